Background: an optimization exercise with open tools, aiming at a short achievable clock period and few clock cycles. Do not read the settings as production practice. At most, simulation tests tie the RTL to the original design; equivalence was not proved. Runs are listed by start time; runs that overlapped did not see each other's results, and the first one shown may already differ from the original design. Not every run is shown, and edits may drop behaviour that the tests do not exercise. No functional check of the RTL was part of runs 3, 4, 6, 7 and 9. Power and IR drop assume default switching activity.

==> design/flow/design.v <==
module proc (DIN, Resetn, Clock, Run, Done, W, DOUT, ADDR, BusWires, Tstep_Q, R0, R1, R2, R3, R4, R5, R6, R7, G, A, IR);
    input [15:0] DIN;
    input Resetn, Clock, Run;
    output Done, W;
	 output [15:0] ADDR, DOUT;
	 output [15:0] BusWires;
    output [8:0] IR;
    wire [2:0] opcode, RX, RY;
    assign opcode = IR[8:6];
    assign RX = IR[5:3];
    assign RY = IR[2:0];
    output [15:0] R0, R1, R2, R3, R4, R5, R6, R7, G, A;
    wire [15:0] AddSubOut;
    reg Done;
    wire [7:0] Rin;
    wire [7:0] Rout;
    reg [2:0] ERin, ERout;
    reg IRin, Enable_in, Enable_out, DINout, Ain, Gin, Gout, ADDRin, DOUTin, AddSub, Clear, W_D, incr_PC; 
    output [2:0] Tstep_Q;
    wire G_ne_0;
	parameter [2:0]	T0 = 3'b000, 
							T1 = 3'b001, 
							T2 = 3'b010, 
							T3 = 3'b011,
							T4 = 3'b100,
							T5 = 3'b101,
							T6 = 3'b110,
							T7 = 3'b111;
	parameter [2:0]	mv = 3'b000, 
							mvi = 3'b001, 
							add = 3'b010, 
							sub = 3'b011,
							ld  = 3'b100,
							st  = 3'b101,
							mvnz = 3'b110;
	parameter [2:0] reg7 = 3'b111;
	upcount #(3) Tstep (Clear | ~Resetn, Clock, Tstep_Q);
	dec3to8 EnableRin(ERin, Enable_in, Rin);
	dec3to8 EnableRout(ERout, Enable_out, Rout);
	regn reg_0 (BusWires, Rin[0], Clock, R0);
	regn reg_1 (BusWires, Rin[1], Clock, R1);
	regn reg_2 (BusWires, Rin[2], Clock, R2);
	regn reg_3 (BusWires, Rin[3], Clock, R3);
	regn reg_4 (BusWires, Rin[4], Clock, R4);
	regn reg_5 (BusWires, Rin[5], Clock, R5);
	regn reg_6 (BusWires, Rin[6], Clock, R6);
	regn reg_A (BusWires, Ain, Clock, A);
	regn reg_G (AddSubOut, Gin, Clock, G);
	regn #(9) reg_IR (DIN[15:7], IRin, Clock, IR);
	regn #(1) reg_W (W_D & Resetn, 1'b1, Clock, W);
	regn reg_ADDR (BusWires, ADDRin, Clock, ADDR);
	regn reg_DOUT (BusWires, DOUTin, Clock, DOUT);
	alu AddSubALU (AddSub, A, BusWires, AddSubOut);
	megamux Multiplexers ({DINout, Rout[7:0], Gout}, DIN, R7, R6, R5, R4, R3, R2, R1, R0, G, BusWires);
	not_equal_0 G_not_0(G, G_ne_0);
	Program_Counter PC(Resetn, BusWires, incr_PC, Rin[7], Clock, R7);
	always@(*) begin
		IRin = 0;
		Enable_in = 0;
		Enable_out = 0;
		Done = 0;
		DINout = 0;
		Ain = 0;
		Gin = 0;
		Gout = 0;
		AddSub = 0;
		Clear = 0;
		ERin = 0;
		ERout = 0;
		ADDRin = 0;
		DOUTin = 0;
		W_D = 0;
		incr_PC = 0;
		case(Tstep_Q)
			T0: begin
					ERout = reg7;
					Enable_out = 1;
					ADDRin = 1;
					if(~Run)		Clear = 1;
				end
			T1: begin	
					incr_PC = 1;
				end
			T2: begin
					IRin = 1;
				end
			T3: begin
					case(opcode)
						mv: 	begin
									ERout = RY;
									ERin = RX;
									Enable_in = 1;
									Enable_out = 1;
									Done = 1;
									Clear = 1;
								end
						mvi: 	begin
									ERout = reg7;
									Enable_out = 1;
									ADDRin = 1;
								end
						add:	begin
									ERout = RX;
									Enable_out = 1;
									Ain = 1;
								end
						sub: 	begin
									ERout = RX;
									Enable_out = 1;
									Ain = 1;
								end
						ld:	begin
									ERout = RY;
									Enable_out = 1;
									ADDRin = 1;
								end
						st:	begin
									ERout = RX;
									Enable_out = 1;
									DOUTin = 1;
								end
						mvnz:	begin
									if(G_ne_0) begin
										ERout = RY;
										ERin = RX;
										Enable_in = 1;
										Enable_out = 1;
									end
									Done = 1;
									Clear = 1;
								end
						default:	;
					endcase
				end
			T4: 	begin
						case(opcode)
							mvi: 	begin
										incr_PC = 1;
									end
							add: 	begin
										ERout = RY;
										Enable_out = 1;
										Gin = 1;
									end
							sub: 	begin
										ERout = RY;
										Enable_out = 1;
										Gin = 1;
										AddSub = 1;
									end
							st:	begin
										ERout = RY;
										Enable_out = 1;
										ADDRin = 1;
										W_D = 1;
									end
							default: ;
						endcase
					end
			T5: 	begin
						case(opcode)
							mvi: 	begin
										DINout = 1;
										ERin = RX;
										Enable_in = 1;
									end
							add: 	begin
										Gout = 1;
										ERin = RX;
										Enable_in = 1;
									end
							sub: 	begin
										Gout = 1;
										ERin = RX;
										Enable_in = 1;
									end
							ld: 	begin
										DINout = 1;
										ERin = RX;
										Enable_in = 1;
									end
							default: ;
						endcase
						Done = 1;
						Clear = 1;
					end
			default:	;
		endcase
	end
endmodule
module not_equal_0(D, Din_ne_0);
	input [15:0] D;
	output Din_ne_0;
	assign Din_ne_0 = (D != 0);
endmodule
module Program_Counter(Resetn, D, incr_PC, R7in, Clock, Q);
	input Resetn, Clock, incr_PC, R7in;
	input [15:0] D;
	output reg [15:0] Q;
	always @(posedge Clock)
		if (~Resetn)
			Q <= 0;
		else if(incr_PC)
			Q <= Q + 1'b1;
		else if(R7in)
			Q <= D;
endmodule
module upcount(Clear, Clock, Q);
	parameter n = 3;
	input Clear, Clock;
	output [n-1:0] Q;
	reg [n-1:0] Q;
	always @(posedge Clock)
		if (Clear)
			Q <= 0;
		else
			Q <= Q + 1;
endmodule
module dec3to8(W, En, Y);
	input [2:0] W;
	input En;
	output [7:0] Y;
	reg [7:0] Y;
	always @(W or En) begin
		if (En == 1)
			case(W)
				3'b111: Y = 8'b10000000;
				3'b110: Y = 8'b01000000;
				3'b101: Y = 8'b00100000;
				3'b100: Y = 8'b00010000;
				3'b011: Y = 8'b00001000;
				3'b010: Y = 8'b00000100;
				3'b001: Y = 8'b00000010;
				3'b000: Y = 8'b00000001;
			endcase
		else
			Y = 8'b00000000;
	end
endmodule
module regn(R, Rin, Clock, Q);
	parameter n = 16;
	input [n-1:0] R;
	input Rin, Clock;
	output [n-1:0] Q;
	reg [n-1:0] Q;
	always @(posedge Clock)
		if (Rin)
			Q <= R;
endmodule
module megamux(Select, IN1, IN2, IN3, IN4, IN5, IN6, IN7, IN8, IN9, IN10, OUT);
	parameter n = 16;
	input [9:0] Select;
	input [n-1:0] IN1, IN2, IN3, IN4, IN5, IN6, IN7, IN8, IN9, IN10;
	output [n-1:0] OUT;
	reg [n-1:0] OUT;
	always @(*) begin
		OUT = IN1;
		case (Select)
			10'b0000000001: OUT = IN10;
			10'b0000000010: OUT = IN9;
			10'b0000000100: OUT = IN8;
			10'b0000001000: OUT = IN7;
			10'b0000010000: OUT = IN6;
			10'b0000100000: OUT = IN5;
			10'b0001000000: OUT = IN4;
			10'b0010000000: OUT = IN3;
			10'b0100000000: OUT = IN2;
			10'b1000000000: OUT = IN1;
			default:	;
		endcase
	end
endmodule
module alu(OP, IN1, IN2, OUT);
	parameter n = 16;
	input OP;
	input [n-1:0] IN1, IN2;
	output [n-1:0] OUT;
	reg [n-1:0] OUT;
	always @(*) begin
		case (OP)
			1'b0: OUT = IN1 + IN2;
			1'b1: OUT = IN1 - IN2;
		endcase
	end
endmodule
module chipselect (A, write, mem_wr_en, led_en, seg_en, port_en, din, portn_out, mem_out);
	input [3:0] A;
	input write;
	output mem_wr_en, led_en, seg_en, port_en;
	input [15:0] portn_out, mem_out;
	output [15:0] din;
	assign mem_wr_en	 = (~(A[3] | A[2] | A[1] | A[0])) & write;
	assign led_en		 = (~(A[3] | A[2] | A[1] | ~A[0])) & write;
	assign seg_en		 = (~(A[3] | A[2] | ~A[1] | A[0])) & write;
	assign port_en		 = (~(A[3] | ~A[2] | A[1] | A[0])) & ~write;
	assign din = (port_en)?portn_out:mem_out;
endmodule
module port_n (SW, Clock, swout);
	input [15:0] SW;
	output [15:0] swout;
	input Clock;
	regn reg_sw(SW, 1'b1, Clock, swout);
endmodule
module seg7_scroll (En, Data, Select, HEX0, HEX1, HEX2, HEX3, HEX4, HEX5, HEX6, Clock, Resetn);
	input [6:0] Data;
	input [2:0] Select;
	output reg [6:0] HEX0, HEX1, HEX2, HEX3, HEX4, HEX5, HEX6;
	input En, Clock, Resetn;
	always@(posedge Clock) begin
		if(~Resetn) begin
			HEX0 <= 7'd0; HEX1 <= 7'd0; HEX2 <= 7'd0; HEX3 <= 7'd0;
			HEX4 <= 7'd0; HEX5 <= 7'd0; HEX6 <= 7'd0;
		end
		else if(En) begin
			case(Select)
				3'b000: HEX0 <= Data;
				3'b001: HEX1 <= Data;
				3'b010: HEX2 <= Data;
				3'b011: HEX3 <= Data;
				3'b100: HEX4 <= Data;
				3'b101: HEX5 <= Data;
				3'b110: HEX6 <= Data;
				default: ;
			endcase
		end
	end
endmodule	
module simple_proc (clk, resetn, sw, mem_rdata, mem_addr, mem_wdata, mem_we,
                    led, hex0, hex1, hex2, hex3, hex4, hex5, hex6);
	input clk, resetn;
	input [15:0] sw;
	input [15:0] mem_rdata;
	output [11:0] mem_addr;
	output [15:0] mem_wdata;
	output mem_we;
	output reg [15:0] led;
	output [6:0] hex0, hex1, hex2, hex3, hex4, hex5, hex6;
	wire [15:0] addr, data_out, din, portn_out;
	wire write, mem_wr_en, led_en, seg_en, port_en, done;
	wire [15:0] bus, R0, R1, R2, R3, R4, R5, R6, R7, G, A;
	wire [2:0] tstep;
	wire [8:0] IR;
	assign mem_addr = addr[11:0];
	assign mem_wdata = data_out;
	assign mem_we = mem_wr_en;
	chipselect cs(addr[15:12], write, mem_wr_en, led_en, seg_en, port_en, din, portn_out, mem_rdata);
	port_n switches(sw, clk, portn_out);
	seg7_scroll seg7(seg_en, data_out[6:0], addr[2:0], hex0, hex1, hex2, hex3, hex4, hex5, hex6, clk, resetn);
	always @(posedge clk)
		if (~resetn)
			led <= 16'd0;
		else if (led_en)
			led <= data_out;
	proc p (din, resetn, clk, 1'b1, done, write, data_out, addr, bus, tstep, R0, R1, R2, R3, R4, R5, R6, R7, G, A, IR);
endmodule
==> design/flow/run.sh <==
#!/bin/bash
# synth_recipe.tcl (not shown) runs the flow's synth.tcl, then flattens the netlist and writes it again
# the make line also repeats each setting of config.mk as NAME=value (left out here)
make -C /OpenROAD-flow-scripts/flow DESIGN_CONFIG=/design/flow/config.mk WORK_HOME=/design/flow/orfs CLKGATE_MAP_FILE= SYNTH_SCRIPT=/design/flow/synth_recipe.tcl finish
==> design/flow/config.mk <==
export PLATFORM = sky130hd
export DESIGN_NAME = simple_proc
export DESIGN_NICKNAME = simple_proc
export VERILOG_FILES = /design/flow/design.v
export SDC_FILE = /design/flow/constraint.sdc
export NUM_CORES = 4
export LEC_CHECK = 0
export CAP_MARGIN = 20
export CORE_MARGIN = 2
export CORE_UTILIZATION = 40
export SLEW_MARGIN = 20
==> design/flow/constraint.sdc <==
create_clock -name core_clock -period 6.3 [get_ports {clk}]
set_input_delay 1.2600 -clock core_clock [delete_from_list [all_inputs] [get_ports {clk}]]
set_output_delay 1.2600 -clock core_clock [all_outputs]
set_load 0.01 [all_outputs]
==> results of run 1 <==
-- worst paths after layout --
kind	start	end	slack, ps
setup / recovery	p.reg_G.Q[14]	p.reg_G.Q[15]	150
hold / removal	seg7.HEX4[5]	seg7.HEX4[5]	490
hold reg to reg	seg7.HEX4[5]	seg7.HEX4[5]	490
setup reg to reg	p.reg_G.Q[14]	p.reg_G.Q[15]	150
-- cell usage in the layout (no fill, tap or decap), types with 7 or more instances in the layout --
cell type / netlist / layout
o21a_1: 7 / 7
nor4_4: 5 / 7
a21oi_1: 30 / 29
and3_1: 17 / 17
buf_4: 14 / 125
o21ai_0: 39 / 37
a22o_1: 7 / 7
xnor2_1: 15 / 15
clkdlybuf4s50_1: 0 / 127
a21o_1: 7 / 7
nand4_1: 15 / 15
a22oi_1: 10 / 10
nand3_1: 33 / 32
edfxtp_1: 185 / 185
nand2b_1: 9 / 9
nor2b_1: 15 / 15
a31oi_1: 7 / 7
nor2_1: 133 / 129
and2_1: 10 / 9
or2_2: 7 / 7
clkbuf_16: 0 / 31
a222oi_1: 7 / 7
mux2_2: 7 / 7
ha_1: 22 / 18
a21boi_0: 9 / 7
mux2i_1: 83 / 83
xor2_1: 8 / 8
nor3_1: 24 / 19
clkinv_2: 0 / 9
dfxtp_1: 101 / 101
inv_1: 38 / 38
a221oi_1: 11 / 10
nand2_1: 48 / 47
-- stage by stage --
stage | hold slack, ps | instance area [µm²] | TNS [ps] | setup slack [ps] | utilization
after floorplan | 433.2 | 12820 | 0 | 149.6 | -
after global placement | 477.5 | 15250 | -200.7 | -200.7 | 0.4834
after detailed placement | 483.6 | 15270 | -259.1 | -259.1 | 0.4838
after CTS | 498.3 | 16390 | 0 | 73.72 | 0.5193
after global routing | 512.9 | 16610 | -117.4 | -117.4 | 0.5264
final | 495.0 | 16610 | 0 | 154.0 | 0.5264
-- per-layer routing --
| metal | GRT usage | wire (µm) |
|---|---|---|
| met5 | 0 | 0 |
| met1 | 0.3366 | 17790 |
| met4 | 0.07872 | 1411 |
| met3 | 0.04746 | 3406 |
| met2 | 0.3636 | 17590 |
-- power by group through the flow --
stage	logic, W	registers (W)	clock network (W)
after floorplan	0.000980	0.00232	0
after global placement	0.00178	0.00234	0
after detailed placement	0.00179	0.00233	0
after CTS	0.00182	0.00230	0.00194
after global routing	0.00204	0.00230	0.00201
final	0.00190	0.00230	0.00191
-- kinds of logic after synthesis --
logic type / count (synthesis) / synth area share
flip-flops: 286 / 0.5908
AO/OA/AOI/OAI: 210 / 0.1230
XOR/XNOR: 23 / 0.01571
buffers and inverters: 103 / 0.03590
adder cells (fa/ha/maj): 23 / 0.02302
multiplexers: 90 / 0.07093
AND/OR/NAND/NOR: 350 / 0.1406
-- tightest hold or removal path: stages, from the launching register on --
cell and delay (ps):
dfxtp_1 320, mux2i_1 60, nor2_1 70
-- final cells by class --
type,count,area [µm²]
Clock buffer,36,814.5
Clock inverter,22,260.3
Fill cell,2727,14940
Inverter,39,146.4
Multi-Input combinational cell,696,5030
Sequential cell,286,7577
Tap cell,402,503.0
Timing Repair Buffer,256,2281
-- repair_timing --
item                                    4_1_cts  5_1_grt
gates resized for setup                      11       29
gates cloned                                  0        0
pin swaps                                     0       13
setup buffers                                 0       11
endpoints found under the setup margin        1        3
==> impl_metrics.tcl, run 1 <==
set metrics [dict create \
    rsz_0062_raised_after_global_routing "true" \
    p_clk_frac 0.312 \
    synthTopCellsByCount "edfxtp_1 (185), nor2_1 (133), dfxtp_1 (101)" \
    numPortBuffers 127 \
    ir_drop_v 0.0002643 \
    cp_slowest_cell "edfxtp_1" \
    final_antenna_net_count 0 \
    share_comb_of_total_power 0.312 \
    min_path_type "register to register" \
    cp-end-kind "register" \
    report.final.setup_viol 0 \
    power.density_mw_per_mm2 367.6 \
    coreArea_mm2 0.03156 \
    totalWireLength_um 40200 \
    fmax_mhz 162.7 \
    start_util 0.4064 \
    first_pass_grt_wire_length_um 59810 \
    clkTransAtPathRegs_ps 60 \
    synth_top_cells_by_area "edfxtp_1 (43%), dfxtp_1 (16%), mux2i_1 (6.5%), nor2_1 (3.9%), ha_1 (2.1%)" \
    yosysSeqAreaShare 0.5908 \
    cts.root.buffer_cell "clkbuf_16" \
    crit_family "compound AO/OA/AOI/OAI gates" \
    ys_types 84 \
    cts_made_buffers 31 \
    timing.critical_path.arrival_ps 6460 \
    drt-initial-drc-count 877 \
    worstMarginPinSlew_ps 1164 \
    synthCells 1085 \
    swShare 0.3164 \
    fp-row-count 65 \
    fin_cells 1737 \
    worst-endpoint-required_ps 6620 \
    finalMaxSlewViolations 0 \
    postCtsHoldBufs 0 \
    number_of_synthesized_register_bits 286 \
    final_net_count 1367 \
    cp_cell_sequence "nor4_4 -> a41oi_4 -> buf_4 -> a311oi_4 -> nand2_1 -> and3_1 -> buf_4 -> a222oi_1 -> a22oi_1 -> buf_4 -> or3_4 -> o31ai_4 -> xor2_1 -> ha_1 -> nand3_1 -> o2111ai_2 -> a41oi_2 -> o21a_1 -> buf_4 -> nand2_1 -> nor4_1 -> a221o_1 -> or4_1" \
    detailedRoute.firstPassIterationCount 7 \
    global_placer_s_final_weighted_congestion 0.9154 \
    cp-start-kind "register" \
    die_height_um 183.1 \
    layout_worst_path_cycle_share 0.9756 \
    slew_headroom 0.2216 \
    h-tree-depth 1 \
    remaining_drc_errors 0 \
    antenna_found_initial 0 \
    critical_path_peak_fanout 9 \
    mappedNetlistNets 1142 \
    setup.worst_path.class "register to register" \
    dpl.cell_count 1668 \
    yosys.cell_count.top_type "edfxtp_1" \
    antenna_cells 0 \
    postSynthAreaPerCell_um2 11.82 \
    flow.area_growth_from_synthesis_pct 29.53 \
    async_flop_share 0 \
    power.share.sequential 0.376 \
    min_path_cells 2 \
    net-switching-power_w 0.001932 \
    clock-sinks 286 \
    final.setup_skew_ps 14.30 \
    cell_type_with_the_largest_total_area_after_synthesis "edfxtp_1" \
    yosys_warnings 11 \
    power.total_w 0.006107 \
    leakage_nw 6.394 \
    outcome "timing/DRC/antenna clean" \
    synth_area_mm2 0.01282 \
    dominantRegCellSynth "edfxtp_1" \
    maximum_number_of_pins_on_one_net_before_global_route_repair 82 \
    die-area_mm2 0.03351 \
    crit_buf_inv 4 \
    globalRouteTotalUtil 0.2370 \
    post_route_cells_drive_above_1_share 0.1888 \
    max_cap_check_violation_count 0 \
    first_global_vias 9561 \
    routed-via-count 9857 \
    timing.critical_path.mode_cell "buf_4" \
    hold_violations 0 \
    minimum_clock_period_ps 6146 \
    avgRoutedWirePerCell_um 23.14 \
    synth_top_cell_area_share 0.4332 \
    clk_path_buf_depth 3 \
    detail_route.vias_per_cell 5.675 \
    fp.dieW_um 183.1 \
    clk_latency_ps 580 \
    num_io_pins 128 \
    critPathMaxStageDelay_ps 460 \
    power_report.internal_total_w 0.004175 \
    place_hpwl_um 28470 \
    aggregate_global_routing_overflow 0 \
    cts_tree "built" \
    synth_edf_count 185 \
    path_depth 23 \
    reg2regPathDepth 23 \
]
Testbench counts, summed over its fixed seeds: cycles 136,224.
==> inputs of run 2 (changes only) <==
==> design/flow/design.v (replaced) <==
module proc_core (clk, resetn, sw, mem_rdata, mem_addr, mem_wdata, mem_we,
                  led, hex0, hex1, hex2, hex3, hex4, hex5, hex6);
	input clk, resetn;
	input [15:0] sw;
	input [15:0] mem_rdata;
	output [11:0] mem_addr;
	output [15:0] mem_wdata;
	output mem_we;
	output reg [15:0] led;
	output reg [6:0] hex0, hex1, hex2, hex3, hex4, hex5, hex6;
	reg s_instr, s_imm, s_ld, s_jmpg;
	reg [15:0] R0, R1, R2, R3, R4, R5, R6;
	reg [15:0] fa;           
	reg [15:0] G;
	reg gnz;
	reg [2:0] dx;            
	wire [15:0] pc = fa + 16'd1;
	wire [15:0] w = mem_rdata;
	wire [2:0] op = w[15:13];
	wire [2:0] X = w[12:10];
	wire [2:0] Y = w[9:7];
	reg [15:0] RX, RY;
	always @(*) begin
		case (X)
			3'd0: RX = R0; 3'd1: RX = R1; 3'd2: RX = R2; 3'd3: RX = R3;
			3'd4: RX = R4; 3'd5: RX = R5; 3'd6: RX = R6; default: RX = pc;
		endcase
		case (Y)
			3'd0: RY = R0; 3'd1: RY = R1; 3'd2: RY = R2; 3'd3: RY = R3;
			3'd4: RY = R4; 3'd5: RY = R5; 3'd6: RY = R6; default: RY = pc;
		endcase
	end
	wire [7:0] reg0 = {pc[15:12] == 4'h0, R6[15:12] == 4'h0, R5[15:12] == 4'h0, R4[15:12] == 4'h0,
	                   R3[15:12] == 4'h0, R2[15:12] == 4'h0, R1[15:12] == 4'h0, R0[15:12] == 4'h0};
	wire [7:0] reg4 = {pc[15:12] == 4'h4, R6[15:12] == 4'h4, R5[15:12] == 4'h4, R4[15:12] == 4'h4,
	                   R3[15:12] == 4'h4, R2[15:12] == 4'h4, R1[15:12] == 4'h4, R0[15:12] == 4'h4};
	wire [7:0] reg1 = {pc[15:12] == 4'h1, R6[15:12] == 4'h1, R5[15:12] == 4'h1, R4[15:12] == 4'h1,
	                   R3[15:12] == 4'h1, R2[15:12] == 4'h1, R1[15:12] == 4'h1, R0[15:12] == 4'h1};
	wire [7:0] reg2 = {pc[15:12] == 4'h2, R6[15:12] == 4'h2, R5[15:12] == 4'h2, R4[15:12] == 4'h2,
	                   R3[15:12] == 4'h2, R2[15:12] == 4'h2, R1[15:12] == 4'h2, R0[15:12] == 4'h2};
	wire x7 = (X == 3'd7);
	wire i_mv   = s_instr & ((op == 3'd0) | ((op == 3'd6) & gnz));
	wire i_mvi  = s_instr & (op == 3'd1);
	wire i_alu  = s_instr & ((op == 3'd2) | (op == 3'd3));
	wire i_ld   = s_instr & (op == 3'd4);
	wire i_st   = s_instr & (op == 3'd5);
	wire ld_sw  = i_ld & reg4[Y];
	wire ld_mem = i_ld & ~reg4[Y];
	wire st_mem = i_st & reg0[Y];
	wire st_led = i_st & reg1[Y];
	wire st_hex = i_st & reg2[Y];
	wire [15:0] alu = (op[0]) ? (RX - RY) : (RX + RY);
	wire use_ry   = (i_mv & x7) | ld_mem | st_mem;
	wire use_sw   = ld_sw & x7;
	wire use_rd   = (s_imm | s_ld) & (dx == 3'd7);
	wire [15:0] A = use_ry ? RY : use_sw ? sw : use_rd ? mem_rdata : s_jmpg ? G : pc;
	wire fetch = ~(ld_mem | st_mem);
	assign mem_addr = A[11:0];
	assign mem_wdata = RX;
	assign mem_we = st_mem;
	always @(posedge clk) begin
		if (~resetn) begin
			s_instr <= 1'b0;
			s_imm <= 1'b0;
			s_ld <= 1'b0;
			s_jmpg <= 1'b0;
			fa <= 16'hffff;
		end else begin
			s_instr <= ~(i_mvi | ld_mem | st_mem | (i_alu & x7));
			s_imm <= i_mvi;
			s_ld <= ld_mem;
			s_jmpg <= i_alu & x7;
			if (fetch & ~(i_alu & x7))
				fa <= A;
		end
	end
	wire wr_i = (i_mv | i_alu | ld_sw) & ~x7;
	wire [15:0] wd_i = i_alu ? alu : ld_sw ? sw : RY;
	wire wr_d = (s_imm | s_ld) & (dx != 3'd7);
	always @(posedge clk) begin
		if (i_mvi | ld_mem)
			dx <= X;
		if (i_alu) begin
			G <= alu;
			gnz <= (alu != 16'd0);
		end
		if (wr_i) begin
			case (X)
				3'd0: R0 <= wd_i; 3'd1: R1 <= wd_i; 3'd2: R2 <= wd_i; 3'd3: R3 <= wd_i;
				3'd4: R4 <= wd_i; 3'd5: R5 <= wd_i; 3'd6: R6 <= wd_i; default: ;
			endcase
		end
		if (wr_d) begin
			case (dx)
				3'd0: R0 <= mem_rdata; 3'd1: R1 <= mem_rdata; 3'd2: R2 <= mem_rdata; 3'd3: R3 <= mem_rdata;
				3'd4: R4 <= mem_rdata; 3'd5: R5 <= mem_rdata; 3'd6: R6 <= mem_rdata; default: ;
			endcase
		end
	end
	always @(posedge clk) begin
		if (~resetn) begin
			led <= 16'd0;
			hex0 <= 7'd0; hex1 <= 7'd0; hex2 <= 7'd0; hex3 <= 7'd0;
			hex4 <= 7'd0; hex5 <= 7'd0; hex6 <= 7'd0;
		end else begin
			if (st_led)
				led <= RX;
			if (st_hex) begin
				case (RY[2:0])
					3'd0: hex0 <= RX[6:0]; 3'd1: hex1 <= RX[6:0]; 3'd2: hex2 <= RX[6:0];
					3'd3: hex3 <= RX[6:0]; 3'd4: hex4 <= RX[6:0]; 3'd5: hex5 <= RX[6:0];
					3'd6: hex6 <= RX[6:0]; default: ;
				endcase
			end
		end
	end
endmodule
module simple_proc (clk, resetn, sw, mem_rdata, mem_addr, mem_wdata, mem_we,
                    led, hex0, hex1, hex2, hex3, hex4, hex5, hex6);
	input clk, resetn;
	input [15:0] sw;
	input [15:0] mem_rdata;
	output [11:0] mem_addr;
	output [15:0] mem_wdata;
	output mem_we;
	output [15:0] led;
	output [6:0] hex0, hex1, hex2, hex3, hex4, hex5, hex6;
	proc_core core (.clk(clk), .resetn(resetn), .sw(sw), .mem_rdata(mem_rdata),
	                .mem_addr(mem_addr), .mem_wdata(mem_wdata), .mem_we(mem_we),
	                .led(led), .hex0(hex0), .hex1(hex1), .hex2(hex2), .hex3(hex3),
	                .hex4(hex4), .hex5(hex5), .hex6(hex6));
endmodule
==> run 2 against run 1 <==
Net effect:
- worst setup slack better by 220 ps
- sequential power fell by 4%
- die area rose by 5.0%
- highest routed layer unchanged
- critical endpoint is now mem_addr[3]
- global-route usage grew 5.3 points
- routed wire length is 31% higher
- worst hold slack lost 40 ps
- combinational power rose by about 50%
- synthesized cell count increased by 54%
- utilization fell by 4.2 points
- clock power is 19% lower
- sequential share of layout area decreased by 18 points
- non-clock buffer count is 45 lower
==> impl_metrics.tcl, run 2 <==
set metrics [dict create \
    aggregate_global_routing_overflow 0 \
    power.share.sequential 0.333 \
    post_route_cells_drive_above_1_share 0.1143 \
    synthTopCellsByCount "nand2_1 (241), nand3_1 (223), dfxtp_1 (197)" \
    totalWireLength_um 52710 \
    final.setup_skew_ps 15.16 \
    postCtsSetupRepairBufs 0 \
    global_placer_s_final_weighted_congestion 0.9854 \
    start_util 0.4040 \
    final_net_count 1815 \
    minimum_clock_period_ps 5928 \
    leakage_nw 6.149 \
    rsz_0062_raised_after_global_routing "false" \
    grt.busiest_layer "met1" \
    ys_types 89 \
    detail_route.vias_per_cell 6.145 \
    crit_buf_inv 5 \
    first_pass_grt_wire_length_um 79130 \
    globalRouteTotalUtil 0.2898 \
    synth_edf_count 20 \
    p_clk_frac 0.235 \
    cell_type_with_the_largest_total_area_after_synthesis "dfxtp_1" \
    drt-initial-drc-count 1667 \
    power_report.internal_total_w 0.003928 \
    cp-end-kind "primary output" \
    cts.root.buffer_cell "clkbuf_16" \
    layout.cells.most_common "nand2_1" \
    clk_latency_ps 540 \
    highest_count_cells_in_the_layout_ignoring_fill_and_taps "nand2_1 (241), nand3_1 (223), dfxtp_1 (197)" \
    outcome "timing/DRC/antenna clean" \
    cts_tree "built" \
    synth_top_cells_by_area "dfxtp_1 (29%), nand3_1 (8.3%), nand2_1 (6.7%), mux2i_1 (6.5%), edfxtp_1 (4.5%)" \
    report.final.setup_viol 0 \
    routed-via-count 13672 \
    maximum_number_of_pins_on_one_net_before_global_route_repair 63 \
    die-area_mm2 0.03518 \
    fp-row-count 67 \
    fp.dieW_um 187.6 \
    finalMaxSlewViolations 0 \
    synth_area_mm2 0.01348 \
    postLayoutCellArea_mm2 0.01617 \
    antenna_found_initial 3 \
    first_global_vias 12449 \
    mappedNetlistNets 1726 \
    dominantRegCellSynth "dfxtp_1" \
    clk_path_buf_depth 3 \
    h-tree-depth 1 \
    share_comb_of_total_power 0.432 \
    finalSetupTns_ps 0 \
    coreArea_mm2 0.03336 \
    synth_top_cell_area_share 0.2926 \
    fmax_mhz 168.7 \
    worst-endpoint-required_ps 5040 \
    slew_headroom 0.2829 \
    number_of_synthesized_register_bits 217 \
    ir_drop_v 0.0002029 \
    cp_cell_sequence "buf_2 -> buf_4 -> buf_4 -> a311oi_1 -> a211oi_1 -> a31oi_1 -> or3_1 -> nand3_1 -> buf_4 -> mux2i_1 -> clkdlybuf4s50_1" \
    cp-start-kind "input port" \
    num_io_pins 128 \
    net-switching-power_w 0.002683 \
    yosysSeqAreaShare 0.3372 \
    synthCells 1668 \
    cts_made_buffers 26 \
    worstMarginPinSlew_ps 1072 \
    detailed_place.area_mm2 0.01529 \
    postSynthAreaPerCell_um2 8.080 \
    place_hpwl_um 39550 \
    cp_slowest_cell "clkdlybuf4s50_1" \
    remaining_drc_errors 0 \
    crit_family "buffers and inverters" \
    clock-sinks 217 \
    die_height_um 187.6 \
    avgRoutedWirePerCell_um 23.69 \
    layout_worst_path_cycle_share 0.9409 \
    power.density_mw_per_mm2 408.8 \
    setup.worst_path.class "input port to primary output" \
    hold_violations 0 \
    swShare 0.4058 \
    async_flop_share 0 \
    numPortBuffers 127 \
    timing.critical_path.arrival_ps 4670 \
    timing.critical_path.mode_cell "buf_4" \
    ctsResizeCount 0 \
    yosys.cell_count.top_type "nand2_1" \
    gr-usage-met3 0.07561 \
    grtUsageMet2 0.4218 \
    max_cap_check_violation_count 0 \
    flow.area_growth_from_synthesis_pct 19.99 \
    min_path_type "register to register" \
    yosys_warnings 1 \
    clkTransAtPathRegs_ps 60 \
    detailedRoute.firstPassIterationCount 6 \
    postCtsHoldBufs 0 \
    final_antenna_net_count 0 \
    critPathMaxStageDelay_ps 620 \
    critical_path_peak_fanout 32 \
    globalRouteMet1Util 0.4251 \
]
## run 2: cell count changes after synthesis, sizes merged, moves of 20 or more
| cell | delta |
|---|---|
| mux4 | +20 |
| a21oi | +34 |
| dfxtp | +96 |
| o211ai | +20 |
| nand2 | +193 |
| nand3 | +189 |
| edfxtp | -165 |
| o21ai | +71 |
| buf | +37 |
| nor2 | -40 |
| clkbuf | +49 |
## run 2: path summary, 6_finish.rpt
kind / from / to / slack (ps) / cells past startpoint
setup reg to reg: core.fa[1] / core.gnz / 1240 / 18
setup / recovery: mem_rdata[7] / mem_addr[3] / 370 / 11
hold reg to reg: core.hex1[3] / core.hex1[3] / 450 / 2
hold / removal: core.hex1[3] / core.hex1[3] / 450 / 2
## run 2: layer usage
metal,share of wire,up-vias
met2,0.42,748
met3,0.11,71
met4,0.021,0
li1,-,6284
met5,0,-
met1,0.45,6569
## run 2: worst reg2reg max path, delay by kind of cell, from the launching register on
kind	cells	cell delay, ps
compound gates	6	1470
simple gates	6	1410
fa+ha+maj	4	1230
flops	1	350
xor+xnor	1	160
buf+inv	1	150
## run 2: kinds of logic after synthesis
logic type,count (synthesis),synth area share
AOI/OAI and AO/OA,377,0.1869
xor gates and xnor gates,39,0.02646
adders and majority gates,24,0.02284
buffers and inverters,182,0.05941
DFF,217,0.3372
muxes,128,0.1160
and+or+nand+nor,701,0.2512
## run 2: layout make-up
class | instances | area [µm²]
repair buffers | 211 | 1897
fillers | 3259 | 17190
multi-input cells | 1269 | 8165
clock inverters | 5 | 57.56
clock buffers | 42 | 824.5
diodes | 1 | 2.502
inverters | 32 | 120.1
well taps | 448 | 560.5
flip-flops and latches | 217 | 4544
## run 2: metrics by stage
| stage | worst slack [ps] | power, W | util | hold slack (ps) | cells |
|---|---|---|---|---|---|
| floorplan | 356.9 | 0.003909 | - | 453.6 | 1668 |
| global placement | 273.5 | 0.004938 | 0.4582 | 442.6 | 2177 |
| detailed placement | 202.1 | 0.004963 | 0.4582 | 447.8 | 2177 |
| CTS | 480.3 | 0.006526 | 0.4846 | 458.5 | 2224 |
| global route | 333.5 | 0.006938 | 0.4846 | 473.9 | 2224 |
| finish | 372.0 | 0.006611 | 0.4847 | 454.5 | 2225 |
## run 2: power groups by stage
stage	clock, W	combinational (W)	sequential (W)
2_1_floorplan	0	0.00190	0.00201
3_3_place_gp	0	0.00274	0.00220
3_5_place_dp	0	0.00276	0.00220
4_1_cts	0.00157	0.00278	0.00218
5_1_grt	0.00163	0.00307	0.00223
6_report	0.00155	0.00285	0.00220
Testbench counts for the RTL of run 2, summed over its fixed seeds: cycles 35,721.
==> inputs of run 3 (changes only) <==
==> design/flow/design.v (replaced) <==
module proc_core (clk, resetn, sw, mem_rdata, mem_addr, mem_wdata, mem_we,
                  led, hex0, hex1, hex2, hex3, hex4, hex5, hex6);
	input clk, resetn;
	input [15:0] sw;
	input [15:0] mem_rdata;
	output [11:0] mem_addr;
	output [15:0] mem_wdata;
	output mem_we;
	output reg [15:0] led;
	output reg [6:0] hex0, hex1, hex2, hex3, hex4, hex5, hex6;
	localparam K_NONE = 2'd0, K_FETCH = 2'd1, K_DATA = 2'd2;
	reg [11:0] ma;
	reg mwe;
	reg [15:0] mwd;
	reg [1:0] rq_k, ar_k;
	reg rq_ep, ar_ep;
	assign mem_addr = ma;
	assign mem_we = mwe;
	assign mem_wdata = mwd;
	reg ep;                  
	reg [15:0] fp;           
	reg [15:0] q0, q1, q2, q3;
	reg [2:0] cnt;           
	reg [15:0] epc;          
	reg ldw;                 
	reg jg;                  
	reg [2:0] dx;            
	reg [15:0] R0, R1, R2, R3, R4, R5, R6;
	reg [15:0] G;
	wire [15:0] pc = epc + 16'd1;
	wire acc_in = (ar_k == K_FETCH) & (ar_ep == ep);
	wire [15:0] w = q0;
	wire [2:0] op = w[15:13];
	wire [2:0] X = w[12:10];
	wire [2:0] Y = w[9:7];
	reg [15:0] RX, RY;
	always @(*) begin
		case (X)
			3'd0: RX = R0; 3'd1: RX = R1; 3'd2: RX = R2; 3'd3: RX = R3;
			3'd4: RX = R4; 3'd5: RX = R5; 3'd6: RX = R6; default: RX = pc;
		endcase
		case (Y)
			3'd0: RY = R0; 3'd1: RY = R1; 3'd2: RY = R2; 3'd3: RY = R3;
			3'd4: RY = R4; 3'd5: RY = R5; 3'd6: RY = R6; default: RY = pc;
		endcase
	end
	wire gnz = (G != 16'd0);
	wire x7 = (X == 3'd7);
	wire e_ok = (cnt != 3'd0) & ~ldw & ~jg;
	wire have_imm = (cnt >= 3'd2) | acc_in;
	wire [15:0] immv = (cnt >= 3'd2) ? q1 : mem_rdata;
	wire i_mv   = e_ok & ((op == 3'd0) | ((op == 3'd6) & gnz));
	wire i_mvi  = e_ok & (op == 3'd1) & have_imm;
	wire i_alu  = e_ok & ((op == 3'd2) | (op == 3'd3));
	wire i_ld   = e_ok & (op == 3'd4);
	wire i_st   = e_ok & (op == 3'd5);
	wire [3:0] ry_reg = RY[15:12];
	wire ld_sw  = i_ld & (ry_reg == 4'h4);
	wire ld_mem = i_ld & (ry_reg != 4'h4);
	wire st_mem = i_st & (ry_reg == 4'h0);
	wire st_led = i_st & (ry_reg == 4'h1);
	wire st_hex = i_st & (ry_reg == 4'h2);
	wire [15:0] alu = op[0] ? (RX - RY) : (RX + RY);
	wire stall = ~e_ok | ((op == 3'd1) & ~have_imm);
	wire [1:0] ncons = stall ? 2'd0 : (op == 3'd1) ? 2'd2 : 2'd1;
	wire ld_arr = ldw & (ar_k == K_DATA);
	wire rd_ry  = i_mv & x7;
	wire rd_imm = i_mvi & x7;
	wire rd_sw  = ld_sw & x7;
	wire rd_ld  = ld_arr & (dx == 3'd7);
	wire redirect = rd_ry | rd_imm | rd_sw | rd_ld | jg;
	wire [15:0] tgt = rd_ry ? RY : rd_imm ? immv : rd_sw ? sw : rd_ld ? mem_rdata : G;
	wire [2:0] total = cnt + {2'd0, acc_in};
	reg [15:0] nq [0:3];
	integer i;
	always @(*) begin
		for (i = 0; i < 4; i = i + 1) begin
			case (i + ncons)
				0: nq[i] = (cnt > 3'd0) ? q0 : mem_rdata;
				1: nq[i] = (cnt > 3'd1) ? q1 : mem_rdata;
				2: nq[i] = (cnt > 3'd2) ? q2 : mem_rdata;
				3: nq[i] = (cnt > 3'd3) ? q3 : mem_rdata;
				default: nq[i] = mem_rdata;
			endcase
		end
	end
	wire inflight = (rq_k == K_FETCH) & (rq_ep == ep);
	wire f_ok = (total + {2'd0, inflight}) < 3'd4;
	always @(posedge clk) begin
		if (~resetn) begin
			ma <= 12'd0;
			mwe <= 1'b0;
			rq_k <= K_FETCH;
			rq_ep <= 1'b0;
			ar_k <= K_NONE;
			ar_ep <= 1'b0;
			ep <= 1'b0;
			fp <= 16'd1;
			cnt <= 3'd0;
			epc <= 16'd0;
			ldw <= 1'b0;
			jg <= 1'b0;
		end else begin
			ar_k <= rq_k;
			ar_ep <= rq_ep;
			jg <= i_alu & x7;
			if (ld_mem)
				ldw <= 1'b1;
			else if (ld_arr)
				ldw <= 1'b0;
			if (redirect) begin
				ep <= ~ep;
				cnt <= 3'd0;
				epc <= tgt;
				fp <= tgt + 16'd1;
				ma <= tgt[11:0];
				mwe <= 1'b0;
				rq_k <= K_FETCH;
				rq_ep <= ~ep;
			end else begin
				cnt <= total - {1'b0, ncons};
				epc <= epc + {14'd0, ncons};
				if (ld_mem | st_mem) begin
					ma <= RY[11:0];
					mwe <= st_mem;
					rq_k <= st_mem ? K_NONE : K_DATA;
				end else if (f_ok) begin
					ma <= fp[11:0];
					mwe <= 1'b0;
					rq_k <= K_FETCH;
					rq_ep <= ep;
					fp <= fp + 16'd1;
				end else begin
					mwe <= 1'b0;
					rq_k <= K_NONE;
				end
			end
		end
	end
	always @(posedge clk) begin
		q0 <= nq[0];
		q1 <= nq[1];
		q2 <= nq[2];
		q3 <= nq[3];
		if (st_mem)
			mwd <= RX;
		if (ld_mem)
			dx <= X;
		if (i_alu)
			G <= alu;
	end
	wire wr_e = (i_mv | i_mvi | i_alu | ld_sw) & ~x7;
	wire [15:0] wd_e = i_alu ? alu : ld_sw ? sw : i_mvi ? immv : RY;
	wire wr_l = ld_arr & (dx != 3'd7);
	always @(posedge clk) begin
		if (wr_e) begin
			case (X)
				3'd0: R0 <= wd_e; 3'd1: R1 <= wd_e; 3'd2: R2 <= wd_e; 3'd3: R3 <= wd_e;
				3'd4: R4 <= wd_e; 3'd5: R5 <= wd_e; 3'd6: R6 <= wd_e; default: ;
			endcase
		end
		if (wr_l) begin
			case (dx)
				3'd0: R0 <= mem_rdata; 3'd1: R1 <= mem_rdata; 3'd2: R2 <= mem_rdata; 3'd3: R3 <= mem_rdata;
				3'd4: R4 <= mem_rdata; 3'd5: R5 <= mem_rdata; 3'd6: R6 <= mem_rdata; default: ;
			endcase
		end
	end
	always @(posedge clk) begin
		if (~resetn) begin
			led <= 16'd0;
			hex0 <= 7'd0; hex1 <= 7'd0; hex2 <= 7'd0; hex3 <= 7'd0;
			hex4 <= 7'd0; hex5 <= 7'd0; hex6 <= 7'd0;
		end else begin
			if (st_led)
				led <= RX;
			if (st_hex) begin
				case (RY[2:0])
					3'd0: hex0 <= RX[6:0]; 3'd1: hex1 <= RX[6:0]; 3'd2: hex2 <= RX[6:0];
					3'd3: hex3 <= RX[6:0]; 3'd4: hex4 <= RX[6:0]; 3'd5: hex5 <= RX[6:0];
					3'd6: hex6 <= RX[6:0]; default: ;
				endcase
			end
		end
	end
endmodule
module simple_proc (clk, resetn, sw, mem_rdata, mem_addr, mem_wdata, mem_we,
                    led, hex0, hex1, hex2, hex3, hex4, hex5, hex6);
	input clk, resetn;
	input [15:0] sw;
	input [15:0] mem_rdata;
	output [11:0] mem_addr;
	output [15:0] mem_wdata;
	output mem_we;
	output [15:0] led;
	output [6:0] hex0, hex1, hex2, hex3, hex4, hex5, hex6;
	proc_core core (.clk(clk), .resetn(resetn), .sw(sw), .mem_rdata(mem_rdata),
	                .mem_addr(mem_addr), .mem_wdata(mem_wdata), .mem_we(mem_we),
	                .led(led), .hex0(hex0), .hex1(hex1), .hex2(hex2), .hex3(hex3),
	                .hex4(hex4), .hex5(hex5), .hex6(hex6));
endmodule
--- a/design/flow/config.mk
+++ b/design/flow/config.mk
@@ -7,2 +7,3 @@
 export LEC_CHECK = 0
+export ABC_CLOCK_PERIOD_IN_PS = 2500
 export CAP_MARGIN = 20
@@ -10,2 +11,3 @@
 export CORE_UTILIZATION = 40
+export SETUP_SLACK_MARGIN = 3.8
 export SLEW_MARGIN = 20
==> run 3 against run 2 <==
Net effect:
- sequential share of layout area decreased by 2.4 points
- worst setup slack gained 1100 ps
- worst hold slack improved by 5.9 ps
- non-clock buffer count rose by 214
- first-iteration DRC count is 38% higher
- clock skew up 12 ps
- critical path depth grew 10
- cell area rose by 65%
- synthesized cell count up 35%
- clock-buffer cell count rose by 13
- critical endpoint is now core.R5[12]
==> impl_metrics.tcl, run 3 <==
set metrics [dict create \
    postSynthAreaPerCell_um2 8.336 \
    post_synth_simple_gate_area 0.1864 \
    fp-row-count 79 \
    post_synth_xor_area_fraction 0.02713 \
    routed-via-count 20031 \
    yosys.cell_count.top_type "dfxtp_1" \
    antenna_cells 0 \
    min_path_cells 2 \
    globalRouteTotalUtil 0.3197 \
    detailedRoute.firstPassIterationCount 10 \
    synthTopCellsByCount "dfxtp_1 (287), nand2_1 (277), nor2_1 (230)" \
    first_global_vias 18899 \
    synthCells 2246 \
    finalMaxSlewViolations 0 \
    flow.area_growth_from_synthesis_pct 42.37 \
    yosys_warnings 2 \
    remaining_drc_errors 0 \
    finalSetupTns_ps 0 \
    setup.worst_path.class "register to register" \
    synth_area_mm2 0.01872 \
    coreArea_mm2 0.04636 \
    avgRoutedWirePerCell_um 25.53 \
    synthAdderAreaFrac 0.02326 \
    critical_path_peak_fanout 7 \
    post_route_cells_drive_above_1_share 0.3151 \
    synth.mux.area_fraction 0.1413 \
    clock-sinks 322 \
    synth_top_cells_by_area "dfxtp_1 (31%), mux2i_1 (8.2%), edfxtp_1 (5.6%), nand2_1 (5.6%), nor2_1 (4.6%)" \
    outcome "timing/DRC/antenna clean" \
    dominantRegCellSynth "dfxtp_1" \
    timing.critical_path.arrival_ps 5240 \
    cell_type_with_the_largest_total_area_after_synthesis "dfxtp_1" \
    reg2regPathDepth 21 \
    clkTransAtPathRegs_ps 60 \
    first_pass_grt_wire_length_um 117300 \
    global_placer_s_final_weighted_congestion 1.002 \
    fmax_mhz 208.3 \
    timing.final.ws_setup_ps 1500 \
    clk_latency_ps 570 \
    number_of_synthesized_register_bits 322 \
    postCtsHoldBufs 0 \
    highest_count_cells_in_the_layout_ignoring_fill_and_taps "dfxtp_1 (266), nand2_1 (234), nor2_1 (191)" \
    die_height_um 220.4 \
    cts_tree "built" \
    layout.cells.most_common "dfxtp_1" \
    slew_headroom 0.2547 \
    cts.root.buffer_cell "clkbuf_16" \
    async_flop_share 0 \
    layout_worst_path_cycle_share 0.7620 \
    min_path_type "register to register" \
    place_hpwl_um 50990 \
    synth_top_cell_area_share 0.3069 \
    yosysSeqAreaShare 0.3630 \
    worst-endpoint-required_ps 6740 \
    synth-compound-area-share 0.2128 \
    synth_edf_count 35 \
    h-tree-depth 2 \
    totalWireLength_um 80940 \
    numPortBuffers 127 \
    cp-end-kind "register" \
    detail_route.vias_per_cell 6.317 \
    pre_cts_slack_ps 638.2 \
    rsz_0062_raised_after_global_routing "true" \
    final.setup_skew_ps 26.83 \
    final_antenna_net_count 0 \
    num_io_pins 128 \
    cp-start-kind "register" \
    start_util 0.4039 \
    largest_family_of_logic_cells_by_synthesized_area "compound AO/OA/AOI/OAI gates" \
    maximum_number_of_pins_on_one_net_before_global_route_repair 90 \
    final_net_count 2605 \
    drt-initial-drc-count 2295 \
    aggregate_global_routing_overflow 0 \
    mappedNetlistNets 2313 \
    ys_types 85 \
    clk_path_buf_depth 3 \
    max_cap_check_violation_count 0 \
    die-area_mm2 0.04855 \
    report.final.setup_viol 0 \
    cts_made_buffers 37 \
    minimum_clock_period_ps 4800 \
    worstMarginPinSlew_ps 1118 \
    antenna_found_initial 1 \
    fp.dieW_um 220.4 \
    hold_violations 0 \
]
==> run 3: metal layers <==
layer,routed length (µm),track usage,up-vias,part of all wire
li1,-,-,8734,-
met1,31930,0.4202,9523,0.39
met2,33830,0.4710,1408,0.42
met3,9660,0.07904,364,0.12
met4,5518,0.1966,2,0.068
met5,11,0,-,0.00014
==> run 3: cell families after synthesis <==
| kind of cell | Yosys count |
|---|---|
| and+or+nand+nor | 757 |
| adders and majority gates | 33 |
| xor gates and xnor gates | 58 |
| AOI/OAI and AO/OA | 621 |
| muxes | 237 |
| buffers and inverters | 218 |
| DFF | 322 |
==> run 3: final cells by class <==
type	count	area, µm²
inverters	36	160.2
repair buffers	425	4339
well taps	607	759.5
fillers	3857	19700
multi-input cells	1716	13340
flip-flops and latches	322	6848
clock buffers	55	1127
clock inverters	10	80.08
==> run 3: critical path, cell delays in order (launching register included) <==
cell      delay (ps)
dfxtp_4          380
buf_6            140
buf_4            130
nor2b_2          410
a22oi_1          180
nor2_1           220
o32ai_4          120
buf_6            190
ha_4             260
mux2i_1           60
ha_1             330
nor2b_1          150
o21ai_1          200
a21boi_1         120
o21a_1           200
o21a_1           190
o21a_1           210
or3_4            390
a21oi_4          150
xnor2_2          120
mux2_4           350
a21o_1           170
==> run 3: final timing paths <==
kind / slack, ps / startpoint / endpoint
worst max-delay path: 1500 / core.q0[8] / core.R5[12]
worst min-delay path: 460 / core.hex0[4] / core.hex0[4]
worst max register to register: 1500 / core.q0[8] / core.R5[12]
worst min register to register: 460 / core.hex0[4] / core.hex0[4]
==> run 3: through the flow <==
step	cell area, µm²	cells	hold slack, ps	utilization
CTS	25720	3124	453.4	0.5549
floorplan	19880	2246	406.4	-
detailed placement	21360	2859	448.3	0.4607
finish	26660	3171	460.4	0.5750
global route	26660	3171	484.2	0.5750
global placement	21330	2858	442.1	0.4601
==> run 3: repair_timing <==
item | 4_1_cts | 5_1_grt
endpoints found under the setup margin | 370 | 313
gates resized for setup | 434 | 155
gates cloned | 19 | 2
setup buffers | 181 | 45
pin swaps | 127 | 112
Power of run 3 is not shown: the default activity estimate is doubtful for this run.
==> inputs of run 4 (changes only) <==
==> design/flow/design.v (replaced) <==
module proc_core (clk, resetn, sw, mem_rdata, mem_addr, mem_wdata, mem_we,
                  led, hex0, hex1, hex2, hex3, hex4, hex5, hex6);
	input clk, resetn;
	input [15:0] sw;
	input [15:0] mem_rdata;
	output [11:0] mem_addr;
	output [15:0] mem_wdata;
	output mem_we;
	output reg [15:0] led;
	output reg [6:0] hex0, hex1, hex2, hex3, hex4, hex5, hex6;
	localparam K_NONE = 2'd0, K_FETCH = 2'd1, K_DATA = 2'd2;
	reg [11:0] ma;
	reg mwe;
	reg [15:0] mwd;
	reg [1:0] rq_k, ar_k;
	reg rq_ep, ar_ep;
	assign mem_addr = ma;
	assign mem_we = mwe;
	assign mem_wdata = mwd;
	reg ep;                  
	reg [15:0] fp;           
	reg [15:0] q0, q1, q2, q3;
	reg qp0, qp1, qp2, qp3;              
	reg [15:0] qt0, qt1, qt2, qt3;       
	reg rq_p, ar_p;
	reg [15:0] rq_t, ar_t;
	reg pv;                  
	reg [15:0] pt;           
	reg [2:0] cnt;           
	reg [15:0] pc;           
	reg pcfix;               
	reg ldw;                 
	reg jg;                  
	reg [2:0] dx;            
	reg [15:0] R0, R1, R2, R3, R4, R5, R6;
	reg [15:0] G;
	reg wv, wsub;
	reg [15:0] wa, wb;
	reg [7:0] wm;            
	wire [15:0] pc1 = pc + 16'd1;
	wire [15:0] pc2 = pc + 16'd2;
	wire [15:0] fp1 = fp + 16'd1;
	wire [15:0] nf = pv ? pt : fp1;      
	localparam NB = 8;
	reg [NB-1:0] bv;
	reg [11:0] btag [0:NB-1];
	reg [15:0] btgt [0:NB-1];
	reg [2:0] brr;
	reg [NB-1:0] bhit;
	reg [15:0] bpt;
	integer j;
	always @(*) begin
		bpt = 16'd0;
		for (j = 0; j < NB; j = j + 1) begin
			bhit[j] = bv[j] & (btag[j] == nf[11:0]);
			bpt = bpt | ({16{bhit[j]}} & btgt[j]);
		end
	end
	wire bh = bhit != {NB{1'b0}};
	wire acc_in = (ar_k == K_FETCH) & (ar_ep == ep);
	reg [7:0] xs, ys;        
	reg d_mv, d_mvi, d_alu, d_sub, d_ld, d_st, d_mvnz, d_rd;
	reg [2:0] X;
	reg [15:0] RX, RY;
	always @(*) begin
		RX = ({16{xs[0]}} & R0) | ({16{xs[1]}} & R1) | ({16{xs[2]}} & R2) | ({16{xs[3]}} & R3) |
		     ({16{xs[4]}} & R4) | ({16{xs[5]}} & R5) | ({16{xs[6]}} & R6) | ({16{xs[7]}} & pc);
		RY = ({16{ys[0]}} & R0) | ({16{ys[1]}} & R1) | ({16{ys[2]}} & R2) | ({16{ys[3]}} & R3) |
		     ({16{ys[4]}} & R4) | ({16{ys[5]}} & R5) | ({16{ys[6]}} & R6) | ({16{ys[7]}} & pc);
	end
	wire [7:0] rg0 = {pc[15:12] == 4'h0, R6[15:12] == 4'h0, R5[15:12] == 4'h0, R4[15:12] == 4'h0,
	                  R3[15:12] == 4'h0, R2[15:12] == 4'h0, R1[15:12] == 4'h0, R0[15:12] == 4'h0};
	wire [7:0] rg1 = {pc[15:12] == 4'h1, R6[15:12] == 4'h1, R5[15:12] == 4'h1, R4[15:12] == 4'h1,
	                  R3[15:12] == 4'h1, R2[15:12] == 4'h1, R1[15:12] == 4'h1, R0[15:12] == 4'h1};
	wire [7:0] rg2 = {pc[15:12] == 4'h2, R6[15:12] == 4'h2, R5[15:12] == 4'h2, R4[15:12] == 4'h2,
	                  R3[15:12] == 4'h2, R2[15:12] == 4'h2, R1[15:12] == 4'h2, R0[15:12] == 4'h2};
	wire [7:0] rg4 = {pc[15:12] == 4'h4, R6[15:12] == 4'h4, R5[15:12] == 4'h4, R4[15:12] == 4'h4,
	                  R3[15:12] == 4'h4, R2[15:12] == 4'h4, R1[15:12] == 4'h4, R0[15:12] == 4'h4};
	wire ry0 = (rg0 & ys) != 8'd0;
	wire ry1 = (rg1 & ys) != 8'd0;
	wire ry2 = (rg2 & ys) != 8'd0;
	wire ry4 = (rg4 & ys) != 8'd0;
	wire [7:0] eqt = {pc == qt0, R6 == qt0, R5 == qt0, R4 == qt0, R3 == qt0, R2 == qt0, R1 == qt0, R0 == qt0};
	wire ry_eqt = (eqt & ys) != 8'd0;
	wire gnz = (G != 16'd0);
	wire x7 = xs[7];
	wire dep = wv & (wm[7] | d_mvnz | (d_rd & (((xs | ys) & wm) != 8'd0)));
	wire e_ok = (cnt != 3'd0) & ~ldw & ~jg & ~dep;
	wire have_imm = (cnt >= 3'd2) | acc_in;
	wire [15:0] immv = (cnt >= 3'd2) ? q1 : mem_rdata;
	wire immp = (cnt >= 3'd2) ? qp1 : ar_p;
	wire i_mv   = e_ok & (d_mv | (d_mvnz & gnz));
	wire i_mvi  = e_ok & d_mvi & have_imm;
	wire i_alu  = e_ok & d_alu;
	wire i_ld   = e_ok & d_ld;
	wire i_st   = e_ok & d_st;
	wire ld_mem = i_ld;
	wire st_mem = i_st & ry0;
	wire st_led = i_st & ry1;
	wire st_hex = i_st & ry2;
	wire [15:0] sum, dif;
	ks_add16 u_add (.a(wa), .b(wb), .cin(1'b0), .s(sum));
	ks_add16 u_sub (.a(wa), .b(~wb), .cin(1'b1), .s(dif));
	wire [15:0] alu = wsub ? dif : sum;
	wire stall = ~e_ok | (d_mvi & ~have_imm);
	wire [1:0] ncons = stall ? 2'd0 : d_mvi ? 2'd2 : 2'd1;
	wire ld_arr = ldw & (ar_k == K_DATA);
	reg ldsw;                
	wire [15:0] ldv = ldsw ? sw : mem_rdata;
	wire j_ok   = i_mv & x7 & qp0 & ry_eqt;            
	wire rd_ry  = i_mv & x7 & ~j_ok;
	wire rd_nt  = e_ok & (d_mv | d_mvnz) & x7 & qp0 & ~i_mv;   
	wire rd_mvp = i_mvi & ~x7 & immp;                  
	wire rd_imm = i_mvi & x7;
	wire rd_ld  = ld_arr & (dx == 3'd7);
	wire redirect = rd_ry | rd_imm | rd_ld | rd_nt | rd_mvp | jg;
	wire [15:0] tgt = rd_ry ? RY : rd_imm ? immv : rd_ld ? ldv : rd_nt ? pc : rd_mvp ? pc1 : G;
	wire [2:0] total = cnt + {2'd0, acc_in};
	reg [15:0] nq [0:3];
	reg [15:0] nt [0:3];
	reg np [0:3];
	integer i;
	always @(*) begin
		for (i = 0; i < 4; i = i + 1) begin
			case (i + ncons)
				0: begin nq[i] = (cnt > 3'd0) ? q0 : mem_rdata; np[i] = (cnt > 3'd0) ? qp0 : ar_p; nt[i] = (cnt > 3'd0) ? qt0 : ar_t; end
				1: begin nq[i] = (cnt > 3'd1) ? q1 : mem_rdata; np[i] = (cnt > 3'd1) ? qp1 : ar_p; nt[i] = (cnt > 3'd1) ? qt1 : ar_t; end
				2: begin nq[i] = (cnt > 3'd2) ? q2 : mem_rdata; np[i] = (cnt > 3'd2) ? qp2 : ar_p; nt[i] = (cnt > 3'd2) ? qt2 : ar_t; end
				3: begin nq[i] = (cnt > 3'd3) ? q3 : mem_rdata; np[i] = (cnt > 3'd3) ? qp3 : ar_p; nt[i] = (cnt > 3'd3) ? qt3 : ar_t; end
				default: begin nq[i] = mem_rdata; np[i] = ar_p; nt[i] = ar_t; end
			endcase
		end
	end
	wire inflight = (rq_k == K_FETCH) & (rq_ep == ep);
	wire f_ok = (total + {2'd0, inflight}) < 3'd4;
	always @(posedge clk) begin
		if (~resetn) begin
			ma <= 12'd0;
			mwe <= 1'b0;
			rq_k <= K_FETCH;
			rq_ep <= 1'b0;
			ar_k <= K_NONE;
			ar_ep <= 1'b0;
			ep <= 1'b0;
			fp <= 16'd0;
			cnt <= 3'd0;
			pc <= 16'd1;
			pcfix <= 1'b0;
			ldw <= 1'b0;
			jg <= 1'b0;
			wv <= 1'b0;
			pv <= 1'b0;
			rq_p <= 1'b0;
		end else begin
			ar_k <= rq_k;
			ar_ep <= rq_ep;
			ar_p <= rq_p;
			ar_t <= rq_t;
			jg <= wv & wm[7];
			wv <= i_alu;
			if (ld_mem)
				ldw <= 1'b1;
			else if (ld_arr)
				ldw <= 1'b0;
			if (redirect) begin
				ep <= ~ep;
				cnt <= 3'd0;
				pc <= tgt;
				pcfix <= 1'b1;
				fp <= tgt;
				pv <= 1'b0;
				ma <= tgt[11:0];
				mwe <= 1'b0;
				rq_k <= K_FETCH;
				rq_ep <= ~ep;
				rq_p <= 1'b0;
			end else begin
				cnt <= total - {1'b0, ncons};
				pcfix <= 1'b0;
				pc <= j_ok ? qt0 + 16'd1 : (pcfix | (ncons == 2'd1)) ? pc1 : (ncons == 2'd2) ? pc2 : pc;
				if (ld_mem | st_mem) begin
					ma <= RY[11:0];
					mwe <= st_mem;
					rq_k <= st_mem ? K_NONE : K_DATA;
				end else if (f_ok) begin
					ma <= nf[11:0];
					mwe <= 1'b0;
					rq_k <= K_FETCH;
					rq_ep <= ep;
					rq_p <= bh;
					rq_t <= bpt;
					fp <= nf;
					pv <= bh;
					pt <= bpt;
				end else begin
					mwe <= 1'b0;
					rq_k <= K_NONE;
				end
			end
		end
	end
	always @(posedge clk) begin
		q0 <= nq[0];
		q1 <= nq[1];
		q2 <= nq[2];
		q3 <= nq[3];
		qp0 <= np[0];
		qp1 <= np[1];
		qp2 <= np[2];
		qp3 <= np[3];
		qt0 <= nt[0];
		qt1 <= nt[1];
		qt2 <= nt[2];
		qt3 <= nt[3];
		X <= nq[0][12:10];
		xs <= 8'd1 << nq[0][12:10];
		ys <= 8'd1 << nq[0][9:7];
		d_mv <= nq[0][15:13] == 3'd0;
		d_mvi <= nq[0][15:13] == 3'd1;
		d_alu <= nq[0][15:14] == 2'b01;
		d_sub <= nq[0][13];
		d_ld <= nq[0][15:13] == 3'd4;
		d_st <= nq[0][15:13] == 3'd5;
		d_mvnz <= nq[0][15:13] == 3'd6;
		d_rd <= (nq[0][15:13] != 3'd1) & (nq[0][15:13] != 3'd7);
		if (st_mem)
			mwd <= RX;
		if (ld_mem) begin
			dx <= X;
			ldsw <= ry4;
		end
		if (i_alu) begin
			wa <= RX;
			wb <= RY;
			wsub <= d_sub;
			wm <= xs;
		end
		if (wv)
			G <= alu;
	end
	reg iv;
	reg [11:0] ia;
	reg [15:0] itg;
	reg [NB-1:0] bsame;
	always @(*)
		for (j = 0; j < NB; j = j + 1)
			bsame[j] = bv[j] & (btag[j] == ia);
	wire bupd = bsame != {NB{1'b0}};
	always @(posedge clk) begin
		ia <= pc[11:0] - 12'd1;
		itg <= RY;
		if (~resetn) begin
			iv <= 1'b0;
			bv <= {NB{1'b0}};
			brr <= 3'd0;
		end else begin
			iv <= rd_ry;
			if (iv) begin
				for (j = 0; j < NB; j = j + 1)
					if (bupd ? bsame[j] : (brr == j)) begin
						bv[j] <= 1'b1;
						btag[j] <= ia;
						btgt[j] <= itg;
					end
				if (~bupd)
					brr <= brr + 3'd1;
			end
		end
	end
	wire wr_e = (i_mv | i_mvi) & ~x7;
	wire [15:0] wd_e = i_mvi ? immv : RY;
	wire [7:0] we_e = wr_e ? xs : 8'd0;
	wire [7:0] we_w = wv ? wm : 8'd0;
	wire [7:0] we_l = ld_arr ? (8'd1 << dx) : 8'd0;
	always @(posedge clk) begin
		if (we_e[0]) R0 <= wd_e; else if (we_w[0]) R0 <= alu; else if (we_l[0]) R0 <= ldv;
		if (we_e[1]) R1 <= wd_e; else if (we_w[1]) R1 <= alu; else if (we_l[1]) R1 <= ldv;
		if (we_e[2]) R2 <= wd_e; else if (we_w[2]) R2 <= alu; else if (we_l[2]) R2 <= ldv;
		if (we_e[3]) R3 <= wd_e; else if (we_w[3]) R3 <= alu; else if (we_l[3]) R3 <= ldv;
		if (we_e[4]) R4 <= wd_e; else if (we_w[4]) R4 <= alu; else if (we_l[4]) R4 <= ldv;
		if (we_e[5]) R5 <= wd_e; else if (we_w[5]) R5 <= alu; else if (we_l[5]) R5 <= ldv;
		if (we_e[6]) R6 <= wd_e; else if (we_w[6]) R6 <= alu; else if (we_l[6]) R6 <= ldv;
	end
	reg sb_led, sb_hex;
	reg [15:0] sb_d;
	reg [2:0] sb_a;
	always @(posedge clk) begin
		sb_d <= RX;
		sb_a <= RY[2:0];
		if (~resetn) begin
			sb_led <= 1'b0;
			sb_hex <= 1'b0;
		end else begin
			sb_led <= st_led;
			sb_hex <= st_hex;
		end
	end
	always @(posedge clk) begin
		if (~resetn) begin
			led <= 16'd0;
			hex0 <= 7'd0; hex1 <= 7'd0; hex2 <= 7'd0; hex3 <= 7'd0;
			hex4 <= 7'd0; hex5 <= 7'd0; hex6 <= 7'd0;
		end else begin
			if (sb_led)
				led <= sb_d;
			if (sb_hex) begin
				case (sb_a)
					3'd0: hex0 <= sb_d[6:0]; 3'd1: hex1 <= sb_d[6:0]; 3'd2: hex2 <= sb_d[6:0];
					3'd3: hex3 <= sb_d[6:0]; 3'd4: hex4 <= sb_d[6:0]; 3'd5: hex5 <= sb_d[6:0];
					3'd6: hex6 <= sb_d[6:0]; default: ;
				endcase
			end
		end
	end
endmodule
module ks_add16 (a, b, cin, s);
	input [15:0] a, b;
	input cin;
	output [15:0] s;
	wire [15:0] p0 = a ^ b;
	wire [15:0] g0 = a & b;
	wire [15:0] g1, p1, g2, p2, g3, p3, g4, p4;
	wire [15:0] gi = {g0[15:1], g0[0] | (p0[0] & cin)};
	genvar i;
	generate
		for (i = 0; i < 16; i = i + 1) begin : l1
			if (i >= 1) begin : a1
				assign g1[i] = gi[i] | (p0[i] & gi[i-1]);
				assign p1[i] = p0[i] & p0[i-1];
			end else begin : b1
				assign g1[i] = gi[i];
				assign p1[i] = p0[i];
			end
			if (i >= 2) begin : a2
				assign g2[i] = g1[i] | (p1[i] & g1[i-2]);
				assign p2[i] = p1[i] & p1[i-2];
			end else begin : b2
				assign g2[i] = g1[i];
				assign p2[i] = p1[i];
			end
			if (i >= 4) begin : a3
				assign g3[i] = g2[i] | (p2[i] & g2[i-4]);
				assign p3[i] = p2[i] & p2[i-4];
			end else begin : b3
				assign g3[i] = g2[i];
				assign p3[i] = p2[i];
			end
			if (i >= 8) begin : a4
				assign g4[i] = g3[i] | (p3[i] & g3[i-8]);
			end else begin : b4
				assign g4[i] = g3[i];
			end
		end
	endgenerate
	assign s = p0 ^ {g4[14:0], cin};
endmodule
module simple_proc (clk, resetn, sw, mem_rdata, mem_addr, mem_wdata, mem_we,
                    led, hex0, hex1, hex2, hex3, hex4, hex5, hex6);
	input clk, resetn;
	input [15:0] sw;
	input [15:0] mem_rdata;
	output [11:0] mem_addr;
	output [15:0] mem_wdata;
	output mem_we;
	output [15:0] led;
	output [6:0] hex0, hex1, hex2, hex3, hex4, hex5, hex6;
	proc_core core (.clk(clk), .resetn(resetn), .sw(sw), .mem_rdata(mem_rdata),
	                .mem_addr(mem_addr), .mem_wdata(mem_wdata), .mem_we(mem_we),
	                .led(led), .hex0(hex0), .hex1(hex1), .hex2(hex2), .hex3(hex3),
	                .hex4(hex4), .hex5(hex5), .hex6(hex6));
endmodule
==> run 4 against run 3 <==
Net effect:
- utilization shrank 1.4 points
- non-clock buffer count increased by 312
- flip-flop and latch count up 451
- still clean
==> impl_metrics.tcl, run 4 <==
set metrics [dict create \
    fp-row-count 117 \
    clk_path_buf_depth 3 \
    die_height_um 325.1 \
    postCtsHoldBufs 0 \
    synth_edf_count 446 \
    min_path_type "register to register" \
    yosysSeqAreaShare 0.4835 \
    synthTopCellsByCount "edfxtp_1 (446), nand2_1 (356), nor2_1 (329)" \
    reg2reg_to "core.ma[8]" \
    remaining_drc_errors 0 \
    cp-end-kind "register" \
    antenna_found_initial 6 \
    aggregate_global_routing_overflow 0 \
    postLayoutCoreUtil 0.5613 \
    flow.area_growth_from_synthesis_pct 38.86 \
    min-delay-start "core.X[1]" \
    rsz_0062_raised_after_global_routing "true" \
    clkTransAtPathRegs_ps 60 \
    reg2regPathDepth 11 \
    h-tree-depth 3 \
    worst_r2r_startpoint "core.R4[2]" \
    first_pass_grt_wire_length_um 261100 \
    power.density_mw_per_mm2 510.7 \
    detail_route.vias_per_cell 6.460 \
    synth_area_mm2 0.04124 \
    timing.final.ws_setup_ps 2748 \
    cts_tree "built" \
    synth_top_cell_area_share 0.3247 \
    timing.critical_path.arrival_ps 4140 \
    regToRegSetupSlack_ps 2750 \
    first_global_vias 35771 \
    final_antenna_net_count 0 \
    coreArea_mm2 0.1020 \
    numPortBuffers 127 \
    number_of_synthesized_register_bits 773 \
    largest_register "core.btgt" \
    min_path_cells 0 \
    routed-via-count 39426 \
    mappedNetlistNets 4221 \
    final.setup_skew_ps 48.55 \
    hold_violations 0 \
    fmax_mhz 281.6 \
    layout_worst_path_cycle_share 0.5638 \
    finalHoldWorstSlack_ps 442.6 \
    pre_cts_slack_ps 1964 \
    dominantRegCellSynth "edfxtp_1" \
    layout_top_registers "core.btgt x128, core.btag x96" \
    async_flop_share 0 \
    avgRoutedWirePerCell_um 31.71 \
    outcome "timing/DRC/antenna clean" \
    post_route_cells_drive_above_1_share 0.3242 \
    minimum_clock_period_ps 3552 \
    slew_headroom 0.1962 \
    min_delay_worst_endpoint "core.dx[1]" \
    max_cap_check_violation_count 0 \
    yosys.cell_count.top_type "edfxtp_1" \
    drt-initial-drc-count 5811 \
    setup.worst_path.class "register to register" \
    clock-sinks 773 \
    postSynthAreaPerCell_um2 9.966 \
    num_io_pins 128 \
    detailedRoute.firstPassIterationCount 9 \
    yosys_warnings 6 \
    finalSetupTns_ps 0 \
    maximum_number_of_pins_on_one_net_before_global_route_repair 80 \
    largest_reg_flops 128 \
    globalRouteTotalUtil 0.3358 \
    final_net_count 4740 \
    die-area_mm2 0.1057 \
    leakage_nw 21.08 \
    worstMarginPinSlew_ps 1182 \
    synth_top_cells_by_area "edfxtp_1 (32%), dfxtp_1 (16%), xnor2_1 (5.6%), mux2i_1 (5.1%), nand2_1 (3.2%)" \
    ys_types 92 \
    synthCells 4138 \
    ir_drop_v 0.0002912 \
    cts_made_buffers 87 \
    layout.cells.most_common "edfxtp_1" \
    place_hpwl_um 119400 \
    clk_latency_ps 710 \
    finalMaxSlewViolations 0 \
    power.total_w 0.02925 \
    fp.dieW_um 325.1 \
    highest_count_cells_in_the_layout_ignoring_fill_and_taps "edfxtp_1 (446), buf_4 (310), nand2_1 (298)" \
    totalWireLength_um 193500 \
    worst-endpoint-required_ps 6890 \
    cp-start-kind "register" \
    report.final.setup_viol 0 \
    cell_type_with_the_largest_total_area_after_synthesis "edfxtp_1" \
    critical_path_peak_fanout 5 \
    global_placer_s_final_weighted_congestion 1.026 \
    start_util 0.4042 \
    cts.root.buffer_cell "clkbuf_16" \
]
==> run 4: final cells by class <==
| class | count | area (µm²) |
|---|---|---|
| antenna | 7 | 17.52 |
| clock buffer | 127 | 2481 |
| clock inverter | 33 | 301.5 |
| fill | 8440 | 44770 |
| inverter | 78 | 356.6 |
| multi-input combinational | 2973 | 23990 |
| sequential | 773 | 20110 |
| tap | 1368 | 1712 |
| timing repair buffer | 737 | 8205 |
| timing repair inverter | 7 | 103.9 |
==> run 4: worst max-delay path by stage <==
stage,cells past startpoint,end,startpoint
after floorplan,11,core.rq_t[0],core.pc[4]
after global placement,9,core.ma[10],core.qt0[6]
after detailed placement,9,core.ma[10],core.qt0[6]
after CTS,11,core.pc[8],core.R4[11]
after global routing,12,core.pc[9],core.wm[7]
final,11,core.ma[8],core.R4[2]
==> run 4: layer usage <==
layer / global-route usage / vias up / routed length, µm
met5: 0 / - / 20
met4: 0.2027 / 2 / 14900
met3: 0.08391 / 714 / 22610
met2: 0.4999 / 2979 / 82960
met1: 0.4394 / 19183 / 73010
li1: - / 16548 / -
==> run 4: cell families after synthesis <==
kind of cell	count (synthesis)	synth area share
buf+inv	406	0.03895
fa+ha+maj	49	0.01541
flops	773	0.4835
simple gates	1252	0.1505
mux	250	0.06253
xor+xnor	392	0.08325
compound gates	1016	0.1659
==> run 4: power by group <==
group | internal (W) | switching [W] | leakage (nW)
logic | 0.00673 | 0.00931 | 12.9
registers | 0.00680 | 0.00137 | 6.82
clock network | 0.00281 | 0.00223 | 1.34
total | 0.0163 | 0.0129 | 21.1
==> run 4: timing repair <==
action                                   CTS  global route
cloned                                    45            26
endpoints found under the setup margin   923           824
setup buffers                            256           169
pin swaps                                148           189
resized for setup                       1008           581
==> run 4: worst max-delay path, stage by stage, from the launching register on <==
cell and delay (ps):
edfxtp_1 500, xnor2_1 510, nand4_1 230, or4_4 590, o22ai_4 190, o41ai_4 120, o2111a_2 400, buf_12 170
nor4_4 260, buf_4 210, a221oi_2 50, a221oi_2 230
==> run 4: per-stage QoR <==
stage | instance area (µm²) | instances
final | 57270 | 6103
after global routing | 57260 | 6099
after CTS | 52880 | 5901
after detailed placement | 44650 | 5440
after global placement | 44580 | 5436
after floorplan | 42150 | 4138
==> inputs of run 5 (changes only) <==
--- a/design/flow/design.v
+++ b/design/flow/design.v
@@ -22,8 +22,2 @@
 	reg [15:0] q0, q1, q2, q3;
-	reg qp0, qp1, qp2, qp3;              
-	reg [15:0] qt0, qt1, qt2, qt3;       
-	reg rq_p, ar_p;
-	reg [15:0] rq_t, ar_t;
-	reg pv;                  
-	reg [15:0] pt;           
 	reg [2:0] cnt;           
@@ -42,19 +36,2 @@
 	wire [15:0] fp1 = fp + 16'd1;
-	wire [15:0] nf = pv ? pt : fp1;      
-	localparam NB = 8;
-	reg [NB-1:0] bv;
-	reg [11:0] btag [0:NB-1];
-	reg [15:0] btgt [0:NB-1];
-	reg [2:0] brr;
-	reg [NB-1:0] bhit;
-	reg [15:0] bpt;
-	integer j;
-	always @(*) begin
-		bpt = 16'd0;
-		for (j = 0; j < NB; j = j + 1) begin
-			bhit[j] = bv[j] & (btag[j] == nf[11:0]);
-			bpt = bpt | ({16{bhit[j]}} & btgt[j]);
-		end
-	end
-	wire bh = bhit != {NB{1'b0}};
 	wire acc_in = (ar_k == K_FETCH) & (ar_ep == ep);
@@ -82,4 +59,2 @@
 	wire ry4 = (rg4 & ys) != 8'd0;
-	wire [7:0] eqt = {pc == qt0, R6 == qt0, R5 == qt0, R4 == qt0, R3 == qt0, R2 == qt0, R1 == qt0, R0 == qt0};
-	wire ry_eqt = (eqt & ys) != 8'd0;
 	wire gnz = (G != 16'd0);
@@ -90,3 +65,2 @@
 	wire [15:0] immv = (cnt >= 3'd2) ? q1 : mem_rdata;
-	wire immp = (cnt >= 3'd2) ? qp1 : ar_p;
 	wire i_mv   = e_ok & (d_mv | (d_mvnz & gnz));
@@ -109,14 +83,9 @@
 	wire [15:0] ldv = ldsw ? sw : mem_rdata;
-	wire j_ok   = i_mv & x7 & qp0 & ry_eqt;            
-	wire rd_ry  = i_mv & x7 & ~j_ok;
-	wire rd_nt  = e_ok & (d_mv | d_mvnz) & x7 & qp0 & ~i_mv;   
-	wire rd_mvp = i_mvi & ~x7 & immp;                  
+	wire rd_ry  = i_mv & x7;
 	wire rd_imm = i_mvi & x7;
 	wire rd_ld  = ld_arr & (dx == 3'd7);
-	wire redirect = rd_ry | rd_imm | rd_ld | rd_nt | rd_mvp | jg;
-	wire [15:0] tgt = rd_ry ? RY : rd_imm ? immv : rd_ld ? ldv : rd_nt ? pc : rd_mvp ? pc1 : G;
+	wire redirect = rd_ry | rd_imm | rd_ld | jg;
+	wire [15:0] tgt = rd_ry ? RY : rd_imm ? immv : rd_ld ? ldv : G;
 	wire [2:0] total = cnt + {2'd0, acc_in};
 	reg [15:0] nq [0:3];
-	reg [15:0] nt [0:3];
-	reg np [0:3];
 	integer i;
@@ -125,7 +94,7 @@
 			case (i + ncons)
-				0: begin nq[i] = (cnt > 3'd0) ? q0 : mem_rdata; np[i] = (cnt > 3'd0) ? qp0 : ar_p; nt[i] = (cnt > 3'd0) ? qt0 : ar_t; end
-				1: begin nq[i] = (cnt > 3'd1) ? q1 : mem_rdata; np[i] = (cnt > 3'd1) ? qp1 : ar_p; nt[i] = (cnt > 3'd1) ? qt1 : ar_t; end
-				2: begin nq[i] = (cnt > 3'd2) ? q2 : mem_rdata; np[i] = (cnt > 3'd2) ? qp2 : ar_p; nt[i] = (cnt > 3'd2) ? qt2 : ar_t; end
-				3: begin nq[i] = (cnt > 3'd3) ? q3 : mem_rdata; np[i] = (cnt > 3'd3) ? qp3 : ar_p; nt[i] = (cnt > 3'd3) ? qt3 : ar_t; end
-				default: begin nq[i] = mem_rdata; np[i] = ar_p; nt[i] = ar_t; end
+				0: nq[i] = (cnt > 3'd0) ? q0 : mem_rdata;
+				1: nq[i] = (cnt > 3'd1) ? q1 : mem_rdata;
+				2: nq[i] = (cnt > 3'd2) ? q2 : mem_rdata;
+				3: nq[i] = (cnt > 3'd3) ? q3 : mem_rdata;
+				default: nq[i] = mem_rdata;
 			endcase
@@ -151,4 +120,2 @@
 			wv <= 1'b0;
-			pv <= 1'b0;
-			rq_p <= 1'b0;
 		end else begin
@@ -156,4 +123,2 @@
 			ar_ep <= rq_ep;
-			ar_p <= rq_p;
-			ar_t <= rq_t;
 			jg <= wv & wm[7];
@@ -170,3 +135,2 @@
 				fp <= tgt;
-				pv <= 1'b0;
 				ma <= tgt[11:0];
@@ -175,3 +139,2 @@
 				rq_ep <= ~ep;
-				rq_p <= 1'b0;
 			end else begin
@@ -179,3 +142,3 @@
 				pcfix <= 1'b0;
-				pc <= j_ok ? qt0 + 16'd1 : (pcfix | (ncons == 2'd1)) ? pc1 : (ncons == 2'd2) ? pc2 : pc;
+				pc <= (pcfix | (ncons == 2'd1)) ? pc1 : (ncons == 2'd2) ? pc2 : pc;
 				if (ld_mem | st_mem) begin
@@ -185,3 +148,3 @@
 				end else if (f_ok) begin
-					ma <= nf[11:0];
+					ma <= fp1[11:0];
 					mwe <= 1'b0;
@@ -189,7 +152,3 @@
 					rq_ep <= ep;
-					rq_p <= bh;
-					rq_t <= bpt;
-					fp <= nf;
-					pv <= bh;
-					pt <= bpt;
+					fp <= fp1;
 				end else begin
@@ -206,10 +165,2 @@
 		q3 <= nq[3];
-		qp0 <= np[0];
-		qp1 <= np[1];
-		qp2 <= np[2];
-		qp3 <= np[3];
-		qt0 <= nt[0];
-		qt1 <= nt[1];
-		qt2 <= nt[2];
-		qt3 <= nt[3];
 		X <= nq[0][12:10];
@@ -240,31 +191,2 @@
 	end
-	reg iv;
-	reg [11:0] ia;
-	reg [15:0] itg;
-	reg [NB-1:0] bsame;
-	always @(*)
-		for (j = 0; j < NB; j = j + 1)
-			bsame[j] = bv[j] & (btag[j] == ia);
-	wire bupd = bsame != {NB{1'b0}};
-	always @(posedge clk) begin
-		ia <= pc[11:0] - 12'd1;
-		itg <= RY;
-		if (~resetn) begin
-			iv <= 1'b0;
-			bv <= {NB{1'b0}};
-			brr <= 3'd0;
-		end else begin
-			iv <= rd_ry;
-			if (iv) begin
-				for (j = 0; j < NB; j = j + 1)
-					if (bupd ? bsame[j] : (brr == j)) begin
-						bv[j] <= 1'b1;
-						btag[j] <= ia;
-						btgt[j] <= itg;
-					end
-				if (~bupd)
-					brr <= brr + 3'd1;
-			end
-		end
-	end
 	wire wr_e = (i_mv | i_mvi) & ~x7;
==> run 5 against run 4 <==
Net effect:
- via count decreased by 41%
- register-to-register slack better by 60 ps
- synthesized cell count shrank 42%
- critical endpoint is now core.R6[14]
==> impl_metrics.tcl, run 5 <==
set metrics [dict create \
    synth_top_cell_area_share 0.2592 \
    place_hpwl_um 58740 \
    ys_types 84 \
    filler_cell_count 4143 \
    yosys_warnings 2 \
    avgRoutedWirePerCell_um 30.95 \
    synth-compound-area-share 0.2183 \
    highest_count_cells_in_the_layout_ignoring_fill_and_taps "nand2_1 (274), dfxtp_1 (200), edfxtp_1 (189)" \
    remaining_drc_errors 0 \
    cp-end-kind "register" \
    synthTopCellsByCount "nand2_1 (298), dfxtp_1 (221), nor2_1 (193)" \
    layout_worst_path_cycle_share 0.5547 \
    clk_path_buf_depth 3 \
    synth_area_mm2 0.02190 \
    cts.root.buffer_cell "clkbuf_16" \
    numPortBuffers 127 \
    rsz_0062_raised_after_global_routing "true" \
    aggregate_global_routing_overflow 0 \
    cell_type_with_the_largest_total_area_after_synthesis "edfxtp_1" \
    min_path_cells 2 \
    synth.mux.area_fraction 0.06691 \
    fp-row-count 85 \
    layout.cells.most_common "nand2_1" \
    h-tree-depth 2 \
    yosysSeqAreaShare 0.4613 \
    crit_buf_inv 0 \
    report.final.setup_viol 0 \
    detailedRoute.firstPassIterationCount 14 \
    crit_family "simple AND/OR/NAND/NOR gates" \
    postSynthAreaPerCell_um2 9.188 \
    net-switching-power_w 0.006858 \
    first_pass_grt_wire_length_um 144300 \
    swShare 0.4466 \
    globalRouteTotalUtil 0.3444 \
    synthAdderAreaFrac 0.02331 \
    post_synth_xor_area_fraction 0.01520 \
    dominantRegCellSynth "dfxtp_1" \
    min_path_type "register to register" \
    clkTransAtPathRegs_ps 60 \
    cp_cell_sequence "a22o_1 -> a221oi_1 -> nand4_1 -> mux2i_2 -> nand2_1 -> nand2_1 -> a31oi_1" \
    die-area_mm2 0.05663 \
    detail_route.vias_per_cell 6.736 \
    final_antenna_net_count 0 \
    minimum_clock_period_ps 3495 \
    reg2regPathDepth 7 \
    cp_slowest_cell "mux2i_2" \
    worst-endpoint-required_ps 6640 \
    setup.worst_path.class "register to register" \
    timing.critical_path.arrival_ps 3830 \
    hold_violations 0 \
    cts_made_buffers 45 \
    largest_family_of_logic_cells_by_synthesized_area "compound AO/OA/AOI/OAI gates" \
    clock-sinks 410 \
    power.share.sequential 0.264 \
    slew_headroom 0.1052 \
    start_util 0.4061 \
    first_global_vias 21136 \
    yosys.cell_count.top_type "nand2_1" \
    fp.dieW_um 238.0 \
    antenna_found_initial 5 \
    leakage_nw 12.14 \
    number_of_synthesized_register_bits 410 \
    synthCells 2383 \
    final.setup_skew_ps 34.93 \
    synth_edf_count 189 \
    power.density_mw_per_mm2 483.9 \
    synth_top_cells_by_area "edfxtp_1 (26%), dfxtp_1 (20%), mux2i_1 (6.1%), nand2_1 (5.1%), a22oi_1 (4.2%)" \
    coreArea_mm2 0.05392 \
    p_clk_frac 0.180 \
    finalSetupTns_ps 0 \
    drt-initial-drc-count 4859 \
    mappedNetlistNets 2456 \
    maximum_number_of_pins_on_one_net_before_global_route_repair 83 \
    num_io_pins 128 \
    postCtsHoldBufs 0 \
    post_synth_simple_gate_area 0.1661 \
    critical_path_peak_fanout 7 \
    totalWireLength_um 107700 \
    ir_drop_v 0.0002227 \
    clk_latency_ps 630 \
    path_depth 7 \
    outcome "timing/DRC/antenna clean" \
    worstMarginPinSlew_ps 1339 \
    final_net_count 2816 \
    flow.area_growth_from_synthesis_pct 44.94 \
    cp-start-kind "register" \
    fmax_mhz 286.2 \
    share_comb_of_total_power 0.556 \
    async_flop_share 0 \
    global_placer_s_final_weighted_congestion 1.045 \
    die_height_um 238.0 \
    power_report.internal_total_w 0.008497 \
    power.total_w 0.01536 \
    finalMaxSlewViolations 0 \
    critPathMaxStageDelay_ps 980 \
    cts_tree "built" \
    post_route_cells_drive_above_1_share 0.3048 \
    timing.critical_path.mode_cell "nand2_1" \
    routed-via-count 23448 \
    max_cap_check_violation_count 0 \
]
run 5: layout make-up:
cell class / count / area, µm² / area share
inverters: 65 / 272.8 / 0.008595
repair inverters: 4 / 87.58 / 0.002760
repair buffers: 484 / 5424 / 0.1709
clock inverters: 24 / 245.2 / 0.007727
flip-flops and latches: 410 / 10150 / 0.3199
clock buffers: 59 / 1241 / 0.03911
well taps: 696 / 870.8 / 0.02744
diodes: 6 / 15.01 / 0.0004731
multi-input cells: 1733 / 13430 / 0.4230
run 5: what timing repair did:
item	CTS	global route
endpoints found under the setup margin	522	399
buffers inserted	192	77
pin swaps	83	116
gates resized for setup	565	394
gates cloned	36	15
run 5: per-stage QoR:
stage               hold WS [ps]  cell area (µm²)  utilization  instances  worst slack [ps]
global route               466.9            31720       0.5883       3476              2812
detailed placement         442.3            23830       0.4420       3070              1922
finish                     467.1            31740       0.5886       3481              2805
CTS                        466.5            29370       0.5447       3381              3398
global placement           433.8            23820       0.4417       3070              1950
floorplan                  402.9            22190            -       2383              3679
run 5: worst min-delay path, stage by stage, from the launching register on:
cell	delay, ps
dfxtp_1	310
nand2_1	50
a21boi_0	60
run 5: per-layer routing:
layer / GRT usage / up-vias / share of wire
li1: - / 9577 / -
met1: 0.4178 / 11001 / 0.34
met2: 0.5100 / 2178 / 0.42
met3: 0.1293 / 688 / 0.15
met4: 0.2287 / 4 / 0.087
met5: 0 / - / 0.00068
run 5: cells by family (layout without fill, tap and decap cells):
| kind of cell | count (synthesis) | count (layout) |
|---|---|---|
| flip-flops | 410 | 410 |
| buffers and inverters | 259 | 636 |
| other | 0 | 6 |
| AND/OR/NAND/NOR | 774 | 792 |
| adder cells (fa/ha/maj) | 39 | 39 |
| multiplexers | 145 | 145 |
| XOR/XNOR | 38 | 38 |
| AO/OA/AOI/OAI | 718 | 719 |
run 5: worst paths after layout:
check	end	start	slack, ps
setup / recovery	core.R6[14]	core.R6[14]	2810
hold / removal	core.hex0[4]	core.hex0[4]	470
setup reg to reg	core.R6[14]	core.R6[14]	2810
hold reg to reg	core.hex0[4]	core.hex0[4]	470
run 5: power groups by stage:
stage	Clock (W)	Sequential, W	Combinational [W]
2_1_floorplan	0	0.00379	0.00325
3_3_place_gp	0	0.00400	0.00476
3_5_place_dp	0	0.00402	0.00483
4_1_cts	0.00275	0.00398	0.00668
5_1_grt	0.00287	0.00408	0.00873
6_report	0.00277	0.00405	0.00854
Testbench counts for the RTL of run 5, summed over its fixed seeds: cycles 42,004.
==> inputs of run 6 (changes only) <==
--- a/design/flow/design.v
+++ b/design/flow/design.v
@@ -30,3 +30,3 @@
 	reg [15:0] G;
-	reg wv, wsub;
+	reg wv, wsub, wg;       
 	reg [15:0] wa, wb;
@@ -61,3 +61,3 @@
 	wire x7 = xs[7];
-	wire dep = wv & (wm[7] | d_mvnz | (d_rd & (((xs | ys) & wm) != 8'd0)));
+	wire dep = wv & (wm[7] | (d_mvnz & wg) | (d_rd & (((xs | ys) & wm) != 8'd0)));
 	wire e_ok = (cnt != 3'd0) & ~ldw & ~jg & ~dep;
@@ -124,3 +124,3 @@
 			jg <= wv & wm[7];
-			wv <= i_alu;
+			wv <= i_alu | (i_mv & ~x7);
 			if (ld_mem)
@@ -182,13 +182,14 @@
 		end
-		if (i_alu) begin
-			wa <= RX;
-			wb <= RY;
-			wsub <= d_sub;
+		if (i_alu | i_mv) begin
+			wa <= i_alu ? RX : RY;
+			wb <= i_alu ? RY : 16'd0;
+			wsub <= i_alu & d_sub;
+			wg <= i_alu;
 			wm <= xs;
 		end
-		if (wv)
+		if (wv & wg)
 			G <= alu;
 	end
-	wire wr_e = (i_mv | i_mvi) & ~x7;
-	wire [15:0] wd_e = i_mvi ? immv : RY;
+	wire wr_e = i_mvi & ~x7;
+	wire [15:0] wd_e = immv;
 	wire [7:0] we_e = wr_e ? xs : 8'd0;
==> run 6 against run 5 <==
Net effect:
- still clean
- sequential share of layout area rose by 0.95 points
- clock skew down 1.4 ps
- non-clock buffer count down 39
==> impl_metrics.tcl, run 6 <==
set metrics [dict create \
    outcome "timing/DRC/antenna clean" \
    cts.root.buffer_cell "clkbuf_16" \
    maximum_number_of_pins_on_one_net_before_global_route_repair 66 \
    worst-endpoint-required_ps 6630 \
    yosys_warnings 2 \
    detailedRoute.firstPassIterationCount 7 \
    h-tree-depth 2 \
    leakage_nw 11.80 \
    cp-end-kind "register" \
    critPathMaxStageDelay_ps 410 \
    drt-initial-drc-count 3149 \
    start_util 0.4050 \
    fp.dieW_um 237.4 \
    layout_worst_path_cycle_share 0.4687 \
    yosys.cell_count.top_type "nand2_1" \
    antenna_found_initial 2 \
    global_placer_s_final_weighted_congestion 0.9811 \
    critical_path_peak_fanout 8 \
    postCtsHoldBufs 0 \
    aggregate_global_routing_overflow 0 \
    hold_violations 0 \
    flow.area_growth_from_synthesis_pct 41.84 \
    mappedNetlistNets 2417 \
    power.total_w 0.01719 \
    clk_latency_ps 620 \
    cp-start-kind "register" \
    slew_headroom 0.2081 \
    clock-sinks 411 \
    synth_top_cells_by_area "edfxtp_1 (26%), dfxtp_1 (20%), mux2i_1 (6.8%), a22oi_1 (4.4%), nand2_1 (3.9%)" \
    synth_edf_count 190 \
    worstMarginPinSlew_ps 1179 \
    globalRouteTotalUtil 0.3290 \
    ir_drop_v 0.0003757 \
    final_antenna_net_count 0 \
    numPortBuffers 127 \
    timing.critical_path.mode_cell "buf_6" \
    reg2regPathDepth 13 \
    cp_slowest_cell "edfxtp_1" \
    cell_type_with_the_largest_total_area_after_synthesis "edfxtp_1" \
    synthCells 2344 \
    max_cap_check_violation_count 0 \
    number_of_synthesized_register_bits 411 \
    finalSetupTns_ps 0 \
    fp-row-count 85 \
    synth_area_mm2 0.02180 \
    avgRoutedWirePerCell_um 29.66 \
    report.final.setup_viol 0 \
    async_flop_share 0 \
    final_net_count 2725 \
    remaining_drc_errors 0 \
    cp_cell_sequence "buf_6 -> ha_4 -> fa_2 -> nor2b_4 -> o31a_1 -> buf_6 -> o2111ai_4 -> a31oi_1 -> nand2_1 -> a32o_2 -> xnor2_4 -> buf_12 -> a31oi_2" \
    num_io_pins 128 \
    coreArea_mm2 0.05381 \
    detail_route.vias_per_cell 6.572 \
    cts_tree "built" \
    clkTransAtPathRegs_ps 60 \
    min_path_cells 0 \
    postSynthAreaPerCell_um2 9.299 \
    min_path_type "register to register" \
    place_hpwl_um 59500 \
    timing.critical_path.arrival_ps 3280 \
    highest_count_cells_in_the_layout_ignoring_fill_and_taps "nand2_1 (198), dfxtp_1 (196), edfxtp_1 (190)" \
    routed-via-count 22274 \
    fmax_mhz 338.6 \
    die_height_um 237.4 \
    cts_made_buffers 47 \
    setup.worst_path.class "register to register" \
    die-area_mm2 0.05637 \
    rsz_0062_raised_after_global_routing "true" \
    first_global_vias 20059 \
    post_route_cells_drive_above_1_share 0.3192 \
    synthTopCellsByCount "nand2_1 (225), dfxtp_1 (221), nor2_1 (210)" \
    power.density_mw_per_mm2 556.1 \
    clk_path_buf_depth 3 \
    final.setup_skew_ps 33.58 \
    ys_types 80 \
    finalMaxSlewViolations 0 \
    synth_top_cell_area_share 0.2618 \
    yosysSeqAreaShare 0.4648 \
    layout.cells.most_common "nand2_1" \
    first_pass_grt_wire_length_um 137200 \
    minimum_clock_period_ps 2953 \
    dominantRegCellSynth "dfxtp_1" \
    totalWireLength_um 100500 \
]
[run 6: cell types whose count changed after synthesis, moves of 17 or more]
cell,before,now
a21oi_1,128,161
a31oi_1,54,15
clkbuf_1,115,144
mux2_2,11,43
nand2_1,298,225
nor2_1,193,210
nor2b_1,64,8
o21ai_0,124,153
o31ai_1,6,24
[run 6: per-layer routing]
metal,up-vias,global-route usage,share of wire
met5,-,0,0.00026
li1,9375,-,-
met1,10648,0.4171,0.37
met3,417,0.1023,0.13
met4,4,0.1761,0.070
met2,1830,0.5020,0.43
[run 6: layout make-up]
type	count	area [µm²]
fillers	4286	22900
multi-input cells	1678	13090
flip-flops and latches	411	10190
repair buffers	445	4831
clock buffers	60	1361
well taps	696	870.8
clock inverters	28	294.0
inverters	69	275.3
diodes	2	5.005
[run 6: final timing paths]
path | start | to | slack [ps]
max | core.wb[0] | core.R0[10] | 3350
min | core.X[1] | core.dx[1] | 460
max reg2reg | core.wb[0] | core.R0[10] | 3350
min reg2reg | core.X[1] | core.dx[1] | 460
[run 6: through the flow]
step,setup slack [ps],hold slack (ps),instance area [µm²],util,instances
floorplan,3646,402.9,22070,-,2344
finish,3347,458.4,30920,0.5745,3389
global placement,2138,423.3,23780,0.4420,3025
global route,3252,457.1,30910,0.5744,3387
CTS,3418,449.5,28840,0.5358,3295
detailed placement,1986,439.5,23800,0.4422,3026
[run 6: logic make-up after synthesis]
kind of cell    synth area share
buf+inv                  0.04874
fa+ha+maj                0.02342
simple gates              0.1490
mux                      0.08972
xor+xnor                 0.01326
flops                     0.4648
compound gates            0.2111
[run 6: power by group]
part / total, W / switching [W] / internal [W] / leakage, nW
clock: 0.00294 / 0.00123 / 0.00171 / 0.816
combinational: 0.0100 / 0.00597 / 0.00406 / 7.42
sequential: 0.00422 / 0.000593 / 0.00363 / 3.57
total: 0.0172 / 0.00779 / 0.00940 / 11.8
[run 6: repair_timing]
| item | 4_1_cts | 5_1_grt |
|---|---|---|
| pin swaps | 112 | 95 |
| cloned | 30 | 15 |
| buffers inserted | 151 | 77 |
| resized for setup | 639 | 358 |
| setup endpoints to repair | 620 | 454 |
[run 6: worst max-delay path: cells and delay by family, from the launching register on]
family / cells / cell delay [ps]
flip-flops: 1 / 410
AO/OA/AOI/OAI: 5 / 890
buffers and inverters: 3 / 460
AND/OR/NAND/NOR: 2 / 210
adder cells (fa/ha/maj): 2 / 520
XOR/XNOR: 1 / 160
==> inputs of run 7 (changes only) <==
--- a/design/flow/design.v
+++ b/design/flow/design.v
@@ -22,2 +22,10 @@
 	reg [15:0] q0, q1, q2, q3;
+	reg qp0, qp1, qp2, qp3;              
+	reg [15:0] qt0, qt1, qt2, qt3;       
+	reg rq_p, ar_p;
+	reg [15:0] rq_t, ar_t;
+	reg pv;                  
+	reg [15:0] pt;           
+	reg jbad;                
+	reg [15:0] jtg;          
 	reg [2:0] cnt;           
@@ -26,2 +34,3 @@
 	reg ldw;                 
+	reg ldc;                 
 	reg jg;                  
@@ -36,2 +45,20 @@
 	wire [15:0] fp1 = fp + 16'd1;
+	wire [15:0] nf = pv ? pt : fp1;      
+	localparam NB = 8;
+	reg [NB-1:0] bv;
+	reg [11:0] btag [0:NB-1];
+	reg [11:0] btagm [0:NB-1];           
+	reg [15:0] btgt [0:NB-1];
+	reg [2:0] brr;
+	reg [NB-1:0] bhit;
+	reg [15:0] bpt;
+	integer j;
+	always @(*) begin
+		bpt = 16'd0;
+		for (j = 0; j < NB; j = j + 1) begin
+			bhit[j] = bv[j] & (pv ? (btag[j] == pt[11:0]) : (btagm[j] == fp[11:0]));
+			bpt = bpt | ({16{bhit[j]}} & btgt[j]);
+		end
+	end
+	wire bh = bhit != {NB{1'b0}};
 	wire acc_in = (ar_k == K_FETCH) & (ar_ep == ep);
@@ -59,8 +86,11 @@
 	wire ry4 = (rg4 & ys) != 8'd0;
+	wire [7:0] eqt = {pc == qt0, R6 == qt0, R5 == qt0, R4 == qt0, R3 == qt0, R2 == qt0, R1 == qt0, R0 == qt0};
+	wire ry_eqt = (eqt & ys) != 8'd0;
 	wire gnz = (G != 16'd0);
 	wire x7 = xs[7];
-	wire dep = wv & (wm[7] | (d_mvnz & wg) | (d_rd & (((xs | ys) & wm) != 8'd0)));
-	wire e_ok = (cnt != 3'd0) & ~ldw & ~jg & ~dep;
+	reg dep;                 
+	wire e_ok = (cnt != 3'd0) & ~ldc & ~jg & ~dep & ~jbad;
 	wire have_imm = (cnt >= 3'd2) | acc_in;
 	wire [15:0] immv = (cnt >= 3'd2) ? q1 : mem_rdata;
+	wire immp = (cnt >= 3'd2) ? qp1 : ar_p;
 	wire i_mv   = e_ok & (d_mv | (d_mvnz & gnz));
@@ -83,9 +113,13 @@
 	wire [15:0] ldv = ldsw ? sw : mem_rdata;
-	wire rd_ry  = i_mv & x7;
+	wire j_pr   = e_ok & (d_mv | d_mvnz) & x7 & qp0;   
+	wire rd_ry  = i_mv & x7 & ~qp0;
+	wire rd_mvp = i_mvi & ~x7 & immp;                  
 	wire rd_imm = i_mvi & x7;
 	wire rd_ld  = ld_arr & (dx == 3'd7);
-	wire redirect = rd_ry | rd_imm | rd_ld | jg;
-	wire [15:0] tgt = rd_ry ? RY : rd_imm ? immv : rd_ld ? ldv : G;
+	wire redirect = jbad | rd_ry | rd_imm | rd_ld | rd_mvp | jg;
+	wire [15:0] tgt = jbad ? jtg : rd_ry ? RY : rd_imm ? immv : rd_ld ? ldv : rd_mvp ? pc1 : G;
 	wire [2:0] total = cnt + {2'd0, acc_in};
 	reg [15:0] nq [0:3];
+	reg [15:0] nt [0:3];
+	reg np [0:3];
 	integer i;
@@ -94,7 +128,7 @@
 			case (i + ncons)
-				0: nq[i] = (cnt > 3'd0) ? q0 : mem_rdata;
-				1: nq[i] = (cnt > 3'd1) ? q1 : mem_rdata;
-				2: nq[i] = (cnt > 3'd2) ? q2 : mem_rdata;
-				3: nq[i] = (cnt > 3'd3) ? q3 : mem_rdata;
-				default: nq[i] = mem_rdata;
+				0: begin nq[i] = (cnt > 3'd0) ? q0 : mem_rdata; np[i] = (cnt > 3'd0) ? qp0 : ar_p; nt[i] = (cnt > 3'd0) ? qt0 : ar_t; end
+				1: begin nq[i] = (cnt > 3'd1) ? q1 : mem_rdata; np[i] = (cnt > 3'd1) ? qp1 : ar_p; nt[i] = (cnt > 3'd1) ? qt1 : ar_t; end
+				2: begin nq[i] = (cnt > 3'd2) ? q2 : mem_rdata; np[i] = (cnt > 3'd2) ? qp2 : ar_p; nt[i] = (cnt > 3'd2) ? qt2 : ar_t; end
+				3: begin nq[i] = (cnt > 3'd3) ? q3 : mem_rdata; np[i] = (cnt > 3'd3) ? qp3 : ar_p; nt[i] = (cnt > 3'd3) ? qt3 : ar_t; end
+				default: begin nq[i] = mem_rdata; np[i] = ar_p; nt[i] = ar_t; end
 			endcase
@@ -102,2 +136,12 @@
 	end
+	wire [15:0] s0 = (cnt > 3'd0) ? q0 : mem_rdata;
+	wire [15:0] s1 = (cnt > 3'd1) ? q1 : mem_rdata;
+	wire [15:0] s2 = (cnt > 3'd2) ? q2 : mem_rdata;
+	wire [2:0] cw, cx, cd;
+	nq_wait w0 (.w(s0), .x(X), .dx(dx), .x7(x7), .alu(d_alu), .cw(cw[0]), .cx(cx[0]), .cd(cd[0]));
+	nq_wait w1 (.w(s1), .x(X), .dx(dx), .x7(x7), .alu(d_alu), .cw(cw[1]), .cx(cx[1]), .cd(cd[1]));
+	nq_wait w2 (.w(s2), .x(X), .dx(dx), .x7(x7), .alu(d_alu), .cw(cw[2]), .cx(cx[2]), .cd(cd[2]));
+	wire ncw = (ncons == 2'd0) ? cw[0] : (ncons == 2'd1) ? cw[1] : cw[2];
+	wire ncx = (ncons == 2'd0) ? cx[0] : (ncons == 2'd1) ? cx[1] : cx[2];
+	wire ncd = (ncons == 2'd0) ? cd[0] : (ncons == 2'd1) ? cd[1] : cd[2];
 	wire inflight = (rq_k == K_FETCH) & (rq_ep == ep);
@@ -118,4 +162,8 @@
 			ldw <= 1'b0;
+			ldc <= 1'b0;
 			jg <= 1'b0;
 			wv <= 1'b0;
+			pv <= 1'b0;
+			rq_p <= 1'b0;
+			jbad <= 1'b0;
 		end else begin
@@ -123,2 +171,6 @@
 			ar_ep <= rq_ep;
+			ar_p <= rq_p;
+			ar_t <= rq_t;
+			rq_t <= bpt;         
+			jbad <= j_pr & ~(i_mv & ry_eqt);
 			jg <= wv & wm[7];
@@ -129,2 +181,3 @@
 				ldw <= 1'b0;
+			ldc <= ld_mem ? ncx : (ldw & ~ld_arr & ncd);
 			if (redirect) begin
@@ -135,2 +188,3 @@
 				fp <= tgt;
+				pv <= 1'b0;
 				ma <= tgt[11:0];
@@ -139,2 +193,3 @@
 				rq_ep <= ~ep;
+				rq_p <= 1'b0;
 			end else begin
@@ -142,3 +197,3 @@
 				pcfix <= 1'b0;
-				pc <= (pcfix | (ncons == 2'd1)) ? pc1 : (ncons == 2'd2) ? pc2 : pc;
+				pc <= j_pr ? qt0 + 16'd1 : (pcfix | (ncons == 2'd1)) ? pc1 : (ncons == 2'd2) ? pc2 : pc;
 				if (ld_mem | st_mem) begin
@@ -148,3 +203,3 @@
 				end else if (f_ok) begin
-					ma <= fp1[11:0];
+					ma <= nf[11:0];
 					mwe <= 1'b0;
@@ -152,3 +207,6 @@
 					rq_ep <= ep;
-					fp <= fp1;
+					rq_p <= bh;
+					fp <= nf;
+					pv <= bh;
+					pt <= bpt;
 				end else begin
@@ -165,2 +223,11 @@
 		q3 <= nq[3];
+		qp0 <= np[0];
+		qp1 <= np[1];
+		qp2 <= np[2];
+		qp3 <= np[3];
+		qt0 <= nt[0];
+		qt1 <= nt[1];
+		qt2 <= nt[2];
+		qt3 <= nt[3];
+		jtg <= i_mv ? RY : pc;
 		X <= nq[0][12:10];
@@ -176,2 +243,3 @@
 		d_rd <= (nq[0][15:13] != 3'd1) & (nq[0][15:13] != 3'd7);
+		dep <= (i_alu | (i_mv & ~x7)) & ncw;
 		if (st_mem)
@@ -182,9 +250,7 @@
 		end
-		if (i_alu | i_mv) begin
-			wa <= i_alu ? RX : RY;
-			wb <= i_alu ? RY : 16'd0;
-			wsub <= i_alu & d_sub;
-			wg <= i_alu;
-			wm <= xs;
-		end
+		wa <= d_alu ? RX : RY;
+		wb <= d_alu ? RY : 16'd0;
+		wsub <= d_alu & d_sub;
+		wg <= d_alu;
+		wm <= xs;
 		if (wv & wg)
@@ -192,2 +258,40 @@
 	end
+	reg iv, iv2;
+	reg [11:0] ia, iam, ia2, iam2;
+	reg [15:0] itg, itg2;
+	reg [NB-1:0] bsame, bsel;
+	always @(*)
+		for (j = 0; j < NB; j = j + 1)
+			bsame[j] = bv[j] & (btag[j] == ia);
+	wire bupd = bsame != {NB{1'b0}};
+	always @(posedge clk) begin
+		ia <= pc[11:0] - 12'd1;
+		iam <= pc[11:0] - 12'd2;
+		itg <= RY;
+		ia2 <= ia;
+		iam2 <= iam;
+		itg2 <= itg;
+		for (j = 0; j < NB; j = j + 1)
+			bsel[j] <= bupd ? bsame[j] : (brr == j);
+		if (~resetn) begin
+			iv <= 1'b0;
+			iv2 <= 1'b0;
+			bv <= {NB{1'b0}};
+			brr <= 3'd0;
+		end else begin
+			iv <= i_mv & x7 & ~(qp0 & ry_eqt);
+			iv2 <= iv;
+			if (iv & ~bupd)
+				brr <= brr + 3'd1;
+			if (iv2) begin
+				for (j = 0; j < NB; j = j + 1)
+					if (bsel[j]) begin
+						bv[j] <= 1'b1;
+						btag[j] <= ia2;
+						btagm[j] <= iam2;
+						btgt[j] <= itg2;
+					end
+			end
+		end
+	end
 	wire wr_e = i_mvi & ~x7;
@@ -279,2 +383,14 @@
 endmodule
+module nq_wait (w, x, dx, x7, alu, cw, cx, cd);
+	input [15:0] w;
+	input [2:0] x, dx;
+	input x7, alu;
+	output cw, cx, cd;
+	wire [2:0] op = w[15:13];
+	wire nop = (op == 3'd7);
+	wire rdy = (op != 3'd1) & ~nop;      
+	assign cw = x7 | (alu & (op == 3'd6)) | (rdy & ((w[12:10] == x) | (w[9:7] == x)));
+	assign cx = (x == 3'd7) | (op == 3'd4) | (~nop & (w[12:10] == x)) | (rdy & (w[9:7] == x));
+	assign cd = (dx == 3'd7) | (op == 3'd4) | (~nop & (w[12:10] == dx)) | (rdy & (w[9:7] == dx));
+endmodule
 module simple_proc (clk, resetn, sw, mem_rdata, mem_addr, mem_wdata, mem_we,
==> run 7 against run 6 <==
Net effect:
- register-to-register slack got worse by 50 ps
- combinational power increased by 37%
- clock skew grew 5.5 ps
- critical endpoint is now core.fp[10]
- worst setup slack worse by 49 ps
- first-iteration DRC count up 75%
- critical path depth stayed put
- largest power group unchanged
- via count is 75% higher
- sequential share of layout area is 8.9 points higher
- still clean on timing, DRC and antenna
- critical path type unchanged
==> impl_metrics.tcl, run 7 <==
set metrics [dict create \
    fp-row-count 124 \
    yosysSeqAreaShare 0.5301 \
    cp-start-kind "register" \
    first_pass_grt_wire_length_um 257900 \
    critPathMaxStageDelay_ps 410 \
    antenna_found_initial 9 \
    dominantRegCellSynth "edfxtp_1" \
    detail_route.vias_per_cell 6.232 \
    globalRouteTotalUtil 0.3003 \
    min_delay_worst_endpoint "core.itg2[8]" \
    cp_cell_sequence "xor2_4 -> or3b_4 -> inv_4 -> ha_4 -> ha_4 -> nand2_4 -> nor4_4 -> xor2_4 -> o21bai_4 -> buf_12 -> a211oi_4 -> nor2_1 -> o221a_2" \
    global_placer_s_final_weighted_congestion 1.013 \
    synth_top_cells_by_area "edfxtp_1 (34%), dfxtp_1 (20%), xnor2_1 (7.7%), mux2i_1 (3.9%), a22oi_1 (2.7%)" \
    mappedNetlistNets 4402 \
    num_io_pins 128 \
    area.sequential_mm2 0.02461 \
    ir_drop_v 0.0003742 \
    maximum_number_of_pins_on_one_net_before_global_route_repair 69 \
    hold_violations 0 \
    aggregate_global_routing_overflow 0 \
    synthCells 4319 \
    layout_worst_path_cycle_share 0.4765 \
    layout.cells.most_common "edfxtp_1" \
    ys_types 88 \
    flow.area_growth_from_synthesis_pct 27.85 \
    drt-initial-drc-count 5508 \
    post_route_cells_drive_above_1_share 0.2743 \
    power.density_mw_per_mm2 510.7 \
    timing.critical_path.arrival_ps 3590 \
    leakage_nw 21.19 \
    finalMaxSlewViolations 0 \
    synth_top_cell_area_share 0.3350 \
    worst-endpoint-required_ps 6890 \
    routed-via-count 38869 \
    rsz_0062_raised_after_global_routing "true" \
    cts_made_buffers 101 \
    die-area_mm2 0.1177 \
    die_height_um 343.0 \
    remaining_drc_errors 0 \
    start_util 0.4027 \
    cts_tree "built" \
    final_antenna_net_count 0 \
    area_taken_by_multi_input_logic_gates_mm2 0.02278 \
    min_path_cells 0 \
    largest_register "core.btgt" \
    clock-sinks 961 \
    async_flop_share 0 \
    slew_headroom 0.06906 \
    number_of_synthesized_register_bits 961 \
    fp.dieW_um 343.0 \
    detailedRoute.firstPassIterationCount 8 \
    critical_path_peak_fanout 7 \
    worstMarginPinSlew_ps 1395 \
    synthTopCellsByCount "edfxtp_1 (513), dfxtp_1 (448), xnor2_1 (402)" \
    final_net_count 4715 \
    cts.root.buffer_cell "clkbuf_16" \
    largest_reg_flops 128 \
    filler_cell_count 9950 \
    outcome "timing/DRC/antenna clean" \
    worst_r2r_startpoint "core.ar_ep" \
    dpl.cell_count 5711 \
    synth_edf_count 513 \
    min-delay-start "core.itg[8]" \
    coreArea_mm2 0.1142 \
    fin_cells 6237 \
    cp-end-kind "register" \
    yosys.cell_count.top_type "edfxtp_1" \
    max_cap_check_violation_count 0 \
    reg2reg_to "core.fp[10]" \
    min_path_type "register to register" \
    crit_buf_inv 2 \
    place_hpwl_um 113600 \
    reg2regPathDepth 13 \
    synth_area_mm2 0.04598 \
    regToRegSetupSlack_ps 3300 \
    highest_count_cells_in_the_layout_ignoring_fill_and_taps "edfxtp_1 (513), xnor2_1 (391), dfxtp_1 (342)" \
    layout_top_registers "core.btgt x128, core.btag x96, core.btagm x96" \
    report.final.setup_viol 0 \
    final.setup_skew_ps 39.11 \
    postCtsHoldBufs 0 \
    numPortBuffers 127 \
    setup.worst_path.class "register to register" \
    clkTransAtPathRegs_ps 60 \
    totalWireLength_um 186300 \
    avgRoutedWirePerCell_um 29.86 \
    clk_path_buf_depth 3 \
    path_depth 13 \
    fmax_mhz 333.1 \
    minimum_clock_period_ps 3002 \
    cp_slowest_cell "or3b_4" \
    yosys_warnings 7 \
    postSynthAreaPerCell_um2 10.65 \
    cell_type_with_the_largest_total_area_after_synthesis "edfxtp_1" \
    clk_latency_ps 730 \
    first_global_vias 36056 \
    finalSetupTns_ps 0 \
    crit_family "simple AND/OR/NAND/NOR gates" \
    h-tree-depth 3 \
]
[run 7: changes by cell type in the layout (fill, tap and decap cells not counted), moves of 93 or more]
cell and change:
xnor2_1 +373, edfxtp_1 +323, dfxtp_1 +146, xor2_1 +112
buf_4 +95, o21ai_0 +93
[run 7: stage by stage]
step                utilization  area [µm²]  total power [W]  hold slack, ps  setup WS (ps)
finish                   0.5148       58790          0.03002           323.7           3298
global route             0.5147       58780          0.03097           325.5           3227
detailed placement       0.4296       49060          0.01965           312.1           2239
CTS                      0.4948       56500          0.02825           320.3           3438
floorplan                     -       46680          0.01599           309.6           3609
global placement         0.4296       49050          0.01958           310.7           2251
[run 7: worst max path at each step]
stage | startpoint | to | slack, ps
detailed placement | core.jbad | core.pt[5] | 2240
CTS | core.ep | core.ma[4] | 3440
finish | core.ar_ep | core.fp[10] | 3300
floorplan | mem_rdata[10] | core.fp[10] | 3610
global placement | core.ys[7] | core.fp[1] | 2250
global route | core.ar_ep | core.fp[10] | 3230
[run 7: metal layers]
layer	vias to the layer above	GRT usage	wire, µm
met1	18955	0.3902	71460
met5	-	0	13
met4	2	0.1895	14780
met2	2680	0.4424	79330
li1	16489	-	-
met3	743	0.08167	20670
[run 7: report_power, final]
part,internal [W],switching [W]
Sequential,0.00818,0.00183
Combinational,0.00580,0.00788
Clock,0.00362,0.00272
[run 7: final cells by class]
type,instances,area share
Timing Repair Buffer,548,0.09631
Clock buffer,138,0.04827
Clock inverter,54,0.01168
Sequential cell,961,0.4187
Multi-Input combinational cell,2947,0.3875
Inverter,73,0.005215
Tap cell,1512,0.03218
Antenna cell,4,0.0001703
[run 7: timing repair]
| action | CTS | global route |
|---|---|---|
| gates cloned | 22 | 9 |
| pin swaps | 164 | 138 |
| endpoints found under the setup margin | 647 | 601 |
| gates resized for setup | 1008 | 337 |
| setup buffers | 193 | 106 |
[run 7: cells by family after synthesis]
family                     Yosys count  share of synthesized area
AOI/OAI and AO/OA                  982                     0.1411
xor gates and xnor gates           533                     0.1017
adders and majority gates           49                    0.01382
buffers and inverters              416                    0.03494
DFF                                961                     0.5301
muxes                              265                    0.06008
and+or+nand+nor                   1113                     0.1183
[run 7: worst register-to-register path, stage by stage, from the launching register on]
cell and delay, ps:
dfxtp_2 340, xor2_4 200, or3b_4 410, inv_4 80, ha_4 130, ha_4 140, nand2_4 50, nor4_4 350
xor2_4 170, o21bai_4 220, buf_12 150, a211oi_4 280, nor2_1 120, o221a_2 260
==> inputs of run 8 (changes only) <==
--- a/design/flow/design.v
+++ b/design/flow/design.v
@@ -40,2 +40,8 @@
 	reg wv, wsub, wg;       
+	reg [2:0] wx;            
+	reg [15:0] ar;           
+	reg arnz;                
+	reg w2g;                 
+	reg [6:0] w2m;           
+	reg xbp, ybp;            
 	reg [15:0] wa, wb;
@@ -65,2 +71,3 @@
 	reg [7:0] xs, ys;        
+	reg [7:0] xd;            
 	reg d_mv, d_mvi, d_alu, d_sub, d_ld, d_st, d_mvnz, d_rd;
@@ -70,5 +77,7 @@
 		RX = ({16{xs[0]}} & R0) | ({16{xs[1]}} & R1) | ({16{xs[2]}} & R2) | ({16{xs[3]}} & R3) |
-		     ({16{xs[4]}} & R4) | ({16{xs[5]}} & R5) | ({16{xs[6]}} & R6) | ({16{xs[7]}} & pc);
+		     ({16{xs[4]}} & R4) | ({16{xs[5]}} & R5) | ({16{xs[6]}} & R6) | ({16{xs[7]}} & pc) |
+		     ({16{xbp}} & ar);
 		RY = ({16{ys[0]}} & R0) | ({16{ys[1]}} & R1) | ({16{ys[2]}} & R2) | ({16{ys[3]}} & R3) |
-		     ({16{ys[4]}} & R4) | ({16{ys[5]}} & R5) | ({16{ys[6]}} & R6) | ({16{ys[7]}} & pc);
+		     ({16{ys[4]}} & R4) | ({16{ys[5]}} & R5) | ({16{ys[6]}} & R6) | ({16{ys[7]}} & pc) |
+		     ({16{ybp}} & ar);
 	end
@@ -82,10 +91,11 @@
 	                  R3[15:12] == 4'h4, R2[15:12] == 4'h4, R1[15:12] == 4'h4, R0[15:12] == 4'h4};
-	wire ry0 = (rg0 & ys) != 8'd0;
-	wire ry1 = (rg1 & ys) != 8'd0;
-	wire ry2 = (rg2 & ys) != 8'd0;
-	wire ry4 = (rg4 & ys) != 8'd0;
+	wire ry0 = ((rg0 & ys) != 8'd0) | (ybp & (ar[15:12] == 4'h0));
+	wire ry1 = ((rg1 & ys) != 8'd0) | (ybp & (ar[15:12] == 4'h1));
+	wire ry2 = ((rg2 & ys) != 8'd0) | (ybp & (ar[15:12] == 4'h2));
+	wire ry4 = ((rg4 & ys) != 8'd0) | (ybp & (ar[15:12] == 4'h4));
 	wire [7:0] eqt = {pc == qt0, R6 == qt0, R5 == qt0, R4 == qt0, R3 == qt0, R2 == qt0, R1 == qt0, R0 == qt0};
-	wire ry_eqt = (eqt & ys) != 8'd0;
-	wire gnz = (G != 16'd0);
-	wire x7 = xs[7];
+	wire ry_eqt = ((eqt & ys) != 8'd0) | (ybp & (ar == qt0));
+	reg gnz0;                
+	wire gnz = w2g ? arnz : gnz0;
+	wire x7 = xd[7];
 	reg dep;                 
@@ -108,2 +118,6 @@
 	wire [15:0] alu = wsub ? dif : sum;
+	wire [15:0] bb = wsub ? ~wb : wb;
+	wire [15:0] zp = wa ^ bb;
+	wire [15:0] zt = {wa[14:0] | bb[14:0], wsub};
+	wire nz = (zp != zt);
 	wire stall = ~e_ok | (d_mvi & ~have_imm);
@@ -119,3 +133,3 @@
 	wire redirect = jbad | rd_ry | rd_imm | rd_ld | rd_mvp | jg;
-	wire [15:0] tgt = jbad ? jtg : rd_ry ? RY : rd_imm ? immv : rd_ld ? ldv : rd_mvp ? pc1 : G;
+	wire [15:0] tgt = jbad ? jtg : rd_ry ? RY : rd_imm ? immv : rd_ld ? ldv : rd_mvp ? pc1 : ar;
 	wire [2:0] total = cnt + {2'd0, acc_in};
@@ -146,2 +160,19 @@
 	wire ncd = (ncons == 2'd0) ? cd[0] : (ncons == 2'd1) ? cd[1] : cd[2];
+	wire wr_e = i_mvi & ~x7;
+	wire [7:0] we_e = wr_e ? xd : 8'd0;
+	wire w2n = wv & ~wm[7] & ~(wr_e & (X == wx));
+	wire [7:0] dxo [0:2];
+	wire [7:0] dyo [0:2];
+	wire [2:0] dxe, dye;
+	wire [7:0] dop [0:2];
+	nq_dec c0 (.w(s0), .wx(wx), .xo(dxo[0]), .yo(dyo[0]), .xe(dxe[0]), .ye(dye[0]), .op(dop[0]));
+	nq_dec c1 (.w(s1), .wx(wx), .xo(dxo[1]), .yo(dyo[1]), .xe(dxe[1]), .ye(dye[1]), .op(dop[1]));
+	nq_dec c2 (.w(s2), .wx(wx), .xo(dxo[2]), .yo(dyo[2]), .xe(dxe[2]), .ye(dye[2]), .op(dop[2]));
+	wire [7:0] nxo = (ncons == 2'd0) ? dxo[0] : (ncons == 2'd1) ? dxo[1] : dxo[2];
+	wire [7:0] nyo = (ncons == 2'd0) ? dyo[0] : (ncons == 2'd1) ? dyo[1] : dyo[2];
+	wire [7:0] nop8 = (ncons == 2'd0) ? dop[0] : (ncons == 2'd1) ? dop[1] : dop[2];
+	wire nxe = (ncons == 2'd0) ? dxe[0] : (ncons == 2'd1) ? dxe[1] : dxe[2];
+	wire nye = (ncons == 2'd0) ? dye[0] : (ncons == 2'd1) ? dye[1] : dye[2];
+	wire nxbp = w2n & nxe;
+	wire nybp = w2n & nye;
 	wire inflight = (rq_k == K_FETCH) & (rq_ep == ep);
@@ -165,2 +196,4 @@
 			wv <= 1'b0;
+			w2g <= 1'b0;
+			w2m <= 7'd0;
 			pv <= 1'b0;
@@ -177,2 +210,4 @@
 			wv <= i_alu | (i_mv & ~x7);
+			w2g <= wv & wg;
+			w2m <= wv ? (wm[6:0] & ~we_e[6:0]) : 7'd0;
 			if (ld_mem)
@@ -233,12 +268,15 @@
 		X <= nq[0][12:10];
-		xs <= 8'd1 << nq[0][12:10];
-		ys <= 8'd1 << nq[0][9:7];
-		d_mv <= nq[0][15:13] == 3'd0;
-		d_mvi <= nq[0][15:13] == 3'd1;
-		d_alu <= nq[0][15:14] == 2'b01;
-		d_sub <= nq[0][13];
-		d_ld <= nq[0][15:13] == 3'd4;
-		d_st <= nq[0][15:13] == 3'd5;
-		d_mvnz <= nq[0][15:13] == 3'd6;
-		d_rd <= (nq[0][15:13] != 3'd1) & (nq[0][15:13] != 3'd7);
+		xs <= nxbp ? 8'd0 : nxo;
+		ys <= nybp ? 8'd0 : nyo;
+		xd <= nxo;
+		xbp <= nxbp;
+		ybp <= nybp;
+		d_mv <= nop8[0];
+		d_mvi <= nop8[1];
+		d_alu <= nop8[2] | nop8[3];
+		d_sub <= nop8[3];
+		d_ld <= nop8[4];
+		d_st <= nop8[5];
+		d_mvnz <= nop8[6];
+		d_rd <= ~nop8[1] & ~nop8[7];
 		dep <= (i_alu | (i_mv & ~x7)) & ncw;
@@ -254,5 +292,10 @@
 		wg <= d_alu;
-		wm <= xs;
-		if (wv & wg)
-			G <= alu;
+		wm <= xd;
+		wx <= X;
+		ar <= alu;
+		arnz <= nz;
+		if (w2g) begin
+			G <= ar;
+			gnz0 <= arnz;
+		end
 	end
@@ -296,15 +339,13 @@
 	end
-	wire wr_e = i_mvi & ~x7;
 	wire [15:0] wd_e = immv;
-	wire [7:0] we_e = wr_e ? xs : 8'd0;
-	wire [7:0] we_w = wv ? wm : 8'd0;
+	wire [6:0] we_w = w2m;
 	wire [7:0] we_l = ld_arr ? (8'd1 << dx) : 8'd0;
 	always @(posedge clk) begin
-		if (we_e[0]) R0 <= wd_e; else if (we_w[0]) R0 <= alu; else if (we_l[0]) R0 <= ldv;
-		if (we_e[1]) R1 <= wd_e; else if (we_w[1]) R1 <= alu; else if (we_l[1]) R1 <= ldv;
-		if (we_e[2]) R2 <= wd_e; else if (we_w[2]) R2 <= alu; else if (we_l[2]) R2 <= ldv;
-		if (we_e[3]) R3 <= wd_e; else if (we_w[3]) R3 <= alu; else if (we_l[3]) R3 <= ldv;
-		if (we_e[4]) R4 <= wd_e; else if (we_w[4]) R4 <= alu; else if (we_l[4]) R4 <= ldv;
-		if (we_e[5]) R5 <= wd_e; else if (we_w[5]) R5 <= alu; else if (we_l[5]) R5 <= ldv;
-		if (we_e[6]) R6 <= wd_e; else if (we_w[6]) R6 <= alu; else if (we_l[6]) R6 <= ldv;
+		if (we_e[0]) R0 <= wd_e; else if (we_w[0]) R0 <= ar; else if (we_l[0]) R0 <= ldv;
+		if (we_e[1]) R1 <= wd_e; else if (we_w[1]) R1 <= ar; else if (we_l[1]) R1 <= ldv;
+		if (we_e[2]) R2 <= wd_e; else if (we_w[2]) R2 <= ar; else if (we_l[2]) R2 <= ldv;
+		if (we_e[3]) R3 <= wd_e; else if (we_w[3]) R3 <= ar; else if (we_l[3]) R3 <= ldv;
+		if (we_e[4]) R4 <= wd_e; else if (we_w[4]) R4 <= ar; else if (we_l[4]) R4 <= ldv;
+		if (we_e[5]) R5 <= wd_e; else if (we_w[5]) R5 <= ar; else if (we_l[5]) R5 <= ldv;
+		if (we_e[6]) R6 <= wd_e; else if (we_w[6]) R6 <= ar; else if (we_l[6]) R6 <= ldv;
 	end
@@ -395,2 +436,13 @@
 endmodule
+module nq_dec (w, wx, xo, yo, xe, ye, op);
+	input [15:0] w;
+	input [2:0] wx;
+	output [7:0] xo, yo, op;
+	output xe, ye;
+	assign xo = 8'd1 << w[12:10];
+	assign yo = 8'd1 << w[9:7];
+	assign op = 8'd1 << w[15:13];
+	assign xe = (w[12:10] == wx);
+	assign ye = (w[9:7] == wx);
+endmodule
 module simple_proc (clk, resetn, sw, mem_rdata, mem_addr, mem_wdata, mem_we,
==> run 8 against run 7 <==
Net effect:
- still clean
- via count fell by 1.4%
- clock power is 0.8% higher
- non-clock buffer count is 1 higher
- routed wire length fell by 3.0%
- power is 1.7% higher
- sequential power up 4%
- global-route usage down 1.4 points
- worst setup slack improved by 290 ps
- critical path depth up 2
- first-iteration DRC count down 9.4%
- clock-buffer cell count increased by 3
- largest cell class unchanged
- highest routed layer unchanged
==> impl_metrics.tcl, run 8 <==
set metrics [dict create \
    maximum_number_of_pins_on_one_net_before_global_route_repair 69 \
    globalRouteTotalUtil 0.2863 \
    synthCells 4409 \
    totalWireLength_um 180600 \
    fin_cells 6351 \
    drt-initial-drc-count 4988 \
    h-tree-depth 3 \
    mappedNetlistNets 4506 \
    largest_reg_flops 128 \
    die_height_um 348.1 \
    aggregate_global_routing_overflow 0 \
    cp-start-kind "register" \
    final.setup_skew_ps 49.10 \
    yosys.cell_count.top_type "edfxtp_1" \
    detailedRoute.firstPassIterationCount 14 \
    ys_types 90 \
    start_util 0.4022 \
    clock-sinks 985 \
    num_io_pins 128 \
    slew_headroom 0.2699 \
    final_antenna_net_count 0 \
    fp.dieW_um 348.1 \
    clk_latency_ps 740 \
    post_route_cells_drive_above_1_share 0.2603 \
    detail_route.vias_per_cell 6.033 \
    finalSetupTns_ps 0 \
    highest_count_cells_in_the_layout_ignoring_fill_and_taps "edfxtp_1 (497), xnor2_1 (397), dfxtp_1 (388)" \
    power.total_w 0.03053 \
    first_pass_grt_wire_length_um 256900 \
    max_cap_check_violation_count 0 \
    min_path_type "register to register" \
    clkTransAtPathRegs_ps 70 \
    final_net_count 4822 \
    cts.root.buffer_cell "clkbuf_16" \
    synthTopCellsByCount "edfxtp_1 (497), dfxtp_1 (488), xnor2_1 (409)" \
    remaining_drc_errors 0 \
    hold_violations 0 \
    critical_path_peak_fanout 5 \
    worstMarginPinSlew_ps 1094 \
    yosysSeqAreaShare 0.5213 \
    report.final.setup_viol 0 \
    cp-end-kind "register" \
    dominantRegCellSynth "edfxtp_1" \
    rsz_0062_raised_after_global_routing "true" \
    fmax_mhz 368.2 \
    largest_register "core.btgt" \
    place_hpwl_um 116900 \
    first_global_vias 36867 \
    worst-endpoint-required_ps 6960 \
    minimum_clock_period_ps 2716 \
    layout.cells.most_common "edfxtp_1" \
    synth_area_mm2 0.04737 \
    flow.area_growth_from_synthesis_pct 26.11 \
    setup.worst_path.class "register to register" \
    synth_top_cell_area_share 0.3151 \
    global_placer_s_final_weighted_congestion 1.035 \
    fp-row-count 126 \
    leakage_nw 21.85 \
    number_of_synthesized_register_bits 985 \
    timing.final.ws_setup_ps 3584 \
    finalMaxSlewViolations 0 \
    cts_made_buffers 101 \
    layout_top_registers "core.btgt x128, core.btag x96, core.btagm x96" \
    timing.critical_path.arrival_ps 3370 \
    ir_drop_v 0.0003846 \
    postSynthAreaPerCell_um2 10.74 \
    antenna_found_initial 10 \
    dpl.cell_count 5809 \
    cts_tree "built" \
    outcome "timing/DRC/antenna clean" \
    clk_path_buf_depth 3 \
    layout_worst_path_cycle_share 0.4311 \
    numPortBuffers 127 \
    die-area_mm2 0.1212 \
    synth_top_cells_by_area "edfxtp_1 (32%), dfxtp_1 (21%), xnor2_1 (7.6%), mux2i_1 (6.1%), xor2_1 (3.4%)" \
    avgRoutedWirePerCell_um 28.44 \
    postLayoutCoreUtil 0.5072 \
    yosys_warnings 13 \
    coreArea_mm2 0.1178 \
    cell_type_with_the_largest_total_area_after_synthesis "edfxtp_1" \
    power.density_mw_per_mm2 511.1 \
    async_flop_share 0 \
    synth_edf_count 497 \
    pre_cts_slack_ps 2205 \
    routed-via-count 38316 \
]
run 8: changes by cell type after synthesis, moves of 22 or more:
cell and change:
mux2i_1 +110, o21ai_0 -105, a22oi_1 -72, nor2_1 +72
xor2_1 +54, nand2_1 -47, a21oi_1 +44, o211ai_1 -41
dfxtp_1 +40, a222oi_1 +32, nand4_1 -25, a221oi_1 +22
o22ai_1 -22
run 8: stage by stage:
stage	hold slack [ps]	instance area [µm²]
3_5_place_dp	312.1	50050
2_1_floorplan	309.6	47620
3_3_place_gp	311.0	50040
6_report	304.1	59730
4_1_cts	300.2	57900
5_1_grt	299.5	59730
run 8: worst paths after layout:
kind | start | endpoint | slack, ps | cells past startpoint
worst max-delay path | core.ep | core.fp[11] | 3580 | 15
worst min-delay path | core.itg[13] | core.itg2[13] | 300 | 0
worst max register to register | core.ep | core.fp[11] | 3580 | 15
worst min register to register | core.itg[13] | core.itg2[13] | 300 | 0
run 8: layout make-up:
class                   count  area (µm²)
multi-input cells        2992       23730
inverters                  96       401.6
clock inverters            50       673.1
fillers                 10166       58030
diodes                      2       5.005
clock buffers             141        2883
flip-flops and latches    985       24900
repair buffers            549        5219
well taps                1536        1922
run 8: power breakdown:
| group | total, W | switching, W | internal (W) |
|---|---|---|---|
| logic | 0.0138 | 0.00771 | 0.00608 |
| registers | 0.0104 | 0.00202 | 0.00834 |
| clock network | 0.00639 | 0.00271 | 0.00368 |
| total | 0.0305 | 0.0124 | 0.0181 |
run 8: logic make-up after synthesis:
family	synth area share
AO/OA/AOI/OAI	0.1256
XOR/XNOR	0.1096
adder cells (fa/ha/maj)	0.01712
buffers and inverters	0.03669
flip-flops	0.5213
multiplexers	0.07771
AND/OR/NAND/NOR	0.1119
run 8: timing repair:
item,CTS,global route
pin swaps,124,124
endpoints found under the setup margin,843,418
buffers inserted,254,67
hold buffers,0,0
gates resized for setup,945,252
cloned,23,5
run 8: metal layers:
metal / global-route usage / wire (µm) / vias up
met5: 0 / 83 / -
met4: 0.1625 / 12240 / 12
met3: 0.06049 / 17080 / 616
met2: 0.4379 / 79520 / 2274
met1: 0.3762 / 71700 / 18740
li1: - / - / 16674
run 8: critical path: stages, from the launching register on:
cell	delay (ps)
dfxtp_4	380
xor2_4	210
nor2_2	60
ha_2	180
ha_4	280
nand2_4	50
nor4_4	260
xor2_2	110
buf_6	140
buf_6	120
buf_8	120
buf_4	130
o21ai_4	190
buf_6	170
o21ai_4	60
a21oi_2	140
Testbench counts for the RTL of run 8, summed over its fixed seeds: cycles 39,551.
==> inputs of run 9 (changes only) <==
--- a/design/flow/design.v
+++ b/design/flow/design.v
@@ -20,10 +20,11 @@
 	reg ep;                  
-	reg [15:0] fp;           
-	reg [15:0] q0, q1, q2, q3;
-	reg qp0, qp1, qp2, qp3;              
-	reg [15:0] qt0, qt1, qt2, qt3;       
-	reg rq_p, ar_p;
+	reg [11:0] fp;           
+	reg [15:0] q0, q1, q2, q3, q4, q5;
+	reg qp0, qp1, qp2, qp3, qp4, qp5;              
+	reg qi0, qi1, qi2, qi3, qi4, qi5;              
+	reg [15:0] qt0, qt1, qt2, qt3, qt4, qt5;       
+	reg rq_p, ar_p, rq_i, ar_i;
 	reg [15:0] rq_t, ar_t;
 	reg pv;                  
-	reg [15:0] pt;           
+	reg [11:0] pt;           
 	reg jbad;                
@@ -50,5 +51,5 @@
 	wire [15:0] pc2 = pc + 16'd2;
-	wire [15:0] fp1 = fp + 16'd1;
-	wire [15:0] nf = pv ? pt : fp1;      
-	localparam NB = 8;
+	wire [11:0] fp1 = fp + 12'd1;
+	wire [11:0] nf = pv ? pt : fp1;      
+	localparam NB = 12;
 	reg [NB-1:0] bv;
@@ -57,5 +58,8 @@
 	reg [15:0] btgt [0:NB-1];
-	reg [2:0] brr;
+	reg [NB-1:0] bk;                     
+	reg [3:0] brr;
 	reg [NB-1:0] bhit;
 	reg [15:0] bpt;
+	reg [11:0] bnx;                      
+	reg [11:0] bnxt [0:NB-1];            
 	integer j;
@@ -63,5 +67,7 @@
 		bpt = 16'd0;
+		bnx = 12'd0;
 		for (j = 0; j < NB; j = j + 1) begin
-			bhit[j] = bv[j] & (pv ? (btag[j] == pt[11:0]) : (btagm[j] == fp[11:0]));
+			bhit[j] = bv[j] & (pv ? (btag[j] == pt) : (btagm[j] == fp));
 			bpt = bpt | ({16{bhit[j]}} & btgt[j]);
+			bnx = bnx | ({12{bhit[j]}} & (bk[j] ? bnxt[j] : btgt[j][11:0]));
 		end
@@ -69,2 +75,3 @@
 	wire bh = bhit != {NB{1'b0}};
+	wire bki = (bhit & bk) != {NB{1'b0}};
 	wire acc_in = (ar_k == K_FETCH) & (ar_ep == ep);
@@ -83,14 +90,13 @@
 	end
-	wire [7:0] rg0 = {pc[15:12] == 4'h0, R6[15:12] == 4'h0, R5[15:12] == 4'h0, R4[15:12] == 4'h0,
-	                  R3[15:12] == 4'h0, R2[15:12] == 4'h0, R1[15:12] == 4'h0, R0[15:12] == 4'h0};
-	wire [7:0] rg1 = {pc[15:12] == 4'h1, R6[15:12] == 4'h1, R5[15:12] == 4'h1, R4[15:12] == 4'h1,
-	                  R3[15:12] == 4'h1, R2[15:12] == 4'h1, R1[15:12] == 4'h1, R0[15:12] == 4'h1};
-	wire [7:0] rg2 = {pc[15:12] == 4'h2, R6[15:12] == 4'h2, R5[15:12] == 4'h2, R4[15:12] == 4'h2,
-	                  R3[15:12] == 4'h2, R2[15:12] == 4'h2, R1[15:12] == 4'h2, R0[15:12] == 4'h2};
-	wire [7:0] rg4 = {pc[15:12] == 4'h4, R6[15:12] == 4'h4, R5[15:12] == 4'h4, R4[15:12] == 4'h4,
-	                  R3[15:12] == 4'h4, R2[15:12] == 4'h4, R1[15:12] == 4'h4, R0[15:12] == 4'h4};
-	wire ry0 = ((rg0 & ys) != 8'd0) | (ybp & (ar[15:12] == 4'h0));
-	wire ry1 = ((rg1 & ys) != 8'd0) | (ybp & (ar[15:12] == 4'h1));
-	wire ry2 = ((rg2 & ys) != 8'd0) | (ybp & (ar[15:12] == 4'h2));
-	wire ry4 = ((rg4 & ys) != 8'd0) | (ybp & (ar[15:12] == 4'h4));
+	reg [3:0] F0, F1, F2, F3, F4, F5, F6;
+	wire [3:0] fpc = {pc[15:12] == 4'h4, pc[15:12] == 4'h2, pc[15:12] == 4'h1, pc[15:12] == 4'h0};
+	wire [3:0] far = {ar[15:12] == 4'h4, ar[15:12] == 4'h2, ar[15:12] == 4'h1, ar[15:12] == 4'h0};
+	wire [7:0] rg0 = {fpc[0], F6[0], F5[0], F4[0], F3[0], F2[0], F1[0], F0[0]};
+	wire [7:0] rg1 = {fpc[1], F6[1], F5[1], F4[1], F3[1], F2[1], F1[1], F0[1]};
+	wire [7:0] rg2 = {fpc[2], F6[2], F5[2], F4[2], F3[2], F2[2], F1[2], F0[2]};
+	wire [7:0] rg4 = {fpc[3], F6[3], F5[3], F4[3], F3[3], F2[3], F1[3], F0[3]};
+	wire ry0 = ((rg0 & ys) != 8'd0) | (ybp & far[0]);
+	wire ry1 = ((rg1 & ys) != 8'd0) | (ybp & far[1]);
+	wire ry2 = ((rg2 & ys) != 8'd0) | (ybp & far[2]);
+	wire ry4 = ((rg4 & ys) != 8'd0) | (ybp & far[3]);
 	wire [7:0] eqt = {pc == qt0, R6 == qt0, R5 == qt0, R4 == qt0, R3 == qt0, R2 == qt0, R1 == qt0, R0 == qt0};
@@ -102,5 +108,5 @@
 	wire e_ok = (cnt != 3'd0) & ~ldc & ~jg & ~dep & ~jbad;
-	wire have_imm = (cnt >= 3'd2) | acc_in;
-	wire [15:0] immv = (cnt >= 3'd2) ? q1 : mem_rdata;
-	wire immp = (cnt >= 3'd2) ? qp1 : ar_p;
+	wire have_imm = qi0 | (cnt >= 3'd2) | acc_in;
+	wire [15:0] immv = qi0 ? qt0 : (cnt >= 3'd2) ? q1 : mem_rdata;
+	wire immp = (cnt >= 3'd2) ? (qp1 | qi1) : (ar_p | ar_i);
 	wire i_mv   = e_ok & (d_mv | (d_mvnz & gnz));
@@ -123,3 +129,3 @@
 	wire stall = ~e_ok | (d_mvi & ~have_imm);
-	wire [1:0] ncons = stall ? 2'd0 : d_mvi ? 2'd2 : 2'd1;
+	wire [1:0] ncons = stall ? 2'd0 : (d_mvi & ~qi0) ? 2'd2 : 2'd1;
 	wire ld_arr = ldw & (ar_k == K_DATA);
@@ -129,3 +135,3 @@
 	wire rd_ry  = i_mv & x7 & ~qp0;
-	wire rd_mvp = i_mvi & ~x7 & immp;                  
+	wire rd_mvp = i_mvi & ~x7 & ~qi0 & immp;           
 	wire rd_imm = i_mvi & x7;
@@ -135,14 +141,19 @@
 	wire [2:0] total = cnt + {2'd0, acc_in};
-	reg [15:0] nq [0:3];
-	reg [15:0] nt [0:3];
-	reg np [0:3];
+	wire [2:0] total_m1 = cnt + {2'd0, acc_in} - 3'd1;
+	wire [2:0] total_m2 = cnt + {2'd0, acc_in} - 3'd2;
+	reg [15:0] nq [0:5];
+	reg [15:0] nt [0:5];
+	reg np [0:5];
+	reg ni [0:5];
 	integer i;
 	always @(*) begin
-		for (i = 0; i < 4; i = i + 1) begin
+		for (i = 0; i < 6; i = i + 1) begin
 			case (i + ncons)
-				0: begin nq[i] = (cnt > 3'd0) ? q0 : mem_rdata; np[i] = (cnt > 3'd0) ? qp0 : ar_p; nt[i] = (cnt > 3'd0) ? qt0 : ar_t; end
-				1: begin nq[i] = (cnt > 3'd1) ? q1 : mem_rdata; np[i] = (cnt > 3'd1) ? qp1 : ar_p; nt[i] = (cnt > 3'd1) ? qt1 : ar_t; end
-				2: begin nq[i] = (cnt > 3'd2) ? q2 : mem_rdata; np[i] = (cnt > 3'd2) ? qp2 : ar_p; nt[i] = (cnt > 3'd2) ? qt2 : ar_t; end
-				3: begin nq[i] = (cnt > 3'd3) ? q3 : mem_rdata; np[i] = (cnt > 3'd3) ? qp3 : ar_p; nt[i] = (cnt > 3'd3) ? qt3 : ar_t; end
-				default: begin nq[i] = mem_rdata; np[i] = ar_p; nt[i] = ar_t; end
+				0: begin nq[i] = (cnt > 3'd0) ? q0 : mem_rdata; np[i] = (cnt > 3'd0) ? qp0 : ar_p; ni[i] = (cnt > 3'd0) ? qi0 : ar_i; nt[i] = (cnt > 3'd0) ? qt0 : ar_t; end
+				1: begin nq[i] = (cnt > 3'd1) ? q1 : mem_rdata; np[i] = (cnt > 3'd1) ? qp1 : ar_p; ni[i] = (cnt > 3'd1) ? qi1 : ar_i; nt[i] = (cnt > 3'd1) ? qt1 : ar_t; end
+				2: begin nq[i] = (cnt > 3'd2) ? q2 : mem_rdata; np[i] = (cnt > 3'd2) ? qp2 : ar_p; ni[i] = (cnt > 3'd2) ? qi2 : ar_i; nt[i] = (cnt > 3'd2) ? qt2 : ar_t; end
+				3: begin nq[i] = (cnt > 3'd3) ? q3 : mem_rdata; np[i] = (cnt > 3'd3) ? qp3 : ar_p; ni[i] = (cnt > 3'd3) ? qi3 : ar_i; nt[i] = (cnt > 3'd3) ? qt3 : ar_t; end
+				4: begin nq[i] = (cnt > 3'd4) ? q4 : mem_rdata; np[i] = (cnt > 3'd4) ? qp4 : ar_p; ni[i] = (cnt > 3'd4) ? qi4 : ar_i; nt[i] = (cnt > 3'd4) ? qt4 : ar_t; end
+				5: begin nq[i] = (cnt > 3'd5) ? q5 : mem_rdata; np[i] = (cnt > 3'd5) ? qp5 : ar_p; ni[i] = (cnt > 3'd5) ? qi5 : ar_i; nt[i] = (cnt > 3'd5) ? qt5 : ar_t; end
+				default: begin nq[i] = mem_rdata; np[i] = ar_p; ni[i] = ar_i; nt[i] = ar_t; end
 			endcase
@@ -178,3 +189,3 @@
 	wire inflight = (rq_k == K_FETCH) & (rq_ep == ep);
-	wire f_ok = (total + {2'd0, inflight}) < 3'd4;
+	wire f_ok = (cnt <= 3'd3) | ((cnt == 3'd4) & ~(acc_in & inflight)) | ((cnt == 3'd5) & ~acc_in & ~inflight);
 	always @(posedge clk) begin
@@ -188,3 +199,3 @@
 			ep <= 1'b0;
-			fp <= 16'd0;
+			fp <= 12'd0;
 			cnt <= 3'd0;
@@ -200,2 +211,3 @@
 			rq_p <= 1'b0;
+			rq_i <= 1'b0;
 			jbad <= 1'b0;
@@ -205,2 +217,3 @@
 			ar_p <= rq_p;
+			ar_i <= rq_i;
 			ar_t <= rq_t;
@@ -222,3 +235,3 @@
 				pcfix <= 1'b1;
-				fp <= tgt;
+				fp <= tgt[11:0];
 				pv <= 1'b0;
@@ -229,6 +242,7 @@
 				rq_p <= 1'b0;
+				rq_i <= 1'b0;
 			end else begin
-				cnt <= total - {1'b0, ncons};
+				cnt <= (ncons == 2'd0) ? total : (ncons == 2'd1) ? total_m1 : total_m2;
 				pcfix <= 1'b0;
-				pc <= j_pr ? qt0 + 16'd1 : (pcfix | (ncons == 2'd1)) ? pc1 : (ncons == 2'd2) ? pc2 : pc;
+				pc <= j_pr ? qt0 + 16'd1 : (pcfix | ((ncons != 2'd0) & ~d_mvi)) ? pc1 : (ncons != 2'd0) ? pc2 : pc;
 				if (ld_mem | st_mem) begin
@@ -238,3 +252,3 @@
 				end else if (f_ok) begin
-					ma <= nf[11:0];
+					ma <= nf;
 					mwe <= 1'b0;
@@ -242,6 +256,7 @@
 					rq_ep <= ep;
-					rq_p <= bh;
+					rq_p <= bh & ~bki;
+					rq_i <= bh & bki;
 					fp <= nf;
 					pv <= bh;
-					pt <= bpt;
+					pt <= bnx;
 				end else begin
@@ -258,2 +273,4 @@
 		q3 <= nq[3];
+		q4 <= nq[4];
+		q5 <= nq[5];
 		qp0 <= np[0];
@@ -262,2 +279,10 @@
 		qp3 <= np[3];
+		qp4 <= np[4];
+		qp5 <= np[5];
+		qi0 <= ni[0];
+		qi1 <= ni[1];
+		qi2 <= ni[2];
+		qi3 <= ni[3];
+		qi4 <= ni[4];
+		qi5 <= ni[5];
 		qt0 <= nt[0];
@@ -266,2 +291,4 @@
 		qt3 <= nt[3];
+		qt4 <= nt[4];
+		qt5 <= nt[5];
 		jtg <= i_mv ? RY : pc;
@@ -304,2 +331,3 @@
 	reg [15:0] itg, itg2;
+	reg ik, ik2;
 	reg [NB-1:0] bsame, bsel;
@@ -309,2 +337,16 @@
 	wire bupd = bsame != {NB{1'b0}};
+	reg sv;
+	reg [11:0] sa, sam1;
+	reg [NB-1:0] binv;
+	always @(*)
+		for (j = 0; j < NB; j = j + 1)
+			binv[j] = sv & ((btag[j] == sa) | (bk[j] & (btag[j] == sam1)));
+	always @(posedge clk) begin
+		sa <= RY[11:0];
+		sam1 <= RY[11:0] - 12'd1;
+		if (~resetn)
+			sv <= 1'b0;
+		else
+			sv <= st_mem;
+	end
 	always @(posedge clk) begin
@@ -312,3 +354,5 @@
 		iam <= pc[11:0] - 12'd2;
-		itg <= RY;
+		itg <= d_mvi ? immv : RY;
+		ik <= d_mvi;
+		ik2 <= ik;
 		ia2 <= ia;
@@ -322,17 +366,18 @@
 			bv <= {NB{1'b0}};
-			brr <= 3'd0;
+			brr <= 4'd0;
 		end else begin
-			iv <= i_mv & x7 & ~(qp0 & ry_eqt);
+			iv <= (i_mv & x7 & ~(qp0 & ry_eqt)) | (i_mvi & ~qi0);
 			iv2 <= iv;
 			if (iv & ~bupd)
-				brr <= brr + 3'd1;
-			if (iv2) begin
-				for (j = 0; j < NB; j = j + 1)
-					if (bsel[j]) begin
-						bv[j] <= 1'b1;
-						btag[j] <= ia2;
-						btagm[j] <= iam2;
-						btgt[j] <= itg2;
-					end
-			end
+				brr <= (brr == 4'd11) ? 4'd0 : brr + 4'd1;
+			for (j = 0; j < NB; j = j + 1)
+				if (iv2 & bsel[j]) begin
+					bv[j] <= 1'b1;
+					btag[j] <= ia2;
+					btagm[j] <= iam2;
+					bnxt[j] <= ia2 + 12'd2;
+					btgt[j] <= itg2;
+					bk[j] <= ik2;
+				end else if (binv[j])
+					bv[j] <= 1'b0;
 		end
@@ -340,2 +385,4 @@
 	wire [15:0] wd_e = immv;
+	wire [3:0] fwd = {wd_e[15:12] == 4'h4, wd_e[15:12] == 4'h2, wd_e[15:12] == 4'h1, wd_e[15:12] == 4'h0};
+	wire [3:0] fld = {ldv[15:12] == 4'h4, ldv[15:12] == 4'h2, ldv[15:12] == 4'h1, ldv[15:12] == 4'h0};
 	wire [6:0] we_w = w2m;
@@ -343,9 +390,9 @@
 	always @(posedge clk) begin
-		if (we_e[0]) R0 <= wd_e; else if (we_w[0]) R0 <= ar; else if (we_l[0]) R0 <= ldv;
-		if (we_e[1]) R1 <= wd_e; else if (we_w[1]) R1 <= ar; else if (we_l[1]) R1 <= ldv;
-		if (we_e[2]) R2 <= wd_e; else if (we_w[2]) R2 <= ar; else if (we_l[2]) R2 <= ldv;
-		if (we_e[3]) R3 <= wd_e; else if (we_w[3]) R3 <= ar; else if (we_l[3]) R3 <= ldv;
-		if (we_e[4]) R4 <= wd_e; else if (we_w[4]) R4 <= ar; else if (we_l[4]) R4 <= ldv;
-		if (we_e[5]) R5 <= wd_e; else if (we_w[5]) R5 <= ar; else if (we_l[5]) R5 <= ldv;
-		if (we_e[6]) R6 <= wd_e; else if (we_w[6]) R6 <= ar; else if (we_l[6]) R6 <= ldv;
+		if (we_e[0]) begin R0 <= wd_e; F0 <= fwd; end else if (we_w[0]) begin R0 <= ar; F0 <= far; end else if (we_l[0]) begin R0 <= ldv; F0 <= fld; end
+		if (we_e[1]) begin R1 <= wd_e; F1 <= fwd; end else if (we_w[1]) begin R1 <= ar; F1 <= far; end else if (we_l[1]) begin R1 <= ldv; F1 <= fld; end
+		if (we_e[2]) begin R2 <= wd_e; F2 <= fwd; end else if (we_w[2]) begin R2 <= ar; F2 <= far; end else if (we_l[2]) begin R2 <= ldv; F2 <= fld; end
+		if (we_e[3]) begin R3 <= wd_e; F3 <= fwd; end else if (we_w[3]) begin R3 <= ar; F3 <= far; end else if (we_l[3]) begin R3 <= ldv; F3 <= fld; end
+		if (we_e[4]) begin R4 <= wd_e; F4 <= fwd; end else if (we_w[4]) begin R4 <= ar; F4 <= far; end else if (we_l[4]) begin R4 <= ldv; F4 <= fld; end
+		if (we_e[5]) begin R5 <= wd_e; F5 <= fwd; end else if (we_w[5]) begin R5 <= ar; F5 <= far; end else if (we_l[5]) begin R5 <= ldv; F5 <= fld; end
+		if (we_e[6]) begin R6 <= wd_e; F6 <= fwd; end else if (we_w[6]) begin R6 <= ar; F6 <= far; end else if (we_l[6]) begin R6 <= ldv; F6 <= fld; end
 	end
==> run 9 against run 8 <==
Net effect:
- synthesized area grew 50%
- final cell count up 49%
- routed wire length increased by 75%
- combinational power grew 56%
- sequential power up 39%
- clock skew down 6.7 ps
- global-route usage is 4.5 points higher
- fmax decreased by 7.9%
- synthesized cell count increased by 49%
- worst setup slack worse by 230 ps
- register-to-register slack got worse by 230 ps
- cell area grew 56%
- largest cell class unchanged
==> impl_metrics.tcl, run 9 <==
set metrics [dict create \
    outcome "timing/DRC/antenna clean" \
    drt-initial-drc-count 9466 \
    fmax_mhz 339.1 \
    coreArea_mm2 0.1765 \
    rsz_0062_raised_after_global_routing "true" \
    regToRegSetupSlack_ps 3350 \
    die-area_mm2 0.1813 \
    num_io_pins 128 \
    largest_reg_flops 192 \
    m1WireLength_um 116900 \
    h-tree-depth 4 \
    cts.root.buffer_cell "clkbuf_16" \
    leakage_nw 33.09 \
    pre_cts_slack_ps 2034 \
    report.final.setup_viol 0 \
    cp-end-kind "register" \
    yosys.cell_count.top_type "edfxtp_1" \
    start_util 0.4033 \
    totalWireLength_um 316800 \
    synthCells 6561 \
    timing.final.ws_setup_ps 3351 \
    aggregate_global_routing_overflow 0 \
    remaining_drc_errors 0 \
    layout_worst_path_cycle_share 0.4681 \
    synth_top_cell_area_share 0.3502 \
    ys_types 90 \
    post_route_cells_drive_above_1_share 0.3040 \
    wl_met2_um 134300 \
    detailedRoute.firstPassIterationCount 15 \
    max_cap_check_violation_count 0 \
    cp-start-kind "register" \
    minimum_clock_period_ps 2949 \
    min-delay-start "core.iam[9]" \
    largest_register "core.btgt" \
    setup.worst_path.class "register to register" \
    postCtsHoldBufs 0 \
    first_pass_grt_wire_length_um 431700 \
    met3_length_um 40190 \
    avgRoutedWirePerCell_um 33.43 \
    flow.area_growth_from_synthesis_pct 30.77 \
    number_of_synthesized_register_bits 1428 \
    place_hpwl_um 174900 \
    finalMaxSlewViolations 0 \
    cts_tree "built" \
    slew_headroom 0.09898 \
    async_flop_share 0 \
    critical_path_peak_fanout 5 \
    synth_area_mm2 0.07118 \
    antenna_found_initial 18 \
    finalSetupTns_ps 0 \
    min_delay_worst_endpoint "core.iam2[9]" \
    final_antenna_net_count 0 \
    layout.cells.most_common "edfxtp_1" \
    reg2reg_to "core.ma[9]" \
    filler_cell_count 14914 \
    first_global_vias 57063 \
    yosys_warnings 17 \
    synth_top_cells_by_area "edfxtp_1 (35%), dfxtp_1 (17%), xnor2_1 (9.5%), mux2i_1 (4.6%), xor2_1 (3.3%)" \
    fp-row-count 154 \
    numPortBuffers 127 \
    cell_type_with_the_largest_total_area_after_synthesis "edfxtp_1" \
    die_height_um 425.8 \
    reg2regPathDepth 11 \
    fp.dieW_um 425.8 \
    globalRouteTotalUtil 0.3310 \
    postSynthAreaPerCell_um2 10.85 \
    global_placer_s_final_weighted_congestion 0.9714 \
    highest_count_cells_in_the_layout_ignoring_fill_and_taps "edfxtp_1 (830), xnor2_1 (733), dfxtp_1 (468)" \
    synth_edf_count 830 \
    synthTopCellsByCount "edfxtp_1 (830), xnor2_1 (776), dfxtp_1 (598)" \
    cts_made_buffers 154 \
    uppermost_layer_routed "met5" \
    layout_top_registers "core.btgt x192, core.bnxt x144, core.btagm x144" \
    clk_path_buf_depth 3 \
    power.total_w 0.04536 \
    maximum_number_of_pins_on_one_net_before_global_route_repair 73 \
    routed-via-count 60793 \
    power.density_mw_per_mm2 487.3 \
    min_path_cells 0 \
    clock-sinks 1428 \
    final_net_count 7094 \
    worst-endpoint-required_ps 6980 \
    worst_r2r_startpoint "core.jbad" \
    worstMarginPinSlew_ps 1347 \
    mappedNetlistNets 6657 \
    yosysSeqAreaShare 0.5183 \
    hold_violations 0 \
    clk_latency_ps 820 \
    detail_route.vias_per_cell 6.415 \
    dominantRegCellSynth "edfxtp_1" \
    min_path_type "register to register" \
    clkTransAtPathRegs_ps 60 \
    timing.critical_path.arrival_ps 3630 \
    final.setup_skew_ps 42.36 \
    ir_drop_v 0.0004234 \
]
## run 9: cell types whose count changed in the layout (fill, tap and decap cells not counted), moves of 94 or more
cell / delta
xor2_1: +94
buf_6: +117
edfxtp_1: +333
xnor2_1: +336
nand3_1: +110
a21oi_1: +110
mux2_2: +137
nor2_4: +105
## run 9: cells by family (layout without fill, tap and decap cells)
family | Yosys count | after routing | share of synthesized area
other cells | 0 | 9 | 0
fa+ha+maj | 63 | 63 | 0.01125
mux | 537 | 537 | 0.07956
flops | 1428 | 1428 | 0.5183
xor+xnor | 1046 | 1046 | 0.1287
simple gates | 1444 | 1484 | 0.09930
compound gates | 1320 | 1323 | 0.1228
buf+inv | 723 | 1247 | 0.04001
## run 9: what timing repair did
item | CTS | global route
setup buffers | 304 | 150
hold endpoints to repair | 0 | 0
gates cloned | 101 | 17
pin swaps | 198 | 190
gates resized for setup | 1463 | 591
setup endpoints to repair | 1446 | 1000
## run 9: worst max-delay path: stages, from the launching register on
cell      delay [ps]
dfxtp_4          350
buf_12           120
or4_4            500
or3_4            370
nor3_4           220
buf_12           160
buf_12           120
a211oi_2          50
o21a_1           270
o211ai_1         340
o21a_1           250
a21oi_2           70
## run 9: per-stage QoR
step / area (µm²) / utilization / instances / hold WS [ps]
4_1_cts: 88890 / 0.5037 / 9301 / 323.4
3_3_place_gp: 75050 / 0.4252 / 8608 / 311.6
3_5_place_dp: 75110 / 0.4255 / 8610 / 312.1
6_report: 93080 / 0.5274 / 9477 / 312.3
2_1_floorplan: 71820 / - / 6561 / 309.6
5_1_grt: 93060 / 0.5273 / 9469 / 328.8
## run 9: where the power goes
group          total [W]  internal [W]  leakage (nW)  switching (W)
Sequential        0.0145        0.0122          12.6        0.00225
Combinational     0.0215       0.00855          17.9         0.0130
Clock            0.00940       0.00532          2.56        0.00408
## run 9: how the worst max path moves through the flow
stage / from / to / slack (ps) / depth (start not counted)
floorplan: mem_rdata[9] / core.ldc / 3450 / 8
finish: core.jbad / core.ma[9] / 3350 / 11
global route: core.cnt[2] / core.F5[0] / 3310 / 10
detailed placement: mem_rdata[11] / core.fp[11] / 2030 / 7
CTS: core.jbad / core.fp[3] / 3330 / 11
global placement: core.d_mvi / core.fp[3] / 1940 / 7
## run 9: cell type report
class | count | area (µm²) | share of cell area
flip-flops and latches | 1428 | 37140 | 0.3990
repair inverters | 1 | 5.005 | 0.00005377
inverters | 94 | 380.4 | 0.004086
diodes | 9 | 22.52 | 0.0002420
multi-input cells | 4453 | 36790 | 0.3953
well taps | 2340 | 2928 | 0.03145
clock inverters | 65 | 737.0 | 0.007917
repair buffers | 866 | 10590 | 0.1137
clock buffers | 221 | 4492 | 0.04826
## run 9: routing by layer
metal / vias up / track usage
met5: - / 0
met4: 14 / 0.2071
met3: 1394 / 0.09950
met2: 4624 / 0.4892
met1: 29943 / 0.4225
li1: 24818 / -
==> inputs of run 10 (changes only) <==
--- a/design/flow/design.v
+++ b/design/flow/design.v
@@ -32,2 +32,3 @@
 	reg [2:0] cnt;           
+	reg [5:0] cth;           
 	reg [15:0] pc;           
@@ -107,6 +108,6 @@
 	reg dep;                 
-	wire e_ok = (cnt != 3'd0) & ~ldc & ~jg & ~dep & ~jbad;
-	wire have_imm = qi0 | (cnt >= 3'd2) | acc_in;
-	wire [15:0] immv = qi0 ? qt0 : (cnt >= 3'd2) ? q1 : mem_rdata;
-	wire immp = (cnt >= 3'd2) ? (qp1 | qi1) : (ar_p | ar_i);
+	wire e_ok = cth[0] & ~ldc & ~jg & ~dep & ~jbad;
+	wire have_imm = qi0 | cth[1] | acc_in;
+	wire [15:0] immv = qi0 ? qt0 : cth[1] ? q1 : mem_rdata;
+	wire immp = cth[1] ? (qp1 | qi1) : (ar_p | ar_i);
 	wire i_mv   = e_ok & (d_mv | (d_mvnz & gnz));
@@ -151,8 +152,8 @@
 			case (i + ncons)
-				0: begin nq[i] = (cnt > 3'd0) ? q0 : mem_rdata; np[i] = (cnt > 3'd0) ? qp0 : ar_p; ni[i] = (cnt > 3'd0) ? qi0 : ar_i; nt[i] = (cnt > 3'd0) ? qt0 : ar_t; end
-				1: begin nq[i] = (cnt > 3'd1) ? q1 : mem_rdata; np[i] = (cnt > 3'd1) ? qp1 : ar_p; ni[i] = (cnt > 3'd1) ? qi1 : ar_i; nt[i] = (cnt > 3'd1) ? qt1 : ar_t; end
-				2: begin nq[i] = (cnt > 3'd2) ? q2 : mem_rdata; np[i] = (cnt > 3'd2) ? qp2 : ar_p; ni[i] = (cnt > 3'd2) ? qi2 : ar_i; nt[i] = (cnt > 3'd2) ? qt2 : ar_t; end
-				3: begin nq[i] = (cnt > 3'd3) ? q3 : mem_rdata; np[i] = (cnt > 3'd3) ? qp3 : ar_p; ni[i] = (cnt > 3'd3) ? qi3 : ar_i; nt[i] = (cnt > 3'd3) ? qt3 : ar_t; end
-				4: begin nq[i] = (cnt > 3'd4) ? q4 : mem_rdata; np[i] = (cnt > 3'd4) ? qp4 : ar_p; ni[i] = (cnt > 3'd4) ? qi4 : ar_i; nt[i] = (cnt > 3'd4) ? qt4 : ar_t; end
-				5: begin nq[i] = (cnt > 3'd5) ? q5 : mem_rdata; np[i] = (cnt > 3'd5) ? qp5 : ar_p; ni[i] = (cnt > 3'd5) ? qi5 : ar_i; nt[i] = (cnt > 3'd5) ? qt5 : ar_t; end
+				0: begin nq[i] = cth[0] ? q0 : mem_rdata; np[i] = cth[0] ? qp0 : ar_p; ni[i] = cth[0] ? qi0 : ar_i; nt[i] = cth[0] ? qt0 : ar_t; end
+				1: begin nq[i] = cth[1] ? q1 : mem_rdata; np[i] = cth[1] ? qp1 : ar_p; ni[i] = cth[1] ? qi1 : ar_i; nt[i] = cth[1] ? qt1 : ar_t; end
+				2: begin nq[i] = cth[2] ? q2 : mem_rdata; np[i] = cth[2] ? qp2 : ar_p; ni[i] = cth[2] ? qi2 : ar_i; nt[i] = cth[2] ? qt2 : ar_t; end
+				3: begin nq[i] = cth[3] ? q3 : mem_rdata; np[i] = cth[3] ? qp3 : ar_p; ni[i] = cth[3] ? qi3 : ar_i; nt[i] = cth[3] ? qt3 : ar_t; end
+				4: begin nq[i] = cth[4] ? q4 : mem_rdata; np[i] = cth[4] ? qp4 : ar_p; ni[i] = cth[4] ? qi4 : ar_i; nt[i] = cth[4] ? qt4 : ar_t; end
+				5: begin nq[i] = cth[5] ? q5 : mem_rdata; np[i] = cth[5] ? qp5 : ar_p; ni[i] = cth[5] ? qi5 : ar_i; nt[i] = cth[5] ? qt5 : ar_t; end
 				default: begin nq[i] = mem_rdata; np[i] = ar_p; ni[i] = ar_i; nt[i] = ar_t; end
@@ -161,5 +162,5 @@
 	end
-	wire [15:0] s0 = (cnt > 3'd0) ? q0 : mem_rdata;
-	wire [15:0] s1 = (cnt > 3'd1) ? q1 : mem_rdata;
-	wire [15:0] s2 = (cnt > 3'd2) ? q2 : mem_rdata;
+	wire [15:0] s0 = cth[0] ? q0 : mem_rdata;
+	wire [15:0] s1 = cth[1] ? q1 : mem_rdata;
+	wire [15:0] s2 = cth[2] ? q2 : mem_rdata;
 	wire [2:0] cw, cx, cd;
@@ -189,3 +190,6 @@
 	wire inflight = (rq_k == K_FETCH) & (rq_ep == ep);
-	wire f_ok = (cnt <= 3'd3) | ((cnt == 3'd4) & ~(acc_in & inflight)) | ((cnt == 3'd5) & ~acc_in & ~inflight);
+	wire f_ok = ~cth[3] | (~cth[4] & ~(acc_in & inflight)) | (~cth[5] & ~acc_in & ~inflight);
+	wire [5:0] th0 = {total > 3'd5, total > 3'd4, total > 3'd3, total > 3'd2, total > 3'd1, total > 3'd0};
+	wire [5:0] th1 = {total_m1 > 3'd5, total_m1 > 3'd4, total_m1 > 3'd3, total_m1 > 3'd2, total_m1 > 3'd1, total_m1 > 3'd0};
+	wire [5:0] th2 = {total_m2 > 3'd5, total_m2 > 3'd4, total_m2 > 3'd3, total_m2 > 3'd2, total_m2 > 3'd1, total_m2 > 3'd0};
 	always @(posedge clk) begin
@@ -201,2 +205,3 @@
 			cnt <= 3'd0;
+			cth <= 6'd0;
 			pc <= 16'd1;
@@ -233,2 +238,3 @@
 				cnt <= 3'd0;
+				cth <= 6'd0;
 				pc <= tgt;
@@ -245,2 +251,3 @@
 				cnt <= (ncons == 2'd0) ? total : (ncons == 2'd1) ? total_m1 : total_m2;
+				cth <= (ncons == 2'd0) ? th0 : (ncons == 2'd1) ? th1 : th2;
 				pcfix <= 1'b0;
@@ -385,3 +392,6 @@
 	wire [15:0] wd_e = immv;
-	wire [3:0] fwd = {wd_e[15:12] == 4'h4, wd_e[15:12] == 4'h2, wd_e[15:12] == 4'h1, wd_e[15:12] == 4'h0};
+	wire [3:0] fqt = {qt0[15:12] == 4'h4, qt0[15:12] == 4'h2, qt0[15:12] == 4'h1, qt0[15:12] == 4'h0};
+	wire [3:0] fq1 = {q1[15:12] == 4'h4, q1[15:12] == 4'h2, q1[15:12] == 4'h1, q1[15:12] == 4'h0};
+	wire [3:0] fmr = {mem_rdata[15:12] == 4'h4, mem_rdata[15:12] == 4'h2, mem_rdata[15:12] == 4'h1, mem_rdata[15:12] == 4'h0};
+	wire [3:0] fwd = qi0 ? fqt : cth[1] ? fq1 : fmr;
 	wire [3:0] fld = {ldv[15:12] == 4'h4, ldv[15:12] == 4'h2, ldv[15:12] == 4'h1, ldv[15:12] == 4'h0};
==> run 10 against run 9 <==
Net effect:
- highest routed layer unchanged
- critical endpoint is now core.pc[8]
- non-clock buffer count decreased by 61
- critical path type unchanged
- combinational power decreased by 8%
- sequential share of layout area increased by 0.70 points
- sequential power about the same
- via count decreased by 1.5%
- still clean
- final cell count increased by 0.26%
==> impl_metrics.tcl, run 10 <==
set metrics [dict create \
    synth_area_mm2 0.07197 \
    worstMarginPinSlew_ps 1315 \
    yosysSeqAreaShare 0.5143 \
    synth_top_cell_area_share 0.3463 \
    flow.area_growth_from_synthesis_pct 27.49 \
    critical_path_peak_fanout 6 \
    largest_register "core.btgt" \
    synthCells 6672 \
    post_route_cells_drive_above_1_share 0.2706 \
    report.final.setup_viol 0 \
    remaining_drc_errors 0 \
    num_io_pins 128 \
    final_net_count 7118 \
    synth_top_cells_by_area "edfxtp_1 (35%), dfxtp_1 (17%), xnor2_1 (9.3%), mux2i_1 (5.6%), xor2_1 (3.4%)" \
    cts.root.buffer_cell "clkbuf_16" \
    setup.worst_path.class "register to register" \
    routed-via-count 59907 \
    die-area_mm2 0.1833 \
    cts_tree "built" \
    antenna_found_initial 19 \
    ir_drop_v 0.0003542 \
    timing.final.ws_setup_ps 3502 \
    leakage_nw 32.62 \
    power.density_mw_per_mm2 470.7 \
    aggregate_global_routing_overflow 0 \
    finalHoldWorstSlack_ps 323.3 \
    layout_top_registers "core.btgt x192, core.bnxt x144, core.btagm x144" \
    maximum_number_of_pins_on_one_net_before_global_route_repair 82 \
    die_height_um 428.2 \
    clock-sinks 1434 \
    hold_violations 0 \
    finalMaxSlewViolations 0 \
    clk_latency_ps 830 \
    max_cap_check_violation_count 0 \
    slew_headroom 0.1236 \
    fmax_mhz 357.4 \
    avgRoutedWirePerCell_um 32.05 \
    coreArea_mm2 0.1786 \
    final_antenna_net_count 0 \
    timing.critical_path.arrival_ps 3480 \
    async_flop_share 0 \
    filler_cell_count 15249 \
    totalWireLength_um 304500 \
    area_taken_by_multi_input_logic_gates_mm2 0.03672 \
    first_global_vias 55423 \
    rsz_0062_raised_after_global_routing "true" \
    postSynthAreaPerCell_um2 10.79 \
    clkTransAtPathRegs_ps 70 \
    place_hpwl_um 174000 \
    synth_edf_count 830 \
    cell_type_with_the_largest_total_area_after_synthesis "edfxtp_1" \
    clk_path_buf_depth 3 \
    synthTopCellsByCount "edfxtp_1 (830), xnor2_1 (768), dfxtp_1 (604)" \
    mappedNetlistNets 6781 \
    worst-endpoint-required_ps 6980 \
    minimum_clock_period_ps 2798 \
    finalSetupTns_ps 0 \
    cts_made_buffers 152 \
    cp-start-kind "register" \
    min_path_type "register to register" \
    yosys_warnings 17 \
    pre_cts_slack_ps 1956 \
    globalRouteTotalUtil 0.3071 \
    outcome "timing/DRC/antenna clean" \
    cp-end-kind "register" \
    layout.cells.most_common "edfxtp_1" \
    fp-row-count 155 \
    highest_count_cells_in_the_layout_ignoring_fill_and_taps "edfxtp_1 (830), xnor2_1 (741), dfxtp_1 (481)" \
    ys_types 88 \
    area.sequential_mm2 0.03725 \
    first_pass_grt_wire_length_um 411400 \
    detail_route.vias_per_cell 6.305 \
    start_util 0.4030 \
    layout_worst_path_cycle_share 0.4441 \
    dominantRegCellSynth "edfxtp_1" \
    global_placer_s_final_weighted_congestion 0.9591 \
    detailedRoute.firstPassIterationCount 9 \
    largest_reg_flops 192 \
    h-tree-depth 4 \
    numPortBuffers 127 \
    postCtsHoldBufs 0 \
    final.setup_skew_ps 56.54 \
    drt-initial-drc-count 8000 \
    yosys.cell_count.top_type "edfxtp_1" \
    fp.dieW_um 428.2 \
    number_of_synthesized_register_bits 1434 \
]
==> run 10: cell count changes after synthesis, moves of 41 or more <==
cell / change
nand2_1: +106
mux2i_1: +73
nor2b_1: +64
a21oi_1: -61
clkbuf_1: +54
o22a_1: -47
nor2_1: -45
o22ai_1: +41
==> run 10: per-layer routing <==
metal	GRT usage	part of all wire
met3	0.07270	0.12
met4	0.1742	0.073
met1	0.4017	0.38
met5	0	0.00034
met2	0.4658	0.43
==> run 10: final cells by class <==
type | instances | share of cell area
tap | 2355 | 0.03211
inverter | 89 | 0.003831
sequential | 1434 | 0.4060
multi-input combinational | 4527 | 0.4002
clock buffer | 202 | 0.04655
timing repair buffer | 805 | 0.1017
clock inverter | 82 | 0.009395
antenna | 8 | 0.0002182
==> run 10: final timing paths <==
kind             endpoint  slack, ps  cells after the start   startpoint
max            core.pc[8]       3500                     11     core.ldc
max reg2reg    core.pc[8]       3500                     11     core.ldc
min          core.itg2[6]        320                      0  core.itg[6]
min reg2reg  core.itg2[6]        320                      0  core.itg[6]
==> run 10: metrics by stage <==
| step | cells | total power, W | instance area (µm²) | util |
|---|---|---|---|---|
| 2_1_floorplan | 6672 | 0.02319 | 72980 | - |
| 3_3_place_gp | 8721 | 0.02880 | 76120 | 0.4261 |
| 3_5_place_dp | 8723 | 0.02896 | 76150 | 0.4264 |
| 4_1_cts | 9346 | 0.04072 | 88230 | 0.4940 |
| 5_1_grt | 9496 | 0.04442 | 91750 | 0.5137 |
| 6_report | 9502 | 0.04319 | 91760 | 0.5137 |
==> run 10: kinds of logic after synthesis <==
family                   after synthesis  share of synthesized area
AO/OA/AOI/OAI                       1232                     0.1139
AND/OR/NAND/NOR                     1566                     0.1077
XOR/XNOR                            1044                     0.1270
buffers and inverters                743                    0.04045
flip-flops                          1434                     0.5143
multiplexers                         578                    0.08344
adder cells (fa/ha/maj)               75                    0.01325
==> run 10: report_power, final <==
group          internal (W)  switching [W]  total [W]
Sequential           0.0122        0.00199     0.0142
Clock               0.00514        0.00410    0.00924
Combinational       0.00795         0.0118     0.0198
==> run 10: repair_timing <==
item | 4_1_cts | 5_1_grt
gates resized for setup | 1247 | 428
setup endpoints to repair | 815 | 705
setup buffers | 291 | 102
gates cloned | 48 | 46
pin swaps | 201 | 191
==> run 10: critical path: stages (launching register included) <==
cell and delay (ps):
dfxtp_1 290, or4b_4 560, buf_6 140, nor2_4 170, buf_6 130, o2111ai_4 170, buf_12 230, nand3_4 80
a21oi_4 70, a2111o_1 430, o211ai_1 230, a31oi_1 160
Testbench counts for the RTL of run 10, summed over its fixed seeds: cycles 34,074.
==> inputs of run 11 (changes only) <==
--- a/design/flow/config.mk
+++ b/design/flow/config.mk
@@ -10,3 +10,3 @@
 export CORE_MARGIN = 2
-export CORE_UTILIZATION = 40
+export CORE_UTILIZATION = 30
 export SETUP_SLACK_MARGIN = 3.8
==> run 11 against run 10 <==
Net effect:
- clock skew is 21 ps lower
- still clean on timing, DRC and antenna
- register-to-register slack worse by 100 ps
- final cell count is 8.7% higher
- critical path depth is 1 higher
==> impl_metrics.tcl, run 11 <==
set metrics [dict create \
    clock-sinks 1434 \
    largest_reg_flops 192 \
    yosysSeqAreaShare 0.5143 \
    cts.root.buffer_cell "clkbuf_16" \
    cts_tree "built" \
    flow.area_growth_from_synthesis_pct 28.52 \
    first_global_vias 55964 \
    global_placer_s_final_weighted_congestion 0.9629 \
    aggregate_global_routing_overflow 0 \
    setup.worst_path.class "register to register" \
    final_net_count 7133 \
    antenna_found_initial 13 \
    synthCells 6672 \
    mappedNetlistNets 6781 \
    rsz_0062_raised_after_global_routing "true" \
    reg2regPathDepth 12 \
    fin_cells 10325 \
    critPathMaxStageDelay_ps 460 \
    gr-usage-met3 0.06313 \
    synthTopCellsByCount "edfxtp_1 (830), xnor2_1 (768), dfxtp_1 (604)" \
    cts_made_buffers 153 \
    final_antenna_net_count 0 \
    avgRoutedWirePerCell_um 30.64 \
    synth_area_mm2 0.07197 \
    power.share.sequential 0.337 \
    totalWireLength_um 316300 \
    fmax_mhz 345.0 \
    share_comb_of_total_power 0.440 \
    filler_cell_count 22543 \
    clk_path_buf_depth 3 \
    start_util 0.3020 \
    finalHoldWorstSlack_ps 316.3 \
    leakage_nw 32.41 \
    highest_count_cells_in_the_layout_ignoring_fill_and_taps "edfxtp_1 (830), xnor2_1 (728), dfxtp_1 (468)" \
    power.density_mw_per_mm2 463.2 \
    yosys.cell_count.top_type "edfxtp_1" \
    max_cap_check_violation_count 0 \
    detail_route.vias_per_cell 5.844 \
    fp-row-count 179 \
    worstMarginPinSlew_ps 1266 \
    hold_violations 0 \
    cp_cell_sequence "buf_4 -> buf_6 -> buf_4 -> xnor2_1 -> nand2_1 -> nor4_4 -> o21ai_4 -> buf_8 -> buf_4 -> o22ai_2 -> a221oi_2 -> nand4_1" \
    dominantRegCellSynth "edfxtp_1" \
    number_of_synthesized_register_bits 1434 \
    layout.cells.most_common "edfxtp_1" \
    synth_top_cell_area_share 0.3463 \
    detailedRoute.firstPassIterationCount 10 \
    layout_worst_path_cycle_share 0.4601 \
    timing.critical_path.mode_cell "buf_4" \
    finalSetupTns_ps 0 \
    async_flop_share 0 \
    h-tree-depth 4 \
    routed-via-count 60336 \
    globalRouteTotalUtil 0.2368 \
    timing.critical_path.arrival_ps 3270 \
    postSynthAreaPerCell_um2 10.79 \
    remaining_drc_errors 0 \
    place_hpwl_um 181800 \
    layout_top_registers "core.btgt x192, core.bnxt x144, core.btagm x144" \
    min_path_cells 0 \
    grt.busiest_layer "met2" \
    synth_top_cells_by_area "edfxtp_1 (35%), dfxtp_1 (17%), xnor2_1 (9.3%), mux2i_1 (5.6%), xor2_1 (3.4%)" \
    fp.dieW_um 493.8 \
    die-area_mm2 0.2438 \
    p_clk_frac 0.223 \
    grtUsageMet2 0.3523 \
    power_report.internal_total_w 0.02510 \
    net-switching-power_w 0.01775 \
    final.setup_skew_ps 35.33 \
    numPortBuffers 127 \
    dpl.cell_count 9524 \
    die_height_um 493.8 \
    synth_edf_count 830 \
    swShare 0.4142 \
    critical_path_peak_fanout 5 \
    report.final.setup_viol 0 \
    clk_latency_ps 830 \
    post_route_cells_drive_above_1_share 0.2717 \
    finalMaxSlewViolations 0 \
    globalRouteMet1Util 0.3094 \
    cp_slowest_cell "nand4_1" \
    worst-endpoint-required_ps 6670 \
    yosys_warnings 17 \
    min_path_type "register to register" \
    clkTransAtPathRegs_ps 70 \
    maximum_number_of_pins_on_one_net_before_global_route_repair 84 \
    num_io_pins 128 \
    first_pass_grt_wire_length_um 420500 \
    slew_headroom 0.1560 \
    cp-end-kind "register" \
    drt-initial-drc-count 9051 \
    largest_register "core.btgt" \
    minimum_clock_period_ps 2899 \
    outcome "timing/DRC/antenna clean" \
    coreArea_mm2 0.2383 \
    cp-start-kind "register" \
    ir_drop_v 0.0003107 \
    ys_types 88 \
    cell_type_with_the_largest_total_area_after_synthesis "edfxtp_1" \
]
## run 11: what timing repair did
action                     in CTS  in global routing
hold buffers                    0                  0
resized for setup            1225                363
buffers inserted              318                101
pin swaps                     193                161
setup endpoints to repair     982                919
cloned                         36                 57
## run 11: cells by family after synthesis
group / count (synthesis) / synth area share
adders and majority gates: 75 / 0.01325
buffers and inverters: 743 / 0.04045
xor gates and xnor gates: 1044 / 0.1270
DFF: 1434 / 0.5143
AOI/OAI and AO/OA: 1232 / 0.1139
and+or+nand+nor: 1566 / 0.1077
muxes: 578 / 0.08344
## run 11: per-stage QoR
stage / util / total power (W) / setup slack, ps / area (µm²)
finish: 0.3882 / 0.04285 / 3401 / 92500
global route: 0.3881 / 0.04405 / 3422 / 92490
CTS: 0.3735 / 0.04097 / 3456 / 89010
detailed placement: 0.3236 / 0.02913 / 1866 / 77100
global placement: 0.3234 / 0.02891 / 2035 / 77070
floorplan: - / 0.02319 / 3298 / 72980
## run 11: power by group through the flow
stage,clock network (W),registers [W],logic [W]
5_1_grt,0.00998,0.0145,0.0195
6_report,0.00955,0.0144,0.0189
2_1_floorplan,0,0.0130,0.0102
3_5_place_dp,0,0.0145,0.0146
4_1_cts,0.00960,0.0143,0.0171
3_3_place_gp,0,0.0145,0.0144
## run 11: worst paths after layout
path	start	endpoint	slack, ps
max	core.pt[0]	core.pt[3]	3400
min	core.iam[4]	core.iam2[4]	320
max reg2reg	core.pt[0]	core.pt[3]	3400
min reg2reg	core.iam[4]	core.iam2[4]	320
## run 11: final cells by class
type	count	area (µm²)	area share
Sequential cell	1434	37280	0.4030
Clock buffer	212	4548	0.04917
Multi-Input combinational cell	4538	36600	0.3956
Antenna cell	6	15.01	0.0001623
Timing Repair Buffer	808	9024	0.09755
Tap cell	3167	3963	0.04284
Inverter	89	362.8	0.003923
Clock inverter	71	710.7	0.007683
## run 11: critical path: cells and delay by family, from the launching register on
| family | cells | cell delay (ps) |
|---|---|---|
| DFF | 1 | 410 |
| buffers and inverters | 5 | 780 |
| AOI/OAI and AO/OA | 3 | 490 |
| and+or+nand+nor | 3 | 660 |
| xor gates and xnor gates | 1 | 120 |
## run 11: per-layer routing
metal | vias to the layer above | wire, µm | part of all wire
li1 | 24998 | - | -
met1 | 29641 | 119600 | 0.38
met2 | 4511 | 133500 | 0.42
met3 | 1176 | 39220 | 0.12
met4 | 10 | 24030 | 0.076
met5 | - | 72 | 0.00023

port drivers added, routing unchanged:
Ports are ideal in the flow. The routed layouts listed here were re-timed in OpenROAD.
Step 1: set_driving_cell puts a clkbuf_16 on clk and a buf_2 on each other input, an assumption about the parent block.
Step 2 moves the port delays by t, midway between the first and last clock arrival at a register: inputs arrive t later, outputs are due t later. That takes back most of the time a late clock gives input paths.
Three values: ideal, step 1, step 2; two values: the first two.
| run | t, ns | slack for setup (ns) | latest minus earliest clock arrival (ns) |
|---|---|---|---|
| run 1 | 0.621 | 0.154 / 0.154 / 0.154 | 0.016 / 0.017 |
| run 2 | 0.583 | 0.372 / 0.292 / 0.048 | 0.015 / 0.015 |
| run 3 | 0.615 | 1.500 / 1.500 / 1.500 | 0.027 / 0.027 |
| run 4 | 0.754 | 2.748 / 2.748 / 2.294 | 0.050 / 0.050 |
| run 5 | 0.676 | 2.805 / 2.805 / 2.786 | 0.036 / 0.036 |
| run 6 | 0.671 | 3.347 / 3.347 / 2.959 | 0.035 / 0.034 |
| run 7 | 0.781 | 3.298 / 3.298 / 2.803 | 0.040 / 0.040 |
| run 8 | 0.780 | 3.584 / 3.530 / 3.003 | 0.049 / 0.049 |
| run 9 | 0.891 | 3.351 / 3.351 / 2.601 | 0.045 / 0.045 |
| run 10 | 0.895 | 3.502 / 3.502 / 2.795 | 0.057 / 0.057 |
| run 11 | 0.901 | 3.401 / 3.380 / 2.737 | 0.037 / 0.037 |
After both steps every run listed still meets setup and hold. The setup slack of run 9, which loses most, moves by 0.000 ns with the drivers and by -0.750 ns with both steps.
